Background: an optimization exercise with open tools, aiming at a short achievable clock period and few clock cycles. Do not read the settings as production practice.
RTL that was checked went through simulation tests only; none was proved equivalent to the original.
The runs stand in the order in which they began. Some may have run side by side, so a run need not build on the results above it, and the first need not be the original design.
Not every run is shown, and edits may drop behaviour that the tests do not exercise.
The RTL of runs 4 to 6, 8, 9, 12, 14 and 16 was laid out without a check of its function.
Power and IR drop assume default switching activity.

File: design/flow/config.mk
export PLATFORM = sky130hd
export DESIGN_NAME = CPU
export DESIGN_NICKNAME = CPU
export VERILOG_FILES = /design/flow/design.v
export SDC_FILE = /design/flow/constraint.sdc
export NUM_CORES = 4
export LEC_CHECK = 0
export CAP_MARGIN = 20
export CORE_MARGIN = 2
export CORE_UTILIZATION = 40
export SLEW_MARGIN = 20
File: design/flow/constraint.sdc
create_clock -name core_clock -period 26.0 [get_ports {Clock}]
set_input_delay 5.2000 -clock core_clock [delete_from_list [all_inputs] [get_ports {Clock}]]
set_output_delay 5.2000 -clock core_clock [all_outputs]
set_load 0.01 [all_outputs]
File: design/flow/design.v
`timescale 1ns / 1ps
module ALU1Biteshe(
 	input A,
    input B,
    input CIN,
    input BInvert,
    input Less,
    input [2:0] Op,
    output Result,
    output CarryOutFinal
    );
   wire JoB, mB, CarryOut, CarryOutSemiFinal, And, Or, Xor, Add;  
   assign JoB = ~B;
   Mux2ne1 muxB(B, JoB, BInvert, mB);
   assign And = A & mB;
   assign Or = A | mB;
   assign Xor = A ^ mB;
  Mux8ne1 coutVlera(1'b0, 1'b0, CarryOut, 1'b0, 1'b0, 1'b0, 1'b0, 1'b0, Op, CarryOutFinal);
  Mbledhesi m1(A, mB, CIN, Add, CarryOut);
  Mux8ne1 MuxiKryesor(And, Or, Add, 1'b0, 1'b0, Xor, 1'b0, 1'b0, Op, Result);
endmodule
`timescale 1ns / 1ps
module ALU24Biteshe(
    input [23:0] A,
    input [23:0] B,
    input [3:0] SHAMT,
    input BNegate,
    input [2:0] Op,
    output Zero,
    output [23:0] ResultFinal,
    output Overflow,
    output CarryOut
    );
  wire [22:0] COUT;
  wire [23:0] Sll, Result, Slt;
  wire [23:0] Mul;
  ALU1Biteshe ALU0(A[0], B[0], BNegate, BNegate, Result[23], Op, Result[0], COUT[0]);
  ALU1Biteshe ALU1(A[1], B[1], COUT[0], BNegate, 1'b0, Op, Result[1], COUT[1]);
  ALU1Biteshe ALU2(A[2], B[2], COUT[1], BNegate, 1'b0, Op, Result[2], COUT[2]);
  ALU1Biteshe ALU3(A[3], B[3], COUT[2], BNegate, 1'b0, Op, Result[3], COUT[3]);
  ALU1Biteshe ALU4(A[4], B[4], COUT[3], BNegate, 1'b0, Op, Result[4], COUT[4]);
  ALU1Biteshe ALU5(A[5], B[5], COUT[4], BNegate, 1'b0, Op, Result[5], COUT[5]);
  ALU1Biteshe ALU6(A[6], B[6], COUT[5], BNegate, 1'b0, Op, Result[6], COUT[6]);
  ALU1Biteshe ALU7(A[7], B[7], COUT[6], BNegate, 1'b0, Op, Result[7], COUT[7]);
  ALU1Biteshe ALU8(A[8], B[8], COUT[7], BNegate, 1'b0, Op, Result[8], COUT[8]);
  ALU1Biteshe ALU9(A[9], B[9], COUT[8], BNegate, 1'b0, Op, Result[9], COUT[9]);
  ALU1Biteshe ALU10(A[10], B[10], COUT[9], BNegate, 1'b0, Op, Result[10], COUT[10]);
  ALU1Biteshe ALU11(A[11], B[11], COUT[10], BNegate, 1'b0, Op, Result[11], COUT[11]);
  ALU1Biteshe ALU12(A[12], B[12], COUT[11], BNegate, 1'b0, Op, Result[12], COUT[12]);
  ALU1Biteshe ALU13(A[13], B[13], COUT[12], BNegate, 1'b0, Op, Result[13], COUT[13]);
  ALU1Biteshe ALU14(A[14], B[14], COUT[13], BNegate, 1'b0, Op, Result[14], COUT[14]);
  ALU1Biteshe ALU15(A[15], B[15], COUT[14], BNegate, 1'b0, Op, Result[15], COUT[15]);
  ALU1Biteshe ALU16(A[16], B[16], COUT[15], BNegate, 1'b0, Op, Result[16], COUT[16]);
  ALU1Biteshe ALU17(A[17], B[17], COUT[16], BNegate, 1'b0, Op, Result[17], COUT[17]);
  ALU1Biteshe ALU18(A[18], B[18], COUT[17], BNegate, 1'b0, Op, Result[18], COUT[18]);
  ALU1Biteshe ALU19(A[19], B[19], COUT[18], BNegate, 1'b0, Op, Result[19], COUT[19]);
  ALU1Biteshe ALU20(A[20], B[20], COUT[19], BNegate, 1'b0, Op, Result[20], COUT[20]);
  ALU1Biteshe ALU21(A[21], B[21], COUT[20], BNegate, 1'b0, Op, Result[21], COUT[21]);
  ALU1Biteshe ALU22(A[22], B[22], COUT[21], BNegate, 1'b0, Op, Result[22], COUT[22]);
  ALU1Biteshe ALU23(A[23], B[23], COUT[22], BNegate, 1'b0, Op, Result[23], CarryOut);
assign Zero = ~(Result[0] | Result[1] | 
                Result[2] | Result[3] | 
                Result[4] | Result[5] | 
                Result[6] | Result[7] | 
                Result[8] | Result[9] | 
                Result[10] | Result[11] | 
                Result[12] | Result[13] | 
                Result[14] | Result[15] | 
                Result[16] | Result[17] | 
                Result[18] | Result[19] | 
                Result[20] | Result[21] | 
                Result[22] | Result[23] ); 
  wire[23:0] Zbritja;
  wire C;
  assign Slt = {23'd0, Zbritja[23]};
  ShiftLeftLogical sll0(A, B, SHAMT, Sll);
  Mbledhesi24Bitesh m(A, ~B, 1'b1, Zbritja, C);
  Mux8ne1_24Bit MuxiKryesor(Result, Result, Result, Slt, 24'd0, Result, Sll, 24'd0, Op, ResultFinal);
    assign Overflow = COUT[22] ^ CarryOut;
endmodule
`timescale 1ns / 1ps
module ALUControl(
input [1:0] ALUOp,
input [3:0] Funct,
input [3:0] opcode,
output reg [3:0] ALUCtrl
);
always @(*)
begin
ALUCtrl = 4'b0010;
case(ALUOp)  
    2'b00: ALUCtrl = 4'b0010;  
    2'b01: ALUCtrl = 4'b1010;  
    2'b10:  
        case(Funct)
            4'b0010: ALUCtrl = 4'b0010;  
            4'b0011: ALUCtrl = 4'b1010;  
            4'b0000: ALUCtrl = 4'b0000;  
            4'b0001 : ALUCtrl = 4'b0001;  
            4'b0100 : ALUCtrl = 4'b0011;  
            4'b0111 : ALUCtrl = 4'b0110;  
            4'b0110 : ALUCtrl = 4'b0101;  
            default : ALUCtrl = 4'b0010;
        endcase
    2'b11:  
        case(opcode)
            4'b0001: ALUCtrl = 4'b0010;  
            4'b0110: ALUCtrl = 4'b0101;  
            default: ALUCtrl = 4'b0010;
        endcase
endcase
end
endmodule
`timescale 1ns / 1ps
module ControlUnit(
    input [3:0] OPCODE,  
    input [3:0] FUNCT,
    output reg RegDst,  
    output reg Branch,
    output reg MemRead,
    output reg MemToReg,
    output reg[1:0] AluOp,
    output reg MemWrite,
    output reg AluSrc,
    output reg RegWrite,
    output reg[1:0] MulToReg,  
    output reg Halt
    );
always @(*)
begin
RegDst = 0;
AluSrc = 0;
MemToReg = 0;
RegWrite = 0;
MemRead = 0;
MemWrite = 0;
Branch = 0;
AluOp = 2'b00;
MulToReg = 2'b00;
Halt = 0;
case(OPCODE)
4'b0110:  
begin
case(FUNCT)
4'b0101:  
 begin
    AluOp = 2'b11;
    end
4'b0000, 4'b0001, 4'b0010, 4'b0011, 4'b0100, 4'b0110, 4'b0111:  
    begin
    RegDst = 1;
    RegWrite = 1;
    AluOp = 2'b10;
   end
4'b1000:  
    begin
    RegDst = 1;
    RegWrite = 1;
    MulToReg = 2'b01;
    end
4'b1001:  
    begin
    RegDst = 1;
    RegWrite = 1;
    MulToReg = 2'b10;
    end
default: ;  
   endcase
end
4'b0010:  
    begin
    AluSrc = 1;
    MemToReg = 1;
    RegWrite = 1;
    MemRead = 1;
    end 
4'b0011:  
    begin
    AluSrc = 1;
    MemWrite = 1;
    end 
4'b0100:  
    begin
    Branch = 1;
    AluOp = 2'b01;
    end 
4'b0001:  
    begin
    AluSrc = 1;
    RegWrite = 1;
    end 
4'b1111:  
    begin
    Halt = 1;
    end
default: ;  
endcase
end
endmodule
`timescale 1ns / 1ps
module Mbledhesi(
  input A,
    input B,
    input CIN,
    output Shuma,
    output COUT
    );
    assign Shuma = A ^ B ^ CIN;
    assign COUT = (CIN & A) | (CIN & B) | (A & B);
endmodule
`timescale 1ns / 1ps
module Mbledhesi24Bitesh(
    input [23:0] A,
    input [23:0] B,
    input CIN,
    output [23:0] Shuma,
    output CarryOut
    );
    wire [22:0] COUT;
    Mbledhesi M0(A[0], B[0], CIN, Shuma[0], COUT[0]);
    Mbledhesi M1(A[1], B[1], COUT[0], Shuma[1], COUT[1]);
    Mbledhesi M2(A[2], B[2], COUT[1], Shuma[2], COUT[2]);
    Mbledhesi M3(A[3], B[3], COUT[2], Shuma[3], COUT[3]);
    Mbledhesi M4(A[4], B[4], COUT[3], Shuma[4], COUT[4]);
    Mbledhesi M5(A[5], B[5], COUT[4], Shuma[5], COUT[5]);
    Mbledhesi M6(A[6], B[6], COUT[5], Shuma[6], COUT[6]);
    Mbledhesi M7(A[7], B[7], COUT[6], Shuma[7], COUT[7]);
    Mbledhesi M8(A[8], B[8], COUT[7], Shuma[8], COUT[8]);
    Mbledhesi M9(A[9], B[9], COUT[8], Shuma[9], COUT[9]);
    Mbledhesi M10(A[10], B[10], COUT[9], Shuma[10], COUT[10]);
    Mbledhesi M11(A[11], B[11], COUT[10], Shuma[11], COUT[11]);
    Mbledhesi M12(A[12], B[12], COUT[11], Shuma[12], COUT[12]);
    Mbledhesi M13(A[13], B[13], COUT[12], Shuma[13], COUT[13]);
    Mbledhesi M14(A[14], B[14], COUT[13], Shuma[14], COUT[14]);
    Mbledhesi M15(A[15], B[15], COUT[14], Shuma[15], COUT[15]);
    Mbledhesi M16(A[16], B[16], COUT[15], Shuma[16], COUT[16]);
    Mbledhesi M17(A[17], B[17], COUT[16], Shuma[17], COUT[17]);
    Mbledhesi M18(A[18], B[18], COUT[17], Shuma[18], COUT[18]);
    Mbledhesi M19(A[19], B[19], COUT[18], Shuma[19], COUT[19]);
    Mbledhesi M20(A[20], B[20], COUT[19], Shuma[20], COUT[20]);
    Mbledhesi M21(A[21], B[21], COUT[20], Shuma[21], COUT[21]);
    Mbledhesi M22(A[22], B[22], COUT[21], Shuma[22], COUT[22]);
    Mbledhesi M23(A[23], B[23], COUT[22], Shuma[23], CarryOut);
endmodule
`timescale 1ns / 1ps
module Mbledhesi48Bitesh(
    input [47:0] A,
    input [47:0] B,
    input CIN,
    output [47:0] Shuma,
    output CarryOut
);
   wire cout; 
   Mbledhesi24Bitesh m0(A[23:0], B[23:0], CIN, Shuma[23:0], cout);
   Mbledhesi24Bitesh m1(A[47:24], B[47:24], cout, Shuma[47:24], CarryOut);
endmodule
`timescale 1ns / 1ps
module MulReg(
input wire[47:0] WriteData,
input wire MulWrite,
input wire Clock,
output wire[47:0] ReadData
    );
reg[47:0] Register;
always @(posedge Clock)
begin
if(MulWrite) 
begin
Register <= WriteData;
    end
end
assign ReadData = Register;
endmodule
`timescale 1ns / 1ps
module Multiply(
input [23:0] A,
input [23:0] B,
output [47:0] Result
    );
    wire [22:0] cout;
    wire[47:0] Result0, Result1, Result2, Result3, Result4, Result5, Result6, Result7, Result8, Result9, 
    Result10, Result11, Result12, Result13, Result14, Result15, Result16, Result17, Result18, Result19, 
    Result20, Result21, Result22, Result23;
    wire[47:0] Mbledhje0, Mbledhje1, Mbledhje2, Mbledhje3, Mbledhje4, Mbledhje5, Mbledhje6, Mbledhje7, Mbledhje8, Mbledhje9, 
    Mbledhje10, Mbledhje11, Mbledhje12, Mbledhje13, Mbledhje14, Mbledhje15, Mbledhje16, Mbledhje17, Mbledhje18, Mbledhje19, 
    Mbledhje20, Mbledhje21, Mbledhje22, Mbledhje23;
    Mux2ne1_48Bit m0(48'd0, {24'd0, A[23:0]}, B[0], Result0);
    Mux2ne1_48Bit m1(48'd0, {23'd0, A[23:0], 1'd0}, B[1], Result1);
    Mux2ne1_48Bit m2(48'd0, {22'd0, A[23:0], 2'd0}, B[2], Result2);
    Mux2ne1_48Bit m3(48'd0, {21'd0, A[23:0], 3'd0}, B[3], Result3);
    Mux2ne1_48Bit m4(48'd0, {20'd0, A[23:0], 4'd0}, B[4], Result4);
    Mux2ne1_48Bit m5(48'd0, {19'd0, A[23:0], 5'd0}, B[5], Result5);
    Mux2ne1_48Bit m6(48'd0, {18'd0, A[23:0], 6'd0}, B[6], Result6);
    Mux2ne1_48Bit m7(48'd0, {17'd0, A[23:0], 7'd0}, B[7], Result7);
    Mux2ne1_48Bit m8(48'd0, {16'd0, A[23:0], 8'd0}, B[8], Result8);
    Mux2ne1_48Bit m9(48'd0, {15'd0, A[23:0], 9'd0}, B[9], Result9);
    Mux2ne1_48Bit m10(48'd0, {14'd0, A[23:0], 10'd0}, B[10], Result10);
    Mux2ne1_48Bit m11(48'd0, {13'd0, A[23:0], 11'd0}, B[11], Result11);
    Mux2ne1_48Bit m12(48'd0, {12'd0, A[23:0], 12'd0}, B[12], Result12);
    Mux2ne1_48Bit m13(48'd0, {11'd0, A[23:0], 13'd0}, B[13], Result13);
    Mux2ne1_48Bit m14(48'd0, {10'd0, A[23:0], 14'd0}, B[14], Result14);
    Mux2ne1_48Bit m15(48'd0, {9'd0, A[23:0], 15'd0}, B[15], Result15);
    Mux2ne1_48Bit m16(48'd0, {8'd0, A[23:0], 16'd0}, B[16], Result16);
    Mux2ne1_48Bit m17(48'd0, {7'd0, A[23:0], 17'd0}, B[17], Result17);
    Mux2ne1_48Bit m18(48'd0, {6'd0, A[23:0], 18'd0}, B[18], Result18);
    Mux2ne1_48Bit m19(48'd0, {5'd0, A[23:0], 19'd0}, B[19], Result19);
    Mux2ne1_48Bit m20(48'd0, {4'd0, A[23:0], 20'd0}, B[20], Result20);
    Mux2ne1_48Bit m21(48'd0, {3'd0, A[23:0], 21'd0}, B[21], Result21);
    Mux2ne1_48Bit m22(48'd0, {2'd0, A[23:0], 22'd0}, B[22], Result22);
    Mux2ne1_48Bit m23(48'd0, {1'd0, A[23:0], 23'd0}, B[23], Result23);
    Mbledhesi48Bitesh a0(Result0, Result1, 1'd0, Mbledhje0, cout[0]);
    Mbledhesi48Bitesh a1(Result2, Result3, 1'd0, Mbledhje1, cout[1]);
    Mbledhesi48Bitesh a2(Result4, Result5, 1'd0, Mbledhje2, cout[2]);
    Mbledhesi48Bitesh a3(Result6, Result7, 1'd0, Mbledhje3, cout[3]);
    Mbledhesi48Bitesh a4(Result8, Result9, 1'd0, Mbledhje4, cout[4]);
    Mbledhesi48Bitesh a5(Result10, Result11, 1'd0, Mbledhje5, cout[5]);
    Mbledhesi48Bitesh a6(Result12, Result13, 1'd0, Mbledhje6, cout[6]);
    Mbledhesi48Bitesh a7(Result14, Result15, 1'd0, Mbledhje7, cout[7]);
    Mbledhesi48Bitesh a8(Result16, Result17, 1'd0, Mbledhje8, cout[8]);
    Mbledhesi48Bitesh a9(Result18, Result19, 1'd0, Mbledhje9, cout[9]);
    Mbledhesi48Bitesh a10(Result20, Result21, 1'd0, Mbledhje10, cout[10]);
    Mbledhesi48Bitesh a11(Result22, Result23, 1'd0, Mbledhje11, cout[11]);
    Mbledhesi48Bitesh a12(Mbledhje0, Mbledhje1, 1'd0, Mbledhje12, cout[12]);
    Mbledhesi48Bitesh a13(Mbledhje2, Mbledhje3, 1'd0, Mbledhje13, cout[13]);
    Mbledhesi48Bitesh a14(Mbledhje4, Mbledhje5, 1'd0, Mbledhje14, cout[14]);
    Mbledhesi48Bitesh a15(Mbledhje6, Mbledhje7, 1'd0, Mbledhje15, cout[15]);
    Mbledhesi48Bitesh a16(Mbledhje8, Mbledhje9, 1'd0, Mbledhje16, cout[16]);
    Mbledhesi48Bitesh a17(Mbledhje10, Mbledhje11, 1'd0, Mbledhje17, cout[17]);
    Mbledhesi48Bitesh a18(Mbledhje12, Mbledhje13, 1'd0, Mbledhje18, cout[18]);
    Mbledhesi48Bitesh a19(Mbledhje14, Mbledhje15, 1'd0, Mbledhje19, cout[19]);
    Mbledhesi48Bitesh a20(Mbledhje16, Mbledhje17, 1'd0, Mbledhje20, cout[20]);
    Mbledhesi48Bitesh a21(Mbledhje18, Mbledhje19, 1'd0, Mbledhje21, cout[21]);
    Mbledhesi48Bitesh a22(Mbledhje20, Mbledhje21, 1'd0, Result, cout[22]);
endmodule
`timescale 1ns / 1ps
module Mux2ne1(
  	input wire Hyrja1,
    input wire Hyrja2,
    input wire S,
    output wire M
    );
wire telijoS, teli1, teli2;
  not(telijoS, S);
  and(teli1, Hyrja1, telijoS);
  and(teli2 , S, Hyrja2);
or(M, teli1, teli2);
endmodule
`timescale 1ns / 1ps
module Mux2ne1_24Bit(
input[23:0] Hyrja0,
    input[23:0] Hyrja1,
    input S,
    output[23:0] Dalja
    );
    wire [23:0] Sp;
    assign Sp = {24{S}};
    assign Dalja = (~Sp & Hyrja0) | (Hyrja1 & Sp);
endmodule
`timescale 1ns / 1ps
module Mux2ne1_48Bit(
input[47:0] Hyrja0,
    input[47:0] Hyrja1,
    input S,
    output[47:0] Dalja
    );
    wire [47:0] Sp;
    assign Sp = {48{S}};
    assign Dalja = (~Sp & Hyrja0) | (Hyrja1 & Sp);
endmodule
`timescale 1ns / 1ps
module Mux2ne1_4Bit(
input[3:0] Hyrja1,
    input[3:0] Hyrja2,
    input S,
    output[3:0] Dalja
    );
Mux2ne1 m0(Hyrja1[0], Hyrja2[0], S, Dalja[0]);
Mux2ne1 m1(Hyrja1[1], Hyrja2[1], S, Dalja[1]);
Mux2ne1 m2(Hyrja1[2], Hyrja2[2], S, Dalja[2]);
Mux2ne1 m3(Hyrja1[3], Hyrja2[3], S, Dalja[3]);
endmodule
`timescale 1ns / 1ps
module Mux4ne1(
 input Hyrja0,
    input Hyrja1,
    input Hyrja2,
    input Hyrja3,
    input [1:0] S,
    output Dalja
    );
    wire Dalja1, Dalja2;
   Mux2ne1 m0(Hyrja0, Hyrja1, S[0], Dalja1);
   Mux2ne1 m1(Hyrja2, Hyrja3, S[0], Dalja2);
   Mux2ne1 m2(Dalja1, Dalja2, S[1], Dalja);
endmodule
`timescale 1ns / 1ps
  module Mux4ne1_24Bit(
    input[23:0] Hyrja0,
    input[23:0] Hyrja1,
    input[23:0] Hyrja2,
    input[23:0] Hyrja3,
    input [1:0] S,
    output[23:0] Dalja
    );
    wire [23:0] Dalja1, Dalja2; 
    Mux2ne1_24Bit m0(Hyrja0, Hyrja1, S[0], Dalja1);
    Mux2ne1_24Bit m1(Hyrja2, Hyrja3, S[0], Dalja2);
    Mux2ne1_24Bit m2(Dalja1, Dalja2, S[1], Dalja);
endmodule
`timescale 1ns / 1ps
module Mux8ne1(
input Hyrja0,
input Hyrja1,
input Hyrja2,
input Hyrja3,
input Hyrja4,
input Hyrja5,
input Hyrja6,
input Hyrja7,
input [2:0] s,
output Dalja);
wire dalja1, dalja2;
Mux4ne1 m0(Hyrja0, Hyrja1, Hyrja2, Hyrja3, s[1:0], dalja1);
Mux4ne1 m1(Hyrja4, Hyrja5, Hyrja6, Hyrja7, s[1:0], dalja2);
Mux2ne1 m(dalja1, dalja2, s[2], Dalja);
endmodule
`timescale 1ns / 1ps
module Mux8ne1_24Bit(
  input[23:0] Hyrja0,
  input[23:0] Hyrja1,
  input[23:0] Hyrja2,
  input[23:0] Hyrja3,
  input[23:0] Hyrja4,
  input[23:0] Hyrja5,
  input[23:0] Hyrja6,
  input[23:0] Hyrja7,
  input[2:0] s,
  output[23:0] Dalja
);
  wire[23:0] dalja1, dalja2;
Mux4ne1_24Bit m0(Hyrja0, Hyrja1, Hyrja2, Hyrja3, s[1:0], dalja1);
Mux4ne1_24Bit m1(Hyrja4, Hyrja5, Hyrja6, Hyrja7, s[1:0], dalja2);
Mux2ne1_24Bit m(dalja1, dalja2, s[2], Dalja);
endmodule
`timescale 1ns / 1ps
module RegisterFile(
input wire[3:0] RS,
input wire[3:0] RT,
input wire[3:0] RD,
input wire[23:0] WriteData,
input wire RegWrite,
input wire Clock,
output wire[23:0] ReadRS,
output wire[23:0] ReadRT
    );
reg[23:0] Registers[15:1];
always @(posedge Clock)
begin
if(RegWrite && RD != 4'd0)
    Registers[RD] <= WriteData;
end
assign ReadRS = (RS == 4'd0) ? 24'd0 : Registers[RS];
assign ReadRT = (RT == 4'd0) ? 24'd0 : Registers[RT];
endmodule
`timescale 1ns / 1ps
module ShiftLeftLogical(
input [23:0] A,
input [23:0] B,
input [3:0] SHAMT,
output[23:0] ResultFinal
    );
  wire cout1, cout2;
    wire[23:0] SHAMTe, Shuma, Zbritja, Result1, Result2;
    assign SHAMTe = {20'd0, SHAMT[3:0]};
  Mbledhesi24Bitesh m0(SHAMTe, B, 1'b0, Shuma, cout1);
  Mbledhesi24Bitesh m00(Shuma, ~(24'd24), 1'b1, Zbritja, cout2);
 assign Result1 = {A[0], 23'd0};
wire [23:0] Dalja1, Dalja2, Dalja3;
Mux8ne1_24Bit m1(A, {A[22:0], 1'd0}, {A[21:0], 2'd0}, {A[20:0], 3'd0}, {A[19:0], 4'd0}, {A[18:0], 5'd0}, {A[17:0], 6'd0}, {A[16:0], 7'd0}, Shuma[2:0], Dalja1);
Mux8ne1_24Bit m2({A[15:0], 8'd0}, {A[14:0], 9'd0}, {A[13:0], 10'd0}, {A[12:0], 11'd0}, {A[11:0], 12'd0}, {A[10:0], 13'd0}, {A[9:0], 14'd0}, {A[8:0], 15'd0}, Shuma[2:0], Dalja2);
Mux8ne1_24Bit m3({A[7:0], 16'd0}, {A[6:0], 17'd0}, {A[5:0], 18'd0}, {A[4:0], 19'd0}, {A[3:0], 20'd0}, {A[2:0], 21'd0}, {A[1:0], 22'd0}, {A[0], 23'd0}, Shuma[2:0], Dalja3);
Mux4ne1_24Bit m4(Dalja1, Dalja2, Dalja3, 24'd0, Shuma[4:3], Result2);
Mux2ne1_24Bit m5(Result1, Result2, Zbritja[23], ResultFinal);
endmodule
`timescale 1ns / 1ps
module Datapath(
input Clock,  
input Reset,  
input RegDst, Branch, MemRead, 
MemWrite, RegWrite, MemToReg, ALUSrc,  
input [1:0] ALUOp,  
input [1:0] MulToReg,  
input Halt,  
output [3:0] opcode,  
output [3:0] funct,
output [23:0] IMemAddress,  
input [23:0] IMemData,  
output [23:0] DMemAddress,  
output [23:0] DMemWriteData,
output DMemWrite,
input [23:0] DMemReadData,
output Halted
);
reg[23:0] pc_initial;  
reg halted_r;
wire [23:0] pc3, pcbeq, pc_next;  
wire [23:0] instruction;  
wire [3:0] mux_regfile;  
wire[23:0] readData1, readData2, writeData,  
mux_ALU, ALU_Out, Zgjerimi, memToMux,  
shifter1beq, shiftTemp, kalo3adresa, branchAdderToMux, beqAddress;  
wire[23:0] aluMemData, mulData;
wire[3:0] ALUCtrl;  
wire MulWrite, zerof, overflow, carryout, cout1, cout2, cout3;  
wire andMuxBranch;  
wire[47:0] MulRes, MulRead;
always@(posedge Clock)
begin
    if(Reset)
        pc_initial <= 24'd10;  
    else
        pc_initial <= pc_next; 
end
always@(posedge Clock)
begin
    if(Reset)
        halted_r <= 1'b0;
    else if(Halt)
        halted_r <= 1'b1;
end
assign Halted = halted_r;
Mbledhesi24Bitesh m1(pc_initial, 24'd3, 1'b0, pc3, cout1); 
assign IMemAddress = pc_initial;
assign instruction = IMemData;
Mux2ne1_4Bit mux0(instruction[15:12], instruction[11:8], RegDst, mux_regfile);
assign Zgjerimi = {{12{instruction[11]}}, instruction[11:0]};
RegisterFile RF(instruction[19:16], instruction[15:12], mux_regfile, writeData, RegWrite, Clock, readData1, readData2 ); 
Mux2ne1_24Bit mux1(readData2, Zgjerimi, ALUSrc, mux_ALU);
ALUControl AC(ALUOp, instruction[3:0], instruction[23:20], ALUCtrl);
ALU24Biteshe ALU(readData1, mux_ALU,instruction[11:0], ALUCtrl[3], ALUCtrl[2:0], zerof, ALU_Out, overflow, carryout);
assign DMemAddress = ALU_Out;
assign DMemWriteData = readData2;
assign DMemWrite = MemWrite;
assign memToMux = DMemReadData;
Mux2ne1_24Bit mux2(ALU_Out, memToMux, MemToReg, aluMemData);
Mux2ne1_24Bit mux5(MulRead[23:0], MulRead[47:24], MulToReg[1], mulData);
Mux2ne1_24Bit mux6(aluMemData, mulData, MulToReg[1] | MulToReg[0], writeData);
assign andMuxBranch = zerof & Branch;
assign pc_next = Halt ? pc_initial : pcbeq;
Mbledhesi24Bitesh m3(pc3, Zgjerimi, 1'b0, beqAddress, cout3); 
Mux2ne1_24Bit mux3(pc3, beqAddress, andMuxBranch, pcbeq);
assign opcode = instruction[23:20];
assign funct = instruction[3:0];
assign MulWrite = ALUOp[1] & ALUOp[0];
Multiply mul0(readData1, mux_ALU, MulRes);
MulReg MR(MulRes, MulWrite, Clock, MulRead);
endmodule
`timescale 1ns / 1ps
module CPU(
input Clock,
input Reset,
output [23:0] imem_addr,
input [23:0] imem_data,
output [23:0] dmem_addr,
output [23:0] dmem_wdata,
output dmem_we,
input [23:0] dmem_rdata,
output halted
);
wire [3:0] opcode, funct;  
wire RegDst, Jump, Branch, MemRead, MemWrite, RegWrite, MemToReg, ALUSrc, Halt;
wire [1:0] ALUOp, MulToReg;
Datapath DP
(
Clock,
Reset,
RegDst, Branch, MemRead, MemWrite, RegWrite, MemToReg, ALUSrc,
ALUOp,
MulToReg,
Halt,
opcode,
funct,
imem_addr,
imem_data,
dmem_addr,
dmem_wdata,
dmem_we,
dmem_rdata,
halted
);
ControlUnit ControlUnit(opcode, 
funct,
RegDst,  
Branch, 
MemRead, 
MemToReg,
ALUOp,
MemWrite, 
ALUSrc,
RegWrite,
MulToReg,
Halt
);
endmodule
File: design/flow/run.sh
#!/bin/bash
# synth_recipe.tcl (not shown) runs the flow's synth.tcl, then flattens the netlist and writes it again
# the make line also repeats each setting of config.mk as NAME=value (left out here)
make -C /OpenROAD-flow-scripts/flow DESIGN_CONFIG=/design/flow/config.mk WORK_HOME=/design/flow/orfs CLKGATE_MAP_FILE= SYNTH_SCRIPT=/design/flow/synth_recipe.tcl finish
==> flow_summary.toml, run 1 <==
[cells_and_area]
fin_util_pct = 45.5
design_area_um2 = 47100
drive_gt1_share_pct = 16.4
seq_area_um2 = 12800
multi_input_area_um2 = 26900
nets = 4487
synthToLayoutAreaGrowth_pct = 12.8
nFillCells = 9408

[synthesis]
synth_edf_count = 408
syn_area_per_cell_um2 = 11.6
synth_cell_type_count = 87
synth_seq_cells = 433
yosysWarnings = 6
synth_cells = 3595
async_flop_share_pct = 0
synth_area_um2 = 41800
synth_ff_type = "edfxtp_1"
ys_seq_area_share_pct = 30.5

[floorplanning]
dieHeight_um = 327
io-pin-count = 124
core_area_um2 = 103000
fp.dieW_um = 327
rows = 118
die_area_um2 = 107000
start_util_pct = 40.4

[place]
dpl.hpwl_um = 101000
gp_congestion = 1.02
postPlaceCellArea_um2 = 45200
portBuffers = 123

[sta]
period_needed_ps = 25440
fmax_mhz = 39.3
final.setup.tns_ps = 0
worst-slew-pin-transition_ps = 1100
slew_headroom_pct = 26.2
slew_violations = 0
finClkSkew_ps = 47.4
final_hold_viol_count = 0
fin_crit_sh_pct = 97.8
setup_viol = 0

[global_route]
grt_use_met3_pct = 6.37
busiest_layer = "met2"
grt_antenna_before_repair = 7
grt_pass1_wl_um = 204000
grt_max_degree = 72
grtUsageMet1_pct = 36.1
grt-ovfl-total = 0
grt_pass1_vias = 30800
grt_use_total_pct = 26.1
use_met2_pct = 40.3

[clock_tree]
clock_latency_ps = 630
path_clk_slew_ps = 60
clk_path_buf_depth = 3
root_buffer = "clkbuf_16"
cts_tree = "yes"
cts_buffers = 46
ctsHoldBuffers = 0
htreeDepth = 2
cts.sinks = 433

[critical_path]
end_kind = "primary output"
path_common_cell = "fa_1"
cpMaxStageDelayCell = "fa_1"
timing.rr.start = "DP.RF.Registers[3][1]"
worst-setup-path-type = "input pin to primary output"
cp_max_fo = 9
cp.required_ps = 20800
crit_start = "imem_data[20]"
startpoint_type = "input pin"
timing.critical_path.slowest_cell_delay_ps = 530
cp_data_arrival_time_ps = 20240

[detailed_routing]
drc_errors = 0
via_per_inst = 5.84
first_pass_iters = 6
drtAntennaViolNets = 0
wl_per_cell_um = 27.0
num_vias = 29900
drt_iter0_markers = 3309
totalWireLength_um = 138000

[job]
drv_cap = 0

[status]
status = "timing/DRC/antenna clean"

[worst_hold_path]
hold_path.class = "flip-flop to flip-flop"
min_from = "DP.halted_r"
[area by class of cell]
type	instances	share of cell area, %
clock inverter	26	0.534
clock buffer	59	2.59
antenna	4	0.0212
inverter	342	2.73
sequential	433	27.1
timing repair buffer	338	6.22
multi-input combinational	2537	57.2
tap	1380	3.67
[layer usage]
| metal | wire length [µm] | vias up |
|---|---|---|
| met4 | 5560 | 2 |
| met3 | 15500 | 268 |
| met2 | 62100 | 1612 |
| li1 | - | 12500 |
| met5 | 13 | - |
| met1 | 54800 | 15600 |
[worst paths after layout]
| check | to | slack [ps] | cells past startpoint |
|---|---|---|---|
| min | DP.halted_r | 480 | 2 |
| max | dmem_addr[22] | 560 | 59 |
| max reg2reg | DP.MR.Register[47] | 5030 | 63 |
| min reg2reg | DP.halted_r | 480 | 2 |
[registers in the layout (all words and copies together) (netlist names)]
register,flops
DP.MR.Register,48
DP.RF.Registers,360
DP.halted_r,1
DP.pc_initial,24
[Yosys cell counts, types with 5 or more instances]
master      n  area (µm²)
xnor2_1    30         263
a21oi_1   101         505
a22oi_1    19         143
o211ai_1   16         120
ha_1      158        1980
o221ai_1    5        43.8
a221oi_1    6        52.6
inv_1     338        1270
dfxtp_1    25         500
nor2b_1    41         257
mux4_1      5         131
buf_4      33         248
a211o_1     6        52.6
a221o_1     7        70.1
nor4_1      7        43.8
o21ai_0    82         410
nand2_1   578        2170
o22a_1      5        43.8
buf_6      17         191
buf_2      36         180
o21a_1      9        67.6
nand4_1     7        43.8
o22ai_1    42         263
nand2b_1   18         113
nor2_1    214         803
a211oi_1   45         338
a21o_1     11        82.6
and3_1      6        37.5
o21ai_1     9        45.0
clkbuf_1  155         582
nor3_1     24         120
mux4_2    148        3330
a31oi_1    14        87.6
mux2i_1   143        1430
and2_1     45         282
fa_1      581       11600
nand3_1    19        95.1
buf_1      42         158
mux2_2     47         529
edfxtp_1  408       12300
[cell usage in the layout, fill, tap and decap left out, types with 17 or more instances in the layout]
cell | Yosys | final
a211oi_1 | 45 | 41
a21oi_1 | 101 | 96
inv_1 | 338 | 337
a22oi_1 | 19 | 19
clkbuf_16 | 0 | 47
and2_1 | 45 | 45
nor2_1 | 214 | 193
edfxtp_1 | 408 | 408
o21ai_0 | 82 | 75
ha_1 | 158 | 157
nand3_1 | 19 | 18
nand2b_1 | 18 | 17
xnor2_1 | 30 | 29
clkdlybuf4s50_1 | 0 | 111
mux4_2 | 148 | 148
mux2i_1 | 143 | 143
nand2_1 | 578 | 577
buf_4 | 33 | 204
fa_1 | 581 | 547
fa_2 | 0 | 34
mux2_2 | 47 | 47
nor3_1 | 24 | 20
nor2b_1 | 41 | 30
dfxtp_1 | 25 | 25
o22ai_1 | 42 | 36
[critical path, delay by kind of cell]
kind | cells | cell delay (ps)
simple gates | 31 | 4710
compound gates | 2 | 440
fa+ha+maj | 22 | 8890
buf+inv | 4 | 970
[kinds of logic after synthesis]
logic type | synth area share [%]
xor+xnor | 0.692
compound gates | 6.76
buf+inv | 6.33
fa+ha+maj | 32.6
flops | 30.5
mux | 13.1
simple gates | 10.0
[per-stage QoR]
stage	std cells	hold slack (ps)	setup slack, ps
floorplan	3595	450	5.24
global placement	5018	451	-449
detailed placement	5019	467	-658
CTS	5106	478	3.76
global route	5115	509	-32.4
finish	5119	476	564
[repair_timing]
action | 4_1_cts | 5_1_grt
setup endpoints to repair | 3 | 6
pin swaps | 3 | 13
buffers inserted | 2 | 2
gates resized for setup | 9 | 66
Testbench counts, summed over its fixed seeds: cycles 26,199.
Power of run 1 is not shown: the default activity estimate is doubtful for this run.
==> inputs of run 2 (changes only) <==
==> design/flow/design.v (replaced) <==
module MulCSA24(
  input  [23:0] a,
  input  [23:0] b,
  output [47:0] s,
  output [47:0] c
);
  wire [575:0] pp;
  genvar gi, gj;
  generate for (gi = 0; gi < 24; gi = gi + 1) begin : g_r
    for (gj = 0; gj < 24; gj = gj + 1) begin : g_c
      assign pp[gi*24+gj] = b[gi] & a[gj];
    end
  end endgenerate
  wire s0 = pp[19] ^ pp[42];
  wire c0 = pp[19] & pp[42];
  wire s1 = pp[20] ^ pp[43] ^ pp[66];
  wire c1 = (pp[20] & pp[43]) | (pp[20] & pp[66]) | (pp[43] & pp[66]);
  wire s2 = pp[89] ^ pp[112];
  wire c2 = pp[89] & pp[112];
  wire s3 = pp[21] ^ pp[44] ^ pp[67];
  wire c3 = (pp[21] & pp[44]) | (pp[21] & pp[67]) | (pp[44] & pp[67]);
  wire s4 = pp[90] ^ pp[113] ^ pp[136];
  wire c4 = (pp[90] & pp[113]) | (pp[90] & pp[136]) | (pp[113] & pp[136]);
  wire s5 = pp[159] ^ pp[182];
  wire c5 = pp[159] & pp[182];
  wire s6 = pp[22] ^ pp[45] ^ pp[68];
  wire c6 = (pp[22] & pp[45]) | (pp[22] & pp[68]) | (pp[45] & pp[68]);
  wire s7 = pp[91] ^ pp[114] ^ pp[137];
  wire c7 = (pp[91] & pp[114]) | (pp[91] & pp[137]) | (pp[114] & pp[137]);
  wire s8 = pp[160] ^ pp[183] ^ pp[206];
  wire c8 = (pp[160] & pp[183]) | (pp[160] & pp[206]) | (pp[183] & pp[206]);
  wire s9 = pp[229] ^ pp[252];
  wire c9 = pp[229] & pp[252];
  wire s10 = pp[23] ^ pp[46] ^ pp[69];
  wire c10 = (pp[23] & pp[46]) | (pp[23] & pp[69]) | (pp[46] & pp[69]);
  wire s11 = pp[92] ^ pp[115] ^ pp[138];
  wire c11 = (pp[92] & pp[115]) | (pp[92] & pp[138]) | (pp[115] & pp[138]);
  wire s12 = pp[161] ^ pp[184] ^ pp[207];
  wire c12 = (pp[161] & pp[184]) | (pp[161] & pp[207]) | (pp[184] & pp[207]);
  wire s13 = pp[230] ^ pp[253] ^ pp[276];
  wire c13 = (pp[230] & pp[253]) | (pp[230] & pp[276]) | (pp[253] & pp[276]);
  wire s14 = pp[299] ^ pp[322];
  wire c14 = pp[299] & pp[322];
  wire s15 = pp[47] ^ pp[70] ^ pp[93];
  wire c15 = (pp[47] & pp[70]) | (pp[47] & pp[93]) | (pp[70] & pp[93]);
  wire s16 = pp[116] ^ pp[139] ^ pp[162];
  wire c16 = (pp[116] & pp[139]) | (pp[116] & pp[162]) | (pp[139] & pp[162]);
  wire s17 = pp[185] ^ pp[208] ^ pp[231];
  wire c17 = (pp[185] & pp[208]) | (pp[185] & pp[231]) | (pp[208] & pp[231]);
  wire s18 = pp[254] ^ pp[277] ^ pp[300];
  wire c18 = (pp[254] & pp[277]) | (pp[254] & pp[300]) | (pp[277] & pp[300]);
  wire s19 = pp[323] ^ pp[346];
  wire c19 = pp[323] & pp[346];
  wire s20 = pp[71] ^ pp[94] ^ pp[117];
  wire c20 = (pp[71] & pp[94]) | (pp[71] & pp[117]) | (pp[94] & pp[117]);
  wire s21 = pp[140] ^ pp[163] ^ pp[186];
  wire c21 = (pp[140] & pp[163]) | (pp[140] & pp[186]) | (pp[163] & pp[186]);
  wire s22 = pp[209] ^ pp[232] ^ pp[255];
  wire c22 = (pp[209] & pp[232]) | (pp[209] & pp[255]) | (pp[232] & pp[255]);
  wire s23 = pp[278] ^ pp[301] ^ pp[324];
  wire c23 = (pp[278] & pp[301]) | (pp[278] & pp[324]) | (pp[301] & pp[324]);
  wire s24 = pp[95] ^ pp[118] ^ pp[141];
  wire c24 = (pp[95] & pp[118]) | (pp[95] & pp[141]) | (pp[118] & pp[141]);
  wire s25 = pp[164] ^ pp[187] ^ pp[210];
  wire c25 = (pp[164] & pp[187]) | (pp[164] & pp[210]) | (pp[187] & pp[210]);
  wire s26 = pp[233] ^ pp[256] ^ pp[279];
  wire c26 = (pp[233] & pp[256]) | (pp[233] & pp[279]) | (pp[256] & pp[279]);
  wire s27 = pp[119] ^ pp[142] ^ pp[165];
  wire c27 = (pp[119] & pp[142]) | (pp[119] & pp[165]) | (pp[142] & pp[165]);
  wire s28 = pp[188] ^ pp[211] ^ pp[234];
  wire c28 = (pp[188] & pp[211]) | (pp[188] & pp[234]) | (pp[211] & pp[234]);
  wire s29 = pp[143] ^ pp[166] ^ pp[189];
  wire c29 = (pp[143] & pp[166]) | (pp[143] & pp[189]) | (pp[166] & pp[189]);
  wire s30 = pp[13] ^ pp[36];
  wire c30 = pp[13] & pp[36];
  wire s31 = pp[14] ^ pp[37] ^ pp[60];
  wire c31 = (pp[14] & pp[37]) | (pp[14] & pp[60]) | (pp[37] & pp[60]);
  wire s32 = pp[83] ^ pp[106];
  wire c32 = pp[83] & pp[106];
  wire s33 = pp[15] ^ pp[38] ^ pp[61];
  wire c33 = (pp[15] & pp[38]) | (pp[15] & pp[61]) | (pp[38] & pp[61]);
  wire s34 = pp[84] ^ pp[107] ^ pp[130];
  wire c34 = (pp[84] & pp[107]) | (pp[84] & pp[130]) | (pp[107] & pp[130]);
  wire s35 = pp[153] ^ pp[176];
  wire c35 = pp[153] & pp[176];
  wire s36 = pp[16] ^ pp[39] ^ pp[62];
  wire c36 = (pp[16] & pp[39]) | (pp[16] & pp[62]) | (pp[39] & pp[62]);
  wire s37 = pp[85] ^ pp[108] ^ pp[131];
  wire c37 = (pp[85] & pp[108]) | (pp[85] & pp[131]) | (pp[108] & pp[131]);
  wire s38 = pp[154] ^ pp[177] ^ pp[200];
  wire c38 = (pp[154] & pp[177]) | (pp[154] & pp[200]) | (pp[177] & pp[200]);
  wire s39 = pp[223] ^ pp[246];
  wire c39 = pp[223] & pp[246];
  wire s40 = pp[17] ^ pp[40] ^ pp[63];
  wire c40 = (pp[17] & pp[40]) | (pp[17] & pp[63]) | (pp[40] & pp[63]);
  wire s41 = pp[86] ^ pp[109] ^ pp[132];
  wire c41 = (pp[86] & pp[109]) | (pp[86] & pp[132]) | (pp[109] & pp[132]);
  wire s42 = pp[155] ^ pp[178] ^ pp[201];
  wire c42 = (pp[155] & pp[178]) | (pp[155] & pp[201]) | (pp[178] & pp[201]);
  wire s43 = pp[224] ^ pp[247] ^ pp[270];
  wire c43 = (pp[224] & pp[247]) | (pp[224] & pp[270]) | (pp[247] & pp[270]);
  wire s44 = pp[293] ^ pp[316];
  wire c44 = pp[293] & pp[316];
  wire s45 = pp[18] ^ pp[41] ^ pp[64];
  wire c45 = (pp[18] & pp[41]) | (pp[18] & pp[64]) | (pp[41] & pp[64]);
  wire s46 = pp[87] ^ pp[110] ^ pp[133];
  wire c46 = (pp[87] & pp[110]) | (pp[87] & pp[133]) | (pp[110] & pp[133]);
  wire s47 = pp[156] ^ pp[179] ^ pp[202];
  wire c47 = (pp[156] & pp[179]) | (pp[156] & pp[202]) | (pp[179] & pp[202]);
  wire s48 = pp[225] ^ pp[248] ^ pp[271];
  wire c48 = (pp[225] & pp[248]) | (pp[225] & pp[271]) | (pp[248] & pp[271]);
  wire s49 = pp[294] ^ pp[317] ^ pp[340];
  wire c49 = (pp[294] & pp[317]) | (pp[294] & pp[340]) | (pp[317] & pp[340]);
  wire s50 = pp[363] ^ pp[386];
  wire c50 = pp[363] & pp[386];
  wire s51 = s0 ^ pp[65] ^ pp[88];
  wire c51 = (s0 & pp[65]) | (s0 & pp[88]) | (pp[65] & pp[88]);
  wire s52 = pp[111] ^ pp[134] ^ pp[157];
  wire c52 = (pp[111] & pp[134]) | (pp[111] & pp[157]) | (pp[134] & pp[157]);
  wire s53 = pp[180] ^ pp[203] ^ pp[226];
  wire c53 = (pp[180] & pp[203]) | (pp[180] & pp[226]) | (pp[203] & pp[226]);
  wire s54 = pp[249] ^ pp[272] ^ pp[295];
  wire c54 = (pp[249] & pp[272]) | (pp[249] & pp[295]) | (pp[272] & pp[295]);
  wire s55 = pp[318] ^ pp[341] ^ pp[364];
  wire c55 = (pp[318] & pp[341]) | (pp[318] & pp[364]) | (pp[341] & pp[364]);
  wire s56 = pp[387] ^ pp[410] ^ pp[433];
  wire c56 = (pp[387] & pp[410]) | (pp[387] & pp[433]) | (pp[410] & pp[433]);
  wire s57 = c0 ^ s1 ^ s2;
  wire c57 = (c0 & s1) | (c0 & s2) | (s1 & s2);
  wire s58 = pp[135] ^ pp[158] ^ pp[181];
  wire c58 = (pp[135] & pp[158]) | (pp[135] & pp[181]) | (pp[158] & pp[181]);
  wire s59 = pp[204] ^ pp[227] ^ pp[250];
  wire c59 = (pp[204] & pp[227]) | (pp[204] & pp[250]) | (pp[227] & pp[250]);
  wire s60 = pp[273] ^ pp[296] ^ pp[319];
  wire c60 = (pp[273] & pp[296]) | (pp[273] & pp[319]) | (pp[296] & pp[319]);
  wire s61 = pp[342] ^ pp[365] ^ pp[388];
  wire c61 = (pp[342] & pp[365]) | (pp[342] & pp[388]) | (pp[365] & pp[388]);
  wire s62 = pp[411] ^ pp[434] ^ pp[457];
  wire c62 = (pp[411] & pp[434]) | (pp[411] & pp[457]) | (pp[434] & pp[457]);
  wire s63 = c1 ^ c2 ^ s3;
  wire c63 = (c1 & c2) | (c1 & s3) | (c2 & s3);
  wire s64 = s4 ^ s5 ^ pp[205];
  wire c64 = (s4 & s5) | (s4 & pp[205]) | (s5 & pp[205]);
  wire s65 = pp[228] ^ pp[251] ^ pp[274];
  wire c65 = (pp[228] & pp[251]) | (pp[228] & pp[274]) | (pp[251] & pp[274]);
  wire s66 = pp[297] ^ pp[320] ^ pp[343];
  wire c66 = (pp[297] & pp[320]) | (pp[297] & pp[343]) | (pp[320] & pp[343]);
  wire s67 = pp[366] ^ pp[389] ^ pp[412];
  wire c67 = (pp[366] & pp[389]) | (pp[366] & pp[412]) | (pp[389] & pp[412]);
  wire s68 = pp[435] ^ pp[458] ^ pp[481];
  wire c68 = (pp[435] & pp[458]) | (pp[435] & pp[481]) | (pp[458] & pp[481]);
  wire s69 = c3 ^ c4 ^ c5;
  wire c69 = (c3 & c4) | (c3 & c5) | (c4 & c5);
  wire s70 = s6 ^ s7 ^ s8;
  wire c70 = (s6 & s7) | (s6 & s8) | (s7 & s8);
  wire s71 = s9 ^ pp[275] ^ pp[298];
  wire c71 = (s9 & pp[275]) | (s9 & pp[298]) | (pp[275] & pp[298]);
  wire s72 = pp[321] ^ pp[344] ^ pp[367];
  wire c72 = (pp[321] & pp[344]) | (pp[321] & pp[367]) | (pp[344] & pp[367]);
  wire s73 = pp[390] ^ pp[413] ^ pp[436];
  wire c73 = (pp[390] & pp[413]) | (pp[390] & pp[436]) | (pp[413] & pp[436]);
  wire s74 = pp[459] ^ pp[482] ^ pp[505];
  wire c74 = (pp[459] & pp[482]) | (pp[459] & pp[505]) | (pp[482] & pp[505]);
  wire s75 = c6 ^ c7 ^ c8;
  wire c75 = (c6 & c7) | (c6 & c8) | (c7 & c8);
  wire s76 = c9 ^ s10 ^ s11;
  wire c76 = (c9 & s10) | (c9 & s11) | (s10 & s11);
  wire s77 = s12 ^ s13 ^ s14;
  wire c77 = (s12 & s13) | (s12 & s14) | (s13 & s14);
  wire s78 = pp[345] ^ pp[368] ^ pp[391];
  wire c78 = (pp[345] & pp[368]) | (pp[345] & pp[391]) | (pp[368] & pp[391]);
  wire s79 = pp[414] ^ pp[437] ^ pp[460];
  wire c79 = (pp[414] & pp[437]) | (pp[414] & pp[460]) | (pp[437] & pp[460]);
  wire s80 = pp[483] ^ pp[506] ^ pp[529];
  wire c80 = (pp[483] & pp[506]) | (pp[483] & pp[529]) | (pp[506] & pp[529]);
  wire s81 = c10 ^ c11 ^ c12;
  wire c81 = (c10 & c11) | (c10 & c12) | (c11 & c12);
  wire s82 = c13 ^ c14 ^ s15;
  wire c82 = (c13 & c14) | (c13 & s15) | (c14 & s15);
  wire s83 = s16 ^ s17 ^ s18;
  wire c83 = (s16 & s17) | (s16 & s18) | (s17 & s18);
  wire s84 = s19 ^ pp[369] ^ pp[392];
  wire c84 = (s19 & pp[369]) | (s19 & pp[392]) | (pp[369] & pp[392]);
  wire s85 = pp[415] ^ pp[438] ^ pp[461];
  wire c85 = (pp[415] & pp[438]) | (pp[415] & pp[461]) | (pp[438] & pp[461]);
  wire s86 = pp[484] ^ pp[507] ^ pp[530];
  wire c86 = (pp[484] & pp[507]) | (pp[484] & pp[530]) | (pp[507] & pp[530]);
  wire s87 = c15 ^ c16 ^ c17;
  wire c87 = (c15 & c16) | (c15 & c17) | (c16 & c17);
  wire s88 = c18 ^ c19 ^ s20;
  wire c88 = (c18 & c19) | (c18 & s20) | (c19 & s20);
  wire s89 = s21 ^ s22 ^ s23;
  wire c89 = (s21 & s22) | (s21 & s23) | (s22 & s23);
  wire s90 = pp[347] ^ pp[370] ^ pp[393];
  wire c90 = (pp[347] & pp[370]) | (pp[347] & pp[393]) | (pp[370] & pp[393]);
  wire s91 = pp[416] ^ pp[439] ^ pp[462];
  wire c91 = (pp[416] & pp[439]) | (pp[416] & pp[462]) | (pp[439] & pp[462]);
  wire s92 = pp[485] ^ pp[508] ^ pp[531];
  wire c92 = (pp[485] & pp[508]) | (pp[485] & pp[531]) | (pp[508] & pp[531]);
  wire s93 = c20 ^ c21 ^ c22;
  wire c93 = (c20 & c21) | (c20 & c22) | (c21 & c22);
  wire s94 = c23 ^ s24 ^ s25;
  wire c94 = (c23 & s24) | (c23 & s25) | (s24 & s25);
  wire s95 = s26 ^ pp[302] ^ pp[325];
  wire c95 = (s26 & pp[302]) | (s26 & pp[325]) | (pp[302] & pp[325]);
  wire s96 = pp[348] ^ pp[371] ^ pp[394];
  wire c96 = (pp[348] & pp[371]) | (pp[348] & pp[394]) | (pp[371] & pp[394]);
  wire s97 = pp[417] ^ pp[440] ^ pp[463];
  wire c97 = (pp[417] & pp[440]) | (pp[417] & pp[463]) | (pp[440] & pp[463]);
  wire s98 = pp[486] ^ pp[509] ^ pp[532];
  wire c98 = (pp[486] & pp[509]) | (pp[486] & pp[532]) | (pp[509] & pp[532]);
  wire s99 = c24 ^ c25 ^ c26;
  wire c99 = (c24 & c25) | (c24 & c26) | (c25 & c26);
  wire s100 = s27 ^ s28 ^ pp[257];
  wire c100 = (s27 & s28) | (s27 & pp[257]) | (s28 & pp[257]);
  wire s101 = pp[280] ^ pp[303] ^ pp[326];
  wire c101 = (pp[280] & pp[303]) | (pp[280] & pp[326]) | (pp[303] & pp[326]);
  wire s102 = pp[349] ^ pp[372] ^ pp[395];
  wire c102 = (pp[349] & pp[372]) | (pp[349] & pp[395]) | (pp[372] & pp[395]);
  wire s103 = pp[418] ^ pp[441] ^ pp[464];
  wire c103 = (pp[418] & pp[441]) | (pp[418] & pp[464]) | (pp[441] & pp[464]);
  wire s104 = pp[487] ^ pp[510] ^ pp[533];
  wire c104 = (pp[487] & pp[510]) | (pp[487] & pp[533]) | (pp[510] & pp[533]);
  wire s105 = c27 ^ c28 ^ s29;
  wire c105 = (c27 & c28) | (c27 & s29) | (c28 & s29);
  wire s106 = pp[212] ^ pp[235] ^ pp[258];
  wire c106 = (pp[212] & pp[235]) | (pp[212] & pp[258]) | (pp[235] & pp[258]);
  wire s107 = pp[281] ^ pp[304] ^ pp[327];
  wire c107 = (pp[281] & pp[304]) | (pp[281] & pp[327]) | (pp[304] & pp[327]);
  wire s108 = pp[350] ^ pp[373] ^ pp[396];
  wire c108 = (pp[350] & pp[373]) | (pp[350] & pp[396]) | (pp[373] & pp[396]);
  wire s109 = pp[419] ^ pp[442] ^ pp[465];
  wire c109 = (pp[419] & pp[442]) | (pp[419] & pp[465]) | (pp[442] & pp[465]);
  wire s110 = pp[488] ^ pp[511] ^ pp[534];
  wire c110 = (pp[488] & pp[511]) | (pp[488] & pp[534]) | (pp[511] & pp[534]);
  wire s111 = c29 ^ pp[167] ^ pp[190];
  wire c111 = (c29 & pp[167]) | (c29 & pp[190]) | (pp[167] & pp[190]);
  wire s112 = pp[213] ^ pp[236] ^ pp[259];
  wire c112 = (pp[213] & pp[236]) | (pp[213] & pp[259]) | (pp[236] & pp[259]);
  wire s113 = pp[282] ^ pp[305] ^ pp[328];
  wire c113 = (pp[282] & pp[305]) | (pp[282] & pp[328]) | (pp[305] & pp[328]);
  wire s114 = pp[351] ^ pp[374] ^ pp[397];
  wire c114 = (pp[351] & pp[374]) | (pp[351] & pp[397]) | (pp[374] & pp[397]);
  wire s115 = pp[420] ^ pp[443] ^ pp[466];
  wire c115 = (pp[420] & pp[443]) | (pp[420] & pp[466]) | (pp[443] & pp[466]);
  wire s116 = pp[489] ^ pp[512] ^ pp[535];
  wire c116 = (pp[489] & pp[512]) | (pp[489] & pp[535]) | (pp[512] & pp[535]);
  wire s117 = pp[191] ^ pp[214] ^ pp[237];
  wire c117 = (pp[191] & pp[214]) | (pp[191] & pp[237]) | (pp[214] & pp[237]);
  wire s118 = pp[260] ^ pp[283] ^ pp[306];
  wire c118 = (pp[260] & pp[283]) | (pp[260] & pp[306]) | (pp[283] & pp[306]);
  wire s119 = pp[329] ^ pp[352] ^ pp[375];
  wire c119 = (pp[329] & pp[352]) | (pp[329] & pp[375]) | (pp[352] & pp[375]);
  wire s120 = pp[398] ^ pp[421] ^ pp[444];
  wire c120 = (pp[398] & pp[421]) | (pp[398] & pp[444]) | (pp[421] & pp[444]);
  wire s121 = pp[467] ^ pp[490] ^ pp[513];
  wire c121 = (pp[467] & pp[490]) | (pp[467] & pp[513]) | (pp[490] & pp[513]);
  wire s122 = pp[215] ^ pp[238] ^ pp[261];
  wire c122 = (pp[215] & pp[238]) | (pp[215] & pp[261]) | (pp[238] & pp[261]);
  wire s123 = pp[284] ^ pp[307] ^ pp[330];
  wire c123 = (pp[284] & pp[307]) | (pp[284] & pp[330]) | (pp[307] & pp[330]);
  wire s124 = pp[353] ^ pp[376] ^ pp[399];
  wire c124 = (pp[353] & pp[376]) | (pp[353] & pp[399]) | (pp[376] & pp[399]);
  wire s125 = pp[422] ^ pp[445] ^ pp[468];
  wire c125 = (pp[422] & pp[445]) | (pp[422] & pp[468]) | (pp[445] & pp[468]);
  wire s126 = pp[239] ^ pp[262] ^ pp[285];
  wire c126 = (pp[239] & pp[262]) | (pp[239] & pp[285]) | (pp[262] & pp[285]);
  wire s127 = pp[308] ^ pp[331] ^ pp[354];
  wire c127 = (pp[308] & pp[331]) | (pp[308] & pp[354]) | (pp[331] & pp[354]);
  wire s128 = pp[377] ^ pp[400] ^ pp[423];
  wire c128 = (pp[377] & pp[400]) | (pp[377] & pp[423]) | (pp[400] & pp[423]);
  wire s129 = pp[263] ^ pp[286] ^ pp[309];
  wire c129 = (pp[263] & pp[286]) | (pp[263] & pp[309]) | (pp[286] & pp[309]);
  wire s130 = pp[332] ^ pp[355] ^ pp[378];
  wire c130 = (pp[332] & pp[355]) | (pp[332] & pp[378]) | (pp[355] & pp[378]);
  wire s131 = pp[287] ^ pp[310] ^ pp[333];
  wire c131 = (pp[287] & pp[310]) | (pp[287] & pp[333]) | (pp[310] & pp[333]);
  wire s132 = pp[9] ^ pp[32];
  wire c132 = pp[9] & pp[32];
  wire s133 = pp[10] ^ pp[33] ^ pp[56];
  wire c133 = (pp[10] & pp[33]) | (pp[10] & pp[56]) | (pp[33] & pp[56]);
  wire s134 = pp[79] ^ pp[102];
  wire c134 = pp[79] & pp[102];
  wire s135 = pp[11] ^ pp[34] ^ pp[57];
  wire c135 = (pp[11] & pp[34]) | (pp[11] & pp[57]) | (pp[34] & pp[57]);
  wire s136 = pp[80] ^ pp[103] ^ pp[126];
  wire c136 = (pp[80] & pp[103]) | (pp[80] & pp[126]) | (pp[103] & pp[126]);
  wire s137 = pp[149] ^ pp[172];
  wire c137 = pp[149] & pp[172];
  wire s138 = pp[12] ^ pp[35] ^ pp[58];
  wire c138 = (pp[12] & pp[35]) | (pp[12] & pp[58]) | (pp[35] & pp[58]);
  wire s139 = pp[81] ^ pp[104] ^ pp[127];
  wire c139 = (pp[81] & pp[104]) | (pp[81] & pp[127]) | (pp[104] & pp[127]);
  wire s140 = pp[150] ^ pp[173] ^ pp[196];
  wire c140 = (pp[150] & pp[173]) | (pp[150] & pp[196]) | (pp[173] & pp[196]);
  wire s141 = pp[219] ^ pp[242];
  wire c141 = pp[219] & pp[242];
  wire s142 = s30 ^ pp[59] ^ pp[82];
  wire c142 = (s30 & pp[59]) | (s30 & pp[82]) | (pp[59] & pp[82]);
  wire s143 = pp[105] ^ pp[128] ^ pp[151];
  wire c143 = (pp[105] & pp[128]) | (pp[105] & pp[151]) | (pp[128] & pp[151]);
  wire s144 = pp[174] ^ pp[197] ^ pp[220];
  wire c144 = (pp[174] & pp[197]) | (pp[174] & pp[220]) | (pp[197] & pp[220]);
  wire s145 = pp[243] ^ pp[266] ^ pp[289];
  wire c145 = (pp[243] & pp[266]) | (pp[243] & pp[289]) | (pp[266] & pp[289]);
  wire s146 = c30 ^ s31 ^ s32;
  wire c146 = (c30 & s31) | (c30 & s32) | (s31 & s32);
  wire s147 = pp[129] ^ pp[152] ^ pp[175];
  wire c147 = (pp[129] & pp[152]) | (pp[129] & pp[175]) | (pp[152] & pp[175]);
  wire s148 = pp[198] ^ pp[221] ^ pp[244];
  wire c148 = (pp[198] & pp[221]) | (pp[198] & pp[244]) | (pp[221] & pp[244]);
  wire s149 = pp[267] ^ pp[290] ^ pp[313];
  wire c149 = (pp[267] & pp[290]) | (pp[267] & pp[313]) | (pp[290] & pp[313]);
  wire s150 = c31 ^ c32 ^ s33;
  wire c150 = (c31 & c32) | (c31 & s33) | (c32 & s33);
  wire s151 = s34 ^ s35 ^ pp[199];
  wire c151 = (s34 & s35) | (s34 & pp[199]) | (s35 & pp[199]);
  wire s152 = pp[222] ^ pp[245] ^ pp[268];
  wire c152 = (pp[222] & pp[245]) | (pp[222] & pp[268]) | (pp[245] & pp[268]);
  wire s153 = pp[291] ^ pp[314] ^ pp[337];
  wire c153 = (pp[291] & pp[314]) | (pp[291] & pp[337]) | (pp[314] & pp[337]);
  wire s154 = c33 ^ c34 ^ c35;
  wire c154 = (c33 & c34) | (c33 & c35) | (c34 & c35);
  wire s155 = s36 ^ s37 ^ s38;
  wire c155 = (s36 & s37) | (s36 & s38) | (s37 & s38);
  wire s156 = s39 ^ pp[269] ^ pp[292];
  wire c156 = (s39 & pp[269]) | (s39 & pp[292]) | (pp[269] & pp[292]);
  wire s157 = pp[315] ^ pp[338] ^ pp[361];
  wire c157 = (pp[315] & pp[338]) | (pp[315] & pp[361]) | (pp[338] & pp[361]);
  wire s158 = c36 ^ c37 ^ c38;
  wire c158 = (c36 & c37) | (c36 & c38) | (c37 & c38);
  wire s159 = c39 ^ s40 ^ s41;
  wire c159 = (c39 & s40) | (c39 & s41) | (s40 & s41);
  wire s160 = s42 ^ s43 ^ s44;
  wire c160 = (s42 & s43) | (s42 & s44) | (s43 & s44);
  wire s161 = pp[339] ^ pp[362] ^ pp[385];
  wire c161 = (pp[339] & pp[362]) | (pp[339] & pp[385]) | (pp[362] & pp[385]);
  wire s162 = c40 ^ c41 ^ c42;
  wire c162 = (c40 & c41) | (c40 & c42) | (c41 & c42);
  wire s163 = c43 ^ c44 ^ s45;
  wire c163 = (c43 & c44) | (c43 & s45) | (c44 & s45);
  wire s164 = s46 ^ s47 ^ s48;
  wire c164 = (s46 & s47) | (s46 & s48) | (s47 & s48);
  wire s165 = s49 ^ s50 ^ pp[409];
  wire c165 = (s49 & s50) | (s49 & pp[409]) | (s50 & pp[409]);
  wire s166 = c45 ^ c46 ^ c47;
  wire c166 = (c45 & c46) | (c45 & c47) | (c46 & c47);
  wire s167 = c48 ^ c49 ^ c50;
  wire c167 = (c48 & c49) | (c48 & c50) | (c49 & c50);
  wire s168 = s51 ^ s52 ^ s53;
  wire c168 = (s51 & s52) | (s51 & s53) | (s52 & s53);
  wire s169 = s54 ^ s55 ^ s56;
  wire c169 = (s54 & s55) | (s54 & s56) | (s55 & s56);
  wire s170 = c51 ^ c52 ^ c53;
  wire c170 = (c51 & c52) | (c51 & c53) | (c52 & c53);
  wire s171 = c54 ^ c55 ^ c56;
  wire c171 = (c54 & c55) | (c54 & c56) | (c55 & c56);
  wire s172 = s57 ^ s58 ^ s59;
  wire c172 = (s57 & s58) | (s57 & s59) | (s58 & s59);
  wire s173 = s60 ^ s61 ^ s62;
  wire c173 = (s60 & s61) | (s60 & s62) | (s61 & s62);
  wire s174 = c57 ^ c58 ^ c59;
  wire c174 = (c57 & c58) | (c57 & c59) | (c58 & c59);
  wire s175 = c60 ^ c61 ^ c62;
  wire c175 = (c60 & c61) | (c60 & c62) | (c61 & c62);
  wire s176 = s63 ^ s64 ^ s65;
  wire c176 = (s63 & s64) | (s63 & s65) | (s64 & s65);
  wire s177 = s66 ^ s67 ^ s68;
  wire c177 = (s66 & s67) | (s66 & s68) | (s67 & s68);
  wire s178 = c63 ^ c64 ^ c65;
  wire c178 = (c63 & c64) | (c63 & c65) | (c64 & c65);
  wire s179 = c66 ^ c67 ^ c68;
  wire c179 = (c66 & c67) | (c66 & c68) | (c67 & c68);
  wire s180 = s69 ^ s70 ^ s71;
  wire c180 = (s69 & s70) | (s69 & s71) | (s70 & s71);
  wire s181 = s72 ^ s73 ^ s74;
  wire c181 = (s72 & s73) | (s72 & s74) | (s73 & s74);
  wire s182 = c69 ^ c70 ^ c71;
  wire c182 = (c69 & c70) | (c69 & c71) | (c70 & c71);
  wire s183 = c72 ^ c73 ^ c74;
  wire c183 = (c72 & c73) | (c72 & c74) | (c73 & c74);
  wire s184 = s75 ^ s76 ^ s77;
  wire c184 = (s75 & s76) | (s75 & s77) | (s76 & s77);
  wire s185 = s78 ^ s79 ^ s80;
  wire c185 = (s78 & s79) | (s78 & s80) | (s79 & s80);
  wire s186 = c75 ^ c76 ^ c77;
  wire c186 = (c75 & c76) | (c75 & c77) | (c76 & c77);
  wire s187 = c78 ^ c79 ^ c80;
  wire c187 = (c78 & c79) | (c78 & c80) | (c79 & c80);
  wire s188 = s81 ^ s82 ^ s83;
  wire c188 = (s81 & s82) | (s81 & s83) | (s82 & s83);
  wire s189 = s84 ^ s85 ^ s86;
  wire c189 = (s84 & s85) | (s84 & s86) | (s85 & s86);
  wire s190 = c81 ^ c82 ^ c83;
  wire c190 = (c81 & c82) | (c81 & c83) | (c82 & c83);
  wire s191 = c84 ^ c85 ^ c86;
  wire c191 = (c84 & c85) | (c84 & c86) | (c85 & c86);
  wire s192 = s87 ^ s88 ^ s89;
  wire c192 = (s87 & s88) | (s87 & s89) | (s88 & s89);
  wire s193 = s90 ^ s91 ^ s92;
  wire c193 = (s90 & s91) | (s90 & s92) | (s91 & s92);
  wire s194 = c87 ^ c88 ^ c89;
  wire c194 = (c87 & c88) | (c87 & c89) | (c88 & c89);
  wire s195 = c90 ^ c91 ^ c92;
  wire c195 = (c90 & c91) | (c90 & c92) | (c91 & c92);
  wire s196 = s93 ^ s94 ^ s95;
  wire c196 = (s93 & s94) | (s93 & s95) | (s94 & s95);
  wire s197 = s96 ^ s97 ^ s98;
  wire c197 = (s96 & s97) | (s96 & s98) | (s97 & s98);
  wire s198 = c93 ^ c94 ^ c95;
  wire c198 = (c93 & c94) | (c93 & c95) | (c94 & c95);
  wire s199 = c96 ^ c97 ^ c98;
  wire c199 = (c96 & c97) | (c96 & c98) | (c97 & c98);
  wire s200 = s99 ^ s100 ^ s101;
  wire c200 = (s99 & s100) | (s99 & s101) | (s100 & s101);
  wire s201 = s102 ^ s103 ^ s104;
  wire c201 = (s102 & s103) | (s102 & s104) | (s103 & s104);
  wire s202 = c99 ^ c100 ^ c101;
  wire c202 = (c99 & c100) | (c99 & c101) | (c100 & c101);
  wire s203 = c102 ^ c103 ^ c104;
  wire c203 = (c102 & c103) | (c102 & c104) | (c103 & c104);
  wire s204 = s105 ^ s106 ^ s107;
  wire c204 = (s105 & s106) | (s105 & s107) | (s106 & s107);
  wire s205 = s108 ^ s109 ^ s110;
  wire c205 = (s108 & s109) | (s108 & s110) | (s109 & s110);
  wire s206 = c105 ^ c106 ^ c107;
  wire c206 = (c105 & c106) | (c105 & c107) | (c106 & c107);
  wire s207 = c108 ^ c109 ^ c110;
  wire c207 = (c108 & c109) | (c108 & c110) | (c109 & c110);
  wire s208 = s111 ^ s112 ^ s113;
  wire c208 = (s111 & s112) | (s111 & s113) | (s112 & s113);
  wire s209 = s114 ^ s115 ^ s116;
  wire c209 = (s114 & s115) | (s114 & s116) | (s115 & s116);
  wire s210 = c111 ^ c112 ^ c113;
  wire c210 = (c111 & c112) | (c111 & c113) | (c112 & c113);
  wire s211 = c114 ^ c115 ^ c116;
  wire c211 = (c114 & c115) | (c114 & c116) | (c115 & c116);
  wire s212 = s117 ^ s118 ^ s119;
  wire c212 = (s117 & s118) | (s117 & s119) | (s118 & s119);
  wire s213 = s120 ^ s121 ^ pp[536];
  wire c213 = (s120 & s121) | (s120 & pp[536]) | (s121 & pp[536]);
  wire s214 = c117 ^ c118 ^ c119;
  wire c214 = (c117 & c118) | (c117 & c119) | (c118 & c119);
  wire s215 = c120 ^ c121 ^ s122;
  wire c215 = (c120 & c121) | (c120 & s122) | (c121 & s122);
  wire s216 = s123 ^ s124 ^ s125;
  wire c216 = (s123 & s124) | (s123 & s125) | (s124 & s125);
  wire s217 = pp[491] ^ pp[514] ^ pp[537];
  wire c217 = (pp[491] & pp[514]) | (pp[491] & pp[537]) | (pp[514] & pp[537]);
  wire s218 = c122 ^ c123 ^ c124;
  wire c218 = (c122 & c123) | (c122 & c124) | (c123 & c124);
  wire s219 = c125 ^ s126 ^ s127;
  wire c219 = (c125 & s126) | (c125 & s127) | (s126 & s127);
  wire s220 = s128 ^ pp[446] ^ pp[469];
  wire c220 = (s128 & pp[446]) | (s128 & pp[469]) | (pp[446] & pp[469]);
  wire s221 = pp[492] ^ pp[515] ^ pp[538];
  wire c221 = (pp[492] & pp[515]) | (pp[492] & pp[538]) | (pp[515] & pp[538]);
  wire s222 = c126 ^ c127 ^ c128;
  wire c222 = (c126 & c127) | (c126 & c128) | (c127 & c128);
  wire s223 = s129 ^ s130 ^ pp[401];
  wire c223 = (s129 & s130) | (s129 & pp[401]) | (s130 & pp[401]);
  wire s224 = pp[424] ^ pp[447] ^ pp[470];
  wire c224 = (pp[424] & pp[447]) | (pp[424] & pp[470]) | (pp[447] & pp[470]);
  wire s225 = pp[493] ^ pp[516] ^ pp[539];
  wire c225 = (pp[493] & pp[516]) | (pp[493] & pp[539]) | (pp[516] & pp[539]);
  wire s226 = c129 ^ c130 ^ s131;
  wire c226 = (c129 & c130) | (c129 & s131) | (c130 & s131);
  wire s227 = pp[356] ^ pp[379] ^ pp[402];
  wire c227 = (pp[356] & pp[379]) | (pp[356] & pp[402]) | (pp[379] & pp[402]);
  wire s228 = pp[425] ^ pp[448] ^ pp[471];
  wire c228 = (pp[425] & pp[448]) | (pp[425] & pp[471]) | (pp[448] & pp[471]);
  wire s229 = pp[494] ^ pp[517] ^ pp[540];
  wire c229 = (pp[494] & pp[517]) | (pp[494] & pp[540]) | (pp[517] & pp[540]);
  wire s230 = c131 ^ pp[311] ^ pp[334];
  wire c230 = (c131 & pp[311]) | (c131 & pp[334]) | (pp[311] & pp[334]);
  wire s231 = pp[357] ^ pp[380] ^ pp[403];
  wire c231 = (pp[357] & pp[380]) | (pp[357] & pp[403]) | (pp[380] & pp[403]);
  wire s232 = pp[426] ^ pp[449] ^ pp[472];
  wire c232 = (pp[426] & pp[449]) | (pp[426] & pp[472]) | (pp[449] & pp[472]);
  wire s233 = pp[495] ^ pp[518] ^ pp[541];
  wire c233 = (pp[495] & pp[518]) | (pp[495] & pp[541]) | (pp[518] & pp[541]);
  wire s234 = pp[335] ^ pp[358] ^ pp[381];
  wire c234 = (pp[335] & pp[358]) | (pp[335] & pp[381]) | (pp[358] & pp[381]);
  wire s235 = pp[404] ^ pp[427] ^ pp[450];
  wire c235 = (pp[404] & pp[427]) | (pp[404] & pp[450]) | (pp[427] & pp[450]);
  wire s236 = pp[473] ^ pp[496] ^ pp[519];
  wire c236 = (pp[473] & pp[496]) | (pp[473] & pp[519]) | (pp[496] & pp[519]);
  wire s237 = pp[359] ^ pp[382] ^ pp[405];
  wire c237 = (pp[359] & pp[382]) | (pp[359] & pp[405]) | (pp[382] & pp[405]);
  wire s238 = pp[428] ^ pp[451] ^ pp[474];
  wire c238 = (pp[428] & pp[451]) | (pp[428] & pp[474]) | (pp[451] & pp[474]);
  wire s239 = pp[383] ^ pp[406] ^ pp[429];
  wire c239 = (pp[383] & pp[406]) | (pp[383] & pp[429]) | (pp[406] & pp[429]);
  wire s240 = pp[6] ^ pp[29];
  wire c240 = pp[6] & pp[29];
  wire s241 = pp[7] ^ pp[30] ^ pp[53];
  wire c241 = (pp[7] & pp[30]) | (pp[7] & pp[53]) | (pp[30] & pp[53]);
  wire s242 = pp[76] ^ pp[99];
  wire c242 = pp[76] & pp[99];
  wire s243 = pp[8] ^ pp[31] ^ pp[54];
  wire c243 = (pp[8] & pp[31]) | (pp[8] & pp[54]) | (pp[31] & pp[54]);
  wire s244 = pp[77] ^ pp[100] ^ pp[123];
  wire c244 = (pp[77] & pp[100]) | (pp[77] & pp[123]) | (pp[100] & pp[123]);
  wire s245 = pp[146] ^ pp[169];
  wire c245 = pp[146] & pp[169];
  wire s246 = s132 ^ pp[55] ^ pp[78];
  wire c246 = (s132 & pp[55]) | (s132 & pp[78]) | (pp[55] & pp[78]);
  wire s247 = pp[101] ^ pp[124] ^ pp[147];
  wire c247 = (pp[101] & pp[124]) | (pp[101] & pp[147]) | (pp[124] & pp[147]);
  wire s248 = pp[170] ^ pp[193] ^ pp[216];
  wire c248 = (pp[170] & pp[193]) | (pp[170] & pp[216]) | (pp[193] & pp[216]);
  wire s249 = c132 ^ s133 ^ s134;
  wire c249 = (c132 & s133) | (c132 & s134) | (s133 & s134);
  wire s250 = pp[125] ^ pp[148] ^ pp[171];
  wire c250 = (pp[125] & pp[148]) | (pp[125] & pp[171]) | (pp[148] & pp[171]);
  wire s251 = pp[194] ^ pp[217] ^ pp[240];
  wire c251 = (pp[194] & pp[217]) | (pp[194] & pp[240]) | (pp[217] & pp[240]);
  wire s252 = c133 ^ c134 ^ s135;
  wire c252 = (c133 & c134) | (c133 & s135) | (c134 & s135);
  wire s253 = s136 ^ s137 ^ pp[195];
  wire c253 = (s136 & s137) | (s136 & pp[195]) | (s137 & pp[195]);
  wire s254 = pp[218] ^ pp[241] ^ pp[264];
  wire c254 = (pp[218] & pp[241]) | (pp[218] & pp[264]) | (pp[241] & pp[264]);
  wire s255 = c135 ^ c136 ^ c137;
  wire c255 = (c135 & c136) | (c135 & c137) | (c136 & c137);
  wire s256 = s138 ^ s139 ^ s140;
  wire c256 = (s138 & s139) | (s138 & s140) | (s139 & s140);
  wire s257 = s141 ^ pp[265] ^ pp[288];
  wire c257 = (s141 & pp[265]) | (s141 & pp[288]) | (pp[265] & pp[288]);
  wire s258 = c138 ^ c139 ^ c140;
  wire c258 = (c138 & c139) | (c138 & c140) | (c139 & c140);
  wire s259 = c141 ^ s142 ^ s143;
  wire c259 = (c141 & s142) | (c141 & s143) | (s142 & s143);
  wire s260 = s144 ^ s145 ^ pp[312];
  wire c260 = (s144 & s145) | (s144 & pp[312]) | (s145 & pp[312]);
  wire s261 = c142 ^ c143 ^ c144;
  wire c261 = (c142 & c143) | (c142 & c144) | (c143 & c144);
  wire s262 = c145 ^ s146 ^ s147;
  wire c262 = (c145 & s146) | (c145 & s147) | (s146 & s147);
  wire s263 = s148 ^ s149 ^ pp[336];
  wire c263 = (s148 & s149) | (s148 & pp[336]) | (s149 & pp[336]);
  wire s264 = c146 ^ c147 ^ c148;
  wire c264 = (c146 & c147) | (c146 & c148) | (c147 & c148);
  wire s265 = c149 ^ s150 ^ s151;
  wire c265 = (c149 & s150) | (c149 & s151) | (s150 & s151);
  wire s266 = s152 ^ s153 ^ pp[360];
  wire c266 = (s152 & s153) | (s152 & pp[360]) | (s153 & pp[360]);
  wire s267 = c150 ^ c151 ^ c152;
  wire c267 = (c150 & c151) | (c150 & c152) | (c151 & c152);
  wire s268 = c153 ^ s154 ^ s155;
  wire c268 = (c153 & s154) | (c153 & s155) | (s154 & s155);
  wire s269 = s156 ^ s157 ^ pp[384];
  wire c269 = (s156 & s157) | (s156 & pp[384]) | (s157 & pp[384]);
  wire s270 = c154 ^ c155 ^ c156;
  wire c270 = (c154 & c155) | (c154 & c156) | (c155 & c156);
  wire s271 = c157 ^ s158 ^ s159;
  wire c271 = (c157 & s158) | (c157 & s159) | (s158 & s159);
  wire s272 = s160 ^ s161 ^ pp[408];
  wire c272 = (s160 & s161) | (s160 & pp[408]) | (s161 & pp[408]);
  wire s273 = c158 ^ c159 ^ c160;
  wire c273 = (c158 & c159) | (c158 & c160) | (c159 & c160);
  wire s274 = c161 ^ s162 ^ s163;
  wire c274 = (c161 & s162) | (c161 & s163) | (s162 & s163);
  wire s275 = s164 ^ s165 ^ pp[432];
  wire c275 = (s164 & s165) | (s164 & pp[432]) | (s165 & pp[432]);
  wire s276 = c162 ^ c163 ^ c164;
  wire c276 = (c162 & c163) | (c162 & c164) | (c163 & c164);
  wire s277 = c165 ^ s166 ^ s167;
  wire c277 = (c165 & s166) | (c165 & s167) | (s166 & s167);
  wire s278 = s168 ^ s169 ^ pp[456];
  wire c278 = (s168 & s169) | (s168 & pp[456]) | (s169 & pp[456]);
  wire s279 = c166 ^ c167 ^ c168;
  wire c279 = (c166 & c167) | (c166 & c168) | (c167 & c168);
  wire s280 = c169 ^ s170 ^ s171;
  wire c280 = (c169 & s170) | (c169 & s171) | (s170 & s171);
  wire s281 = s172 ^ s173 ^ pp[480];
  wire c281 = (s172 & s173) | (s172 & pp[480]) | (s173 & pp[480]);
  wire s282 = c170 ^ c171 ^ c172;
  wire c282 = (c170 & c171) | (c170 & c172) | (c171 & c172);
  wire s283 = c173 ^ s174 ^ s175;
  wire c283 = (c173 & s174) | (c173 & s175) | (s174 & s175);
  wire s284 = s176 ^ s177 ^ pp[504];
  wire c284 = (s176 & s177) | (s176 & pp[504]) | (s177 & pp[504]);
  wire s285 = c174 ^ c175 ^ c176;
  wire c285 = (c174 & c175) | (c174 & c176) | (c175 & c176);
  wire s286 = c177 ^ s178 ^ s179;
  wire c286 = (c177 & s178) | (c177 & s179) | (s178 & s179);
  wire s287 = s180 ^ s181 ^ pp[528];
  wire c287 = (s180 & s181) | (s180 & pp[528]) | (s181 & pp[528]);
  wire s288 = c178 ^ c179 ^ c180;
  wire c288 = (c178 & c179) | (c178 & c180) | (c179 & c180);
  wire s289 = c181 ^ s182 ^ s183;
  wire c289 = (c181 & s182) | (c181 & s183) | (s182 & s183);
  wire s290 = s184 ^ s185 ^ pp[552];
  wire c290 = (s184 & s185) | (s184 & pp[552]) | (s185 & pp[552]);
  wire s291 = c182 ^ c183 ^ c184;
  wire c291 = (c182 & c183) | (c182 & c184) | (c183 & c184);
  wire s292 = c185 ^ s186 ^ s187;
  wire c292 = (c185 & s186) | (c185 & s187) | (s186 & s187);
  wire s293 = s188 ^ s189 ^ pp[553];
  wire c293 = (s188 & s189) | (s188 & pp[553]) | (s189 & pp[553]);
  wire s294 = c186 ^ c187 ^ c188;
  wire c294 = (c186 & c187) | (c186 & c188) | (c187 & c188);
  wire s295 = c189 ^ s190 ^ s191;
  wire c295 = (c189 & s190) | (c189 & s191) | (s190 & s191);
  wire s296 = s192 ^ s193 ^ pp[554];
  wire c296 = (s192 & s193) | (s192 & pp[554]) | (s193 & pp[554]);
  wire s297 = c190 ^ c191 ^ c192;
  wire c297 = (c190 & c191) | (c190 & c192) | (c191 & c192);
  wire s298 = c193 ^ s194 ^ s195;
  wire c298 = (c193 & s194) | (c193 & s195) | (s194 & s195);
  wire s299 = s196 ^ s197 ^ pp[555];
  wire c299 = (s196 & s197) | (s196 & pp[555]) | (s197 & pp[555]);
  wire s300 = c194 ^ c195 ^ c196;
  wire c300 = (c194 & c195) | (c194 & c196) | (c195 & c196);
  wire s301 = c197 ^ s198 ^ s199;
  wire c301 = (c197 & s198) | (c197 & s199) | (s198 & s199);
  wire s302 = s200 ^ s201 ^ pp[556];
  wire c302 = (s200 & s201) | (s200 & pp[556]) | (s201 & pp[556]);
  wire s303 = c198 ^ c199 ^ c200;
  wire c303 = (c198 & c199) | (c198 & c200) | (c199 & c200);
  wire s304 = c201 ^ s202 ^ s203;
  wire c304 = (c201 & s202) | (c201 & s203) | (s202 & s203);
  wire s305 = s204 ^ s205 ^ pp[557];
  wire c305 = (s204 & s205) | (s204 & pp[557]) | (s205 & pp[557]);
  wire s306 = c202 ^ c203 ^ c204;
  wire c306 = (c202 & c203) | (c202 & c204) | (c203 & c204);
  wire s307 = c205 ^ s206 ^ s207;
  wire c307 = (c205 & s206) | (c205 & s207) | (s206 & s207);
  wire s308 = s208 ^ s209 ^ pp[558];
  wire c308 = (s208 & s209) | (s208 & pp[558]) | (s209 & pp[558]);
  wire s309 = c206 ^ c207 ^ c208;
  wire c309 = (c206 & c207) | (c206 & c208) | (c207 & c208);
  wire s310 = c209 ^ s210 ^ s211;
  wire c310 = (c209 & s210) | (c209 & s211) | (s210 & s211);
  wire s311 = s212 ^ s213 ^ pp[559];
  wire c311 = (s212 & s213) | (s212 & pp[559]) | (s213 & pp[559]);
  wire s312 = c210 ^ c211 ^ c212;
  wire c312 = (c210 & c211) | (c210 & c212) | (c211 & c212);
  wire s313 = c213 ^ s214 ^ s215;
  wire c313 = (c213 & s214) | (c213 & s215) | (s214 & s215);
  wire s314 = s216 ^ s217 ^ pp[560];
  wire c314 = (s216 & s217) | (s216 & pp[560]) | (s217 & pp[560]);
  wire s315 = c214 ^ c215 ^ c216;
  wire c315 = (c214 & c215) | (c214 & c216) | (c215 & c216);
  wire s316 = c217 ^ s218 ^ s219;
  wire c316 = (c217 & s218) | (c217 & s219) | (s218 & s219);
  wire s317 = s220 ^ s221 ^ pp[561];
  wire c317 = (s220 & s221) | (s220 & pp[561]) | (s221 & pp[561]);
  wire s318 = c218 ^ c219 ^ c220;
  wire c318 = (c218 & c219) | (c218 & c220) | (c219 & c220);
  wire s319 = c221 ^ s222 ^ s223;
  wire c319 = (c221 & s222) | (c221 & s223) | (s222 & s223);
  wire s320 = s224 ^ s225 ^ pp[562];
  wire c320 = (s224 & s225) | (s224 & pp[562]) | (s225 & pp[562]);
  wire s321 = c222 ^ c223 ^ c224;
  wire c321 = (c222 & c223) | (c222 & c224) | (c223 & c224);
  wire s322 = c225 ^ s226 ^ s227;
  wire c322 = (c225 & s226) | (c225 & s227) | (s226 & s227);
  wire s323 = s228 ^ s229 ^ pp[563];
  wire c323 = (s228 & s229) | (s228 & pp[563]) | (s229 & pp[563]);
  wire s324 = c226 ^ c227 ^ c228;
  wire c324 = (c226 & c227) | (c226 & c228) | (c227 & c228);
  wire s325 = c229 ^ s230 ^ s231;
  wire c325 = (c229 & s230) | (c229 & s231) | (s230 & s231);
  wire s326 = s232 ^ s233 ^ pp[564];
  wire c326 = (s232 & s233) | (s232 & pp[564]) | (s233 & pp[564]);
  wire s327 = c230 ^ c231 ^ c232;
  wire c327 = (c230 & c231) | (c230 & c232) | (c231 & c232);
  wire s328 = c233 ^ s234 ^ s235;
  wire c328 = (c233 & s234) | (c233 & s235) | (s234 & s235);
  wire s329 = s236 ^ pp[542] ^ pp[565];
  wire c329 = (s236 & pp[542]) | (s236 & pp[565]) | (pp[542] & pp[565]);
  wire s330 = c234 ^ c235 ^ c236;
  wire c330 = (c234 & c235) | (c234 & c236) | (c235 & c236);
  wire s331 = s237 ^ s238 ^ pp[497];
  wire c331 = (s237 & s238) | (s237 & pp[497]) | (s238 & pp[497]);
  wire s332 = pp[520] ^ pp[543] ^ pp[566];
  wire c332 = (pp[520] & pp[543]) | (pp[520] & pp[566]) | (pp[543] & pp[566]);
  wire s333 = c237 ^ c238 ^ s239;
  wire c333 = (c237 & c238) | (c237 & s239) | (c238 & s239);
  wire s334 = pp[452] ^ pp[475] ^ pp[498];
  wire c334 = (pp[452] & pp[475]) | (pp[452] & pp[498]) | (pp[475] & pp[498]);
  wire s335 = pp[521] ^ pp[544] ^ pp[567];
  wire c335 = (pp[521] & pp[544]) | (pp[521] & pp[567]) | (pp[544] & pp[567]);
  wire s336 = c239 ^ pp[407] ^ pp[430];
  wire c336 = (c239 & pp[407]) | (c239 & pp[430]) | (pp[407] & pp[430]);
  wire s337 = pp[453] ^ pp[476] ^ pp[499];
  wire c337 = (pp[453] & pp[476]) | (pp[453] & pp[499]) | (pp[476] & pp[499]);
  wire s338 = pp[522] ^ pp[545] ^ pp[568];
  wire c338 = (pp[522] & pp[545]) | (pp[522] & pp[568]) | (pp[545] & pp[568]);
  wire s339 = pp[431] ^ pp[454] ^ pp[477];
  wire c339 = (pp[431] & pp[454]) | (pp[431] & pp[477]) | (pp[454] & pp[477]);
  wire s340 = pp[500] ^ pp[523] ^ pp[546];
  wire c340 = (pp[500] & pp[523]) | (pp[500] & pp[546]) | (pp[523] & pp[546]);
  wire s341 = pp[455] ^ pp[478] ^ pp[501];
  wire c341 = (pp[455] & pp[478]) | (pp[455] & pp[501]) | (pp[478] & pp[501]);
  wire s342 = pp[4] ^ pp[27];
  wire c342 = pp[4] & pp[27];
  wire s343 = pp[5] ^ pp[28] ^ pp[51];
  wire c343 = (pp[5] & pp[28]) | (pp[5] & pp[51]) | (pp[28] & pp[51]);
  wire s344 = pp[74] ^ pp[97];
  wire c344 = pp[74] & pp[97];
  wire s345 = s240 ^ pp[52] ^ pp[75];
  wire c345 = (s240 & pp[52]) | (s240 & pp[75]) | (pp[52] & pp[75]);
  wire s346 = pp[98] ^ pp[121] ^ pp[144];
  wire c346 = (pp[98] & pp[121]) | (pp[98] & pp[144]) | (pp[121] & pp[144]);
  wire s347 = c240 ^ s241 ^ s242;
  wire c347 = (c240 & s241) | (c240 & s242) | (s241 & s242);
  wire s348 = pp[122] ^ pp[145] ^ pp[168];
  wire c348 = (pp[122] & pp[145]) | (pp[122] & pp[168]) | (pp[145] & pp[168]);
  wire s349 = c241 ^ c242 ^ s243;
  wire c349 = (c241 & c242) | (c241 & s243) | (c242 & s243);
  wire s350 = s244 ^ s245 ^ pp[192];
  wire c350 = (s244 & s245) | (s244 & pp[192]) | (s245 & pp[192]);
  wire s351 = c243 ^ c244 ^ c245;
  wire c351 = (c243 & c244) | (c243 & c245) | (c244 & c245);
  wire s352 = s246 ^ s247 ^ s248;
  wire c352 = (s246 & s247) | (s246 & s248) | (s247 & s248);
  wire s353 = c246 ^ c247 ^ c248;
  wire c353 = (c246 & c247) | (c246 & c248) | (c247 & c248);
  wire s354 = s249 ^ s250 ^ s251;
  wire c354 = (s249 & s250) | (s249 & s251) | (s250 & s251);
  wire s355 = c249 ^ c250 ^ c251;
  wire c355 = (c249 & c250) | (c249 & c251) | (c250 & c251);
  wire s356 = s252 ^ s253 ^ s254;
  wire c356 = (s252 & s253) | (s252 & s254) | (s253 & s254);
  wire s357 = c252 ^ c253 ^ c254;
  wire c357 = (c252 & c253) | (c252 & c254) | (c253 & c254);
  wire s358 = s255 ^ s256 ^ s257;
  wire c358 = (s255 & s256) | (s255 & s257) | (s256 & s257);
  wire s359 = c255 ^ c256 ^ c257;
  wire c359 = (c255 & c256) | (c255 & c257) | (c256 & c257);
  wire s360 = s258 ^ s259 ^ s260;
  wire c360 = (s258 & s259) | (s258 & s260) | (s259 & s260);
  wire s361 = c258 ^ c259 ^ c260;
  wire c361 = (c258 & c259) | (c258 & c260) | (c259 & c260);
  wire s362 = s261 ^ s262 ^ s263;
  wire c362 = (s261 & s262) | (s261 & s263) | (s262 & s263);
  wire s363 = c261 ^ c262 ^ c263;
  wire c363 = (c261 & c262) | (c261 & c263) | (c262 & c263);
  wire s364 = s264 ^ s265 ^ s266;
  wire c364 = (s264 & s265) | (s264 & s266) | (s265 & s266);
  wire s365 = c264 ^ c265 ^ c266;
  wire c365 = (c264 & c265) | (c264 & c266) | (c265 & c266);
  wire s366 = s267 ^ s268 ^ s269;
  wire c366 = (s267 & s268) | (s267 & s269) | (s268 & s269);
  wire s367 = c267 ^ c268 ^ c269;
  wire c367 = (c267 & c268) | (c267 & c269) | (c268 & c269);
  wire s368 = s270 ^ s271 ^ s272;
  wire c368 = (s270 & s271) | (s270 & s272) | (s271 & s272);
  wire s369 = c270 ^ c271 ^ c272;
  wire c369 = (c270 & c271) | (c270 & c272) | (c271 & c272);
  wire s370 = s273 ^ s274 ^ s275;
  wire c370 = (s273 & s274) | (s273 & s275) | (s274 & s275);
  wire s371 = c273 ^ c274 ^ c275;
  wire c371 = (c273 & c274) | (c273 & c275) | (c274 & c275);
  wire s372 = s276 ^ s277 ^ s278;
  wire c372 = (s276 & s277) | (s276 & s278) | (s277 & s278);
  wire s373 = c276 ^ c277 ^ c278;
  wire c373 = (c276 & c277) | (c276 & c278) | (c277 & c278);
  wire s374 = s279 ^ s280 ^ s281;
  wire c374 = (s279 & s280) | (s279 & s281) | (s280 & s281);
  wire s375 = c279 ^ c280 ^ c281;
  wire c375 = (c279 & c280) | (c279 & c281) | (c280 & c281);
  wire s376 = s282 ^ s283 ^ s284;
  wire c376 = (s282 & s283) | (s282 & s284) | (s283 & s284);
  wire s377 = c282 ^ c283 ^ c284;
  wire c377 = (c282 & c283) | (c282 & c284) | (c283 & c284);
  wire s378 = s285 ^ s286 ^ s287;
  wire c378 = (s285 & s286) | (s285 & s287) | (s286 & s287);
  wire s379 = c285 ^ c286 ^ c287;
  wire c379 = (c285 & c286) | (c285 & c287) | (c286 & c287);
  wire s380 = s288 ^ s289 ^ s290;
  wire c380 = (s288 & s289) | (s288 & s290) | (s289 & s290);
  wire s381 = c288 ^ c289 ^ c290;
  wire c381 = (c288 & c289) | (c288 & c290) | (c289 & c290);
  wire s382 = s291 ^ s292 ^ s293;
  wire c382 = (s291 & s292) | (s291 & s293) | (s292 & s293);
  wire s383 = c291 ^ c292 ^ c293;
  wire c383 = (c291 & c292) | (c291 & c293) | (c292 & c293);
  wire s384 = s294 ^ s295 ^ s296;
  wire c384 = (s294 & s295) | (s294 & s296) | (s295 & s296);
  wire s385 = c294 ^ c295 ^ c296;
  wire c385 = (c294 & c295) | (c294 & c296) | (c295 & c296);
  wire s386 = s297 ^ s298 ^ s299;
  wire c386 = (s297 & s298) | (s297 & s299) | (s298 & s299);
  wire s387 = c297 ^ c298 ^ c299;
  wire c387 = (c297 & c298) | (c297 & c299) | (c298 & c299);
  wire s388 = s300 ^ s301 ^ s302;
  wire c388 = (s300 & s301) | (s300 & s302) | (s301 & s302);
  wire s389 = c300 ^ c301 ^ c302;
  wire c389 = (c300 & c301) | (c300 & c302) | (c301 & c302);
  wire s390 = s303 ^ s304 ^ s305;
  wire c390 = (s303 & s304) | (s303 & s305) | (s304 & s305);
  wire s391 = c303 ^ c304 ^ c305;
  wire c391 = (c303 & c304) | (c303 & c305) | (c304 & c305);
  wire s392 = s306 ^ s307 ^ s308;
  wire c392 = (s306 & s307) | (s306 & s308) | (s307 & s308);
  wire s393 = c306 ^ c307 ^ c308;
  wire c393 = (c306 & c307) | (c306 & c308) | (c307 & c308);
  wire s394 = s309 ^ s310 ^ s311;
  wire c394 = (s309 & s310) | (s309 & s311) | (s310 & s311);
  wire s395 = c309 ^ c310 ^ c311;
  wire c395 = (c309 & c310) | (c309 & c311) | (c310 & c311);
  wire s396 = s312 ^ s313 ^ s314;
  wire c396 = (s312 & s313) | (s312 & s314) | (s313 & s314);
  wire s397 = c312 ^ c313 ^ c314;
  wire c397 = (c312 & c313) | (c312 & c314) | (c313 & c314);
  wire s398 = s315 ^ s316 ^ s317;
  wire c398 = (s315 & s316) | (s315 & s317) | (s316 & s317);
  wire s399 = c315 ^ c316 ^ c317;
  wire c399 = (c315 & c316) | (c315 & c317) | (c316 & c317);
  wire s400 = s318 ^ s319 ^ s320;
  wire c400 = (s318 & s319) | (s318 & s320) | (s319 & s320);
  wire s401 = c318 ^ c319 ^ c320;
  wire c401 = (c318 & c319) | (c318 & c320) | (c319 & c320);
  wire s402 = s321 ^ s322 ^ s323;
  wire c402 = (s321 & s322) | (s321 & s323) | (s322 & s323);
  wire s403 = c321 ^ c322 ^ c323;
  wire c403 = (c321 & c322) | (c321 & c323) | (c322 & c323);
  wire s404 = s324 ^ s325 ^ s326;
  wire c404 = (s324 & s325) | (s324 & s326) | (s325 & s326);
  wire s405 = c324 ^ c325 ^ c326;
  wire c405 = (c324 & c325) | (c324 & c326) | (c325 & c326);
  wire s406 = s327 ^ s328 ^ s329;
  wire c406 = (s327 & s328) | (s327 & s329) | (s328 & s329);
  wire s407 = c327 ^ c328 ^ c329;
  wire c407 = (c327 & c328) | (c327 & c329) | (c328 & c329);
  wire s408 = s330 ^ s331 ^ s332;
  wire c408 = (s330 & s331) | (s330 & s332) | (s331 & s332);
  wire s409 = c330 ^ c331 ^ c332;
  wire c409 = (c330 & c331) | (c330 & c332) | (c331 & c332);
  wire s410 = s333 ^ s334 ^ s335;
  wire c410 = (s333 & s334) | (s333 & s335) | (s334 & s335);
  wire s411 = c333 ^ c334 ^ c335;
  wire c411 = (c333 & c334) | (c333 & c335) | (c334 & c335);
  wire s412 = s336 ^ s337 ^ s338;
  wire c412 = (s336 & s337) | (s336 & s338) | (s337 & s338);
  wire s413 = c336 ^ c337 ^ c338;
  wire c413 = (c336 & c337) | (c336 & c338) | (c337 & c338);
  wire s414 = s339 ^ s340 ^ pp[569];
  wire c414 = (s339 & s340) | (s339 & pp[569]) | (s340 & pp[569]);
  wire s415 = c339 ^ c340 ^ s341;
  wire c415 = (c339 & c340) | (c339 & s341) | (c340 & s341);
  wire s416 = pp[524] ^ pp[547] ^ pp[570];
  wire c416 = (pp[524] & pp[547]) | (pp[524] & pp[570]) | (pp[547] & pp[570]);
  wire s417 = c341 ^ pp[479] ^ pp[502];
  wire c417 = (c341 & pp[479]) | (c341 & pp[502]) | (pp[479] & pp[502]);
  wire s418 = pp[525] ^ pp[548] ^ pp[571];
  wire c418 = (pp[525] & pp[548]) | (pp[525] & pp[571]) | (pp[548] & pp[571]);
  wire s419 = pp[503] ^ pp[526] ^ pp[549];
  wire c419 = (pp[503] & pp[526]) | (pp[503] & pp[549]) | (pp[526] & pp[549]);
  wire s420 = pp[3] ^ pp[26];
  wire c420 = pp[3] & pp[26];
  wire s421 = s342 ^ pp[50] ^ pp[73];
  wire c421 = (s342 & pp[50]) | (s342 & pp[73]) | (pp[50] & pp[73]);
  wire s422 = c342 ^ s343 ^ s344;
  wire c422 = (c342 & s343) | (c342 & s344) | (s343 & s344);
  wire s423 = c343 ^ c344 ^ s345;
  wire c423 = (c343 & c344) | (c343 & s345) | (c344 & s345);
  wire s424 = c345 ^ c346 ^ s347;
  wire c424 = (c345 & c346) | (c345 & s347) | (c346 & s347);
  wire s425 = c347 ^ c348 ^ s349;
  wire c425 = (c347 & c348) | (c347 & s349) | (c348 & s349);
  wire s426 = c349 ^ c350 ^ s351;
  wire c426 = (c349 & c350) | (c349 & s351) | (c350 & s351);
  wire s427 = c351 ^ c352 ^ s353;
  wire c427 = (c351 & c352) | (c351 & s353) | (c352 & s353);
  wire s428 = c353 ^ c354 ^ s355;
  wire c428 = (c353 & c354) | (c353 & s355) | (c354 & s355);
  wire s429 = c355 ^ c356 ^ s357;
  wire c429 = (c355 & c356) | (c355 & s357) | (c356 & s357);
  wire s430 = c357 ^ c358 ^ s359;
  wire c430 = (c357 & c358) | (c357 & s359) | (c358 & s359);
  wire s431 = c359 ^ c360 ^ s361;
  wire c431 = (c359 & c360) | (c359 & s361) | (c360 & s361);
  wire s432 = c361 ^ c362 ^ s363;
  wire c432 = (c361 & c362) | (c361 & s363) | (c362 & s363);
  wire s433 = c363 ^ c364 ^ s365;
  wire c433 = (c363 & c364) | (c363 & s365) | (c364 & s365);
  wire s434 = c365 ^ c366 ^ s367;
  wire c434 = (c365 & c366) | (c365 & s367) | (c366 & s367);
  wire s435 = c367 ^ c368 ^ s369;
  wire c435 = (c367 & c368) | (c367 & s369) | (c368 & s369);
  wire s436 = c369 ^ c370 ^ s371;
  wire c436 = (c369 & c370) | (c369 & s371) | (c370 & s371);
  wire s437 = c371 ^ c372 ^ s373;
  wire c437 = (c371 & c372) | (c371 & s373) | (c372 & s373);
  wire s438 = c373 ^ c374 ^ s375;
  wire c438 = (c373 & c374) | (c373 & s375) | (c374 & s375);
  wire s439 = c375 ^ c376 ^ s377;
  wire c439 = (c375 & c376) | (c375 & s377) | (c376 & s377);
  wire s440 = c377 ^ c378 ^ s379;
  wire c440 = (c377 & c378) | (c377 & s379) | (c378 & s379);
  wire s441 = c379 ^ c380 ^ s381;
  wire c441 = (c379 & c380) | (c379 & s381) | (c380 & s381);
  wire s442 = c381 ^ c382 ^ s383;
  wire c442 = (c381 & c382) | (c381 & s383) | (c382 & s383);
  wire s443 = c383 ^ c384 ^ s385;
  wire c443 = (c383 & c384) | (c383 & s385) | (c384 & s385);
  wire s444 = c385 ^ c386 ^ s387;
  wire c444 = (c385 & c386) | (c385 & s387) | (c386 & s387);
  wire s445 = c387 ^ c388 ^ s389;
  wire c445 = (c387 & c388) | (c387 & s389) | (c388 & s389);
  wire s446 = c389 ^ c390 ^ s391;
  wire c446 = (c389 & c390) | (c389 & s391) | (c390 & s391);
  wire s447 = c391 ^ c392 ^ s393;
  wire c447 = (c391 & c392) | (c391 & s393) | (c392 & s393);
  wire s448 = c393 ^ c394 ^ s395;
  wire c448 = (c393 & c394) | (c393 & s395) | (c394 & s395);
  wire s449 = c395 ^ c396 ^ s397;
  wire c449 = (c395 & c396) | (c395 & s397) | (c396 & s397);
  wire s450 = c397 ^ c398 ^ s399;
  wire c450 = (c397 & c398) | (c397 & s399) | (c398 & s399);
  wire s451 = c399 ^ c400 ^ s401;
  wire c451 = (c399 & c400) | (c399 & s401) | (c400 & s401);
  wire s452 = c401 ^ c402 ^ s403;
  wire c452 = (c401 & c402) | (c401 & s403) | (c402 & s403);
  wire s453 = c403 ^ c404 ^ s405;
  wire c453 = (c403 & c404) | (c403 & s405) | (c404 & s405);
  wire s454 = c405 ^ c406 ^ s407;
  wire c454 = (c405 & c406) | (c405 & s407) | (c406 & s407);
  wire s455 = c407 ^ c408 ^ s409;
  wire c455 = (c407 & c408) | (c407 & s409) | (c408 & s409);
  wire s456 = c409 ^ c410 ^ s411;
  wire c456 = (c409 & c410) | (c409 & s411) | (c410 & s411);
  wire s457 = c411 ^ c412 ^ s413;
  wire c457 = (c411 & c412) | (c411 & s413) | (c412 & s413);
  wire s458 = c413 ^ c414 ^ s415;
  wire c458 = (c413 & c414) | (c413 & s415) | (c414 & s415);
  wire s459 = c415 ^ c416 ^ s417;
  wire c459 = (c415 & c416) | (c415 & s417) | (c416 & s417);
  wire s460 = c417 ^ c418 ^ s419;
  wire c460 = (c417 & c418) | (c417 & s419) | (c418 & s419);
  wire s461 = c419 ^ pp[527] ^ pp[550];
  wire c461 = (c419 & pp[527]) | (c419 & pp[550]) | (pp[527] & pp[550]);
  wire s462 = pp[2] ^ pp[25];
  wire c462 = pp[2] & pp[25];
  wire s463 = s420 ^ pp[49] ^ pp[72];
  wire c463 = (s420 & pp[49]) | (s420 & pp[72]) | (pp[49] & pp[72]);
  wire s464 = c420 ^ s421 ^ pp[96];
  wire c464 = (c420 & s421) | (c420 & pp[96]) | (s421 & pp[96]);
  wire s465 = c421 ^ s422 ^ pp[120];
  wire c465 = (c421 & s422) | (c421 & pp[120]) | (s422 & pp[120]);
  wire s466 = c422 ^ s423 ^ s346;
  wire c466 = (c422 & s423) | (c422 & s346) | (s423 & s346);
  wire s467 = c423 ^ s424 ^ s348;
  wire c467 = (c423 & s424) | (c423 & s348) | (s424 & s348);
  wire s468 = c424 ^ s425 ^ s350;
  wire c468 = (c424 & s425) | (c424 & s350) | (s425 & s350);
  wire s469 = c425 ^ s426 ^ s352;
  wire c469 = (c425 & s426) | (c425 & s352) | (s426 & s352);
  wire s470 = c426 ^ s427 ^ s354;
  wire c470 = (c426 & s427) | (c426 & s354) | (s427 & s354);
  wire s471 = c427 ^ s428 ^ s356;
  wire c471 = (c427 & s428) | (c427 & s356) | (s428 & s356);
  wire s472 = c428 ^ s429 ^ s358;
  wire c472 = (c428 & s429) | (c428 & s358) | (s429 & s358);
  wire s473 = c429 ^ s430 ^ s360;
  wire c473 = (c429 & s430) | (c429 & s360) | (s430 & s360);
  wire s474 = c430 ^ s431 ^ s362;
  wire c474 = (c430 & s431) | (c430 & s362) | (s431 & s362);
  wire s475 = c431 ^ s432 ^ s364;
  wire c475 = (c431 & s432) | (c431 & s364) | (s432 & s364);
  wire s476 = c432 ^ s433 ^ s366;
  wire c476 = (c432 & s433) | (c432 & s366) | (s433 & s366);
  wire s477 = c433 ^ s434 ^ s368;
  wire c477 = (c433 & s434) | (c433 & s368) | (s434 & s368);
  wire s478 = c434 ^ s435 ^ s370;
  wire c478 = (c434 & s435) | (c434 & s370) | (s435 & s370);
  wire s479 = c435 ^ s436 ^ s372;
  wire c479 = (c435 & s436) | (c435 & s372) | (s436 & s372);
  wire s480 = c436 ^ s437 ^ s374;
  wire c480 = (c436 & s437) | (c436 & s374) | (s437 & s374);
  wire s481 = c437 ^ s438 ^ s376;
  wire c481 = (c437 & s438) | (c437 & s376) | (s438 & s376);
  wire s482 = c438 ^ s439 ^ s378;
  wire c482 = (c438 & s439) | (c438 & s378) | (s439 & s378);
  wire s483 = c439 ^ s440 ^ s380;
  wire c483 = (c439 & s440) | (c439 & s380) | (s440 & s380);
  wire s484 = c440 ^ s441 ^ s382;
  wire c484 = (c440 & s441) | (c440 & s382) | (s441 & s382);
  wire s485 = c441 ^ s442 ^ s384;
  wire c485 = (c441 & s442) | (c441 & s384) | (s442 & s384);
  wire s486 = c442 ^ s443 ^ s386;
  wire c486 = (c442 & s443) | (c442 & s386) | (s443 & s386);
  wire s487 = c443 ^ s444 ^ s388;
  wire c487 = (c443 & s444) | (c443 & s388) | (s444 & s388);
  wire s488 = c444 ^ s445 ^ s390;
  wire c488 = (c444 & s445) | (c444 & s390) | (s445 & s390);
  wire s489 = c445 ^ s446 ^ s392;
  wire c489 = (c445 & s446) | (c445 & s392) | (s446 & s392);
  wire s490 = c446 ^ s447 ^ s394;
  wire c490 = (c446 & s447) | (c446 & s394) | (s447 & s394);
  wire s491 = c447 ^ s448 ^ s396;
  wire c491 = (c447 & s448) | (c447 & s396) | (s448 & s396);
  wire s492 = c448 ^ s449 ^ s398;
  wire c492 = (c448 & s449) | (c448 & s398) | (s449 & s398);
  wire s493 = c449 ^ s450 ^ s400;
  wire c493 = (c449 & s450) | (c449 & s400) | (s450 & s400);
  wire s494 = c450 ^ s451 ^ s402;
  wire c494 = (c450 & s451) | (c450 & s402) | (s451 & s402);
  wire s495 = c451 ^ s452 ^ s404;
  wire c495 = (c451 & s452) | (c451 & s404) | (s452 & s404);
  wire s496 = c452 ^ s453 ^ s406;
  wire c496 = (c452 & s453) | (c452 & s406) | (s453 & s406);
  wire s497 = c453 ^ s454 ^ s408;
  wire c497 = (c453 & s454) | (c453 & s408) | (s454 & s408);
  wire s498 = c454 ^ s455 ^ s410;
  wire c498 = (c454 & s455) | (c454 & s410) | (s455 & s410);
  wire s499 = c455 ^ s456 ^ s412;
  wire c499 = (c455 & s456) | (c455 & s412) | (s456 & s412);
  wire s500 = c456 ^ s457 ^ s414;
  wire c500 = (c456 & s457) | (c456 & s414) | (s457 & s414);
  wire s501 = c457 ^ s458 ^ s416;
  wire c501 = (c457 & s458) | (c457 & s416) | (s458 & s416);
  wire s502 = c458 ^ s459 ^ s418;
  wire c502 = (c458 & s459) | (c458 & s418) | (s459 & s418);
  wire s503 = c459 ^ s460 ^ pp[572];
  wire c503 = (c459 & s460) | (c459 & pp[572]) | (s460 & pp[572]);
  wire s504 = c460 ^ s461 ^ pp[573];
  wire c504 = (c460 & s461) | (c460 & pp[573]) | (s461 & pp[573]);
  wire s505 = c461 ^ pp[551] ^ pp[574];
  wire c505 = (c461 & pp[551]) | (c461 & pp[574]) | (pp[551] & pp[574]);
  assign s[0] = pp[0];
  assign c[0] = 1'b0;
  assign s[1] = pp[1];
  assign c[1] = pp[24];
  assign s[2] = s462;
  assign c[2] = pp[48];
  assign s[3] = c462;
  assign c[3] = s463;
  assign s[4] = c463;
  assign c[4] = s464;
  assign s[5] = c464;
  assign c[5] = s465;
  assign s[6] = c465;
  assign c[6] = s466;
  assign s[7] = c466;
  assign c[7] = s467;
  assign s[8] = c467;
  assign c[8] = s468;
  assign s[9] = c468;
  assign c[9] = s469;
  assign s[10] = c469;
  assign c[10] = s470;
  assign s[11] = c470;
  assign c[11] = s471;
  assign s[12] = c471;
  assign c[12] = s472;
  assign s[13] = c472;
  assign c[13] = s473;
  assign s[14] = c473;
  assign c[14] = s474;
  assign s[15] = c474;
  assign c[15] = s475;
  assign s[16] = c475;
  assign c[16] = s476;
  assign s[17] = c476;
  assign c[17] = s477;
  assign s[18] = c477;
  assign c[18] = s478;
  assign s[19] = c478;
  assign c[19] = s479;
  assign s[20] = c479;
  assign c[20] = s480;
  assign s[21] = c480;
  assign c[21] = s481;
  assign s[22] = c481;
  assign c[22] = s482;
  assign s[23] = c482;
  assign c[23] = s483;
  assign s[24] = c483;
  assign c[24] = s484;
  assign s[25] = c484;
  assign c[25] = s485;
  assign s[26] = c485;
  assign c[26] = s486;
  assign s[27] = c486;
  assign c[27] = s487;
  assign s[28] = c487;
  assign c[28] = s488;
  assign s[29] = c488;
  assign c[29] = s489;
  assign s[30] = c489;
  assign c[30] = s490;
  assign s[31] = c490;
  assign c[31] = s491;
  assign s[32] = c491;
  assign c[32] = s492;
  assign s[33] = c492;
  assign c[33] = s493;
  assign s[34] = c493;
  assign c[34] = s494;
  assign s[35] = c494;
  assign c[35] = s495;
  assign s[36] = c495;
  assign c[36] = s496;
  assign s[37] = c496;
  assign c[37] = s497;
  assign s[38] = c497;
  assign c[38] = s498;
  assign s[39] = c498;
  assign c[39] = s499;
  assign s[40] = c499;
  assign c[40] = s500;
  assign s[41] = c500;
  assign c[41] = s501;
  assign s[42] = c501;
  assign c[42] = s502;
  assign s[43] = c502;
  assign c[43] = s503;
  assign s[44] = c503;
  assign c[44] = s504;
  assign s[45] = c504;
  assign c[45] = s505;
  assign s[46] = c505;
  assign c[46] = pp[575];
  assign s[47] = 1'b0;
  assign c[47] = 1'b0;
endmodule
`timescale 1ns / 1ps
module CPU(
input Clock,
input Reset,
output [23:0] imem_addr,
input [23:0] imem_data,
output [23:0] dmem_addr,
output [23:0] dmem_wdata,
output dmem_we,
input [23:0] dmem_rdata,
output halted
);
reg [23:0] pc;
reg        halted_r;
reg [23:0] d_ir;
reg [23:0] d_pc3;
reg        d_valid;
reg        d_pred;
reg        e_wen;         
reg [3:0]  e_dst;
reg        e_ld;
reg        e_mul;
reg [8:0]  e_sel;         
reg [23:0] e_a;
reg [23:0] e_b;
reg [23:0] e_addr;
reg [23:0] e_sd;
reg        e_we;
reg        w_wen;
reg [3:0]  w_dst;
reg [23:0] w_val;
reg [47:0] p_s;
reg [47:0] p_c;
reg [23:0] rf [1:15];
reg [23:0] btb_tag0, btb_tag1, btb_tag2, btb_tag3;
reg [23:0] btb_tgt0, btb_tgt1, btb_tgt2, btb_tgt3;
reg [3:0]  btb_v;
reg [1:0]  btb_ptr;
assign imem_addr = pc;
wire [23:0] pc3 = pc + 24'd3;
wire h0 = btb_v[0] & (btb_tag0 == pc3);
wire h1 = btb_v[1] & (btb_tag1 == pc3);
wire h2 = btb_v[2] & (btb_tag2 == pc3);
wire h3 = btb_v[3] & (btb_tag3 == pc3);
wire btb_hit = h0 | h1 | h2 | h3;
wire [23:0] btb_tgt = ({24{h0}} & btb_tgt0) | ({24{h1}} & btb_tgt1) |
                      ({24{h2}} & btb_tgt2) | ({24{h3}} & btb_tgt3);
wire [3:0] op = d_ir[23:20];
wire [3:0] rs = d_ir[19:16];
wire [3:0] rt = d_ir[15:12];
wire [3:0] rd = d_ir[11:8];
wire [3:0] fn = d_ir[3:0];
wire [23:0] imm = {{12{d_ir[11]}}, d_ir[11:0]};
wire imm_nz = |d_ir[11:0];
wire is_addi = (op == 4'b0001);
wire is_ld   = (op == 4'b0010);
wire is_st   = (op == 4'b0011);
wire is_beq  = (op == 4'b0100);
wire is_r    = (op == 4'b0110);
wire is_halt = (op == 4'b1111);
wire r_and = is_r & (fn == 4'b0000);
wire r_or  = is_r & (fn == 4'b0001);
wire r_add = is_r & (fn == 4'b0010);
wire r_sub = is_r & (fn == 4'b0011);
wire r_slt = is_r & (fn == 4'b0100);
wire r_mul = is_r & (fn == 4'b0101);
wire r_xor = is_r & (fn == 4'b0110);
wire r_sll = is_r & (fn == 4'b0111);
wire r_lo  = is_r & (fn == 4'b1000);
wire r_hi  = is_r & (fn == 4'b1001);
wire r_wr  = r_and | r_or | r_add | r_sub | r_slt | r_xor | r_sll | r_lo | r_hi;
wire [3:0] dst = is_r ? rd : rt;
wire wr = (is_addi | is_ld | r_wr) & (dst != 4'd0);
wire same = (rs == rt);
wire [23:0] rf_rs = (rs == 4'd0) ? 24'd0 : rf[rs];
wire [23:0] rf_rt = (rt == 4'd0) ? 24'd0 : rf[rt];
wire w_rs = w_wen & (w_dst == rs);
wire w_rt = w_wen & (w_dst == rt);
wire e_rs = e_wen & (e_dst == rs);
wire e_rt = e_wen & (e_dst == rt);
wire [23:0] e_res;
wire [23:0] a_nl = e_rs ? e_res : (w_rs ? w_val : rf_rs);
wire [23:0] b_nl = e_rt ? e_res : (w_rt ? w_val : rf_rt);
wire a_ldf = e_rs & e_ld;
wire b_ldf = e_rt & e_ld;
wire stall = d_valid & e_wen & e_ld &
             ((is_beq & ~same & (e_dst == rs | e_dst == rt)) |
              ((is_ld | is_st) & (e_dst == rs)));
wire taken = is_beq & (same | (a_nl == b_nl));
wire [23:0] target = d_pc3 + imm;
wire go = d_valid & ~stall;
wire redirect = go & taken & imm_nz & ~d_pred;
wire halting = go & is_halt;
wire btb_ins = go & is_beq & same & imm_nz & ~d_pred;
wire [23:0] sum  = e_a + e_b;
wire [23:0] diff = e_a - e_b;
wire [4:0]  sh   = e_b[4:0] + 5'd7;
wire [23:0] tsh  = e_b - 24'd17;    
wire [23:0] shl  = (sh < 5'd24) ? (e_a << sh) : 24'd0;
wire [23:0] sll  = tsh[23] ? shl : {e_a[0], 23'd0};
wire [47:0] prod = p_s + p_c;
assign e_res = ({24{e_sel[0]}} & (e_a & e_b)) |
               ({24{e_sel[1]}} & (e_a | e_b)) |
               ({24{e_sel[2]}} & sum) |
               ({24{e_sel[3]}} & diff) |
               ({24{e_sel[4]}} & {23'd0, diff[23]}) |
               ({24{e_sel[5]}} & (e_a ^ e_b)) |
               ({24{e_sel[6]}} & sll) |
               ({24{e_sel[7]}} & prod[23:0]) |
               ({24{e_sel[8]}} & prod[47:24]);
wire [47:0] m_s, m_c;
MulCSA24 mul0(.a(e_a), .b(e_b), .s(m_s), .c(m_c));
assign dmem_addr  = e_addr;
assign dmem_wdata = e_sd;
assign dmem_we    = e_we;
assign halted     = halted_r;
always @(posedge Clock) begin
    if (Reset) begin
        pc       <= 24'd10;
        halted_r <= 1'b0;
        d_valid  <= 1'b0;
        e_wen    <= 1'b0;
        e_ld     <= 1'b0;
        e_mul    <= 1'b0;
        e_we     <= 1'b0;
        w_wen    <= 1'b0;
        btb_v    <= 4'd0;
        btb_ptr  <= 2'd0;
    end else begin
        if (halting | halted_r) begin
            halted_r <= 1'b1;
            d_valid  <= 1'b0;
        end else if (!stall) begin
            if (redirect)     pc <= target;
            else if (btb_hit) pc <= btb_tgt;
            else              pc <= pc3;
            d_valid <= ~redirect;
        end
        e_wen <= go & wr;
        e_ld  <= go & is_ld;
        e_mul <= go & r_mul;
        e_we  <= go & is_st;
        w_wen <= e_wen;
        if (btb_ins) begin
            btb_v[btb_ptr] <= 1'b1;
            btb_ptr <= btb_ptr + 2'd1;
        end
    end
end
always @(posedge Clock) begin
    if (!stall) begin
        d_ir  <= imem_data;
        d_pc3 <= pc3;
        d_pred <= btb_hit;
    end
    e_dst  <= dst;
    e_sel  <= {r_hi, r_lo, r_sll, r_xor, r_slt, r_sub, r_add | is_addi, r_or, r_and};
    e_a    <= a_ldf ? dmem_rdata : a_nl;
    e_b    <= (b_ldf & ~is_addi) ? dmem_rdata : (is_addi ? imm : b_nl);
    e_sd   <= b_ldf ? dmem_rdata : b_nl;
    e_addr <= a_nl + imm;
    w_dst  <= e_dst;
    w_val  <= e_ld ? dmem_rdata : e_res;
    if (e_mul) begin
        p_s <= m_s;
        p_c <= m_c;
    end
    if (w_wen)
        rf[w_dst] <= w_val;
    if (btb_ins) begin
        case (btb_ptr)
            2'd0: begin btb_tag0 <= d_pc3; btb_tgt0 <= target; end
            2'd1: begin btb_tag1 <= d_pc3; btb_tgt1 <= target; end
            2'd2: begin btb_tag2 <= d_pc3; btb_tgt2 <= target; end
            default: begin btb_tag3 <= d_pc3; btb_tgt3 <= target; end
        endcase
    end
end
endmodule
==> run 2 against run 1 <==
Still clean. Clock skew rose by 21 ps. Worst setup slack improved by 17000 ps. Global-route usage rose by 2.9 points. Sequential share of layout area rose by 8.0 points. Via count rose by 62%. Largest cell class unchanged.
==> flow_summary.toml, run 2 <==
[floorplanning]
die_area_um2 = 160000
rows = 145
fp.dieW_um = 400
dieHeight_um = 400
io-pin-count = 124
core_area_um2 = 156000
start_util_pct = 40.3

[power_and_ir_drop]
p_sw_w = 0.00197
ir_drop_v = 0.0000833
power_leakage_nw = 27.3
combPwrFrac_pct = 38.3
p_int_w = 0.00329
pwr_density_cell_nw_per_um2 = 75.3
total_power_w = 0.00526
seq_power_share_pct = 33.9
pwr-share-clk_pct = 27.8
swShare_pct = 37.4

[sta]
final.setup.tns_ps = 0
final_hold_viol_count = 0
finClkSkew_ps = 68.0
fmax_mhz = 120
fin_crit_sh_pct = 32.0
worst-slew-pin-transition_ps = 1280
slew_violations = 0
setup_viol = 0
slew_headroom_pct = 14.9
period_needed_ps = 8320
rsz0062_at_grt = "no"

[global_route]
grt_max_degree = 60
grt_use_total_pct = 29.0
grt_antenna_before_repair = 14
grt_pass1_wl_um = 340000
grt-ovfl-total = 0
grt_pass1_vias = 47600

[critical_path]
timing.critical_path.slowest_cell_delay_ps = 860
cpMaxStageDelayCell = "o311ai_0"
reg2reg_setup_slack_ps = 17680
cp_max_fo = 20
crit_start = "e_b[9]"
path_buf_inv = 3
path_depth = 27
reg2regPathDepth = 27
timing.rr.start = "e_b[9]"
worst-setup-path-type = "flip-flop to flip-flop"
cp_data_arrival_time_ps = 8950
startpoint_type = "flip-flop"
r2r-end = "e_addr[22]"
cp.required_ps = 26630
end_kind = "flip-flop"
cp_top_family = "compound AO/OA/AOI/OAI gates"

[place]
portBuffers = 123
gp_congestion = 1.01
dp_cells = 7849
dpl.hpwl_um = 176000

[clock_tree]
clock_latency_ps = 770
path_clk_slew_ps = 70
postCtsSetupBuffers = 0
cts_tree = "yes"
clk_path_buf_depth = 3
cts.sinks = 876
root_buffer = "clkbuf_16"
post_cts_resized = 0
htreeDepth = 3
cts_buffers = 99
ctsHoldBuffers = 0

[synthesis]
synth_top_cells_by_count = "inv_1, edfxtp_1, nor2_1"
post-synth-top-count-cell = "inv_1"
synth_edf_count = 694
synth_ff_type = "edfxtp_1"
synth_cells = 5878
async_flop_share_pct = 0
synth_area_leaders = "edfxtp_1, fa_1, mux4_2"
yosysWarnings = 1
synth_cell_type_count = 94
ys_seq_area_share_pct = 39.0
yosys.area.top_type_share_pct = 33.2
syn_area_per_cell_um2 = 10.7
synth_seq_cells = 876
synth_top_area_cell = "edfxtp_1"
synth_area_um2 = 62800

[job]
drv_cap = 0

[cells_and_area]
final_cell_mix = "inv_1, edfxtp_1, nor2_1"
nets = 6632
final_cells = 8037
final_common_cell = "inv_1"
largest_reg_flops = 360
largest_register = "rf"
top_regs = "rf (360), p_s (47), p_c (46)"
synthToLayoutAreaGrowth_pct = 11.1
drive_gt1_share_pct = 9.89

[detailed_routing]
totalWireLength_um = 235000
num_vias = 48400
drtAntennaViolNets = 0
first_pass_iters = 6
drc_errors = 0
wl_per_cell_um = 29.2
via_per_inst = 6.02
drt_iter0_markers = 5993

[worst_hold_path]
whs_path_depth = 0
hold_path_end = "w_dst[0]"
hold_path.class = "flip-flop to flip-flop"
min_from = "e_dst[0]"

[status]
status = "timing/DRC/antenna clean"
run 2: cell types whose count changed in the layout (fill, tap and decap cells not counted), moves of 54 or more:
| cell | before | now |
|---|---|---|
| inv_1 | 337 | 697 |
| nor2_1 | 193 | 681 |
| o21ai_0 | 75 | 133 |
| xnor2_1 | 29 | 145 |
| dfxtp_1 | 25 | 174 |
| xor2_1 | 3 | 103 |
| edfxtp_1 | 408 | 694 |
| fa_1 | 547 | 481 |
| a21oi_1 | 96 | 224 |
| a31oi_1 | 10 | 64 |
| nand3_1 | 18 | 108 |
| buf_4 | 204 | 120 |
run 2: worst max path at each step:
stage | to | slack, ps
finish | e_addr[22] | 17680
global route | e_addr[22] | 17040
CTS | e_addr[22] | 17900
detailed placement | e_addr[22] | 17950
global placement | e_addr[22] | 18060
floorplan | pc[13] | 19650
run 2: final cells by class:
type / count / area (µm²)
antenna: 2 / 5.00
clock buffer: 129 / 2670
clock inverter: 57 / 713
fill: 14600 / 86200
inverter: 722 / 2710
multi-input combinational: 3949 / 34500
sequential: 876 / 24500
tap: 2058 / 2570
timing repair buffer: 244 / 2160
run 2: metrics by stage:
stage	cell area, µm²	hold slack, ps	worst slack (ps)	utilization, %
after global placement	66400	396	18060	42.5
after global routing	69800	412	17040	44.7
final	69800	403	17680	44.7
after CTS	69800	407	17900	44.7
after floorplan	62800	373	19650	-
after detailed placement	66400	391	17950	42.6
run 2: power groups by stage:
| stage | Sequential, W | Clock [W] | Combinational [W] |
|---|---|---|---|
| 2_1_floorplan | 0.00175 | 0 | 0.00132 |
| 3_3_place_gp | 0.00181 | 0 | 0.00202 |
| 3_5_place_dp | 0.00181 | 0 | 0.00205 |
| 4_1_cts | 0.00178 | 0.00148 | 0.00206 |
| 5_1_grt | 0.00179 | 0.00154 | 0.00230 |
| 6_report | 0.00178 | 0.00146 | 0.00201 |
run 2: layer usage:
layer  up-vias  wire length [µm]  GRT usage (%)
li1      20600                 -              -
met1     24700             96800           40.3
met2      2634            103000           43.9
met3       497             22600           5.52
met4        10             12300           13.5
met5         -                64              0
run 2: logic make-up after synthesis:
group                    synth area share (%)
multiplexers                             8.87
XOR/XNOR                                 3.46
flip-flops                               39.0
adder cells (fa/ha/maj)                  19.5
buffers and inverters                    6.42
AO/OA/AOI/OAI                            10.9
AND/OR/NAND/NOR                          11.9
Testbench counts for the RTL of run 2, summed over its fixed seeds: cycles 27,318.
==> inputs of run 3 (changes only) <==
--- a/design/flow/design.v
+++ b/design/flow/design.v
@@ -1142,8 +1142,11 @@
 reg [3:0]  e_dst;
 reg        e_ld;
+reg        e_add;         
 reg        e_mul;
 reg [8:0]  e_sel;         
 reg [23:0] e_a;
 reg [23:0] e_b;
+reg [23:0] m_a;           
+reg [23:0] m_b;
 reg [23:0] e_addr;
 reg [23:0] e_sd;
@@ -1155,17 +1158,20 @@
 reg [47:0] p_c;
 reg [23:0] rf [1:15];
-reg [23:0] btb_tag0, btb_tag1, btb_tag2, btb_tag3;
-reg [23:0] btb_tgt0, btb_tgt1, btb_tgt2, btb_tgt3;
-reg [3:0]  btb_v;
-reg [1:0]  btb_ptr;
+function eqsum(input [23:0] a, input [23:0] b, input [23:0] k);
+    reg [23:0] c;
+    begin
+        c = (a & b) | ((a | b) & ~k);
+        eqsum = ((a ^ b ^ k) == {c[22:0], 1'b0});
+    end
+endfunction
 assign imem_addr = pc;
 wire [23:0] pc3 = pc + 24'd3;
-wire h0 = btb_v[0] & (btb_tag0 == pc3);
-wire h1 = btb_v[1] & (btb_tag1 == pc3);
-wire h2 = btb_v[2] & (btb_tag2 == pc3);
-wire h3 = btb_v[3] & (btb_tag3 == pc3);
-wire btb_hit = h0 | h1 | h2 | h3;
-wire [23:0] btb_tgt = ({24{h0}} & btb_tgt0) | ({24{h1}} & btb_tgt1) |
-                      ({24{h2}} & btb_tgt2) | ({24{h3}} & btb_tgt3);
+wire [11:0] pc3_hi_p = pc3[23:12] + 12'd1;
+wire [11:0] pc3_hi_m = pc3[23:12] - 12'd1;
+wire f_beq = (imem_data[23:20] == 4'b0100) & (imem_data[19:16] == imem_data[15:12]);
+wire [12:0] f_lo = {1'b0, pc3[11:0]} + {1'b0, imem_data[11:0]};
+wire [11:0] f_hi = imem_data[11] ? (f_lo[12] ? pc3[23:12] : pc3_hi_m)
+                                 : (f_lo[12] ? pc3_hi_p : pc3[23:12]);
+wire [23:0] f_tgt = {f_hi, f_lo[11:0]};
 wire [3:0] op = d_ir[23:20];
 wire [3:0] rs = d_ir[19:16];
@@ -1199,20 +1205,22 @@
 wire w_rs = w_wen & (w_dst == rs);
 wire w_rt = w_wen & (w_dst == rt);
+wire [23:0] a_ne = w_rs ? w_val : rf_rs;
+wire [23:0] b_ne = w_rt ? w_val : rf_rt;
 wire e_rs = e_wen & (e_dst == rs);
 wire e_rt = e_wen & (e_dst == rt);
 wire [23:0] e_res;
-wire [23:0] a_nl = e_rs ? e_res : (w_rs ? w_val : rf_rs);
-wire [23:0] b_nl = e_rt ? e_res : (w_rt ? w_val : rf_rt);
-wire a_ldf = e_rs & e_ld;
-wire b_ldf = e_rt & e_ld;
-wire stall = d_valid & e_wen & e_ld &
-             ((is_beq & ~same & (e_dst == rs | e_dst == rt)) |
-              ((is_ld | is_st) & (e_dst == rs)));
-wire taken = is_beq & (same | (a_nl == b_nl));
+wire [23:0] e_fwd = e_ld ? dmem_rdata : e_res;
+wire [23:0] a_full = e_rs ? e_fwd : a_ne;
+wire [23:0] b_full = e_rt ? e_fwd : b_ne;
+wire stall = d_valid & (((is_beq & ~same) & (e_rs | e_rt) & ~e_add) |
+                        ((is_ld | is_st) & e_rs));
+wire eq = e_rs ? eqsum(e_a, e_b, b_ne) :
+          e_rt ? eqsum(e_a, e_b, a_ne) :
+                 (a_ne == b_ne);
+wire taken = is_beq & (same | eq);
 wire [23:0] target = d_pc3 + imm;
 wire go = d_valid & ~stall;
 wire redirect = go & taken & imm_nz & ~d_pred;
 wire halting = go & is_halt;
-wire btb_ins = go & is_beq & same & imm_nz & ~d_pred;
 wire [23:0] sum  = e_a + e_b;
 wire [23:0] diff = e_a - e_b;
@@ -1232,5 +1240,5 @@
                ({24{e_sel[8]}} & prod[47:24]);
 wire [47:0] m_s, m_c;
-MulCSA24 mul0(.a(e_a), .b(e_b), .s(m_s), .c(m_c));
+MulCSA24 mul0(.a(m_a), .b(m_b), .s(m_s), .c(m_c));
 assign dmem_addr  = e_addr;
 assign dmem_wdata = e_sd;
@@ -1247,6 +1255,4 @@
         e_we     <= 1'b0;
         w_wen    <= 1'b0;
-        btb_v    <= 4'd0;
-        btb_ptr  <= 2'd0;
     end else begin
         if (halting | halted_r) begin
@@ -1254,7 +1260,7 @@
             d_valid  <= 1'b0;
         end else if (!stall) begin
-            if (redirect)     pc <= target;
-            else if (btb_hit) pc <= btb_tgt;
-            else              pc <= pc3;
+            if (redirect)   pc <= target;
+            else if (f_beq) pc <= f_tgt;
+            else            pc <= pc3;
             d_valid <= ~redirect;
         end
@@ -1264,24 +1270,25 @@
         e_we  <= go & is_st;
         w_wen <= e_wen;
-        if (btb_ins) begin
-            btb_v[btb_ptr] <= 1'b1;
-            btb_ptr <= btb_ptr + 2'd1;
-        end
     end
 end
 always @(posedge Clock) begin
     if (!stall) begin
-        d_ir  <= imem_data;
-        d_pc3 <= pc3;
-        d_pred <= btb_hit;
+        d_ir   <= imem_data;
+        d_pc3  <= pc3;
+        d_pred <= f_beq;
     end
     e_dst  <= dst;
+    e_add  <= r_add | is_addi;
     e_sel  <= {r_hi, r_lo, r_sll, r_xor, r_slt, r_sub, r_add | is_addi, r_or, r_and};
-    e_a    <= a_ldf ? dmem_rdata : a_nl;
-    e_b    <= (b_ldf & ~is_addi) ? dmem_rdata : (is_addi ? imm : b_nl);
-    e_sd   <= b_ldf ? dmem_rdata : b_nl;
-    e_addr <= a_nl + imm;
+    e_a    <= a_full;
+    e_b    <= is_addi ? imm : b_full;
+    e_sd   <= b_full;
+    e_addr <= a_ne + imm;
+    if (go & r_mul) begin
+        m_a <= a_full;
+        m_b <= b_full;
+    end
     w_dst  <= e_dst;
-    w_val  <= e_ld ? dmem_rdata : e_res;
+    w_val  <= e_fwd;
     if (e_mul) begin
         p_s <= m_s;
@@ -1290,12 +1297,4 @@
     if (w_wen)
         rf[w_dst] <= w_val;
-    if (btb_ins) begin
-        case (btb_ptr)
-            2'd0: begin btb_tag0 <= d_pc3; btb_tgt0 <= target; end
-            2'd1: begin btb_tag1 <= d_pc3; btb_tgt1 <= target; end
-            2'd2: begin btb_tag2 <= d_pc3; btb_tgt2 <= target; end
-            default: begin btb_tag3 <= d_pc3; btb_tgt3 <= target; end
-        endcase
-    end
 end
 endmodule
==> design/flow/flow/run.sh (new file) <==
#!/bin/bash
# The standard layout (standard.sh), with ORFS's repair_timing asked to
# keep 20 ns of setup slack at the design's 26 ns clock.
set -o pipefail
bash standard.sh SETUP_SLACK_MARGIN=20 finish > standard.log 2>&1
==> design/flow/standard.sh (new file) <==
#!/bin/bash
# synth_recipe.tcl (not shown) runs the flow's synth.tcl, then flattens the netlist and writes it again
# the make line also repeats each setting of config.mk as NAME=value (left out here)
make -C /OpenROAD-flow-scripts/flow DESIGN_CONFIG=/design/flow/config.mk WORK_HOME=/design/flow/orfs CLKGATE_MAP_FILE= SYNTH_SCRIPT=/design/flow/synth_recipe.tcl "${@:-finish}"
removed: design/flow/run.sh
==> run 3 against run 2 <==
Still clean. Via count down 14%. Maximum frequency grew 13%. Clock power is 14% lower. Hold slack got worse by 14 ps. Routed wire length is 17% lower. Sequential power is 23% lower. Worst setup slack improved by 970 ps. Sequential share of layout area fell by 3.7 points. Largest cell class unchanged. Largest power group is now sequential cells.
==> flow_summary.toml, run 3 <==
[clock_tree]
htreeDepth = 3
clk_path_buf_depth = 3
cts_tree = "yes"
ctsHoldBuffers = 0
root_buffer = "clkbuf_16"
clock_latency_ps = 700
cts_buffers = 81
cts.sinks = 726
path_clk_slew_ps = 60

[status]
status = "timing/DRC/antenna clean"

[global_route]
grt_pass1_vias = 42300
grt_antenna_before_repair = 5
grt_pass1_wl_um = 284000
grt-ovfl-total = 0
grt_max_degree = 97
grt_use_total_pct = 26.5

[synthesis]
synth_area_leaders = "edfxtp_1, fa_1, mux4_2"
async_flop_share_pct = 0
syn_area_per_cell_um2 = 11.1
synth_top_area_cell = "edfxtp_1"
post-synth-top-count-cell = "inv_1"
synth_seq_cells = 726
synth_cell_type_count = 84
synth_top_cells_by_count = "inv_1, edfxtp_1, fa_1"
synth_edf_count = 550
synth_cells = 5138
synth_area_um2 = 56800
yosysWarnings = 1
synth_ff_type = "edfxtp_1"
yosys.area.top_type_share_pct = 29.1
ys_seq_area_share_pct = 35.3

[power_and_ir_drop]
power_leakage_nw = 25.8
ir_drop_v = 0.0000487
pwr_density_cell_nw_per_um2 = 51.8

[floorplanning]
core_area_um2 = 141000
die_area_um2 = 145000
io-pin-count = 124
start_util_pct = 40.2
fp.dieW_um = 381
dieHeight_um = 381
rows = 138

[detailed_routing]
drtAntennaViolNets = 0
via_per_inst = 5.82
drt_iter0_markers = 4639
totalWireLength_um = 194000
wl_per_cell_um = 27.0
drc_errors = 0
first_pass_iters = 6
num_vias = 41800

[cells_and_area]
top_regs = "rf (360), p_s (47), p_c (46)"
final_common_cell = "inv_1"
nets = 6014
drive_gt1_share_pct = 15.4
final_cell_mix = "inv_1, edfxtp_1, fa_1"
largest_register = "rf"
synthToLayoutAreaGrowth_pct = 13.7
largest_reg_flops = 360

[sta]
slew_violations = 0
slew_headroom_pct = 16.3
worst-slew-pin-transition_ps = 1250
period_needed_ps = 7350
setup_viol = 0
fmax_mhz = 136
fin_ws_ps = 18650
finClkSkew_ps = 60.3
fin_crit_sh_pct = 28.3
final_hold_viol_count = 0
rsz0062_at_grt = "yes"
whs_ps = 389
final.setup.tns_ps = 0

[place]
place_ws_ps = 17220
gp_congestion = 0.979
portBuffers = 123
dpl.hpwl_um = 137000

[critical_path]
crit_end = "pc[19]"
reg2regPathDepth = 15
worst-setup-path-type = "input pin to flip-flop"
reg2reg_setup_slack_ps = 19960
startpoint_type = "input pin"
end_kind = "flip-flop"
cp_max_fo = 5
cp.required_ps = 26580
r2r-end = "pc[18]"
cp_data_arrival_time_ps = 7930
crit_start = "imem_data[0]"

[job]
drv_cap = 0

[worst_hold_path]
hold_path.class = "flip-flop to flip-flop"
run 3: cell count changes after synthesis, moves of 29 or more:
cell      before  now
clkbuf_1     258  216
nand2_1      531  451
inv_1        698  648
edfxtp_1     694  550
a22oi_1       72   41
a21o_1        31   68
a31oi_1       64   35
nand3_1      108   67
nor2_1       689  216
fa_1         481  535
and2_1        27  346
mux2i_1       90  121
run 3: logic make-up after synthesis:
group,count (synthesis),share of synthesized area [%]
AND/OR/NAND/NOR,1355,11.9
buffers and inverters,933,6.41
AO/OA/AOI/OAI,817,9.82
adder cells (fa/ha/maj),737,23.3
flip-flops,726,35.3
multiplexers,330,9.59
XOR/XNOR,240,3.70
run 3: how the worst min path moves through the flow:
stage / from / to / depth (start not counted)
floorplan: e_dst[0] / w_dst[0] / 0
global placement: e_dst[2] / w_dst[2] / 0
detailed placement: e_dst[1] / w_dst[1] / 0
CTS: e_dst[1] / w_dst[1] / 0
global route: e_dst[0] / w_dst[0] / 0
finish: e_dst[2] / w_dst[2] / 0
run 3: layer usage:
layer  share of wire [%]  global-route usage [%]
met5                   0                       0
met4                 3.9                    9.46
met3                  10                    6.70
met2                  45                    40.8
met1                  41                    36.2
run 3: final cells by class:
cell class	instances	area (µm²)
inverter	650	2440
antenna	1	2.50
tap	1890	2360
fill	13100	76700
clock buffer	102	2210
timing repair buffer	289	2720
clock inverter	47	707
sequential	726	20300
multi-input combinational	3479	33900
run 3: through the flow:
step | instances | area [µm²] | util, % | power, W
floorplan | 5138 | 57000 | - | 0.00179
global placement | 6971 | 60300 | 42.7 | 0.00204
detailed placement | 6972 | 60300 | 42.7 | 0.00204
CTS | 7159 | 64100 | 45.4 | 0.00332
global route | 7183 | 64600 | 45.7 | 0.00346
finish | 7184 | 64600 | 45.7 | 0.00335
run 3: where the power goes:
part	internal [W]	switching, W	leakage (nW)
Clock	0.000749	0.000512	1.41
Sequential	0.00130	0.0000763	6.64
Combinational	0.000300	0.000412	17.8
run 3: timing repair:
item                                    4_1_cts  5_1_grt
endpoints found under the setup margin      152      117
resized for setup                           625       84
pin swaps                                    46       45
setup buffers                                36       22
gates cloned                                  2        1
run 3: worst max-delay path: stages:
cell	delay (ps)
buf_8	100
ha_4	150
fa_2	360
a21o_1	180
a21oi_2	160
o21a_1	190
o22ai_4	100
o41a_1	500
nand4_1	190
o21ai_2	80
o211ai_1	150
xor2_1	190
nor2_1	60
a221o_1	320
Testbench counts for the RTL of run 3, summed over its fixed seeds: cycles 26,793.
==> inputs of run 4 (changes only) <==
--- a/design/flow/design.v
+++ b/design/flow/design.v
@@ -1158,4 +1158,8 @@
 reg [47:0] p_c;
 reg [23:0] rf [1:15];
+reg [23:0] btb_tag0, btb_tag1, btb_tag2, btb_tag3;
+reg [23:0] btb_tgt0, btb_tgt1, btb_tgt2, btb_tgt3;
+reg [3:0]  btb_v;
+reg [1:0]  btb_ptr;
 function eqsum(input [23:0] a, input [23:0] b, input [23:0] k);
     reg [23:0] c;
@@ -1167,11 +1171,11 @@
 assign imem_addr = pc;
 wire [23:0] pc3 = pc + 24'd3;
-wire [11:0] pc3_hi_p = pc3[23:12] + 12'd1;
-wire [11:0] pc3_hi_m = pc3[23:12] - 12'd1;
-wire f_beq = (imem_data[23:20] == 4'b0100) & (imem_data[19:16] == imem_data[15:12]);
-wire [12:0] f_lo = {1'b0, pc3[11:0]} + {1'b0, imem_data[11:0]};
-wire [11:0] f_hi = imem_data[11] ? (f_lo[12] ? pc3[23:12] : pc3_hi_m)
-                                 : (f_lo[12] ? pc3_hi_p : pc3[23:12]);
-wire [23:0] f_tgt = {f_hi, f_lo[11:0]};
+wire h0 = btb_v[0] & (btb_tag0 == pc3);
+wire h1 = btb_v[1] & (btb_tag1 == pc3);
+wire h2 = btb_v[2] & (btb_tag2 == pc3);
+wire h3 = btb_v[3] & (btb_tag3 == pc3);
+wire btb_hit = h0 | h1 | h2 | h3;
+wire [23:0] btb_tgt = ({24{h0}} & btb_tgt0) | ({24{h1}} & btb_tgt1) |
+                      ({24{h2}} & btb_tgt2) | ({24{h3}} & btb_tgt3);
 wire [3:0] op = d_ir[23:20];
 wire [3:0] rs = d_ir[19:16];
@@ -1223,4 +1227,5 @@
 wire redirect = go & taken & imm_nz & ~d_pred;
 wire halting = go & is_halt;
+wire btb_ins = go & is_beq & same & imm_nz & ~d_pred;
 wire [23:0] sum  = e_a + e_b;
 wire [23:0] diff = e_a - e_b;
@@ -1255,4 +1260,6 @@
         e_we     <= 1'b0;
         w_wen    <= 1'b0;
+        btb_v    <= 4'd0;
+        btb_ptr  <= 2'd0;
     end else begin
         if (halting | halted_r) begin
@@ -1261,5 +1268,5 @@
         end else if (!stall) begin
             if (redirect)   pc <= target;
-            else if (f_beq) pc <= f_tgt;
+            else if (btb_hit) pc <= btb_tgt;
             else            pc <= pc3;
             d_valid <= ~redirect;
@@ -1270,4 +1277,8 @@
         e_we  <= go & is_st;
         w_wen <= e_wen;
+        if (btb_ins) begin
+            btb_v[btb_ptr] <= 1'b1;
+            btb_ptr <= btb_ptr + 2'd1;
+        end
     end
 end
@@ -1276,5 +1287,5 @@
         d_ir   <= imem_data;
         d_pc3  <= pc3;
-        d_pred <= f_beq;
+        d_pred <= btb_hit;
     end
     e_dst  <= dst;
@@ -1297,4 +1308,12 @@
     if (w_wen)
         rf[w_dst] <= w_val;
+    if (btb_ins) begin
+        case (btb_ptr)
+            2'd0: begin btb_tag0 <= d_pc3; btb_tgt0 <= target; end
+            2'd1: begin btb_tag1 <= d_pc3; btb_tgt1 <= target; end
+            2'd2: begin btb_tag2 <= d_pc3; btb_tgt2 <= target; end
+            default: begin btb_tag3 <= d_pc3; btb_tgt3 <= target; end
+        endcase
+    end
 end
 endmodule
==> run 4 against run 3 <==
Still clean on timing, DRC and antenna. Clock skew decreased by 22 ps. Global-route usage is 1.9 points higher. Die area increased by 15%. Cell count grew 13%. Largest power group unchanged. Highest routed layer is now met5.
==> flow_summary.toml, run 4 <==
[status]
status = "timing/DRC/antenna clean"

[cells_and_area]
synthToLayoutAreaGrowth_pct = 13.0
final_cell_mix = "edfxtp_1, inv_1, fa_1"
largest_reg_flops = 360
final_common_cell = "edfxtp_1"
largest_register = "rf"
top_regs = "rf (360), p_s (47), p_c (46)"
final_cells = 8110
nets = 6616
drive_gt1_share_pct = 13.1
nFillCells = 14900

[sta]
setup_viol = 0
period_needed_ps = 6520
fin_ws_ps = 19480
final.setup.tns_ps = 0
slew_violations = 0
finClkSkew_ps = 38.7
whs_ps = 398
worst-slew-pin-transition_ps = 1190
rsz0062_at_grt = "yes"
final_hold_viol_count = 0
fin_crit_sh_pct = 25.1
slew_headroom_pct = 18.7
fmax_mhz = 153

[synthesis]
synth_top_area_cell = "edfxtp_1"
synth_cells = 5761
ys_seq_area_share_pct = 39.8
synth_top_cells_by_count = "edfxtp_1, inv_1, fa_1"
synth_cell_type_count = 93
syn_area_per_cell_um2 = 11.3
synth_top_family_by_area = "adder cells"
synth_ff_type = "edfxtp_1"
synthSimpleGateAreaFrac_pct = 12.6
async_flop_share_pct = 0
synthMuxAreaShare_pct = 8.26
synthXorXnorAreaFrac_pct = 3.76
synth_area_leaders = "edfxtp_1, fa_1, mux4_2"
yosysWarnings = 1
synth_seq_cells = 924
yosys.area.top_type_share_pct = 34.2
synth_compound_area_share_pct = 9.58
synth_edf_count = 742
synthAdderAreaFrac_pct = 20.1
post-synth-top-count-cell = "edfxtp_1"
synth_area_um2 = 65100

[detailed_routing]
drt_iter0_markers = 5967
drc_errors = 0
num_vias = 48500
drtAntennaViolNets = 0
first_pass_iters = 7
via_per_inst = 5.99
wl_per_cell_um = 29.3
totalWireLength_um = 238000

[critical_path]
cp_data_arrival_time_ps = 1320
cpMaxStageDelayCell = "dfxtp_4"
startpoint_type = "flip-flop"
worst-setup-path-type = "flip-flop to primary output"
cp.required_ps = 20800
path_depth = 2
end_kind = "primary output"
path_cells = "buf_12 -> buf_6"
timing.critical_path.slowest_cell_delay_ps = 350
cp_max_fo = 2
path_buf_inv = 2
cp_top_family = "flip-flops"
reg2regPathDepth = 13
reg2reg_setup_slack_ps = 20230

[floorplanning]
core_area_um2 = 162000
io-pin-count = 124
start_util_pct = 40.2
die_area_um2 = 166000
rows = 148
dieHeight_um = 408
fp.dieW_um = 408

[place]
dp_cells = 7872
dpl.hpwl_um = 169000
portBuffers = 123
place_ws_ps = 18400
gp_congestion = 1.01

[clock_tree]
cts_tree = "yes"
htreeDepth = 3
path_clk_slew_ps = 60
cts.sinks = 924
clk_path_buf_depth = 3
root_buffer = "clkbuf_16"
cts_buffers = 103
clock_latency_ps = 750
ctsHoldBuffers = 0

[worst_hold_path]
whs_path_depth = 0
hold_path.class = "flip-flop to flip-flop"

[job]
drv_cap = 0

[power_and_ir_drop]
ir_drop_v = 0.0000591
pwr_density_cell_nw_per_um2 = 55.4
power_leakage_nw = 28.8

[global_route]
grt_max_degree = 67
grt-ovfl-total = 0
grt_pass1_wl_um = 344000
grt_antenna_before_repair = 12
grt_use_total_pct = 28.4
grt_pass1_vias = 48300
## run 4: cell count changes after synthesis, moves of 20 or more
cell / change
nand2_1: +20
a21o_1: -21
inv_1: +26
a222oi_1: +23
o22ai_1: +23
nor2_1: +66
xor2_1: +24
edfxtp_1: +192
nor2b_1: +23
clkbuf_1: +51
o31ai_1: +22
## run 4: what timing repair did
action / CTS / global route
setup endpoints to repair: 143 / 120
setup buffers: 26 / 7
pin swaps: 0 / 1
cloned: 3 / 0
resized for setup: 499 / 48
endpoints found under the hold margin: 0 / 0
## run 4: per-layer routing
layer | wire length [µm] | part of all wire [%] | track usage (%) | up-vias
li1 | - | - | - | 20400
met1 | 101000 | 42 | 41.2 | 25100
met2 | 103000 | 43 | 42.0 | 2606
met3 | 24300 | 10 | 5.89 | 468
met4 | 9630 | 4.1 | 10.2 | 8
met5 | 58 | 0.024 | 0 | -
## run 4: worst reg2reg max path, stage by stage, from the launching register on
cell	delay, ps
dfxtp_4	350
buf_4	260
nand4_4	340
nor4_4	470
a31oi_1	150
a2111oi_0	1020
nand4_1	320
or4b_1	710
nor4_4	300
buf_4	400
or4_2	630
nor2_1	220
nor4bb_1	400
o31ai_1	90
## run 4: final cells by class
class                           count  area, µm²  area share (%)
Multi-Input combinational cell   3841      35800            48.6
Antenna cell                        7       17.5          0.0238
Tap cell                         2175       2720            3.70
Sequential cell                   924      26200            35.5
Clock inverter                     69        893            1.21
Clock buffer                      126       2830            3.84
Timing Repair Buffer              293       2730            3.71
Inverter                          675       2530            3.44
## run 4: stage by stage
stage	cell area, µm²	utilization (%)	power, W
4_1_cts	73400	45.2	0.00406
5_1_grt	73600	45.4	0.00420
2_1_floorplan	65200	-	0.00216
3_5_place_dp	69100	42.6	0.00246
3_3_place_gp	69100	42.6	0.00247
6_report	73600	45.4	0.00408
## run 4: cell families after synthesis
family          after synthesis
compound gates              912
xor+xnor                    273
fa+ha+maj                   728
buf+inv                     998
flops                       924
mux                         331
simple gates               1595
## run 4: final timing paths
path                 start            to
setup / recovery     pc[6]  imem_addr[6]
hold / removal    e_dst[1]      w_dst[1]
setup reg to reg     pc[4]        pc[11]
hold reg to reg   e_dst[1]      w_dst[1]
## run 4: power by group
group	internal (W)	leakage, nW	switching (W)
Sequential	0.00166	8.54	0.0000930
Clock	0.000950	1.82	0.000652
Combinational	0.000281	18.4	0.000445
==> inputs of run 5 (changes only) <==
--- a/design/flow/design.v
+++ b/design/flow/design.v
@@ -1158,8 +1158,4 @@
 reg [47:0] p_c;
 reg [23:0] rf [1:15];
-reg [23:0] btb_tag0, btb_tag1, btb_tag2, btb_tag3;
-reg [23:0] btb_tgt0, btb_tgt1, btb_tgt2, btb_tgt3;
-reg [3:0]  btb_v;
-reg [1:0]  btb_ptr;
 function eqsum(input [23:0] a, input [23:0] b, input [23:0] k);
     reg [23:0] c;
@@ -1171,11 +1167,13 @@
 assign imem_addr = pc;
 wire [23:0] pc3 = pc + 24'd3;
-wire h0 = btb_v[0] & (btb_tag0 == pc3);
-wire h1 = btb_v[1] & (btb_tag1 == pc3);
-wire h2 = btb_v[2] & (btb_tag2 == pc3);
-wire h3 = btb_v[3] & (btb_tag3 == pc3);
-wire btb_hit = h0 | h1 | h2 | h3;
-wire [23:0] btb_tgt = ({24{h0}} & btb_tgt0) | ({24{h1}} & btb_tgt1) |
-                      ({24{h2}} & btb_tgt2) | ({24{h3}} & btb_tgt3);
+wire [16:0] pc3_hi_p = pc3[23:7] + 17'd1;
+wire [16:0] pc3_hi_m = pc3[23:7] - 17'd1;
+wire f_beq;
+wire [23:0] pc_next;
+wire [23:0] pc_alt;
+wire f_ok;
+FetchNext fn0(.pc3(pc3), .pc3_hi_p(pc3_hi_p), .pc3_hi_m(pc3_hi_m),
+              .word(imem_data), .ok(f_ok), .alt(pc_alt),
+              .beq(f_beq), .next(pc_next));
 wire [3:0] op = d_ir[23:20];
 wire [3:0] rs = d_ir[19:16];
@@ -1227,5 +1225,7 @@
 wire redirect = go & taken & imm_nz & ~d_pred;
 wire halting = go & is_halt;
-wire btb_ins = go & is_beq & same & imm_nz & ~d_pred;
+wire hold = stall | halting | halted_r;
+assign f_ok = ~hold & ~redirect;
+assign pc_alt = hold ? pc : (redirect ? target : pc3);
 wire [23:0] sum  = e_a + e_b;
 wire [23:0] diff = e_a - e_b;
@@ -1260,14 +1260,10 @@
         e_we     <= 1'b0;
         w_wen    <= 1'b0;
-        btb_v    <= 4'd0;
-        btb_ptr  <= 2'd0;
     end else begin
+        pc <= pc_next;
         if (halting | halted_r) begin
             halted_r <= 1'b1;
             d_valid  <= 1'b0;
         end else if (!stall) begin
-            if (redirect)   pc <= target;
-            else if (btb_hit) pc <= btb_tgt;
-            else            pc <= pc3;
             d_valid <= ~redirect;
         end
@@ -1277,8 +1273,4 @@
         e_we  <= go & is_st;
         w_wen <= e_wen;
-        if (btb_ins) begin
-            btb_v[btb_ptr] <= 1'b1;
-            btb_ptr <= btb_ptr + 2'd1;
-        end
     end
 end
@@ -1287,5 +1279,5 @@
         d_ir   <= imem_data;
         d_pc3  <= pc3;
-        d_pred <= btb_hit;
+        d_pred <= f_beq;
     end
     e_dst  <= dst;
@@ -1308,12 +1300,21 @@
     if (w_wen)
         rf[w_dst] <= w_val;
-    if (btb_ins) begin
-        case (btb_ptr)
-            2'd0: begin btb_tag0 <= d_pc3; btb_tgt0 <= target; end
-            2'd1: begin btb_tag1 <= d_pc3; btb_tgt1 <= target; end
-            2'd2: begin btb_tag2 <= d_pc3; btb_tgt2 <= target; end
-            default: begin btb_tag3 <= d_pc3; btb_tgt3 <= target; end
-        endcase
-    end
 end
 endmodule
+module FetchNext(
+input  [23:0] pc3,
+input  [16:0] pc3_hi_p,
+input  [16:0] pc3_hi_m,
+input  [23:0] word,
+input         ok,
+input  [23:0] alt,
+output        beq,
+output [23:0] next
+);
+wire short = (word[11:6] == 6'b000000) | (word[11:6] == 6'b111111);
+assign beq = (word[23:20] == 4'b0100) & (word[19:16] == word[15:12]) & short;
+wire [7:0]  lo = {1'b0, pc3[6:0]} + {1'b0, word[6:0]};
+wire [16:0] hi = word[6] ? (lo[7] ? pc3[23:7] : pc3_hi_m)
+                         : (lo[7] ? pc3_hi_p : pc3[23:7]);
+assign next = (beq & ok) ? {hi, lo[6:0]} : alt;
+endmodule
--- a/design/flow/config.mk
+++ b/design/flow/config.mk
@@ -10,2 +10,3 @@
 export CORE_UTILIZATION = 40
 export SLEW_MARGIN = 20
+export SYNTH_HIERARCHICAL = 1
==> run 5 against run 4 <==
Clock power down 23%. Total power down 15%. Highest routed layer unchanged. Core utilization grew 0.17 points. First-iteration DRC count decreased by 9.9%. Clock skew grew 33 ps. Hold slack got worse by 0.93 ps. Maximum frequency is 1.3% higher. Global-route usage shrank 0.60 points. Die area fell by 9.3%. Sequential power shrank 21%. Routed wire length fell by 11%. Via count decreased by 8.9%.
==> flow_summary.toml, run 5 <==
[synthesis]
yosys.area.top_type_share_pct = 28.1
synth_seq_cells = 729
syn_area_per_cell_um2 = 11.0
synth_area_um2 = 59000
synth_cells = 5370
synth_edf_count = 553
async_flop_share_pct = 0
yosysWarnings = 7
post-synth-top-count-cell = "inv_1"
ys_seq_area_share_pct = 34.1
synth_ff_type = "edfxtp_1"
synth_top_cells_by_count = "inv_1, edfxtp_1, fa_1"
synth_cell_type_count = 106
synth_top_area_cell = "edfxtp_1"
synth_area_leaders = "edfxtp_1, fa_1, mux4_2"

[sta]
slew_violations = 0
fin_crit_sh_pct = 24.8
whs_ps = 397
final_hold_viol_count = 0
slew_headroom_pct = 20.5
finClkSkew_ps = 71.9
final.setup.tns_ps = 0
setup_viol = 0
period_needed_ps = 6440
worst-slew-pin-transition_ps = 1180
rsz0062_at_grt = "yes"
fmax_mhz = 155

[clock_tree]
root_buffer = "clkbuf_16"
htreeDepth = 3
ctsHoldBuffers = 0
cts_buffers = 82
clock_latency_ps = 710
cts.sinks = 729
cts_tree = "yes"
path_clk_slew_ps = 70
clk_path_buf_depth = 3

[power_and_ir_drop]
pwr_density_cell_nw_per_um2 = 51.9
ir_drop_v = 0.0000551
total_power_w = 0.00346
power_leakage_nw = 26.4

[place]
portBuffers = 123
dp_cells = 7167
gp_congestion = 1.03
dpl.hpwl_um = 146000

[cells_and_area]
final_cells = 7408
fin_util_pct = 45.6
final_common_cell = "inv_1"
drive_gt1_share_pct = 17.1
synthToLayoutAreaGrowth_pct = 12.8
largest_register = "rf"
final_cell_mix = "inv_1, edfxtp_1, fa_1"
nets = 6201
top_regs = "rf (360), p_c (48), p_s (48)"
largest_reg_flops = 360

[critical_path]
path_cells = "buf_12 -> ha_4 -> a211oi_4 -> o21a_4 -> a21oi_4 -> buf_12 -> buf_12 -> o221a_4 -> o31ai_2 -> nor2b_1"
cp.required_ps = 26640
cp_max_fo = 5
timing.critical_path.slowest_cell_delay_ps = 270
path_buf_inv = 3
cp_data_arrival_time_ps = 7070
cpMaxStageDelayCell = "o31ai_2"
cp_top_family = "compound AO/OA/AOI/OAI gates"
startpoint_type = "input pin"
end_kind = "flip-flop"
worst-setup-path-type = "input pin to flip-flop"
path_common_cell = "buf_12"

[worst_hold_path]
hold_path.class = "flip-flop to flip-flop"

[global_route]
grt-ovfl-total = 0
grt_pass1_wl_um = 306000
grt_antenna_before_repair = 9
grt_pass1_vias = 43900
grt_max_degree = 63
grt_use_total_pct = 27.8

[detailed_routing]
drc_errors = 0
num_vias = 44200
drtAntennaViolNets = 0
first_pass_iters = 6
totalWireLength_um = 212000
drt_iter0_markers = 5379
via_per_inst = 5.97
wl_per_cell_um = 28.6

[floorplanning]
die_area_um2 = 151000
io-pin-count = 124
fp.dieW_um = 388
start_util_pct = 40.4
core_area_um2 = 146000
rows = 140
dieHeight_um = 388

[job]
drv_cap = 0

[status]
status = "timing/DRC/antenna clean"
[run 5: cell count changes after synthesis, sizes merged, moves of 24 or more]
cell,delta
nor2,-35
buf,+206
a222oi,-24
a22oi,-40
mux2i,-61
edfxtp,-189
clkbuf,-146
[run 5: cell type report]
class / instances / area [µm²]
multi-input combinational: 3590 / 35000
antenna: 4 / 10.0
fill: 13400 / 79500
clock buffer: 115 / 2340
tap: 1917 / 2400
clock inverter: 39 / 563
inverter: 676 / 2540
timing repair buffer: 338 / 3340
sequential: 729 / 20300
[run 5: per-module statistics from Yosys, one instance, submodules excluded]
module	times used	flops+latches	cell area, µm²
CPU	1	729	41500
MulCSA24	1	0	16100
FetchNext	1	0	1460
[run 5: kinds of logic (layout without fill, tap and decap cells)]
group / Yosys count / count (layout) / share of synthesized area, %
simple gates: 1434 / 1438 / 12.1
buf+inv: 1059 / 1168 / 8.27
compound gates: 874 / 876 / 10.7
fa+ha+maj: 734 / 734 / 22.4
flops: 729 / 729 / 34.1
mux: 284 / 284 / 8.59
xor+xnor: 255 / 255 / 3.79
other cells: 1 / 7 / 0.00636
[run 5: final timing paths]
kind / startpoint / end / slack [ps] / cells past startpoint
max: imem_data[1] / pc[9] / 19560 / 10
min: e_dst[1] / w_dst[1] / 400 / 0
max reg2reg: flip-flop / pc[0] / 19970 / 20
min reg2reg: e_dst[1] / w_dst[1] / 400 / 0
[run 5: where the power goes]
| part | total, W | switching [W] | internal, W |
|---|---|---|---|
| clock | 0.00124 | 0.000516 | 0.000728 |
| sequential | 0.00139 | 0.0000833 | 0.00130 |
| combinational | 0.000826 | 0.000492 | 0.000334 |
| total | 0.00346 | 0.00109 | 0.00237 |
[run 5: per-stage QoR]
step / worst slack, ps / cell area [µm²]
finish: 19560 / 66600
global route: 19530 / 66600
CTS: 19530 / 66200
detailed placement: 17990 / 61700
global placement: 18040 / 61700
floorplan: 19200 / 59300
[run 5: worst register-to-register path, stage by stage (launching register included)]
cell and delay (ps):
dfxtp_2 700, nand2b_1 510, buf_4 410, o22ai_1 180, o32ai_4 620, fa_1 560
xor2_1 290, nand4_1 140, nor4_1 290, nand4_1 280, a21oi_2 260, o21bai_2 80
buf_4 230, nand2_1 340, inv_1 90, inv_1 80, nand4bb_4 200, buf_6 130
buf_12 120, mux2_4 290, nor2b_1 120
[run 5: per-layer routing]
layer	vias up	routed length (µm)	GRT usage, %	share of wire [%]
li1	18500	-	-	-
met1	22700	86700	38.7	41
met2	2569	91900	41.3	43
met3	436	24800	7.75	12
met4	2	8410	10.1	4.0
met5	-	16	0	0.0076
[run 5: what timing repair did]
action                     CTS  global route
pin swaps                   45            21
buffers inserted            61             6
cloned                      14             1
resized for setup          680            77
setup endpoints to repair  170           132
==> inputs of run 6 (changes only) <==
==> design/flow/design.v: back to that of run 4 <==
==> design/flow/flow/run.sh (replaced) <==
#!/bin/bash
# The standard layout (standard.sh), with ORFS's repair_timing asked to
# keep 21 ns of setup slack at the design's 26 ns clock.
set -o pipefail
bash standard.sh SETUP_SLACK_MARGIN=21 finish > standard.log 2>&1
--- a/design/flow/config.mk
+++ b/design/flow/config.mk
@@ -8,5 +8,7 @@
 export CAP_MARGIN = 20
 export CORE_MARGIN = 2
-export CORE_UTILIZATION = 40
+export CORE_UTILIZATION = 60
+export CTS_CLUSTER_DIAMETER = 80
+export CTS_CLUSTER_SIZE = 24
+export GPL_TIMING_DRIVEN = 1
 export SLEW_MARGIN = 20
-export SYNTH_HIERARCHICAL = 1
==> run 6 against run 5 <==
Still clean on timing, DRC and antenna. Sequential cell count is 195 higher. Worst setup slack worse by 42 ps. Register-to-register slack better by 530 ps. Maximum frequency is 0.64% lower. Sequential power is 27% higher. Total power is 0.78% higher. Cell count is 1.1% lower. Sequential share of layout area is 5.2 points higher. Non-clock buffer count is 42 higher. Global-route usage is 14 points higher. Highest routed layer unchanged.
==> flow_summary.toml, run 6 <==
[detailed_routing]
drc_errors = 0
via_per_inst = 6.73
totalWireLength_um = 233000
drtAntennaViolNets = 0
num_vias = 49300
wl_per_cell_um = 31.8
first_pass_iters = 8
drt_iter0_markers = 6243

[clock_tree]
clk_path_buf_depth = 3
ctsHoldBuffers = 0
htreeDepth = 2
cts.sinks = 924
clock_latency_ps = 710
root_buffer = "clkbuf_16"
cts_tree = "yes"
cts_buffers = 53
path_clk_slew_ps = 100

[sta]
fin_crit_sh_pct = 24.9
finClkSkew_ps = 35.5
slew_headroom_pct = 18.1
setup_viol = 0
slew_violations = 0
final.setup.tns_ps = 0
final_hold_viol_count = 0
period_needed_ps = 6480
fmax_mhz = 154
worst-slew-pin-transition_ps = 1230
rsz0062_at_grt = "yes"
fin_ws_ps = 19520

[global_route]
grt_antenna_before_repair = 7
grt_max_degree = 68
grt-ovfl-total = 0
grt_pass1_wl_um = 335000
grt_use_total_pct = 41.9
grt_pass1_vias = 48800

[place]
portBuffers = 123
place_ws_ps = 19000
postPlaceCellArea_um2 = 68400
gp_congestion = 1.06
dpl.hpwl_um = 163000

[status]
status = "timing/DRC/antenna clean"

[critical_path]
cp_max_fo = 1
cp_top_family = "flip-flops"
cp.required_ps = 20800
cpMaxStageDelayCell = "dfxtp_4"
cp_data_arrival_time_ps = 1280
end_kind = "primary output"
path_cells = "buf_6"
worst-setup-path-type = "flip-flop to primary output"
path_buf_inv = 1
startpoint_type = "flip-flop"
timing.critical_path.slowest_cell_delay_ps = 440

[cells_and_area]
final_common_cell = "edfxtp_1"
fin_util_pct = 68.2
nets = 6651
synthToLayoutAreaGrowth_pct = 12.4
largest_reg_flops = 360
design_area_um2 = 73200
top_regs = "rf (360), p_s (47), p_c (46)"
largest_register = "rf"
final_cell_mix = "edfxtp_1, inv_1, fa_1"
drive_gt1_share_pct = 16.2

[synthesis]
yosys.area.top_type_share_pct = 34.2
post-synth-top-count-cell = "edfxtp_1"
synth_area_um2 = 65100
ys_seq_area_share_pct = 39.8
synth_edf_count = 742
synth_area_leaders = "edfxtp_1, fa_1, mux4_2"
yosysWarnings = 1
async_flop_share_pct = 0
synth_seq_cells = 924
syn_area_per_cell_um2 = 11.3
synth_top_area_cell = "edfxtp_1"
synth_top_cells_by_count = "edfxtp_1, inv_1, fa_1"
synth_cells = 5761
synth_cell_type_count = 93
synth_ff_type = "edfxtp_1"

[power_and_ir_drop]
power_leakage_nw = 28.8
ir_drop_v = 0.0000749
p_sw_w = 0.00110
seq_power_share_pct = 50.4
p_int_w = 0.00238
pwr-share-clk_pct = 27.4
pwr_density_cell_nw_per_um2 = 47.6
combPwrFrac_pct = 22.2
swShare_pct = 31.6

[worst_hold_path]
hold_path.class = "flip-flop to flip-flop"

[floorplanning]
start_util_pct = 60.7
dieHeight_um = 333
rows = 120
fp.dieW_um = 333
die_area_um2 = 111000
core_area_um2 = 107000
io-pin-count = 124

[job]
drv_cap = 0
run 6: worst register-to-register path: cells and delay by family (launching register included):
family / cells / cell delay (ps)
compound gates: 8 / 2970
flops: 1 / 660
mux: 2 / 560
fa+ha+maj: 1 / 470
buf+inv: 1 / 350
simple gates: 1 / 210
run 6: routing by layer:
metal | share of wire, % | GRT usage, % | vias up | wire length [µm]
met2 | 44 | 62.4 | 3304 | 102000
met5 | 0.0064 | 0 | - | 15
met4 | 7.0 | 24.6 | 2 | 16300
met3 | 12 | 9.82 | 678 | 28300
li1 | - | - | 20400 | -
met1 | 37 | 56.5 | 24900 | 86200
run 6: power by group through the flow:
| stage | Sequential, W | Clock [W] | Combinational, W |
|---|---|---|---|
| 4_1_cts | 0.00175 | 0.000960 | 0.000726 |
| 3_3_place_gp | 0.00179 | 0 | 0.000670 |
| 2_1_floorplan | 0.00173 | 0 | 0.000437 |
| 3_5_place_dp | 0.00179 | 0 | 0.000672 |
| 6_report | 0.00176 | 0.000955 | 0.000773 |
| 5_1_grt | 0.00176 | 0.00100 | 0.000815 |
run 6: metrics by stage:
stage	std cells	hold slack (ps)	power (W)
6_report	7323	397	0.00348
5_1_grt	7320	405	0.00357
4_1_cts	7280	398	0.00343
3_5_place_dp	7093	387	0.00246
3_3_place_gp	7093	391	0.00246
2_1_floorplan	5761	373	0.00217
run 6: layout make-up:
cell class              count  area, µm²
multi-input cells        3839      36900
repair buffers            380       4020
well taps                1403       1760
clock inverters            22        334
clock buffers              77       1430
diodes                      3       7.51
flip-flops and latches    924      26200
fillers                  7950      34100
inverters                 675       2560
run 6: final timing paths:
check	startpoint	end	slack, ps	depth (start not counted)
worst max-delay path	e_addr[23]	dmem_addr[23]	19520	1
worst min-delay path	e_dst[3]	w_dst[3]	400	0
worst max register to register	e_a[2]	m_a[20]	20500	13
worst min register to register	e_dst[3]	w_dst[3]	400	0
run 6: cell families (layout without fill, tap and decap cells):
family          after synthesis  after routing  share of synthesized area, %
compound gates              912            912                          9.58
simple gates               1595           1595                          12.6
xor+xnor                    273            273                          3.76
other cells                   0              3                             0
flops                       924            924                          39.8
buf+inv                     998           1154                          5.86
fa+ha+maj                   728            728                          20.1
mux                         331            331                          8.26
run 6: repair_timing:
item	4_1_cts	5_1_grt
buffers inserted	79	35
cloned	9	2
setup endpoints to repair	318	278
pin swaps	70	48
gates resized for setup	822	163
==> inputs of run 7 (changes only) <==
--- a/design/flow/design.v
+++ b/design/flow/design.v
@@ -1158,8 +1158,4 @@
 reg [47:0] p_c;
 reg [23:0] rf [1:15];
-reg [23:0] btb_tag0, btb_tag1, btb_tag2, btb_tag3;
-reg [23:0] btb_tgt0, btb_tgt1, btb_tgt2, btb_tgt3;
-reg [3:0]  btb_v;
-reg [1:0]  btb_ptr;
 function eqsum(input [23:0] a, input [23:0] b, input [23:0] k);
     reg [23:0] c;
@@ -1171,11 +1167,16 @@
 assign imem_addr = pc;
 wire [23:0] pc3 = pc + 24'd3;
-wire h0 = btb_v[0] & (btb_tag0 == pc3);
-wire h1 = btb_v[1] & (btb_tag1 == pc3);
-wire h2 = btb_v[2] & (btb_tag2 == pc3);
-wire h3 = btb_v[3] & (btb_tag3 == pc3);
-wire btb_hit = h0 | h1 | h2 | h3;
-wire [23:0] btb_tgt = ({24{h0}} & btb_tgt0) | ({24{h1}} & btb_tgt1) |
-                      ({24{h2}} & btb_tgt2) | ({24{h3}} & btb_tgt3);
+wire [16:0] pc3_hi_p = pc3[23:7] + 17'd1;
+wire [16:0] pc3_hi_m = pc3[23:7] - 17'd1;
+wire f_beq;
+wire [23:0] pc_next;
+wire [23:0] pc_alt;
+wire f_ok;
+wire       z_next;        
+wire [3:0] z_reg;
+FetchNext fn0(.pc3(pc3), .pc3_hi_p(pc3_hi_p), .pc3_hi_m(pc3_hi_m),
+              .word(imem_data), .ok(f_ok), .alt(pc_alt),
+              .zd(z_next), .zreg(z_reg),
+              .beq(f_beq), .next(pc_next));
 wire [3:0] op = d_ir[23:20];
 wire [3:0] rs = d_ir[19:16];
@@ -1225,7 +1226,12 @@
 wire [23:0] target = d_pc3 + imm;
 wire go = d_valid & ~stall;
-wire redirect = go & taken & imm_nz & ~d_pred;
+wire redirect = go & is_beq & (d_pred ? ~taken : (taken & imm_nz));
+wire [23:0] fix = d_pred ? d_pc3 : target;
+assign z_next = go & is_addi & wr & ~e_rs & eqsum(a_ne, imm, 24'd0);
+assign z_reg = dst;
 wire halting = go & is_halt;
-wire btb_ins = go & is_beq & same & imm_nz & ~d_pred;
+wire hold = stall | halting | halted_r;
+assign f_ok = ~hold & ~redirect;
+assign pc_alt = hold ? pc : (redirect ? fix : pc3);
 wire [23:0] sum  = e_a + e_b;
 wire [23:0] diff = e_a - e_b;
@@ -1260,14 +1266,10 @@
         e_we     <= 1'b0;
         w_wen    <= 1'b0;
-        btb_v    <= 4'd0;
-        btb_ptr  <= 2'd0;
     end else begin
+        pc <= pc_next;
         if (halting | halted_r) begin
             halted_r <= 1'b1;
             d_valid  <= 1'b0;
         end else if (!stall) begin
-            if (redirect)   pc <= target;
-            else if (btb_hit) pc <= btb_tgt;
-            else            pc <= pc3;
             d_valid <= ~redirect;
         end
@@ -1277,8 +1279,4 @@
         e_we  <= go & is_st;
         w_wen <= e_wen;
-        if (btb_ins) begin
-            btb_v[btb_ptr] <= 1'b1;
-            btb_ptr <= btb_ptr + 2'd1;
-        end
     end
 end
@@ -1287,5 +1285,5 @@
         d_ir   <= imem_data;
         d_pc3  <= pc3;
-        d_pred <= btb_hit;
+        d_pred <= f_beq;
     end
     e_dst  <= dst;
@@ -1308,12 +1306,25 @@
     if (w_wen)
         rf[w_dst] <= w_val;
-    if (btb_ins) begin
-        case (btb_ptr)
-            2'd0: begin btb_tag0 <= d_pc3; btb_tgt0 <= target; end
-            2'd1: begin btb_tag1 <= d_pc3; btb_tgt1 <= target; end
-            2'd2: begin btb_tag2 <= d_pc3; btb_tgt2 <= target; end
-            default: begin btb_tag3 <= d_pc3; btb_tgt3 <= target; end
-        endcase
-    end
 end
 endmodule
+module FetchNext(
+input  [23:0] pc3,
+input  [16:0] pc3_hi_p,
+input  [16:0] pc3_hi_m,
+input  [23:0] word,
+input         ok,
+input  [23:0] alt,
+input         zd,
+input  [3:0]  zreg,
+output        beq,
+output [23:0] next
+);
+wire short = (word[11:6] == 6'b000000) | (word[11:6] == 6'b111111);
+wire z = zd & (((word[19:16] == zreg) & (word[15:12] == 4'd0)) |
+               ((word[15:12] == zreg) & (word[19:16] == 4'd0)));
+assign beq = (word[23:20] == 4'b0100) & ((word[19:16] == word[15:12]) | z) & short;
+wire [7:0]  lo = {1'b0, pc3[6:0]} + {1'b0, word[6:0]};
+wire [16:0] hi = word[6] ? (lo[7] ? pc3[23:7] : pc3_hi_m)
+                         : (lo[7] ? pc3_hi_p : pc3[23:7]);
+assign next = (beq & ok) ? {hi, lo[6:0]} : alt;
+endmodule
==> design/flow/flow/run.sh (replaced) <==
#!/bin/bash
# The standard layout (standard.sh), with ORFS's repair_timing asked to
# keep 20 ns of setup slack at the design's 26 ns clock.
set -o pipefail
bash standard.sh SETUP_SLACK_MARGIN=20 finish > standard.log 2>&1
--- a/design/flow/config.mk
+++ b/design/flow/config.mk
@@ -8,7 +8,5 @@
 export CAP_MARGIN = 20
 export CORE_MARGIN = 2
-export CORE_UTILIZATION = 60
-export CTS_CLUSTER_DIAMETER = 80
-export CTS_CLUSTER_SIZE = 24
-export GPL_TIMING_DRIVEN = 1
+export CORE_UTILIZATION = 40
 export SLEW_MARGIN = 20
+export SYNTH_HIERARCHICAL = 1
==> run 7 against run 6 <==
Highest routed layer unchanged. Sequential share of layout area fell by 5.6 points. Worst setup slack improved by 50 ps. Still clean on timing, DRC and antenna. Synthesized area is 7.8% lower. Hold slack worse by 2.9 ps. Cell count grew 4.7%. Clock power up 29%. Critical path depth stayed put. Cell area shrank 7.9%. Combinational power rose by 6.0%. Maximum frequency up 0.78%. Critical path type unchanged. Count of clock-buffer cells in the layout up 29.
==> flow_summary.toml, run 7 <==
[sta]
setup_viol = 0
whs_ps = 394
final.setup.tns_ps = 0
fmax_mhz = 156
final_hold_viol_count = 0
slew_violations = 0
fin_ws_ps = 19570
fin_crit_sh_pct = 24.7
worst-slew-pin-transition_ps = 1100
slew_headroom_pct = 25.7
period_needed_ps = 6430
finClkSkew_ps = 67.7
rsz0062_at_grt = "yes"

[clock_tree]
root_buffer = "clkbuf_16"
clk_path_buf_depth = 3
cts_buffers = 84
cts.sinks = 729
cts_tree = "yes"
clock_latency_ps = 730
htreeDepth = 3
path_clk_slew_ps = 60

[global_route]
grt_max_degree = 71
grt-ovfl-total = 0
grt_pass1_wl_um = 308000
grt_use_total_pct = 27.5
grt_pass1_vias = 45100
grt_antenna_before_repair = 8

[floorplanning]
die_area_um2 = 153000
rows = 142
start_util_pct = 40.2
dieHeight_um = 391
core_area_um2 = 149000
fp.dieW_um = 391
io-pin-count = 124

[place]
portBuffers = 123
gp_congestion = 1.02
dpl.hpwl_um = 146000
place_ws_ps = 18040
dp_cells = 7432

[synthesis]
synthAdderAreaFrac_pct = 22.5
yosysWarnings = 7
synthXorXnorAreaFrac_pct = 4.06
synth_cell_type_count = 103
syn_area_per_cell_um2 = 10.8
synth_edf_count = 553
yosys.area.top_type_share_pct = 27.7
synth_seq_cells = 729
synth_ff_type = "edfxtp_1"
ys_seq_area_share_pct = 33.5
synth_area_um2 = 60000
async_flop_share_pct = 0
synth_area_leaders = "edfxtp_1, fa_1, dfxtp_1"
synth_compound_area_share_pct = 10.4
synth_cells = 5542
synthMuxAreaShare_pct = 8.67
synth_top_area_cell = "edfxtp_1"
synth_top_family_by_area = "adder cells"
post-synth-top-count-cell = "inv_1"
synth_top_cells_by_count = "inv_1, edfxtp_1, fa_1"
synthSimpleGateAreaFrac_pct = 12.3

[cells_and_area]
final_cells = 7670
synthToLayoutAreaGrowth_pct = 12.3
top_regs = "rf (360), p_c (48), p_s (48)"
nets = 6385
largest_reg_flops = 360
final_cell_mix = "inv_1, edfxtp_1, fa_1"
largest_register = "rf"
drive_gt1_share_pct = 15.8
final_common_cell = "inv_1"

[critical_path]
end_kind = "primary output"
timing.critical_path.slowest_cell_delay_ps = 380
cp.required_ps = 20800
cp_max_fo = 1
r2r-end = "pc[21]"
startpoint_type = "flip-flop"
cp_top_family = "flip-flops"
path_cells = "buf_6"
path_depth = 1
reg2regPathDepth = 23
path_buf_inv = 1
worst-setup-path-type = "flip-flop to primary output"
cpMaxStageDelayCell = "dfxtp_2"
reg2reg_setup_slack_ps = 19810
cp_data_arrival_time_ps = 1230

[job]
drv_cap = 0

[detailed_routing]
wl_per_cell_um = 27.5
first_pass_iters = 6
drc_errors = 0
num_vias = 45000
via_per_inst = 5.87
drtAntennaViolNets = 0
totalWireLength_um = 211000
drt_iter0_markers = 5131

[power_and_ir_drop]
ir_drop_v = 0.0000510
pwr_density_cell_nw_per_um2 = 50.8
power_leakage_nw = 27.0

[worst_hold_path]
hold_path_end = "w_dst[1]"
whs_path_depth = 0
hold_path.class = "flip-flop to flip-flop"
min_from = "e_dst[1]"

[status]
status = "timing/DRC/antenna clean"
-- run 7: routing by layer --
layer | track usage [%] | part of all wire (%)
met1 | 38.4 | 41
met2 | 41.7 | 44
met3 | 6.30 | 10
met4 | 10.1 | 4.2
met5 | 0 | 0.0062
-- run 7: cell families after synthesis --
family	after synthesis
multiplexers	312
buffers and inverters	1106
adder cells (fa/ha/maj)	757
AND/OR/NAND/NOR	1470
other	1
flip-flops	729
AO/OA/AOI/OAI	889
XOR/XNOR	278
-- run 7: worst max-delay path by stage --
stage,startpoint,endpoint,slack (ps)
final,e_sd[5],dmem_wdata[5],19570
after CTS,e_sd[15],dmem_wdata[15],19530
after floorplan,imem_data[16],pc[3],19140
after global routing,pc[1],imem_addr[1],19540
after detailed placement,imem_data[2],pc[8],18040
after global placement,imem_data[2],pc[20],18040
-- run 7: power by group --
part	internal (W)	switching [W]
Combinational	0.000341	0.000478
Clock	0.000692	0.000534
Sequential	0.00130	0.0000756
-- run 7: area by class of cell --
type,instances,area (µm²)
timing repair buffer,336,3360
fill,13800,82000
sequential,729,20300
multi-input combinational,3710,35600
inverter,717,2690
clock buffer,106,2280
antenna,5,12.5
clock inverter,51,563
tap,2016,2520
-- run 7: timing repair --
action | CTS | global route
resized for setup | 698 | 69
setup buffers | 46 | 17
setup endpoints to repair | 201 | 126
gates cloned | 9 | 1
pin swaps | 19 | 8
hold buffers | 0 | 0
endpoints found under the hold margin | 0 | 0
-- run 7: per-stage QoR --
| stage | cell area (µm²) | power (W) | utilization [%] |
|---|---|---|---|
| after floorplan | 60100 | 0.00185 | - |
| after global placement | 62600 | 0.00212 | 41.9 |
| after detailed placement | 62600 | 0.00212 | 41.9 |
| after CTS | 66900 | 0.00341 | 44.8 |
| after global routing | 67400 | 0.00353 | 45.1 |
| final | 67400 | 0.00342 | 45.1 |
-- run 7: modules after synthesis (local to each module, per instance) --
module,cells inside,copies in the design,area (µm²),flip-flops and latches
CPU,3571,1,42300,729
FetchNext,219,1,1650,0
MulCSA24,1752,1,16100,0
Testbench counts for the RTL of run 7, summed over its fixed seeds: cycles 26,342.
==> inputs of run 8 (changes only) <==
--- a/design/flow/design.v
+++ b/design/flow/design.v
@@ -1232,6 +1232,6 @@
 wire halting = go & is_halt;
 wire hold = stall | halting | halted_r;
-assign f_ok = ~hold & ~redirect;
-assign pc_alt = hold ? pc : (redirect ? fix : pc3);
+assign f_ok = ~Reset & ~hold & ~redirect;
+assign pc_alt = Reset ? 24'd10 : hold ? pc : (redirect ? fix : pc3);
 wire [23:0] sum  = e_a + e_b;
 wire [23:0] diff = e_a - e_b;
@@ -1257,6 +1257,6 @@
 assign halted     = halted_r;
 always @(posedge Clock) begin
+    pc <= pc_next;        
     if (Reset) begin
-        pc       <= 24'd10;
         halted_r <= 1'b0;
         d_valid  <= 1'b0;
@@ -1267,5 +1267,4 @@
         w_wen    <= 1'b0;
     end else begin
-        pc <= pc_next;
         if (halting | halted_r) begin
             halted_r <= 1'b1;
==> design/flow/flow/run.sh (replaced) <==
#!/bin/bash
# The standard layout (standard.sh), with ORFS's repair_timing asked to
# keep 21 ns of setup slack at the design's 26 ns clock.
set -o pipefail
bash standard.sh SETUP_SLACK_MARGIN=21 finish > standard.log 2>&1
--- a/design/flow/config.mk
+++ b/design/flow/config.mk
@@ -8,5 +8,5 @@
 export CAP_MARGIN = 20
 export CORE_MARGIN = 2
-export CORE_UTILIZATION = 40
+export CORE_UTILIZATION = 60
 export SLEW_MARGIN = 20
 export SYNTH_HIERARCHICAL = 1
==> run 8 against run 7 <==
Non-clock buffer count rose by 97. Cell area grew 3.9%. First-iteration DRC count is 12% higher. Routed wire length increased by 4.7%. Largest cell class unchanged.
==> flow_summary.toml, run 8 <==
[synthesis]
async_flop_share_pct = 0
synth_seq_cells = 729
synth_ff_type = "edfxtp_1"
post-synth-top-count-cell = "inv_1"
synth_edf_count = 553
synth_area_um2 = 60900
synth_top_area_cell = "edfxtp_1"
yosys.area.top_type_share_pct = 27.3
synth_cell_type_count = 113
ys_seq_area_share_pct = 33.0
yosysWarnings = 7
synth_cells = 5660
synth_top_cells_by_count = "inv_1, edfxtp_1, fa_1"
synth_area_leaders = "edfxtp_1, fa_1, mux4_2"
syn_area_per_cell_um2 = 10.8

[sta]
fin_ws_ps = 19560
slew_violations = 0
rsz0062_at_grt = "yes"
fmax_mhz = 155
finClkSkew_ps = 62.5
fin_crit_sh_pct = 24.8
final_hold_viol_count = 0
period_needed_ps = 6440
slew_headroom_pct = 18.4
final.setup.tns_ps = 0
worst-slew-pin-transition_ps = 1220
setup_viol = 0

[cells_and_area]
top_regs = "rf (360), p_c (48), p_s (48)"
nets = 6587
largest_reg_flops = 360
final_cell_mix = "inv_1, edfxtp_1, fa_1"
nFillCells = 7428
largest_register = "rf"
fin_util_pct = 69.8
synthToLayoutAreaGrowth_pct = 15.0
final_common_cell = "inv_1"
drive_gt1_share_pct = 19.9
final_cells = 7211

[place]
dp_cells = 6874
gp_congestion = 1.08
dpl.hpwl_um = 149000
place_ws_ps = 17940
portBuffers = 123

[clock_tree]
htreeDepth = 3
cts_buffers = 81
path_clk_slew_ps = 70
clk_path_buf_depth = 3
cts.sinks = 729
ctsHoldBuffers = 0
clock_latency_ps = 710
root_buffer = "clkbuf_16"
cts_tree = "yes"

[critical_path]
cp.required_ps = 20800
cpMaxStageDelayCell = "dfxtp_4"
r2r-end = "pc[8]"
cp_data_arrival_time_ps = 1240
path_buf_inv = 1
timing.critical_path.slowest_cell_delay_ps = 410
path_cells = "buf_6"
crit_start = "e_sd[20]"
cp_top_family = "flip-flops"
reg2regPathDepth = 20
crit_end = "dmem_wdata[20]"
reg2reg_setup_slack_ps = 19950
end_kind = "primary output"
worst-setup-path-type = "flip-flop to primary output"
cp_max_fo = 1
startpoint_type = "flip-flop"
path_depth = 1

[detailed_routing]
totalWireLength_um = 221000
num_vias = 47300
wl_per_cell_um = 30.7
drc_errors = 0
drtAntennaViolNets = 0
drt_iter0_markers = 5769
first_pass_iters = 6
via_per_inst = 6.56

[status]
status = "timing/DRC/antenna clean"

[power_and_ir_drop]
power_leakage_nw = 28.0
seq_power_share_pct = 39.1
swShare_pct = 32.4
ir_drop_v = 0.0000717
pwr_density_cell_nw_per_um2 = 51.0
combPwrFrac_pct = 26.7
total_power_w = 0.00357
p_int_w = 0.00241
p_sw_w = 0.00116
pwr-share-clk_pct = 34.2

[floorplanning]
dieHeight_um = 323
start_util_pct = 60.7
fp.dieW_um = 323
io-pin-count = 124
core_area_um2 = 100000
rows = 116
die_area_um2 = 104000

[global_route]
grt_pass1_vias = 47300
grt-ovfl-total = 0
grt_max_degree = 60
grt_use_total_pct = 43.0
grt_pass1_wl_um = 322000
grt_antenna_before_repair = 7

[worst_hold_path]
min_from = "e_dst[1]"
hold_path.class = "flip-flop to flip-flop"

[job]
drv_cap = 0
run 8: layout make-up:
cell class                      count  area (µm²)  share of cell area [%]
Tap cell                         1357        1700                    2.42
Clock buffer                      115        2290                    3.27
Antenna cell                        5        12.5                  0.0179
Inverter                          696        2680                    3.82
Clock inverter                     37         544                   0.777
Multi-Input combinational cell   3839       37500                    53.5
Timing Repair Buffer              433        5000                    7.13
Sequential cell                   729       20300                    29.0
run 8: modules after synthesis, one instance, submodules excluded:
module	area [µm²]	copies in the design	flip-flops and latches	cells
FetchNext	1650	1	0	219
CPU	43200	1	729	3689
MulCSA24	16100	1	0	1752
run 8: kinds of logic (layout without fill, tap and decap cells):
group / Yosys count / in the layout / share of synthesized area [%]
fa+ha+maj: 757 / 757 / 22.1
buf+inv: 1095 / 1281 / 8.37
simple gates: 1590 / 1590 / 13.1
flops: 729 / 729 / 33.0
other cells: 1 / 8 / 0.00616
mux: 315 / 315 / 8.69
xor+xnor: 259 / 259 / 3.72
compound gates: 914 / 915 / 10.9
run 8: worst reg2reg max path, delay by kind of cell (launching register included):
family                   cells  cell delay, ps
XOR/XNOR                     1             240
adder cells (fa/ha/maj)      1             570
multiplexers                 2             840
flip-flops                   1             360
AND/OR/NAND/NOR              8            1700
AO/OA/AOI/OAI                4            1210
buffers and inverters        4            1060
run 8: metal layers:
layer	track usage (%)	wire, µm
met5	0	54
met4	28.0	16900
met3	11.9	26900
met2	65.6	98300
met1	54.1	79000
run 8: how the worst min path moves through the flow:
stage	cells after the start	slack [ps]	end
after floorplan	0	370	w_dst[0]
final	0	390	w_dst[1]
after detailed placement	0	390	w_dst[1]
after global routing	0	400	w_dst[1]
after CTS	0	400	w_dst[1]
after global placement	0	380	w_dst[1]
run 8: power groups by stage:
stage	Sequential (W)	Combinational, W	Clock, W
after floorplan	0.00138	0.000506	0
after global placement	0.00142	0.000753	0
after detailed placement	0.00142	0.000756	0
after CTS	0.00139	0.000892	0.00122
after global routing	0.00140	0.000999	0.00127
final	0.00140	0.000955	0.00122
run 8: metrics by stage:
| step | hold WS, ps | cell area [µm²] |
|---|---|---|
| 2_1_floorplan | 373 | 61500 |
| 3_5_place_dp | 388 | 63100 |
| 5_1_grt | 399 | 70000 |
| 4_1_cts | 397 | 69200 |
| 6_report | 392 | 70000 |
| 3_3_place_gp | 381 | 63000 |
run 8: repair_timing:
item / CTS / global route
setup buffers: 120 / 40
pin swaps: 69 / 60
cloned: 18 / 1
resized for setup: 979 / 129
setup endpoints to repair: 316 / 274
==> inputs of run 9 (changes only) <==
==> design/flow/flow/run.sh (replaced) <==
#!/bin/bash
# The standard layout (standard.sh), with ORFS's repair_timing asked to
# keep 21 ns of setup slack at the design's 26 ns clock, and the flops that
# drive output ports placed beside their port buffers (flow/pin_flops.tcl,
# run before detailed placement).
set -o pipefail
bash standard.sh SETUP_SLACK_MARGIN=21 PRE_DETAIL_PLACE_TCL=$PWD/flow/pin_flops.tcl finish > standard.log 2>&1
==> design/flow/flow/pin_flops.tcl (new file) <==
# Before detailed placement: put each flip-flop that drives an output port's
# buffer right beside that buffer, so the flop-to-pin wire is short. The
# detailed placer then legalizes them.
set block [ord::get_db_block]
set moved 0
foreach bterm [$block getBTerms] {
  if { [$bterm getIoType] != "OUTPUT" } { continue }
  set net [$bterm getNet]
  if { $net == "NULL" } { continue }
  set buf ""
  foreach it [$net getITerms] {
    if { [$it getIoType] == "OUTPUT" } { set buf [$it getInst] }
  }
  if { $buf == "" } { continue }
  set innet ""
  foreach it [$buf getITerms] {
    if { [$it getIoType] == "INPUT" && [[$it getMTerm] getSigType] == "SIGNAL" } { set innet [$it getNet] }
  }
  if { $innet == "" || $innet == "NULL" } { continue }
  set drv ""
  foreach it [$innet getITerms] {
    if { [$it getIoType] == "OUTPUT" } { set drv [$it getInst] }
  }
  if { $drv == "" } { continue }
  if { ![[$drv getMaster] isSequential] } { continue }
  set loc [$buf getLocation]
  $drv setLocation [lindex $loc 0] [lindex $loc 1]
  $drv setPlacementStatus PLACED
  incr moved
}
puts "pin_flops: moved $moved flip-flops next to their output buffers"
==> run 9 against run 8 <==
Total power fell by 0.29%. Count of clock-buffer cells in the layout rose by 4. Routed wire length rose by 1.5%. Via count rose by 1.3%. Largest power group unchanged. Cell count rose by 0.61%. Clock power barely moved. Still clean on timing, DRC and antenna. Cell area rose by 0.89%. Die area did not move.
==> flow_summary.toml, run 9 <==
[status]
status = "timing/DRC/antenna clean"

[clock_tree]
cts_tree = "yes"
clock_latency_ps = 690
root_buffer = "clkbuf_16"
path_clk_slew_ps = 60
cts_buffers = 81
clk_path_buf_depth = 3
htreeDepth = 3
cts.sinks = 729
ctsHoldBuffers = 0

[detailed_routing]
num_vias = 47900
first_pass_iters = 8
totalWireLength_um = 224000
drt_iter0_markers = 5979
wl_per_cell_um = 30.9
drc_errors = 0
via_per_inst = 6.61
drtAntennaViolNets = 0

[synthesis]
synth_seq_cells = 729
synth_cells = 5660
synth_compound_area_share_pct = 10.9
synthAdderAreaFrac_pct = 22.1
async_flop_share_pct = 0
syn_area_per_cell_um2 = 10.8
synth_area_leaders = "edfxtp_1, fa_1, mux4_2"
synth_area_um2 = 60900
synth_ff_type = "edfxtp_1"
synth_cell_type_count = 113
ys_seq_area_share_pct = 33.0
yosys.area.top_type_share_pct = 27.3
synthXorXnorAreaFrac_pct = 3.72
synthSimpleGateAreaFrac_pct = 13.1
synthMuxAreaShare_pct = 8.69
synth_top_cells_by_count = "inv_1, edfxtp_1, fa_1"
yosysWarnings = 7
synth_top_area_cell = "edfxtp_1"
synth_top_family_by_area = "adder cells"
synth_edf_count = 553
post-synth-top-count-cell = "inv_1"

[cells_and_area]
nets = 6633
multi_input_area_um2 = 37600
drive_gt1_share_pct = 20.7
synthToLayoutAreaGrowth_pct = 16.0
largest_register = "rf"
nFillCells = 7264
final_cell_mix = "inv_1, edfxtp_1, fa_1"
largest_reg_flops = 360
seq_area_um2 = 20300
final_common_cell = "inv_1"
fin_util_pct = 70.5
final_cells = 7255
top_regs = "rf (360), p_c (48), p_s (48)"

[critical_path]
worst-setup-path-type = "input pin to flip-flop"
end_kind = "flip-flop"
cp.required_ps = 26570
cp_data_arrival_time_ps = 7000
startpoint_type = "input pin"
cp_max_fo = 8

[floorplanning]
io-pin-count = 124
die_area_um2 = 104000
rows = 116
dieHeight_um = 323
core_area_um2 = 100000
fp.dieW_um = 323
start_util_pct = 60.7

[global_route]
grt-ovfl-total = 0
grt_use_total_pct = 43.1
grt_pass1_wl_um = 323000
grt_pass1_vias = 47800
grt_antenna_before_repair = 14
grt_max_degree = 60

[power_and_ir_drop]
pwr_density_cell_nw_per_um2 = 50.4
ir_drop_v = 0.0000789
power_leakage_nw = 28.3

[place]
dp_cells = 6874
place_ws_ps = 17950
dpl.hpwl_um = 150000
portBuffers = 123
gp_congestion = 1.08

[sta]
fin_crit_sh_pct = 24.7
slew_headroom_pct = 17.8
finClkSkew_ps = 39.5
fmax_mhz = 155
slew_violations = 0
worst-slew-pin-transition_ps = 1220
final.setup.tns_ps = 0
setup_viol = 0
final_hold_viol_count = 0
fin_ws_ps = 19570
rsz0062_at_grt = "yes"
period_needed_ps = 6430

[job]
drv_cap = 0

[worst_hold_path]
hold_path.class = "flip-flop to flip-flop"
run 9: cell counts after synthesis:
Identical to the previous run, type by type.
run 9: cell families after synthesis:
group,Yosys count
adders and majority gates,757
DFF,729
and+or+nand+nor,1590
other,1
AOI/OAI and AO/OA,914
xor gates and xnor gates,259
buffers and inverters,1095
muxes,315
run 9: per-stage QoR:
step / hold WS (ps) / total power (W) / instance area [µm²]
floorplan: 373 / 0.00189 / 61500
global placement: 381 / 0.00217 / 63000
detailed placement: 388 / 0.00217 / 63100
CTS: 375 / 0.00350 / 69500
global route: 387 / 0.00365 / 70700
finish: 374 / 0.00356 / 70700
run 9: modules after synthesis (local to each module, per instance):
module / cells inside / area (µm²)
MulCSA24: 1752 / 16100
FetchNext: 219 / 1650
CPU: 3689 / 43200
run 9: worst paths after layout:
kind | startpoint | end | slack [ps] | cells after the start
max | imem_data[3] | pc[16] | 19570 | 9
min | e_dst[0] | w_dst[0] | 370 | 0
max reg2reg | flip-flop | pc[22] | 19940 | 18
min reg2reg | e_dst[0] | w_dst[0] | 370 | 0
run 9: layer usage:
metal  global-route usage, %  part of all wire, %  vias to the layer above  wire length (µm)
li1                        -                    -                    19800                 -
met1                    53.9                   36                    24100             80000
met2                    65.8                   45                     3226            100000
met3                    12.4                   12                      837             27400
met4                    28.1                  7.5                        8             16800
met5                       0                0.021                        -                48
run 9: what timing repair did:
action,CTS,global route
gates cloned,15,7
buffers inserted,150,52
resized for setup,982,144
setup endpoints to repair,316,275
pin swaps,84,63
run 9: final cells by class:
class	count	area share, %
multi-input cells	3839	53.1
diodes	3	0.0106
repair buffers	479	7.99
inverters	696	3.79
clock buffers	119	3.33
clock inverters	33	0.605
well taps	1357	2.40
flip-flops and latches	729	28.7
run 9: power by group:
group          internal [W]  switching [W]  total (W)  leakage (nW)
Clock              0.000679       0.000521    0.00120          1.35
Combinational      0.000418       0.000556   0.000974          20.3
Sequential          0.00131      0.0000755    0.00139          6.67
run 9: worst max-delay path, stage by stage:
cell and delay (ps):
buf_4 130, ha_4 150, a2111o_1 470, a21oi_4 250, buf_12 150, buf_16 130
a211o_1 120, nand2_2 90, mux2_4 290
==> inputs of run 10 (changes only) <==
--- a/design/flow/design.v
+++ b/design/flow/design.v
@@ -1176,5 +1176,5 @@
 wire [3:0] z_reg;
 FetchNext fn0(.pc3(pc3), .pc3_hi_p(pc3_hi_p), .pc3_hi_m(pc3_hi_m),
-              .word(imem_data), .ok(f_ok), .alt(pc_alt),
+              .word(imem_data), .ok(f_ok), .rst(Reset), .alt(pc_alt),
               .zd(z_next), .zreg(z_reg),
               .beq(f_beq), .next(pc_next));
@@ -1232,6 +1232,7 @@
 wire halting = go & is_halt;
 wire hold = stall | halting | halted_r;
-assign f_ok = ~Reset & ~hold & ~redirect;
-assign pc_alt = Reset ? 24'd10 : hold ? pc : (redirect ? fix : pc3);
+assign f_ok = ~hold & ~redirect;
+wire [23:0] pc_alt_nr = hold ? pc : (redirect ? fix : pc3);
+Mux24 mr(.s(Reset), .a(pc_alt_nr), .b(24'd10), .y(pc_alt));
 wire [23:0] sum  = e_a + e_b;
 wire [23:0] diff = e_a - e_b;
@@ -1313,4 +1314,5 @@
 input  [23:0] word,
 input         ok,
+input         rst,
 input  [23:0] alt,
 input         zd,
@@ -1319,11 +1321,51 @@
 output [23:0] next
 );
+wire sel, c7;
+wire [6:0] lo;
+FetchSel fs(.word(word), .ok(ok), .rst(rst), .zd(zd), .zreg(zreg), .beq(beq), .sel(sel));
+FetchAdd fa(.a(pc3[6:0]), .b(word[6:0]), .s(lo), .c(c7));
+wire [16:0] hi_c1 = word[6] ? pc3[23:7] : pc3_hi_p;    
+wire [16:0] hi_c0 = word[6] ? pc3_hi_m : pc3[23:7];    
+wire [16:0] hi;
+Mux17 mh(.s(c7), .a(hi_c0), .b(hi_c1), .y(hi));
+Mux24 mn(.s(sel), .a(alt), .b({hi, lo}), .y(next));
+endmodule
+module FetchSel(
+input  [23:0] word,
+input         ok,
+input         rst,
+input         zd,
+input  [3:0]  zreg,
+output        beq,
+output        sel
+);
 wire short = (word[11:6] == 6'b000000) | (word[11:6] == 6'b111111);
 wire z = zd & (((word[19:16] == zreg) & (word[15:12] == 4'd0)) |
                ((word[15:12] == zreg) & (word[19:16] == 4'd0)));
 assign beq = (word[23:20] == 4'b0100) & ((word[19:16] == word[15:12]) | z) & short;
-wire [7:0]  lo = {1'b0, pc3[6:0]} + {1'b0, word[6:0]};
-wire [16:0] hi = word[6] ? (lo[7] ? pc3[23:7] : pc3_hi_m)
-                         : (lo[7] ? pc3_hi_p : pc3[23:7]);
-assign next = (beq & ok) ? {hi, lo[6:0]} : alt;
+assign sel = beq & ok & ~rst;
+endmodule
+module FetchAdd(
+input  [6:0] a,
+input  [6:0] b,
+output [6:0] s,
+output       c
+);
+assign {c, s} = {1'b0, a} + {1'b0, b};
+endmodule
+module Mux17(
+input         s,
+input  [16:0] a,
+input  [16:0] b,
+output [16:0] y
+);
+assign y = s ? b : a;
+endmodule
+module Mux24(
+input         s,
+input  [23:0] a,
+input  [23:0] b,
+output [23:0] y
+);
+assign y = s ? b : a;
 endmodule
==> run 10 against run 9 <==
Sequential share of layout area is 0.60 points higher. Die area down 0.48%. Register-to-register slack lost 210 ps. Largest power group unchanged. Clock power about the same. Largest cell class unchanged. Hold slack gained 11 ps. Cell area decreased by 2.0%. Highest routed layer unchanged. Still clean on timing, DRC and antenna. Synthesized area fell by 0.49%. Critical path type unchanged.
==> flow_summary.toml, run 10 <==
[power_and_ir_drop]
p_int_w = 0.00244
seq_power_share_pct = 38.6
power_leakage_nw = 27.9
ir_drop_v = 0.0000712
combPwrFrac_pct = 27.6
pwr-share-clk_pct = 33.8
p_sw_w = 0.00113
pwr_density_cell_nw_per_um2 = 51.6
swShare_pct = 31.7

[floorplanning]
die_area_um2 = 104000
fp.dieW_um = 322
start_util_pct = 60.5
core_area_um2 = 100000
io-pin-count = 124
rows = 116
dieHeight_um = 322

[place]
gp_congestion = 1.00
dp_cells = 6721
postPlaceCellArea_um2 = 62900
dpl.hpwl_um = 142000
portBuffers = 123
place_ws_ps = 17790

[critical_path]
path_common_cell = "buf_12"
path_buf_inv = 5
cp_data_arrival_time_ps = 7220
reg2regPathDepth = 20
cp.required_ps = 26560
worst-setup-path-type = "input pin to flip-flop"
startpoint_type = "input pin"
cpMaxStageDelayCell = "or4_4"
path_depth = 10
timing.critical_path.slowest_cell_delay_ps = 430
end_kind = "flip-flop"
cp_top_family = "buffers and inverters"
path_cells = "buf_8 -> buf_12 -> or4_4 -> nor3_4 -> o21ai_2 -> a2111oi_4 -> buf_6 -> buf_12 -> buf_16 -> mux2_4"
cp_max_fo = 6

[sta]
slew_headroom_pct = 16.6
setup_viol = 0
final_hold_viol_count = 0
fmax_mhz = 150
fin_ws_ps = 19350
period_needed_ps = 6650
finClkSkew_ps = 73.3
fin_crit_sh_pct = 25.6
worst-slew-pin-transition_ps = 1240
slew_violations = 0
final.setup.tns_ps = 0
rsz0062_at_grt = "yes"

[synthesis]
synthXorXnorAreaFrac_pct = 3.99
synthAdderAreaFrac_pct = 22.3
synth_cell_type_count = 102
synth_compound_area_share_pct = 10.0
synth_top_family_by_area = "adder cells"
synth_seq_cells = 729
synth_area_leaders = "edfxtp_1, fa_1, dfxtp_1"
async_flop_share_pct = 0
yosysWarnings = 7
synthSimpleGateAreaFrac_pct = 11.7
synth_top_cells_by_count = "inv_1, edfxtp_1, fa_1"
synth_top_area_cell = "edfxtp_1"
synth_area_um2 = 60600
syn_area_per_cell_um2 = 11.0
synth_ff_type = "edfxtp_1"
post-synth-top-count-cell = "inv_1"
ys_seq_area_share_pct = 33.2
synth_edf_count = 553
yosys.area.top_type_share_pct = 27.4
synth_cells = 5526
synthMuxAreaShare_pct = 10.4

[clock_tree]
path_clk_slew_ps = 60
htreeDepth = 3
cts_tree = "yes"
root_buffer = "clkbuf_16"
cts.sinks = 729
cts_buffers = 84
clk_path_buf_depth = 3
clock_latency_ps = 700
ctsHoldBuffers = 0

[status]
status = "timing/DRC/antenna clean"

[cells_and_area]
drive_gt1_share_pct = 20.1
largest_register = "rf"
top_regs = "rf (360), p_c (48), p_s (48)"
nFillCells = 7375
nets = 6489
design_area_um2 = 69200
final_common_cell = "inv_1"
final_cell_mix = "inv_1, edfxtp_1, fa_1"
final_cells = 7051
largest_reg_flops = 360
synthToLayoutAreaGrowth_pct = 14.3

[detailed_routing]
wl_per_cell_um = 29.4
via_per_inst = 6.46
first_pass_iters = 6
drc_errors = 0
drt_iter0_markers = 5544
totalWireLength_um = 207000
num_vias = 45600
drtAntennaViolNets = 0

[global_route]
grt_use_total_pct = 40.2
grt_max_degree = 58
grt_pass1_wl_um = 301000
grt_antenna_before_repair = 19
grt_pass1_vias = 45500
grt-ovfl-total = 0

[worst_hold_path]
hold_path.class = "flip-flop to flip-flop"
whs_path_depth = 0

[job]
drv_cap = 0
-- run 10: cell types whose count changed after synthesis, moves of 22 or more --
cell,before,now
and3_1,41,19
nor2b_1,40,18
and2_1,378,356
mux2_4,21,80
o22ai_1,70,43
-- run 10: repair_timing --
| action | in CTS | in global routing |
|---|---|---|
| setup buffers | 118 | 42 |
| gates cloned | 9 | 3 |
| gates resized for setup | 854 | 130 |
| setup endpoints to repair | 309 | 271 |
| endpoints found under the hold margin | 0 | 0 |
| pin swaps | 56 | 55 |
-- run 10: layer usage --
layer | part of all wire [%] | vias up | track usage (%) | routed length, µm
li1 | - | 19200 | - | -
met1 | 38 | 23100 | 52.7 | 78000
met2 | 45 | 2622 | 62.1 | 93400
met3 | 11 | 595 | 9.12 | 22100
met4 | 6.7 | 12 | 22.4 | 13800
met5 | 0.037 | - | 0 | 77
-- run 10: cell type report --
cell class              instances  area (µm²)  area share [%]
repair buffers                436        4830            6.98
diodes                          4        10.0          0.0145
clock buffers                 105        2260            3.27
inverters                     695        2670            3.86
clock inverters                48         539           0.779
well taps                    1298        1620            2.35
multi-input cells            3736       37000            53.4
flip-flops and latches        729       20300            29.3
-- run 10: power groups by stage --
| stage | Sequential, W | Clock (W) | Combinational, W |
|---|---|---|---|
| after floorplan | 0.00138 | 0 | 0.000592 |
| after global placement | 0.00141 | 0 | 0.000842 |
| after detailed placement | 0.00140 | 0 | 0.000852 |
| after CTS | 0.00137 | 0.00121 | 0.000937 |
| after global routing | 0.00138 | 0.00126 | 0.00105 |
| final | 0.00138 | 0.00121 | 0.000985 |
-- run 10: cells by family (layout without fill, tap and decap cells) --
logic type / after synthesis / after routing
AO/OA/AOI/OAI: 866 / 866
XOR/XNOR: 276 / 276
adder cells (fa/ha/maj): 757 / 757
buffers and inverters: 1085 / 1284
flip-flops: 729 / 729
multiplexers: 377 / 377
other: 3 / 31
AND/OR/NAND/NOR: 1433 / 1433
-- run 10: per-module statistics from Yosys, one instance, submodules excluded, excerpt --
module     flops+latches  cells  cell area [µm²]  copies in the design
FetchSel               0     29              211                     1
Mux17                  0     19              260                     1
Mux24                  0     27              397                     2
MulCSA24               0   1752            16000                     1
FetchAdd               0     37              287                     1
FetchNext              0     38              567                     1
-- run 10: stage by stage --
step                      utilization [%]  hold slack (ps)  total power (W)
final                                69.1              384          0.00357
after floorplan                         -              373          0.00197
after CTS                            68.2              391          0.00353
after global placement               62.8              381          0.00225
after global routing                 69.1              394          0.00369
after detailed placement             62.8              380          0.00225
-- run 10: final timing paths --
kind	start	slack (ps)	endpoint
max	imem_data[6]	19350	pc[2]
min	e_dst[1]	380	w_dst[1]
max reg2reg	d_ir[13]	19730	pc[2]
min reg2reg	e_dst[1]	380	w_dst[1]
Testbench counts for the RTL of run 10, summed over its fixed seeds: cycles 26,342.
==> inputs of run 11 (changes only) <==
--- a/design/flow/design.v
+++ b/design/flow/design.v
@@ -1321,13 +1321,21 @@
 output [23:0] next
 );
-wire sel, c7;
+wire sel0, sel1, sel2, c7a, c7b;
 wire [6:0] lo;
-FetchSel fs(.word(word), .ok(ok), .rst(rst), .zd(zd), .zreg(zreg), .beq(beq), .sel(sel));
-FetchAdd fa(.a(pc3[6:0]), .b(word[6:0]), .s(lo), .c(c7));
+wire [6:0] lo_unused;
+FetchSel fs0(.word(word), .ok(ok), .rst(rst), .zd(zd), .zreg(zreg), .beq(beq), .sel(sel0));
+FetchSel fs1(.word(word), .ok(ok), .rst(rst), .zd(zd), .zreg(zreg), .beq(), .sel(sel1));
+FetchSel fs2(.word(word), .ok(ok), .rst(rst), .zd(zd), .zreg(zreg), .beq(), .sel(sel2));
+FetchAdd fa0(.a(pc3[6:0]), .b(word[6:0]), .s(lo), .c(c7a));
+FetchAdd fa1(.a(pc3[6:0]), .b(word[6:0]), .s(lo_unused), .c(c7b));
 wire [16:0] hi_c1 = word[6] ? pc3[23:7] : pc3_hi_p;    
 wire [16:0] hi_c0 = word[6] ? pc3_hi_m : pc3[23:7];    
 wire [16:0] hi;
-Mux17 mh(.s(c7), .a(hi_c0), .b(hi_c1), .y(hi));
-Mux24 mn(.s(sel), .a(alt), .b({hi, lo}), .y(next));
+Mux8 mh0(.s(c7a), .a(hi_c0[7:0]),  .b(hi_c1[7:0]),  .y(hi[7:0]));
+Mux9 mh1(.s(c7b), .a(hi_c0[16:8]), .b(hi_c1[16:8]), .y(hi[16:8]));
+wire [23:0] tgt = {hi, lo};
+Mux8 mn0(.s(sel0), .a(alt[7:0]),   .b(tgt[7:0]),   .y(next[7:0]));
+Mux8 mn1(.s(sel1), .a(alt[15:8]),  .b(tgt[15:8]),  .y(next[15:8]));
+Mux8 mn2(.s(sel2), .a(alt[23:16]), .b(tgt[23:16]), .y(next[23:16]));
 endmodule
 module FetchSel(
@@ -1354,4 +1362,20 @@
 assign {c, s} = {1'b0, a} + {1'b0, b};
 endmodule
+module Mux8(
+input        s,
+input  [7:0] a,
+input  [7:0] b,
+output [7:0] y
+);
+assign y = s ? b : a;
+endmodule
+module Mux9(
+input        s,
+input  [8:0] a,
+input  [8:0] b,
+output [8:0] y
+);
+assign y = s ? b : a;
+endmodule
 module Mux17(
 input         s,
==> run 11 against run 10 <==
Combinational power is 5% higher. Largest power group unchanged. Sequential share of layout area is 0.45 points lower. Count of clock-buffer cells in the layout is 6 lower. Via count grew 1.7%. Worst setup slack worse by 39 ps. Total power is 1.6% higher. Synthesized cell count increased by 1.3%. Cell area grew 1.6%. Largest cell class unchanged. Still clean on timing, DRC and antenna. Die area rose by 0.93%. Sequential power hardly changed.
==> flow_summary.toml, run 11 <==
[status]
status = "timing/DRC/antenna clean"

[detailed_routing]
drtAntennaViolNets = 0
via_per_inst = 6.45
drt_iter0_markers = 5581
first_pass_iters = 6
drc_errors = 0
num_vias = 46400
wl_per_cell_um = 29.5
totalWireLength_um = 212000

[critical_path]
path_common_cell = "buf_6"
cp_max_fo = 8
end_kind = "flip-flop"
path_cells = "buf_8 -> buf_12 -> buf_6 -> or4_4 -> nor3_4 -> o21ai_4 -> a2111oi_4 -> buf_6 -> mux2_4"
cp_top_family = "simple AND/OR/NAND/NOR gates"
cp.required_ps = 26590
worst-setup-path-type = "input pin to flip-flop"
cp_data_arrival_time_ps = 7280
timing.critical_path.slowest_cell_delay_ps = 440
startpoint_type = "input pin"
path_buf_inv = 4
cpMaxStageDelayCell = "or4_4"

[clock_tree]
path_clk_slew_ps = 60
cts_tree = "yes"
clk_path_buf_depth = 3
cts_buffers = 81
clock_latency_ps = 700
root_buffer = "clkbuf_16"
cts.sinks = 729
htreeDepth = 3
ctsHoldBuffers = 0

[sta]
final.setup.tns_ps = 0
slew_violations = 0
worst-slew-pin-transition_ps = 1160
period_needed_ps = 6690
final_hold_viol_count = 0
setup_viol = 0
fin_crit_sh_pct = 25.7
slew_headroom_pct = 22.7
fin_ws_ps = 19310
finClkSkew_ps = 81.1
rsz0062_at_grt = "yes"
fmax_mhz = 149

[cells_and_area]
largest_reg_flops = 360
final_cell_mix = "inv_1, edfxtp_1, fa_1"
top_regs = "rf (360), p_c (48), p_s (48)"
synthToLayoutAreaGrowth_pct = 15.0
final_common_cell = "inv_1"
design_area_um2 = 70300
nets = 6560
drive_gt1_share_pct = 20.3
largest_register = "rf"
fin_util_pct = 69.3

[place]
place_ws_ps = 18000
postPlaceCellArea_um2 = 63600
portBuffers = 123
gp_congestion = 1.04
dpl.hpwl_um = 145000

[synthesis]
synth_area_um2 = 61200
yosysWarnings = 7
syn_area_per_cell_um2 = 10.9
synth_cells = 5597

[power_and_ir_drop]
power_leakage_nw = 28.2
p_sw_w = 0.00117
seq_power_share_pct = 38.0
p_int_w = 0.00246
swShare_pct = 32.2
pwr-share-clk_pct = 33.6
ir_drop_v = 0.0000709
combPwrFrac_pct = 28.4
pwr_density_cell_nw_per_um2 = 51.6

[worst_hold_path]
hold_path.class = "flip-flop to flip-flop"

[floorplanning]
fp.dieW_um = 323
core_area_um2 = 101000
die_area_um2 = 105000
start_util_pct = 60.3
rows = 117
dieHeight_um = 323
io-pin-count = 124

[global_route]
grt-ovfl-total = 0
grt_pass1_vias = 45500
grt_pass1_wl_um = 305000
grt_max_degree = 79
grt_antenna_before_repair = 22
grt_use_total_pct = 40.2

[job]
drv_cap = 0
-- run 11: repair_timing --
| action | in CTS | in global routing |
|---|---|---|
| pin swaps | 54 | 58 |
| hold endpoints to repair | 0 | 0 |
| resized for setup | 868 | 190 |
| setup endpoints to repair | 299 | 279 |
| cloned | 5 | 5 |
| buffers inserted | 95 | 69 |
-- run 11: path summary, 6_finish.rpt --
kind | start | to | slack, ps | cells past startpoint
hold reg to reg | e_dst[2] | w_dst[2] | 380 | 0
setup reg to reg | flip-flop | pc[22] | 19730 | 18
setup / recovery | imem_data[6] | pc[2] | 19310 | 9
hold / removal | e_dst[2] | w_dst[2] | 380 | 0
-- run 11: power groups by stage --
| stage | Combinational (W) | Clock [W] | Sequential (W) |
|---|---|---|---|
| CTS | 0.000962 | 0.00122 | 0.00138 |
| global route | 0.00109 | 0.00127 | 0.00138 |
| floorplan | 0.000608 | 0 | 0.00138 |
| finish | 0.00103 | 0.00122 | 0.00138 |
| global placement | 0.000863 | 0 | 0.00141 |
| detailed placement | 0.000878 | 0 | 0.00140 |
-- run 11: worst reg2reg max path: stages (launching register included) --
cell,delay [ps]
dfxtp_2,650
nand2_1,570
buf_4,420
o22ai_1,190
o32a_1,370
inv_1,200
fa_1,500
xnor2_1,170
nor4_1,210
nand4_1,180
o41ai_2,600
a211oi_4,170
mux2i_4,260
buf_6,250
nor2_1,360
inv_1,130
a2111oi_4,350
buf_6,230
mux2_4,350
-- run 11: final cells by class --
| type | count | area [µm²] |
|---|---|---|
| antenna | 4 | 10.0 |
| clock buffer | 99 | 2180 |
| clock inverter | 53 | 636 |
| fill | 7418 | 31100 |
| inverter | 697 | 2690 |
| multi-input combinational | 3805 | 37800 |
| sequential | 729 | 20300 |
| tap | 1368 | 1710 |
| timing repair buffer | 432 | 5030 |
-- run 11: metal layers --
layer | wire (µm) | GRT usage, % | up-vias
met4 | 14000 | 21.7 | 18
met5 | 115 | 0 | -
met2 | 94900 | 61.4 | 2783
met3 | 22300 | 8.20 | 592
met1 | 80800 | 54.3 | 23500
li1 | - | - | 19500
-- run 11: metrics by stage --
stage / cells / power (W) / hold slack [ps]
after floorplan: 5621 / 0.00199 / 373
after detailed placement: 6854 / 0.00228 / 385
final: 7187 / 0.00363 / 383
after global placement: 6847 / 0.00227 / 380
after CTS: 7106 / 0.00356 / 393
after global routing: 7183 / 0.00374 / 403
Testbench counts for the RTL of run 11, summed over its fixed seeds: cycles 26,342.
==> inputs of run 12 (changes only) <==
--- a/design/flow/design.v
+++ b/design/flow/design.v
@@ -1226,6 +1226,7 @@
 wire [23:0] target = d_pc3 + imm;
 wire go = d_valid & ~stall;
-wire redirect = go & is_beq & (d_pred ? ~taken : (taken & imm_nz));
-wire [23:0] fix = d_pred ? d_pc3 : target;
+wire short = (d_ir[11:6] == 6'b000000) | (d_ir[11:6] == 6'b111111);
+wire redirect = go & is_beq & (d_pred ? (~taken | ~short) : (taken & imm_nz));
+wire [23:0] fix = taken ? target : d_pc3;
 assign z_next = go & is_addi & wr & ~e_rs & eqsum(a_ne, imm, 24'd0);
 assign z_reg = dst;
@@ -1348,8 +1349,7 @@
 output        sel
 );
-wire short = (word[11:6] == 6'b000000) | (word[11:6] == 6'b111111);
 wire z = zd & (((word[19:16] == zreg) & (word[15:12] == 4'd0)) |
                ((word[15:12] == zreg) & (word[19:16] == 4'd0)));
-assign beq = (word[23:20] == 4'b0100) & ((word[19:16] == word[15:12]) | z) & short;
+assign beq = (word[23:20] == 4'b0100) & ((word[19:16] == word[15:12]) | z);
 assign sel = beq & ok & ~rst;
 endmodule
==> run 12 against run 11 <==
Maximum frequency grew 3.1%. Register-to-register slack gained 180 ps. Worst setup slack gained 200 ps. Routed wire length shrank 1.3%. Hold slack gained 2.0 ps. Die area shrank 0.80%. Cell count shrank 2.8%. Critical path type unchanged. Total power grew 1.3%. Count of clock-buffer cells in the layout grew 9.
==> flow_summary.toml, run 12 <==
[job]
drv_cap = 0

[power_and_ir_drop]
p_sw_w = 0.00117
seq_power_share_pct = 37.7
p_int_w = 0.00250
swShare_pct = 31.9
combPwrFrac_pct = 28.2
power_leakage_nw = 28.1
pwr-share-clk_pct = 34.1
pwr_density_cell_nw_per_um2 = 52.7
ir_drop_v = 0.0000630

[critical_path]
reg2regPathDepth = 15
crit_end = "pc[8]"
cp.required_ps = 26520
worst-setup-path-type = "input pin to flip-flop"
cp_data_arrival_time_ps = 7010
timing.rr.start = "d_ir[16]"
startpoint_type = "input pin"
reg2reg_setup_slack_ps = 19910
end_kind = "flip-flop"
cp_max_fo = 8
crit_start = "imem_data[13]"
r2r-end = "pc[0]"

[clock_tree]
cts_buffers = 83
clock_latency_ps = 700
htreeDepth = 3
cts.sinks = 729
ctsHoldBuffers = 0
root_buffer = "clkbuf_16"
cts_tree = "yes"
path_clk_slew_ps = 60
clk_path_buf_depth = 3

[floorplanning]
die_area_um2 = 104000
dieHeight_um = 322
core_area_um2 = 100000
fp.dieW_um = 322
io-pin-count = 124
start_util_pct = 60.6
rows = 116

[synthesis]
synth_area_um2 = 60700
yosysWarnings = 7
syn_area_per_cell_um2 = 11.1
synth_cells = 5454

[detailed_routing]
drc_errors = 0
first_pass_iters = 8
drt_iter0_markers = 5299
drtAntennaViolNets = 0
num_vias = 45500
totalWireLength_um = 209000
wl_per_cell_um = 30.0
via_per_inst = 6.51

[place]
gp_congestion = 1.02
postPlaceCellArea_um2 = 63000
portBuffers = 123
dpl.hpwl_um = 144000
place_ws_ps = 17910

[sta]
slew_violations = 0
fin_crit_sh_pct = 24.9
fmax_mhz = 154
slew_headroom_pct = 19.0
period_needed_ps = 6490
worst-slew-pin-transition_ps = 1220
rsz0062_at_grt = "yes"
final_hold_viol_count = 0
whs_ps = 385
fin_ws_ps = 19510
finClkSkew_ps = 61.7
final.setup.tns_ps = 0
setup_viol = 0

[global_route]
use_met2_pct = 61.3
grtUsageMet1_pct = 54.3
busiest_layer = "met2"
grt_pass1_vias = 45400
grt_pass1_wl_um = 303000
grt-ovfl-total = 0
grt_use_total_pct = 40.5
grt_use_met3_pct = 8.66
grt_antenna_before_repair = 15
grt_max_degree = 60

[cells_and_area]
largest_reg_flops = 360
fin_util_pct = 69.6
design_area_um2 = 69700
top_regs = "rf (360), p_c (48), p_s (48)"
final_cell_mix = "inv_1, edfxtp_1, fa_1"
final_common_cell = "inv_1"
largest_register = "rf"
nets = 6427
nFillCells = 7341
synthToLayoutAreaGrowth_pct = 14.9
drive_gt1_share_pct = 21.1

[status]
status = "timing/DRC/antenna clean"

[worst_hold_path]
hold_path.class = "flip-flop to flip-flop"
-- run 12: what timing repair did --
action | 4_1_cts | 5_1_grt
pin swaps | 75 | 62
gates cloned | 6 | 7
gates resized for setup | 919 | 101
setup buffers | 117 | 49
setup endpoints to repair | 308 | 277
-- run 12: worst min-delay path by stage --
stage	start	endpoint	slack, ps	cells after the start
2_1_floorplan	e_dst[0]	w_dst[0]	370	0
3_3_place_gp	e_dst[3]	w_dst[3]	390	0
3_5_place_dp	e_dst[2]	w_dst[2]	380	0
4_1_cts	e_dst[3]	w_dst[3]	390	0
5_1_grt	e_dst[3]	w_dst[3]	390	0
6_report	e_dst[1]	w_dst[1]	380	0
-- run 12: critical path, cell delays in order --
cell	delay (ps)
buf_12	110
buf_6	110
xor2_1	140
nor4_1	300
nand3_1	170
a2111oi_4	450
buf_12	180
mux2_4	330
-- run 12: cell type report --
| class | count | area, µm² | area share (%) |
|---|---|---|---|
| Multi-Input combinational cell | 3666 | 37400 | 53.7 |
| Sequential cell | 729 | 20300 | 29.1 |
| Timing Repair Buffer | 429 | 4730 | 6.79 |
| Inverter | 704 | 2710 | 3.89 |
| Clock buffer | 108 | 2260 | 3.25 |
| Tap cell | 1298 | 1620 | 2.33 |
| Clock inverter | 48 | 662 | 0.949 |
| Antenna cell | 5 | 12.5 | 0.0179 |
-- run 12: stage by stage --
step,total power (W),instances
floorplan,0.00199,5478
global placement,0.00228,6647
detailed placement,0.00229,6647
CTS,0.00362,6926
global route,0.00379,6982
finish,0.00368,6987
-- run 12: power by group through the flow --
stage	sequential (W)	combinational [W]	clock (W)
floorplan	0.00139	0.000606	0
global placement	0.00142	0.000866	0
global route	0.00139	0.00110	0.00130
detailed placement	0.00141	0.000880	0
CTS	0.00138	0.000980	0.00126
finish	0.00139	0.00104	0.00125
-- run 12: per-layer routing --
layer / up-vias / share of wire [%]
met5: - / 0.053
met4: 16 / 6.4
met3: 661 / 11
met2: 2816 / 45
met1: 22900 / 38
li1: 19100 / -
==> inputs of run 13 (changes only) <==
==> design/flow/design.v: back to that of run 7 <==
==> design/flow/flow/run.sh (replaced) <==
#!/bin/bash
# The standard layout (standard.sh), with ORFS's repair_timing asked to
# keep 20 ns of setup slack at the design's 26 ns clock, and the flops that
# drive output ports placed beside their port buffers (flow/pin_flops.tcl,
# run before detailed placement).
set -o pipefail
bash standard.sh SETUP_SLACK_MARGIN=20 PRE_DETAIL_PLACE_TCL=$PWD/flow/pin_flops.tcl finish > standard.log 2>&1
--- a/design/flow/config.mk
+++ b/design/flow/config.mk
@@ -8,5 +8,5 @@
 export CAP_MARGIN = 20
 export CORE_MARGIN = 2
-export CORE_UTILIZATION = 60
+export CORE_UTILIZATION = 40
 export SLEW_MARGIN = 20
 export SYNTH_HIERARCHICAL = 1
==> run 13 against run 12 <==
Still clean. Via count down 1.4%. Critical path depth up 3. Routed wire length up 1.3%. Synthesized area down 1.1%. Count of clock-buffer cells in the layout increased by 8. Synthesized cell count increased by 1.6%. Critical path type unchanged. Largest power group unchanged.
==> flow_summary.toml, run 13 <==
[status]
status = "timing/DRC/antenna clean"

[global_route]
grt_antenna_before_repair = 13
grt_max_degree = 71
grt-ovfl-total = 0
grt_pass1_vias = 45000
grt_use_total_pct = 27.6
grt_pass1_wl_um = 308000

[sta]
whs_ps = 398
rsz0062_at_grt = "yes"
final.setup.tns_ps = 0
finClkSkew_ps = 104
setup_viol = 0
period_needed_ps = 6460
fin_crit_sh_pct = 24.8
fmax_mhz = 155
worst-slew-pin-transition_ps = 1120
slew_violations = 0
slew_headroom_pct = 24.9
final_hold_viol_count = 0

[cells_and_area]
top_regs = "rf (360), p_c (48), p_s (48)"
synthToLayoutAreaGrowth_pct = 12.5
largest_reg_flops = 360
final_cell_mix = "inv_1, edfxtp_1, fa_1"
largest_register = "rf"
drive_gt1_share_pct = 15.9
final_common_cell = "inv_1"
nets = 6391

[critical_path]
end_kind = "flip-flop"
cp_data_arrival_time_ps = 7060
cp.required_ps = 26600
cp_max_fo = 6
reg2reg_setup_slack_ps = 19780
worst-setup-path-type = "input pin to flip-flop"
startpoint_type = "input pin"
reg2regPathDepth = 21
r2r-end = "pc[19]"

[power_and_ir_drop]
pwr_density_cell_nw_per_um2 = 51.3
power_leakage_nw = 27.0
ir_drop_v = 0.0000538

[clock_tree]
ctsHoldBuffers = 0
clock_latency_ps = 760
clk_path_buf_depth = 3
cts_buffers = 86
cts.sinks = 729
path_clk_slew_ps = 60
cts_tree = "yes"
htreeDepth = 3
root_buffer = "clkbuf_16"

[synthesis]
async_flop_share_pct = 0
synth_area_leaders = "edfxtp_1, fa_1, dfxtp_1"
yosysWarnings = 7
synth_area_um2 = 60000
synth_top_area_cell = "edfxtp_1"
synth_cell_type_count = 103
post-synth-top-count-cell = "inv_1"
synth_ff_type = "edfxtp_1"
syn_area_per_cell_um2 = 10.8
synth_seq_cells = 729
synth_top_cells_by_count = "inv_1, edfxtp_1, fa_1"
synth_cells = 5542
ys_seq_area_share_pct = 33.5
synth_edf_count = 553
yosys.area.top_type_share_pct = 27.7

[floorplanning]
core_area_um2 = 149000
io-pin-count = 124
fp.dieW_um = 391
dieHeight_um = 391
die_area_um2 = 153000
rows = 142
start_util_pct = 40.2

[place]
gp_congestion = 1.02
dpl.hpwl_um = 147000
portBuffers = 123

[worst_hold_path]
hold_path.class = "flip-flop to flip-flop"
min_from = "e_dst[1]"
whs_path_depth = 0
hold_path_end = "w_dst[1]"

[detailed_routing]
drt_iter0_markers = 5336
num_vias = 44900
totalWireLength_um = 212000
drc_errors = 0
drtAntennaViolNets = 0
via_per_inst = 5.85
wl_per_cell_um = 27.6
first_pass_iters = 7

[job]
drv_cap = 0
-- run 13: cell types whose count changed in the layout (fill, tap and decap cells not counted), moves of 19 or more --
cell      previous run  this run
mux4_2             161       141
nand2b_1            23        44
buf_12              43        15
conb_1              27         3
nor2_1             185       204
o21ai_0             78       115
mux2_4             110        25
and2_2               0        28
buf_6              137        78
inv_1              684       714
nand2_1            401       483
xor2_1             138        98
-- run 13: area by class of cell --
class,count,area (µm²)
Sequential cell,729,20300
Clock inverter,44,574
Fill cell,13800,81800
Antenna cell,4,10.0
Clock buffer,116,2390
Tap cell,2016,2520
Timing Repair Buffer,340,3350
Multi-Input combinational cell,3710,35800
Inverter,717,2690
-- run 13: report_power, final --
part	switching [W]	total [W]	leakage [nW]	internal, W
logic	0.000487	0.000834	18.9	0.000347
registers	0.0000677	0.00137	6.67	0.00130
clock network	0.000544	0.00126	1.43	0.000716
total	0.00110	0.00346	27.0	0.00237
-- run 13: Yosys stat by module, one instance, submodules excluded --
module	area, µm²	cells inside	times used
FetchNext	1650	219	1
MulCSA24	16100	1752	1
CPU	42300	3571	1
-- run 13: timing repair --
| action | CTS | global route |
|---|---|---|
| pin swaps | 24 | 11 |
| endpoints found under the setup margin | 192 | 118 |
| gates cloned | 9 | 1 |
| setup buffers | 60 | 8 |
| gates resized for setup | 686 | 63 |
| endpoints found under the hold margin | 0 | 0 |
-- run 13: cell families (layout without fill, tap and decap cells) --
kind of cell,after synthesis,count (layout),share of synthesized area [%]
buffers and inverters,1106,1217,8.59
other,1,7,0.00625
xor gates and xnor gates,278,278,4.06
AOI/OAI and AO/OA,889,890,10.4
DFF,729,729,33.5
and+or+nand+nor,1470,1470,12.3
muxes,312,312,8.67
adders and majority gates,757,757,22.5
-- run 13: through the flow --
step                      setup slack, ps  util, %  cells  power (W)  instance area [µm²]
after CTS                           19540     45.0   7661    0.00345                67200
after global placement              18040     41.9   7431    0.00212                62600
final                               19540     45.2   7676    0.00346                67600
after floorplan                     19140        -   5544    0.00185                60100
after global routing                19490     45.2   7672    0.00358                67600
after detailed placement            17960     41.9   7432    0.00212                62600
-- run 13: layer usage --
metal,vias to the layer above,routed length (µm),track usage (%)
li1,19100,-,-
met1,23000,88300,38.3
met2,2365,93800,41.8
met3,419,21100,6.46
met4,6,8820,10.4
met5,-,37,0
-- run 13: worst max path at each step --
stage	cells past startpoint	endpoint	start
finish	11	pc[19]	imem_data[6]
global route	10	pc[16]	imem_data[14]
CTS	1	imem_addr[8]	pc[8]
floorplan	7	pc[3]	imem_data[16]
detailed placement	8	pc[11]	imem_data[2]
global placement	8	pc[20]	imem_data[2]
-- run 13: worst max-delay path, stage by stage --
cell and delay [ps]:
buf_6 110, buf_12 140, nor4_4 280, a2bb2o_4 180, nand3_4 80, a21oi_4 240
buf_6 160, buf_12 100, buf_16 130, mux2_4 300, nor2b_4 130
Testbench counts for the RTL of run 13, summed over its fixed seeds: cycles 26,342.
==> inputs of run 14 (changes only) <==
==> design/flow/design.v: back to that of run 12 <==
--- a/design/flow/config.mk
+++ b/design/flow/config.mk
@@ -8,5 +8,5 @@
 export CAP_MARGIN = 20
 export CORE_MARGIN = 2
-export CORE_UTILIZATION = 40
+export CORE_UTILIZATION = 60
 export SLEW_MARGIN = 20
 export SYNTH_HIERARCHICAL = 1
==> run 14 against run 13 <==
Largest cell class unchanged. Critical endpoint is now pc[1]. Clock power down 7%. Clock skew shrank 46 ps. Still clean on timing, DRC and antenna. Sequential power hardly changed. First-iteration DRC count is 3.1% higher. Core utilization rose by 21 points. Critical path type unchanged. Largest power group unchanged. Via count fell by 0.18%.
==> flow_summary.toml, run 14 <==
[detailed_routing]
drc_errors = 0
first_pass_iters = 6
totalWireLength_um = 205000
via_per_inst = 6.51
drt_iter0_markers = 5504
num_vias = 44800
wl_per_cell_um = 29.8
drtAntennaViolNets = 0

[floorplanning]
start_util_pct = 60.6
fp.dieW_um = 322
io-pin-count = 124
dieHeight_um = 322
core_area_um2 = 100000
rows = 116
die_area_um2 = 104000

[critical_path]
startpoint_type = "input pin"
path_buf_inv = 2
reg2regPathDepth = 17
cpMaxStageDelayCell = "a2111oi_4"
reg2reg_setup_slack_ps = 19650
cp_top_family = "simple AND/OR/NAND/NOR gates"
worst-setup-path-type = "input pin to flip-flop"
crit_end = "pc[1]"
path_depth = 7
path_common_cell = "buf_12"
path_cells = "buf_12 -> xor2_2 -> nor4_2 -> nand3_1 -> a2111oi_4 -> buf_12 -> mux2_4"
timing.critical_path.slowest_cell_delay_ps = 470
cp_max_fo = 8
crit_start = "imem_data[15]"
r2r-end = "pc[1]"
cp_data_arrival_time_ps = 6980
cp.required_ps = 26570
end_kind = "flip-flop"

[global_route]
grt_antenna_before_repair = 14
grt_use_total_pct = 39.7
grt_pass1_wl_um = 297000
grt_pass1_vias = 44300
grt_max_degree = 66
grt-ovfl-total = 0

[clock_tree]
clock_latency_ps = 700
cts.sinks = 729
ctsHoldBuffers = 0
root_buffer = "clkbuf_16"
clk_path_buf_depth = 3
path_clk_slew_ps = 60
htreeDepth = 3
cts_buffers = 79
cts_tree = "yes"

[sta]
period_needed_ps = 6400
whs_ps = 389
setup_viol = 0
worst-slew-pin-transition_ps = 1220
slew_violations = 0
final.setup.tns_ps = 0
final_hold_viol_count = 0
slew_headroom_pct = 17.5
fmax_mhz = 156
fin_crit_sh_pct = 24.6
rsz0062_at_grt = "yes"
finClkSkew_ps = 58.2

[cells_and_area]
final_common_cell = "inv_1"
final_cell_mix = "inv_1, edfxtp_1, fa_1"
nFillCells = 7616
largest_register = "rf"
top_regs = "rf (360), p_c (48), p_s (48)"
nets = 6318
drive_gt1_share_pct = 16.9
fin_util_pct = 66.7
largest_reg_flops = 360
synthToLayoutAreaGrowth_pct = 10.1

[place]
portBuffers = 123
gp_congestion = 1.03
dpl.hpwl_um = 144000

[synthesis]
yosysWarnings = 7
synth_cells = 5454
synth_area_um2 = 60700
syn_area_per_cell_um2 = 11.1

[power_and_ir_drop]
power_leakage_nw = 26.9
pwr_density_cell_nw_per_um2 = 52.7
ir_drop_v = 0.0000661

[job]
drv_cap = 0

[status]
status = "timing/DRC/antenna clean"

[worst_hold_path]
whs_path_depth = 0
hold_path.class = "flip-flop to flip-flop"
## run 14: timing repair
action,CTS,global route
endpoints found under the setup margin,203,144
setup buffers,45,22
resized for setup,603,63
gates cloned,3,1
pin swaps,29,16
## run 14: worst min-delay path by stage
stage,start,to,slack [ps]
floorplan,e_dst[0],w_dst[0],370
global placement,e_dst[0],w_dst[0],380
detailed placement,e_dst[0],w_dst[0],380
CTS,e_dst[0],w_dst[0],390
global route,e_dst[0],w_dst[0],410
finish,e_dst[0],w_dst[0],390
## run 14: layout make-up
class / instances / area, µm² / share of cell area, %
Antenna cell: 9 / 22.5 / 0.0337
Clock buffer: 105 / 2190 / 3.28
Clock inverter: 41 / 500 / 0.749
Inverter: 704 / 2640 / 3.96
Multi-Input combinational cell: 3663 / 36500 / 54.6
Sequential cell: 729 / 20300 / 30.3
Tap cell: 1298 / 1620 / 2.43
Timing Repair Buffer: 327 / 3080 / 4.61
## run 14: stage by stage
stage | area [µm²] | power (W) | worst slack [ps] | cells
detailed placement | 62500 | 0.00229 | 17800 | 6649
global placement | 62500 | 0.00228 | 17800 | 6647
floorplan | 60900 | 0.00198 | 19220 | 5478
CTS | 66200 | 0.00348 | 19610 | 6843
finish | 66800 | 0.00352 | 19600 | 6876
global route | 66800 | 0.00363 | 19570 | 6867
## run 14: report_power, final
group	leakage (nW)	internal [W]	switching (W)
sequential	6.62	0.00131	0.0000745
combinational	19.0	0.000414	0.000547
clock	1.29	0.000663	0.000511
total	26.9	0.00239	0.00113
## run 14: routing by layer
metal  up-vias  track usage [%]  part of all wire [%]
li1      18800                -                     -
met3       656             8.13                    10
met4        10             23.1                   6.7
met1     22600             52.6                    38
met2      2688             60.8                    45
met5         -                0                 0.028
==> inputs of run 15 (changes only) <==
--- a/design/flow/design.v
+++ b/design/flow/design.v
@@ -1176,5 +1176,5 @@
 wire [3:0] z_reg;
 FetchNext fn0(.pc3(pc3), .pc3_hi_p(pc3_hi_p), .pc3_hi_m(pc3_hi_m),
-              .word(imem_data), .ok(f_ok), .rst(Reset), .alt(pc_alt),
+              .word(imem_data), .ok(f_ok), .alt(pc_alt),
               .zd(z_next), .zreg(z_reg),
               .beq(f_beq), .next(pc_next));
@@ -1234,6 +1234,5 @@
 wire hold = stall | halting | halted_r;
 assign f_ok = ~hold & ~redirect;
-wire [23:0] pc_alt_nr = hold ? pc : (redirect ? fix : pc3);
-Mux24 mr(.s(Reset), .a(pc_alt_nr), .b(24'd10), .y(pc_alt));
+assign pc_alt = hold ? pc : (redirect ? fix : pc3);
 wire [23:0] sum  = e_a + e_b;
 wire [23:0] diff = e_a - e_b;
@@ -1259,6 +1258,6 @@
 assign halted     = halted_r;
 always @(posedge Clock) begin
-    pc <= pc_next;        
     if (Reset) begin
+        pc       <= 24'd10;
         halted_r <= 1'b0;
         d_valid  <= 1'b0;
@@ -1269,4 +1268,5 @@
         w_wen    <= 1'b0;
     end else begin
+        pc <= pc_next;
         if (halting | halted_r) begin
             halted_r <= 1'b1;
@@ -1315,5 +1315,4 @@
 input  [23:0] word,
 input         ok,
-input         rst,
 input  [23:0] alt,
 input         zd,
@@ -1322,74 +1321,10 @@
 output [23:0] next
 );
-wire sel0, sel1, sel2, c7a, c7b;
-wire [6:0] lo;
-wire [6:0] lo_unused;
-FetchSel fs0(.word(word), .ok(ok), .rst(rst), .zd(zd), .zreg(zreg), .beq(beq), .sel(sel0));
-FetchSel fs1(.word(word), .ok(ok), .rst(rst), .zd(zd), .zreg(zreg), .beq(), .sel(sel1));
-FetchSel fs2(.word(word), .ok(ok), .rst(rst), .zd(zd), .zreg(zreg), .beq(), .sel(sel2));
-FetchAdd fa0(.a(pc3[6:0]), .b(word[6:0]), .s(lo), .c(c7a));
-FetchAdd fa1(.a(pc3[6:0]), .b(word[6:0]), .s(lo_unused), .c(c7b));
-wire [16:0] hi_c1 = word[6] ? pc3[23:7] : pc3_hi_p;    
-wire [16:0] hi_c0 = word[6] ? pc3_hi_m : pc3[23:7];    
-wire [16:0] hi;
-Mux8 mh0(.s(c7a), .a(hi_c0[7:0]),  .b(hi_c1[7:0]),  .y(hi[7:0]));
-Mux9 mh1(.s(c7b), .a(hi_c0[16:8]), .b(hi_c1[16:8]), .y(hi[16:8]));
-wire [23:0] tgt = {hi, lo};
-Mux8 mn0(.s(sel0), .a(alt[7:0]),   .b(tgt[7:0]),   .y(next[7:0]));
-Mux8 mn1(.s(sel1), .a(alt[15:8]),  .b(tgt[15:8]),  .y(next[15:8]));
-Mux8 mn2(.s(sel2), .a(alt[23:16]), .b(tgt[23:16]), .y(next[23:16]));
-endmodule
-module FetchSel(
-input  [23:0] word,
-input         ok,
-input         rst,
-input         zd,
-input  [3:0]  zreg,
-output        beq,
-output        sel
-);
 wire z = zd & (((word[19:16] == zreg) & (word[15:12] == 4'd0)) |
                ((word[15:12] == zreg) & (word[19:16] == 4'd0)));
 assign beq = (word[23:20] == 4'b0100) & ((word[19:16] == word[15:12]) | z);
-assign sel = beq & ok & ~rst;
-endmodule
-module FetchAdd(
-input  [6:0] a,
-input  [6:0] b,
-output [6:0] s,
-output       c
-);
-assign {c, s} = {1'b0, a} + {1'b0, b};
-endmodule
-module Mux8(
-input        s,
-input  [7:0] a,
-input  [7:0] b,
-output [7:0] y
-);
-assign y = s ? b : a;
-endmodule
-module Mux9(
-input        s,
-input  [8:0] a,
-input  [8:0] b,
-output [8:0] y
-);
-assign y = s ? b : a;
-endmodule
-module Mux17(
-input         s,
-input  [16:0] a,
-input  [16:0] b,
-output [16:0] y
-);
-assign y = s ? b : a;
-endmodule
-module Mux24(
-input         s,
-input  [23:0] a,
-input  [23:0] b,
-output [23:0] y
-);
-assign y = s ? b : a;
+wire [7:0]  lo = {1'b0, pc3[6:0]} + {1'b0, word[6:0]};
+wire [16:0] hi = word[6] ? (lo[7] ? pc3[23:7] : pc3_hi_m)
+                         : (lo[7] ? pc3_hi_p : pc3[23:7]);
+assign next = (beq & ok) ? {hi, lo[6:0]} : alt;
 endmodule
--- a/design/flow/config.mk
+++ b/design/flow/config.mk
@@ -8,5 +8,5 @@
 export CAP_MARGIN = 20
 export CORE_MARGIN = 2
-export CORE_UTILIZATION = 60
+export CORE_UTILIZATION = 40
 export SLEW_MARGIN = 20
 export SYNTH_HIERARCHICAL = 1
==> run 15 against run 14 <==
Global-route usage is 12 points lower. Synthesized area down 1.2%. Critical path type unchanged. Sequential cell count unchanged. Cell area is 1.7% higher. Die area is 48% higher. Register-to-register slack got worse by 30 ps. First-iteration DRC count is 7.9% lower. Count of clock-buffer cells in the layout grew 13. Total power is 1.6% lower. Clock power rose by 11%.
==> flow_summary.toml, run 15 <==
[status]
status = "timing/DRC/antenna clean"

[clock_tree]
clock_latency_ps = 730
cts_tree = "yes"
cts_buffers = 86
path_clk_slew_ps = 60
htreeDepth = 3
root_buffer = "clkbuf_16"
clk_path_buf_depth = 3
ctsHoldBuffers = 0
cts.sinks = 729

[sta]
slew_headroom_pct = 23.6
period_needed_ps = 6470
slew_violations = 0
final.setup.tns_ps = 0
fin_ws_ps = 19530
worst-slew-pin-transition_ps = 1150
fin_crit_sh_pct = 24.9
fmax_mhz = 155
finClkSkew_ps = 97.6
final_hold_viol_count = 0
rsz0062_at_grt = "yes"
setup_viol = 0

[synthesis]
synthXorXnorAreaFrac_pct = 4.16
synth_top_area_cell = "edfxtp_1"
synth_area_leaders = "edfxtp_1, fa_1, mux4_2"
synthAdderAreaFrac_pct = 22.5
synth_compound_area_share_pct = 10.2
syn_area_per_cell_um2 = 10.9
synth_top_cells_by_count = "inv_1, edfxtp_1, fa_1"
yosys.area.top_type_share_pct = 27.7
synth_top_family_by_area = "adder cells"
synth_cells = 5512
synth_cell_type_count = 97
synth_edf_count = 553
post-synth-top-count-cell = "inv_1"
async_flop_share_pct = 0
synthSimpleGateAreaFrac_pct = 12.5
synthMuxAreaShare_pct = 8.76
synth_seq_cells = 729
synth_area_um2 = 60000
synth_ff_type = "edfxtp_1"
ys_seq_area_share_pct = 33.6
yosysWarnings = 7

[global_route]
use_met2_pct = 42.3
grt_pass1_wl_um = 312000
grt_antenna_before_repair = 10
grt_use_total_pct = 28.0
grt-ovfl-total = 0
grt_max_degree = 75
grt_use_met3_pct = 6.84
busiest_layer = "met2"
grt_pass1_vias = 45000
grtUsageMet1_pct = 38.9

[detailed_routing]
via_per_inst = 5.88
drt_iter0_markers = 5069
first_pass_iters = 6
wl_per_cell_um = 28.3
drc_errors = 0
totalWireLength_um = 216000
drtAntennaViolNets = 0
num_vias = 44900

[critical_path]
path_cells = "clkdlybuf4s15_2 -> ha_4 -> a21o_1 -> a221oi_4 -> buf_6 -> buf_12 -> a22o_1 -> nand3_1 -> mux2_4 -> nor2b_4"
startpoint_type = "input pin"
end_kind = "flip-flop"
cpMaxStageDelayCell = "a221oi_4"
cp_data_arrival_time_ps = 7050
cp_max_fo = 6
cp_top_family = "compound AO/OA/AOI/OAI gates"
path_buf_inv = 3
worst-setup-path-type = "input pin to flip-flop"
cp.required_ps = 26580
timing.critical_path.slowest_cell_delay_ps = 340

[cells_and_area]
nets = 6349
final_cell_mix = "inv_1, edfxtp_1, fa_1"
top_regs = "rf (360), p_c (48), p_s (48)"
largest_register = "rf"
synthToLayoutAreaGrowth_pct = 13.2
final_common_cell = "inv_1"
drive_gt1_share_pct = 16.5
largest_reg_flops = 360

[floorplanning]
dieHeight_um = 391
io-pin-count = 124
fp.dieW_um = 391
die_area_um2 = 153000
start_util_pct = 40.1
core_area_um2 = 149000
rows = 142

[power_and_ir_drop]
pwr_density_cell_nw_per_um2 = 51.0
power_leakage_nw = 26.8
ir_drop_v = 0.0000551

[place]
gp_congestion = 1.01
place_ws_ps = 18030
portBuffers = 123
dpl.hpwl_um = 149000

[job]
drv_cap = 0

[worst_hold_path]
hold_path.class = "flip-flop to flip-flop"
[run 15: kinds of logic (layout without fill, tap and decap cells)]
family,after synthesis,in the layout
DFF,729,729
AOI/OAI and AO/OA,865,865
xor gates and xnor gates,285,285
adders and majority gates,757,757
and+or+nand+nor,1471,1471
muxes,309,309
buffers and inverters,1095,1197
other,1,6
[run 15: modules after synthesis, one instance, submodules excluded]
| module | area [µm²] | times used |
|---|---|---|
| MulCSA24 | 16100 | 1 |
| CPU | 42200 | 1 |
| FetchNext | 1660 | 1 |
[run 15: path summary, 6_finish.rpt]
check,startpoint,endpoint,slack [ps],depth (start not counted)
worst min register to register,e_dst[0],w_dst[0],390,0
worst max register to register,flip-flop,pc[3],19620,20
worst min-delay path,e_dst[0],w_dst[0],390,0
worst max-delay path,imem_data[3],pc[16],19530,10
[run 15: stage by stage]
step / hold slack [ps] / utilization, % / total power [W] / instances / cell area [µm²]
after floorplan: 373 / - / 0.00183 / 5514 / 60100
after global placement: 383 / 42.0 / 0.00211 / 7386 / 62700
after detailed placement: 381 / 42.0 / 0.00211 / 7387 / 62700
after CTS: 389 / 45.1 / 0.00345 / 7619 / 67400
after global routing: 399 / 45.4 / 0.00358 / 7632 / 67900
final: 391 / 45.4 / 0.00347 / 7635 / 67900
[run 15: timing repair]
item | CTS | global route
resized for setup | 706 | 74
buffers inserted | 56 | 10
setup endpoints to repair | 193 | 127
pin swaps | 55 | 22
endpoints found under the hold margin | 0 | 0
cloned | 14 | 1
[run 15: layer usage]
| layer | vias to the layer above | share of wire [%] |
|---|---|---|
| li1 | 19000 | - |
| met1 | 23000 | 41 |
| met2 | 2427 | 44 |
| met3 | 433 | 11 |
| met4 | 4 | 4.0 |
| met5 | - | 0.019 |
[run 15: cell type report]
class                      instances  area, µm²
fill                           13800      81500
multi-input combinational       3690      36000
sequential                       729      20300
timing repair buffer             338       3460
inverter                         697       2620
tap                             2016       2520
clock buffer                     118       2400
clock inverter                    44        624
antenna                            3       7.51
[run 15: power breakdown]
group | switching, W | leakage (nW) | internal [W]
sequential | 0.0000689 | 6.66 | 0.00130
clock | 0.000549 | 1.46 | 0.000748
combinational | 0.000473 | 18.7 | 0.000326
Testbench counts for the RTL of run 15, summed over its fixed seeds: cycles 26,342.
==> inputs of run 16 (changes only) <==
--- a/design/flow/design.v
+++ b/design/flow/design.v
@@ -1233,6 +1233,6 @@
 wire halting = go & is_halt;
 wire hold = stall | halting | halted_r;
-assign f_ok = ~hold & ~redirect;
-assign pc_alt = hold ? pc : (redirect ? fix : pc3);
+assign f_ok = ~Reset & ~hold & ~redirect;
+assign pc_alt = Reset ? 24'd10 : hold ? pc : (redirect ? fix : pc3);
 wire [23:0] sum  = e_a + e_b;
 wire [23:0] diff = e_a - e_b;
@@ -1258,6 +1258,6 @@
 assign halted     = halted_r;
 always @(posedge Clock) begin
+    pc <= pc_next;        
     if (Reset) begin
-        pc       <= 24'd10;
         halted_r <= 1'b0;
         d_valid  <= 1'b0;
@@ -1268,5 +1268,4 @@
         w_wen    <= 1'b0;
     end else begin
-        pc <= pc_next;
         if (halting | halted_r) begin
             halted_r <= 1'b1;
==> run 16 against run 15 <==
Routed wire length decreased by 1.9%. Clock power is essentially flat. Via count increased by 1.1%. Critical path type is now flip-flop to primary output. Die area hardly changed. Register-to-register slack better by 190 ps. Still clean on timing, DRC and antenna. Highest routed layer unchanged. Count of clock-buffer cells in the layout shrank 13. Total power up 1.1%. First-iteration DRC count fell by 9.4%. Maximum frequency rose by 1.1%. Synthesized area about the same.
==> flow_summary.toml, run 16 <==
[floorplanning]
fp.dieW_um = 391
start_util_pct = 40.2
core_area_um2 = 149000
die_area_um2 = 153000
dieHeight_um = 391
io-pin-count = 124
rows = 142

[synthesis]
async_flop_share_pct = 0
synth_top_family_by_area = "adder cells"
synth_area_leaders = "edfxtp_1, fa_1, dfxtp_1"
ys_seq_area_share_pct = 33.5
syn_area_per_cell_um2 = 10.8
synth_seq_cells = 729
yosysWarnings = 7
synth_ff_type = "edfxtp_1"
synth_cells = 5569
synth_edf_count = 553
synth_area_um2 = 60000
synth_compound_area_share_pct = 10.2
synthMuxAreaShare_pct = 8.85
yosys.area.top_type_share_pct = 27.7
synthAdderAreaFrac_pct = 22.5
synth_top_cells_by_count = "inv_1, edfxtp_1, fa_1"
synth_cell_type_count = 102
post-synth-top-count-cell = "inv_1"
synthXorXnorAreaFrac_pct = 3.87
synthSimpleGateAreaFrac_pct = 12.9
synth_top_area_cell = "edfxtp_1"

[critical_path]
crit_start = "pc[22]"
path_buf_inv = 1
cp_top_family = "flip-flops"
cpMaxStageDelayCell = "dfxtp_4"
r2r-end = "pc[6]"
end_kind = "primary output"
timing.critical_path.slowest_cell_delay_ps = 350
reg2reg_setup_slack_ps = 19810
cp_max_fo = 2
cp.required_ps = 20800
reg2regPathDepth = 22
path_cells = "buf_6"
cp_data_arrival_time_ps = 1200
startpoint_type = "flip-flop"
worst-setup-path-type = "flip-flop to primary output"

[worst_hold_path]
min_from = "e_dst[1]"
hold_path_end = "w_dst[1]"
whs_path_depth = 0
hold_path.class = "flip-flop to flip-flop"

[cells_and_area]
design_area_um2 = 68200
drive_gt1_share_pct = 16.3
final_cell_mix = "inv_1, edfxtp_1, fa_1"
nets = 6460
nFillCells = 13800
largest_reg_flops = 360
final_common_cell = "inv_1"
final_cells = 7746
largest_register = "rf"
synthToLayoutAreaGrowth_pct = 13.7
top_regs = "rf (360), p_c (48), p_s (48)"

[detailed_routing]
via_per_inst = 5.86
totalWireLength_um = 212000
drt_iter0_markers = 4593
num_vias = 45400
first_pass_iters = 7
drc_errors = 0
drtAntennaViolNets = 0
wl_per_cell_um = 27.3

[global_route]
use_met2_pct = 42.0
grt-ovfl-total = 0
grtUsageMet1_pct = 39.0
grt_max_degree = 60
grt_antenna_before_repair = 9
grt_pass1_vias = 45200
grt_use_met3_pct = 6.26
busiest_layer = "met2"
grt_pass1_wl_um = 310000
grt_use_total_pct = 27.5

[sta]
period_needed_ps = 6400
fin_crit_sh_pct = 24.6
slew_violations = 0
final.setup.tns_ps = 0
fmax_mhz = 156
rsz0062_at_grt = "yes"
slew_headroom_pct = 25.1
setup_viol = 0
worst-slew-pin-transition_ps = 1120
whs_ps = 393
final_hold_viol_count = 0
finClkSkew_ps = 74.5

[clock_tree]
cts_tree = "yes"
clk_path_buf_depth = 3
root_buffer = "clkbuf_16"
ctsHoldBuffers = 0
htreeDepth = 3
cts_buffers = 88
path_clk_slew_ps = 70
cts.sinks = 729
clock_latency_ps = 730

[status]
status = "timing/DRC/antenna clean"

[place]
postPlaceCellArea_um2 = 62900
gp_congestion = 0.997
portBuffers = 123
dp_cells = 7459
dpl.hpwl_um = 149000

[power_and_ir_drop]
power_leakage_nw = 27.6
ir_drop_v = 0.0000566
pwr_density_cell_nw_per_um2 = 51.4

[job]
drv_cap = 0
-- run 16: repair_timing --
action                                  in CTS  in global routing
resized for setup                          666                 88
setup buffers                               69                 27
pin swaps                                   39                 21
cloned                                      23                  0
endpoints found under the setup margin     206                124
-- run 16: per-stage QoR --
| step | total power, W | setup WS [ps] | utilization [%] |
|---|---|---|---|
| 5_1_grt | 0.00362 | 19570 | 45.7 |
| 2_1_floorplan | 0.00185 | 19280 | - |
| 4_1_cts | 0.00348 | 19560 | 45.3 |
| 3_3_place_gp | 0.00214 | 17450 | 42.0 |
| 3_5_place_dp | 0.00214 | 17340 | 42.1 |
| 6_report | 0.00350 | 19600 | 45.7 |
-- run 16: kinds of logic after synthesis --
kind of cell / Yosys count
simple gates: 1503
buf+inv: 1068
compound gates: 875
fa+ha+maj: 757
flops: 729
mux: 371
xor+xnor: 265
other cells: 1
-- run 16: modules after synthesis (local to each module, per instance) --
| module | cells inside | area [µm²] | times used | flops+latches |
|---|---|---|---|---|
| MulCSA24 | 1752 | 16100 | 1 | 0 |
| FetchNext | 211 | 1660 | 1 | 0 |
| CPU | 3606 | 42300 | 1 | 729 |
-- run 16: worst max-delay path by stage --
stage,end,slack (ps),cells past startpoint
after CTS,imem_addr[22],19560,1
after global routing,imem_addr[11],19570,1
after detailed placement,pc[2],17340,7
after floorplan,pc[10],19280,6
final,imem_addr[22],19600,1
after global placement,pc[23],17450,7
-- run 16: routing by layer --
| metal | up-vias | wire, µm | share of wire [%] |
|---|---|---|---|
| met1 | 23400 | 89600 | 42 |
| met5 | - | 27 | 0.013 |
| li1 | 19400 | - | - |
| met3 | 378 | 20700 | 9.8 |
| met4 | 4 | 6980 | 3.3 |
| met2 | 2290 | 94400 | 45 |
-- run 16: where the power goes --
group / switching [W] / total (W) / internal, W / leakage [nW]
Clock: 0.000557 / 0.00128 / 0.000720 / 1.46
Sequential: 0.0000696 / 0.00138 / 0.00131 / 6.66
Combinational: 0.000509 / 0.000851 / 0.000342 / 19.5
-- run 16: layout make-up --
class                   count  area [µm²]  share of cell area, %
diodes                      2        5.00                0.00734
clock buffers             105        2360                   3.46
clock inverters            60         642                  0.941
inverters                 681        2560                   3.76
multi-input cells        3784       36100                   53.0
flip-flops and latches    729       20300                   29.7
well taps                2016        2520                   3.70
repair buffers            368        3710                   5.43
repair inverters            1        5.00                0.00734

what the ideal ports hide:
How much do the figures lean on ideal ports? The routed layouts below were timed once more, with nothing changed but the port constraints.
Step 1 assumes that a clkbuf_16 drives the clock port and a buf_2 every other input.
Step 2 times the ports against the registers' clock, not the clock port: input delays grow and output delays shrink by t, the midpoint of the rising clock arrivals with the driver on.
Three values: ideal ports, drivers, drivers and shift; two values: the first two.
| run | shift t [ns] | setup WS [ns] | worst setup path after step 2 | clock arrival spread, ns |
|---|---|---|---|---|
| run 1 | 0.661 | 0.564 / 0.533 / 0.018 | input to register | 0.047 / 0.047 |
| run 2 | 0.813 | 17.681 / 17.681 / 17.681 | register to register | 0.068 / 0.068 |
| run 3 | 0.740 | 18.647 / 18.677 / 17.938 | input to register | 0.060 / 0.061 |
| run 4 | 0.814 | 19.476 / 19.398 / 19.225 | input to register | 0.039 / 0.039 |
| run 5 | 0.757 | 19.563 / 19.485 / 18.774 | input to register | 0.074 / 0.074 |
| run 6 | 0.770 | 19.521 / 19.442 / 19.543 | input to register | 0.038 / 0.039 |
| run 7 | 0.773 | 19.571 / 19.491 / 18.888 | input to register | 0.069 / 0.070 |
| run 8 | 0.760 | 19.555 / 19.479 / 18.965 | input to register | 0.062 / 0.063 |
| run 9 | 0.750 | 19.566 / 19.568 / 18.849 | input to register | 0.041 / 0.040 |
| run 10 | 0.738 | 19.349 / 19.384 / 18.645 | input to register | 0.073 / 0.073 |
| run 11 | 0.740 | 19.310 / 19.351 / 18.611 | input to register | 0.085 / 0.085 |
| run 12 | 0.737 | 19.513 / 19.497 / 18.760 | input to register | 0.063 / 0.062 |
| run 13 | 0.794 | 19.541 / 19.499 / 18.799 | input to register | 0.104 / 0.104 |
| run 14 | 0.746 | 19.595 / 19.551 / 18.879 | input to register | 0.058 / 0.059 |
| run 15 | 0.764 | 19.530 / 19.520 / 18.802 | input to register | 0.097 / 0.097 |
| run 16 | 0.786 | 19.603 / 19.516 / 18.824 | input to register | 0.079 / 0.079 |
After both steps setup and hold are still met in every run listed. The setup slack of run 5, which loses most, moves by -0.078 ns with the drivers and by -0.789 ns with both steps.
